Background: an optimization exercise with open tools, aiming at small area. Do not read the settings as production practice. Function was checked by simulation only, so behaviour that the tests miss may differ from the original. The runs stand in the order in which they began. Some may have run side by side, so a run need not build on the results above it, and the first need not be the original design. The series may have gaps, and a smaller design here may also do less where the tests do not look. The clock cells of runs 10 to 26 come from the design's own scripts or RTL, not from TritonCTS. The flow treats the clock pin as an ideal source. Dropping or thinning the clock tree relies on that and would not hold on a real chip. Power is estimated from default activity; no workload was simulated.

File: config.mk
export PLATFORM = sky130hd
export DESIGN_NAME = TLP_Detector
export DESIGN_NICKNAME = TLP_Detector
export VERILOG_FILES = /design/flow/design.v
export SDC_FILE = /design/flow/constraint.sdc
export NUM_CORES = 4
export LEC_CHECK = 0
export CAP_MARGIN = 20
export CORE_MARGIN = 2
export CORE_UTILIZATION = 40
export SLEW_MARGIN = 20
File: constraint.sdc
create_clock -name core_clock -period 5.0 [get_ports {clk}]
set_input_delay 1.0000 -clock core_clock [delete_from_list [all_inputs] [get_ports {clk}]]
set_output_delay 1.0000 -clock core_clock [all_outputs]
set_load 0.01 [all_outputs]
File: design.v
module counter (input clk, input reset, input datak, input stp, output fin);
localparam [4:0] SEED = 5'b00001;
localparam [4:0] LAST = 5'b00011;  
reg [4:0] st;
wire [4:0] step = {st[3:0], st[4] ^ st[2]};
assign fin = (st == LAST);
always @(posedge clk)
	if (!reset) st <= 5'b00000;
	else if (stp) st <= SEED;
	else if (datak || fin) st <= 5'b00000;
	else st <= step;
endmodule
module decoder (input [7:0] data_in , output reg[9:0] data_out);
always @(*)
begin
case(data_in)
8'h00:data_out = 10'd1;
8'h01:data_out = 10'd2;
8'h02:data_out = 10'd4;
8'h42:data_out = 10'd8;
8'h04:data_out = 10'd16;
8'h44:data_out = 10'd32;
8'h05:data_out = 10'd64;
8'h45:data_out = 10'd128;
8'h0a:data_out = 10'd256;
8'h4a:data_out = 10'd512;
default: data_out = 10'd0;
endcase
end
endmodule
module TLP_Detector #(parameter width = 8)
       (input clk,
	input reset,
	input [7:0] data_in,
	input datak,
	output reg [3:0] tlp_count,
	output [159:0] TLP,
	output MRd, output MWr, output IORd, output IOWr,
	output CfgRd0, output CfgWr0, output CfgRd1, output CfgWr1, output Cpl, output CplD
	);
reg [151:0] sh_n;
always @(posedge clk)
	sh_n <= {sh_n[143:0], ~data_in};
wire stp = datak && data_in == 8'hFB;
wire fin;    
counter framing (.clk(clk), .reset(reset), .datak(datak), .stp(stp), .fin(fin));
wire hit = reset && datak && data_in == 8'hFD && fin;
reg det_n;
always @(posedge clk)
	det_n <= ~hit;
always @(posedge clk or negedge reset)
	if (!reset) tlp_count <= 4'b0000;
	else if (hit) tlp_count <= tlp_count + 1'b1;
wire det = ~det_n;
assign TLP[7:0] = {8{det}} & 8'hFB;
genvar i;
generate
	for (i = 1; i <= 18; i = i + 1) begin : g_byte
		assign TLP[8*i+7:8*i] = ~({8{det_n}} | sh_n[8*(19-i)+7:8*(19-i)]);
	end
endgenerate
assign TLP[159:152] = {8{det}} & 8'hFD;
wire [9:0] dec;
decoder fsmdecoder(~sh_n[8*16+7:8*16], dec);
assign {CplD, Cpl, CfgWr1, CfgRd1, CfgWr0, CfgRd0, IOWr, IORd, MWr, MRd} = {10{det}} & dec;
endmodule
File: run.sh
#!/bin/bash
# synth_recipe.tcl (not shown) runs the flow's synth.tcl, then flattens the netlist and writes it again
# the make line also repeats each setting of config.mk as NAME=value (left out here)
make -C /OpenROAD-flow-scripts/flow DESIGN_CONFIG=/design/flow/config.mk WORK_HOME=/design/flow/orfs CLKGATE_MAP_FILE= SYNTH_SCRIPT=/design/flow/synth_recipe.tcl finish
==> flow_metrics.tcl, run 1 <==
set metrics [dict create \
    dieArea_um2 11600 \
    ctsResizeCount 0 \
    layout-drive-gt1-share 0.0629 \
    hpwl_um 6750 \
    design.core.area_um2 10400 \
    die_w_um 108 \
    grt_max_degree 79 \
    ys_seq_area_frac 0.758 \
    synth_top_family_by_area "simple AND/OR/NAND/NOR gates" \
    peakVddDrop_mv 0.195 \
    critical-path-slowest-cell "dfxtp_4" \
    start_kind "register" \
    ctsHoldBuffers 0 \
    cpLargestDelayFamily "buffers and inverters" \
    reg2regPathDepth 3 \
    first_global_vias 2921 \
    yosys.area_share.xor_xnor 0.00814 \
    cts_buffers 17 \
    leakage_nw 2.68 \
    first_pass_iters 4 \
    grt.total_usage 0.160 \
    root_buffer "clkbuf_8" \
    post_cts_buffers 0 \
    antenna_found_initial 0 \
    clock_sinks 162 \
    synth_fa_ha_area_frac 0.00291 \
    synth.avg_cell_area_um2 11.0 \
    fin_worst_skew_ps 7.46 \
    wl_met2_um 4110 \
    worstSetupPathType "register to output port" \
    gp_congestion 0.772 \
    min_path_type "register to register" \
    slew_viol_final 0 \
    dieHeight_um 108 \
    max_slew.worst_pin.slew_ps 753 \
    final_cell_mix "182 x clkdlybuf4s50_1, 157 x dfxtp_1, 148 x nor2_1" \
    synth_cells 390 \
    outcome "finished clean" \
    final_nets 572 \
    dp_slack_ps 1790 \
    drc 0 \
    hold_viol_final 0 \
    io_buffers 182 \
    synthDistinctLibCells 27 \
    m1WireLength_um 4020 \
    row_count 37 \
    cp_data_required_time_ps 4000 \
    drv_cap 0 \
    grt_first_pass_wirelength_um 14000 \
    synthMuxAreaShare 0.00262 \
    area_delta_synth_final_pct 56.1 \
    overflow 0 \
    slowest_delay_ps 830 \
    r2r_start "framing.st[2]" \
    ys_ff_latch 162 \
    h-tree-depth 4 \
    cts_tree "built" \
    min_period_ps 3670 \
    viasPerCell 4.27 \
    crit_chain "buf_4, nor2_1, clkdlybuf4s50_1" \
    routed_wl_um 9340 \
    path_depth 3 \
    arrival_ps 2670 \
    top_layer_used "met4" \
    worstSkewPairLatency_ps 510 \
    end_kind "output port" \
    path_clk_slew_ps 60 \
    period_share 0.735 \
    crit_start "det_n" \
    fmax_mhz 272 \
    n_fill_cell 837 \
    grt_setup_unrepaired "no" \
    io_pins 185 \
    setup_slack_ps 1330 \
    initial_core_util 0.415 \
    crit_path_max_fanout 78 \
    num_antenna_cells 0 \
    yosys.area_share.simple 0.170 \
    cts.path.max_buffers 2 \
    setup_violations 0 \
    path_buf_inv 2 \
    finalSetupTns_ps 0 \
    whs_path_depth 0 \
    powerDensity_nw_per_um2 397 \
    whs_ps 327 \
    layout_commonest_cell "clkdlybuf4s50_1" \
    yosys_warnings 3 \
    ff_latch_area_um2 3270 \
    initialDrtViolationCount 117 \
    wl_met3_um 1150 \
    netlist_area_um2 4310 \
    vias 3024 \
    min_from "sh_n[5]" \
    multi_input_area_um2 817 \
    synth_compound_area_frac 0.00436 \
    slew_headroom 0.498 \
    wl_per_cell_um 13.2 \
    ant_nets 0 \
]
-- through the flow --
step	instance area, um2	util	power, mW	instances
after floorplan	4310	-	1.42	391
after global placement	6130	0.591	1.44	677
after detailed placement	6130	0.591	1.44	677
after CTS	6720	0.648	2.70	708
after global routing	6720	0.648	2.77	708
final	6720	0.648	2.67	708
-- layer usage --
metal | up-vias | track usage
li1 | 1523 | -
met1 | 1353 | 0.180
met2 | 141 | 0.248
met3 | 7 | 0.104
met4 | 0 | 0.0495
met5 | - | 0
-- worst paths after layout --
check                          endpoint  slack (ps)
max                             TLP[49]        1330
max reg2reg                tlp_count[1]        3330
min reg2reg                    sh_n[13]         330
min                            sh_n[13]         330
max in group asynchronous  tlp_count[2]        4080
min in group asynchronous  tlp_count[0]         720
-- cell usage after synthesis, drive strengths merged --
master | n | area, um2
and2 | 4 | 26.3
buf | 17 | 124
clkbuf | 16 | 60.1
conb | 1 | 3.75
dfrtp | 4 | 100
dfxtp | 158 | 3160
ha | 1 | 12.5
inv | 12 | 45.0
mux2 | 1 | 11.3
nand2 | 3 | 11.3
nand3 | 3 | 15.0
nand3b | 2 | 15.0
nand4 | 3 | 18.8
nand4b | 1 | 8.76
nor2 | 148 | 556
nor2b | 1 | 6.26
nor3 | 4 | 20.0
nor3b | 1 | 7.51
nor4 | 3 | 33.8
o31a | 1 | 10.0
o41ai | 1 | 8.76
or4b | 1 | 13.8
xnor2 | 2 | 17.5
xor2 | 2 | 17.5
-- where the power goes --
group          total, mW  internal [mW]  switching, mW
Combinational     0.0175         0.0107        0.00676
Clock               1.26          0.795          0.466
Sequential          1.39           1.36         0.0331
-- worst register-to-register path: cells and delay by family (launching register included) --
family        cells  cell delay, ps
simple gates      2             840
mux               1             380
flops             1             340
-- cells by family (layout without fill, tap and decap cells) --
logic type,count (synthesis),in the layout
multiplexers,1,1
adder cells (fa/ha/maj),1,1
flip-flops,162,162
AO/OA/AOI/OAI,2,2
other,1,2
AND/OR/NAND/NOR,174,174
XOR/XNOR,4,4
buffers and inverters,45,226
-- state kept, by name, indices dropped and copies added, names as in the netlist --
| name | flops |
|---|---|
| det_n | 1 |
| framing.st | 5 |
| sh_n | 152 |
| tlp_count | 4 |
-- final cells by class --
class,count,area share
flip-flops and latches,162,0.486
repair buffers,183,0.272
multi-input cells,184,0.122
clock buffers,22,0.0689
well taps,136,0.0253
clock inverters,9,0.0194
inverters,12,0.00670
==> run 2, diff against run 1 <==
==> flow/run.sh (new file) <==
#!/bin/bash
set -euo pipefail
bash standard.sh \
  "BUFFER_PORTS_ARGS=-buffer_cell sky130_fd_sc_hd__buf_1" \
  "CTS_ARGS=-sink_clustering_enable -repair_clock_nets -dont_use_dummy_load -sink_clustering_size 20 -sink_clustering_max_diameter 60 -root_buf sky130_fd_sc_hd__clkbuf_8 -buf_list {sky130_fd_sc_hd__clkbuf_4 sky130_fd_sc_hd__clkbuf_8}" \
  finish > standard_flow.log 2>&1
==> standard.sh (new file) <==
#!/bin/bash
# synth_recipe.tcl (not shown) runs the flow's synth.tcl, then flattens the netlist and writes it again
# the make line also repeats each setting of config.mk as NAME=value (left out here)
make -C /OpenROAD-flow-scripts/flow DESIGN_CONFIG=/design/flow/config.mk WORK_HOME=/design/flow/orfs CLKGATE_MAP_FILE= SYNTH_SCRIPT=/design/flow/synth_recipe.tcl "${@:-finish}"
--- a/config.mk
+++ b/config.mk
@@ -7,5 +7,5 @@
 export LEC_CHECK = 0
 export CAP_MARGIN = 20
 export CORE_MARGIN = 2
-export CORE_UTILIZATION = 40
+export CORE_UTILIZATION = 70
 export SLEW_MARGIN = 20
removed: run.sh
==> run 2 against run 1 <==
Net effect: largest power group unchanged; critical path type unchanged; cell area shrank 23%; clock power shrank 48%; flip-flop and latch count is the same; non-clock buffer count is the same; still clean on timing, DRC and antenna.
==> flow_metrics.tcl, run 2 <==
set metrics [dict create \
    start_kind "register" \
    cts_tree "built" \
    vias 2992 \
    dieHeight_um 82.4 \
    synthDistinctLibCells 27 \
    fin_worst_skew_ps 23.1 \
    hold-path-endpoint "sh_n[83]" \
    m1WireLength_um 3420 \
    worstSetupPathType "register to output port" \
    min_path_type "register to register" \
    layout-drive-gt1-share 0.0430 \
    drv_cap 0 \
    grt.total_usage 0.244 \
    synth_top_family_by_area "simple AND/OR/NAND/NOR gates" \
    synth-edff-count 0 \
    whs_path_depth 0 \
    clkPwrFrac 0.318 \
    synth_fa_ha_area_frac 0.00291 \
    slew_headroom 0.377 \
    grt_first_pass_wirelength_um 11800 \
    yosys_warnings 3 \
    netlist_area_um2 4310 \
    drc 0 \
    power_frac_seq 0.676 \
    reg2regPathDepth 3 \
    r2r_setup_slack_ps 3340 \
    period_share 0.638 \
    max_slew.worst_pin.slew_ps 935 \
    n_fill_cell 318 \
    hold_viol_final 0 \
    wl_met2_um 4210 \
    initial_core_util 0.727 \
    final_cell_mix "182 x buf_1, 157 x dfxtp_1, 148 x nor2_1" \
    async_flop_share 0.0247 \
    leakage_nw 2.11 \
    peakVddDrop_mv 0.302 \
    top_register "sh_n" \
    final_nets 572 \
    row_count 28 \
    slew_viol_final 0 \
    min_period_ps 3190 \
    ys.flop_type "dfxtp_1" \
    layout_commonest_cell "buf_1" \
    num_antenna_cells 0 \
    grt_max_degree 102 \
    io_buffers 182 \
    pwr-share-comb 0.006 \
    viasPerCell 4.73 \
    crit_path_max_fanout 101 \
    ant_nets 0 \
    cp_data_required_time_ps 4000 \
    min_from "sh_n[75]" \
    fmax_mhz 314 \
    die_w_um 82.4 \
    gp_congestion 0.768 \
    synth_top_area_frac 0.735 \
    p_sw_mw 0.398 \
    wl_per_cell_um 13.3 \
    yosys.area_share.simple 0.170 \
    routed_wl_um 8400 \
    p_sw_frac 0.193 \
    root_buffer "clkbuf_8" \
    r2r_start "framing.st[2]" \
    cts_buffers 17 \
    h-tree-depth 4 \
    powerDensity_nw_per_um2 400 \
    area_delta_synth_final_pct 19.6 \
    top_layer_used "met4" \
    grt_setup_unrepaired "no" \
    ctsResizeCount 0 \
    synth_cells 390 \
    yosysMostFrequentCell "dfxtp_1" \
    dieArea_um2 6790 \
    post_cts_buffers 0 \
    finalSetupTns_ps 0 \
    synth_top_cells_by_count "158 x dfxtp_1, 148 x nor2_1, 16 x buf_4, 16 x clkbuf_1, 12 x inv_1" \
    ys_ff_latch 162 \
    largest_reg_flops 152 \
    synthMuxAreaShare 0.00262 \
    first_pass_iters 4 \
    r2r-end "tlp_count[1]" \
    outcome "finished clean" \
    cts.path.max_buffers 2 \
    synth.largest_area_cell "dfxtp_1" \
    path_clk_slew_ps 80 \
    first_global_vias 2612 \
    ys_seq_area_frac 0.758 \
    design.core.area_um2 5920 \
    overflow 0 \
    arrival_ps 2190 \
    synth.area.top_cells "dfxtp_1 73%, nor2_1 13%, buf_4 2.8%" \
    clock_sinks 162 \
    wl_met3_um 690 \
    antenna_found_initial 0 \
    yosys.area_share.xor_xnor 0.00814 \
    setup_slack_ps 1810 \
    worstSkewPairLatency_ps 420 \
    synth_compound_area_frac 0.00436 \
    intPower_mw 1.66 \
    ctsHoldBuffers 0 \
    synth.avg_cell_area_um2 11.0 \
    io_pins 185 \
    reg.largest.list "sh_n (152), framing.st (5), tlp_count (4)" \
    end_kind "output port" \
    hpwl_um 5960 \
    setup_violations 0 \
    initialDrtViolationCount 95 \
    dp_slack_ps 2250 \
]
## run 2: changes by cell type in the layout (fill, tap and decap cells not counted)
cell / change
clkinv_2: -2
buf_1: +182
clkbuf_8: +13
clkbuf_1: -2
bufinv_16: -3
clkbuf_16: -16
clkdlybuf4s50_1: -182
clkinvlp_4: -4
## run 2: cell families after synthesis
group / after synthesis
multiplexers: 1
flip-flops: 162
other: 1
buffers and inverters: 45
adder cells (fa/ha/maj): 1
AND/OR/NAND/NOR: 174
XOR/XNOR: 4
AO/OA/AOI/OAI: 2
## run 2: area by class of cell
type	instances	area, um2	share of cell area
clock buffer	17	234	0.0455
inverter	12	45.0	0.00875
multi-input combinational	184	817	0.159
sequential	162	3270	0.635
tap	75	93.8	0.0182
timing repair buffer	183	691	0.134
## run 2: power by group through the flow
| stage | logic, mW | registers [mW] | clock network, mW |
|---|---|---|---|
| after detailed placement | 0.0124 | 1.42 | 0 |
| after floorplan | 0.00884 | 1.41 | 0 |
| final | 0.0124 | 1.39 | 0.656 |
| after CTS | 0.0124 | 1.39 | 0.670 |
| after global routing | 0.0140 | 1.40 | 0.722 |
| after global placement | 0.0119 | 1.42 | 0 |
## run 2: routing by layer
layer,up-vias,track usage
li1,1510,-
met1,1350,0.265
met2,122,0.425
met3,10,0.103
met4,0,0.0867
met5,-,0
## run 2: how the worst max path moves through the flow
stage,start,to
2_1_floorplan,det_n,TLP[0]
3_3_place_gp,det_n,TLP[91]
3_5_place_dp,det_n,TLP[118]
4_1_cts,det_n,TLP[90]
5_1_grt,det_n,TLP[90]
6_report,det_n,TLP[90]
## run 2: through the flow
step / area [um2] / power, mW / hold slack, ps / util / std cells
global route: 5150 / 2.13 / 328 / 0.869 / 633
global placement: 4910 / 1.43 / 310 / 0.830 / 616
finish: 5150 / 2.06 / 320 / 0.869 / 633
floorplan: 4310 / 1.42 / 310 / - / 391
detailed placement: 4910 / 1.43 / 314 / 0.830 / 616
CTS: 5150 / 2.07 / 321 / 0.869 / 633
## run 2: critical path, stage by stage, from the launching register on
cell and delay [ps]:
dfxtp_4 950, buf_4 510, nor2_1 110, buf_1 160
==> run 3, diff against run 2 <==
==> flow/run.sh (replaced) <==
#!/bin/bash
set -euo pipefail
bash standard.sh \
  "BUFFER_PORTS_ARGS=-buffer_cell sky130_fd_sc_hd__buf_1" \
  "CTS_ARGS=-sink_clustering_enable -repair_clock_nets -dont_use_dummy_load -sink_clustering_size 40 -sink_clustering_max_diameter 100 -root_buf sky130_fd_sc_hd__clkbuf_8 -buf_list sky130_fd_sc_hd__clkbuf_8" \
  finish > standard_flow.log 2>&1
==> run 3 against run 2 <==
Net effect: synthesized cell count unchanged; sequential share of layout area unchanged; register-to-register slack about the same; die area unchanged; clock skew unchanged; maximum frequency unchanged; global-route usage unchanged; utilization unchanged; synthesized area unchanged; largest cell class unchanged; largest power group unchanged; highest routed layer unchanged.
==> flow_metrics.tcl, run 3 <==
set metrics [dict create \
    outcome "finished clean" \
    row_count 28 \
    start_kind "register" \
    r2r_setup_slack_ps 3340 \
    fin_worst_skew_ps 23.1 \
    grt.total_usage 0.244 \
    dp_cells 616 \
    io_buffers 182 \
    worstSetupPathType "register to output port" \
    worstSkewPairLatency_ps 420 \
    dieHeight_um 82.4 \
    first_global_vias 2612 \
    final_cell_mix "182 x buf_1, 157 x dfxtp_1, 148 x nor2_1" \
    p_sw_frac 0.193 \
    intPower_mw 1.66 \
    ys_ff_latch 162 \
    grt_setup_unrepaired "no" \
    ctsHoldBuffers 0 \
    netlist_area_um2 4310 \
    synth-edff-count 0 \
    layout-drive-gt1-share 0.0430 \
    h-tree-depth 4 \
    post_cts_buffers 0 \
    synth_top_cells_by_count "158 x dfxtp_1, 148 x nor2_1, 16 x buf_4, 16 x clkbuf_1, 12 x inv_1" \
    area_delta_synth_final_pct 19.6 \
    ctsResizeCount 0 \
    num_antenna_cells 0 \
    antenna_found_initial 0 \
    max_slew.worst_pin.slew_ps 935 \
    layout_commonest_cell "buf_1" \
    io_pins 185 \
    p_sw_mw 0.398 \
    ys.flop_type "dfxtp_1" \
    grt_max_degree 102 \
    end_kind "output port" \
    design.core.area_um2 5920 \
    initial_core_util 0.727 \
    grt_first_pass_wirelength_um 11800 \
    top_register "sh_n" \
    wl_per_cell_um 13.3 \
    vias 2992 \
    power_frac_seq 0.676 \
    synth_top_area_frac 0.735 \
    first_pass_iters 4 \
    min_period_ps 3190 \
    top_layer_used "met4" \
    synthDistinctLibCells 27 \
    reg.largest.list "sh_n (152), framing.st (5), tlp_count (4)" \
    finalSetupTns_ps 0 \
    m1WireLength_um 3420 \
    fin_cells 633 \
    cts_buffers 17 \
    leakage_nw 2.11 \
    slew_viol_final 0 \
    synth.largest_area_cell "dfxtp_1" \
    dieArea_um2 6790 \
    synth.avg_cell_area_um2 11.0 \
    peakVddDrop_mv 0.302 \
    gp_congestion 0.768 \
    cts_tree "built" \
    routed_wl_um 8400 \
    wl_met3_um 690 \
    finalPower_mw 2.06 \
    min_path_type "register to register" \
    largest_reg_flops 152 \
    clkPwrFrac 0.318 \
    final_nets 572 \
    ant_nets 0 \
    arrival_ps 2190 \
    yosys_warnings 3 \
    drc 0 \
    hold_viol_final 0 \
    initialDrtViolationCount 95 \
    drv_cap 0 \
    clock_sinks 162 \
    cp_data_required_time_ps 4000 \
    overflow 0 \
    period_share 0.638 \
    path_clk_slew_ps 80 \
    root_buffer "clkbuf_8" \
    async_flop_share 0.0247 \
    viasPerCell 4.73 \
    fmax_mhz 314 \
    synth_cells 390 \
    cts.path.max_buffers 2 \
    crit_path_max_fanout 101 \
    yosysMostFrequentCell "dfxtp_1" \
    die_w_um 82.4 \
    synth.area.top_cells "dfxtp_1 73%, nor2_1 13%, buf_4 2.8%" \
    hpwl_um 5960 \
    setup_violations 0 \
    ys_seq_area_frac 0.758 \
    pwr-share-comb 0.006 \
    powerDensity_nw_per_um2 400 \
    slew_headroom 0.377 \
    wl_met2_um 4210 \
]
## run 3: cell counts after synthesis
No cell type changed its count.
## run 3: layer usage
| layer | global-route usage | vias to the layer above |
|---|---|---|
| li1 | - | 1510 |
| met1 | 0.265 | 1350 |
| met2 | 0.425 | 122 |
| met3 | 0.103 | 10 |
| met4 | 0.0867 | 0 |
| met5 | 0 | - |
## run 3: power groups by stage
| stage | Combinational [mW] | Sequential, mW | Clock, mW |
|---|---|---|---|
| 3_5_place_dp | 0.0124 | 1.42 | 0 |
| 6_report | 0.0124 | 1.39 | 0.656 |
| 5_1_grt | 0.0140 | 1.40 | 0.722 |
| 4_1_cts | 0.0124 | 1.39 | 0.670 |
| 2_1_floorplan | 0.00884 | 1.41 | 0 |
| 3_3_place_gp | 0.0119 | 1.42 | 0 |
## run 3: worst paths after layout
path	from	endpoint	depth (start not counted)
min reg2reg	sh_n[75]	sh_n[83]	0
min	sh_n[75]	sh_n[83]	0
max in group asynchronous	reset	tlp_count[2]	1
max reg2reg	framing.st[2]	tlp_count[1]	3
max	det_n	TLP[90]	3
min in group asynchronous	reset	tlp_count[1]	1
## run 3: per-stage QoR
step | cell area (um2) | hold slack [ps] | setup slack (ps) | util
global placement | 4910 | 310 | 2280 | 0.830
finish | 5150 | 320 | 1810 | 0.869
global route | 5150 | 328 | 1600 | 0.869
floorplan | 4310 | 310 | 2460 | -
detailed placement | 4910 | 314 | 2250 | 0.830
CTS | 5150 | 321 | 1800 | 0.869
## run 3: critical path: stages (launching register included)
cell and delay [ps]:
dfxtp_4 950, buf_4 510, nor2_1 110, buf_1 160
## run 3: area by class of cell
cell class / count / area, um2
inverters: 12 / 45.0
well taps: 75 / 93.8
fillers: 318 / 773
repair buffers: 183 / 691
clock buffers: 17 / 234
flip-flops and latches: 162 / 3270
multi-input cells: 184 / 817
## run 3: logic make-up (layout without fill, tap and decap cells)
group                      Yosys count  after routing  share of synthesized area
DFF                                162            162                      0.758
AOI/OAI and AO/OA                    2              2                    0.00436
other                                1              2                   0.000871
adders and majority gates            1              1                    0.00291
and+or+nand+nor                    174            174                      0.170
muxes                                1              1                    0.00262
xor gates and xnor gates             4              4                    0.00814
buffers and inverters               45            212                     0.0532
==> run 4, diff against run 3 <==
==> flow/run.sh (replaced) <==
#!/bin/bash
set -euo pipefail
bash standard.sh \
  "BUFFER_PORTS_ARGS=-buffer_cell sky130_fd_sc_hd__buf_1" \
  "CTS_ARGS=-sink_clustering_enable -repair_clock_nets -dont_use_dummy_load -sink_clustering_size 30 -root_buf sky130_fd_sc_hd__clkbuf_8 -buf_list sky130_fd_sc_hd__clkbuf_4" \
  finish > standard_flow.log 2>&1
--- a/config.mk
+++ b/config.mk
@@ -5,7 +5,8 @@
 export SDC_FILE = /design/flow/constraint.sdc
 export NUM_CORES = 4
 export LEC_CHECK = 0
+export ABC_AREA = 1
 export CAP_MARGIN = 20
 export CORE_MARGIN = 2
-export CORE_UTILIZATION = 70
+export CORE_UTILIZATION = 85
 export SLEW_MARGIN = 20
==> run 4 against run 3 <==
Net effect: the flow now stops in 3_3_place_gp; synthesized area grew 4.6%; synthesized cell count increased by 13%.
==> flow_metrics.tcl, run 4 <==
set metrics [dict create \
    dieHeight_um 76.8 \
    firstError "[ERROR GPL-0301] Utilization 100.253 % exceeds 100%." \
    lastStage "3_3_place_gp" \
    ys.flop_type "dfxtp_1" \
    synth.area.top_cells "dfxtp_1 70%, nor2_1 13%, buf_4 3.7%" \
    ys_seq_area_frac 0.724 \
    synth.avg_cell_area_um2 10.3 \
    synth_top_area_frac 0.702 \
    io_buffers 182 \
    yosys_warnings 3 \
    ys_ff_latch 162 \
    row_count 26 \
    die_w_um 76.8 \
    synth.largest_area_cell "dfxtp_1" \
    yosysMostFrequentCell "nor2_1" \
    synth_top_cells_by_count "161 x nor2_1, 158 x dfxtp_1, 26 x nand2_1" \
    netlist_area_um2 4510 \
    outcome "did not finish" \
    initial_core_util 0.882 \
    io_pins 185 \
    async_flop_share 0.0247 \
    synth_cells 439 \
    synthDistinctLibCells 23 \
    synth-edff-count 0 \
]
## run 4: cell types whose count changed after synthesis, moves of 3 or more
cell	change
nand2_2	+3
and2_1	-3
clkbuf_1	-16
buf_4	+6
nor2_2	+4
nor3_1	-3
inv_1	+13
buf_2	+10
nor2_1	+13
nand2_1	+23
## run 4: cell families after synthesis
family	count (synthesis)	synth area share
adder cells (fa/ha/maj)	1	0.00278
AND/OR/NAND/NOR	212	0.195
AO/OA/AOI/OAI	2	0.00333
XOR/XNOR	2	0.00389
flip-flops	162	0.724
buffers and inverters	59	0.0703
other	1	0.000832
==> run 5, diff against run 4 <==
--- a/config.mk
+++ b/config.mk
@@ -9,4 +9,5 @@
 export CAP_MARGIN = 20
 export CORE_MARGIN = 2
 export CORE_UTILIZATION = 85
+export PLACE_DENSITY = 0.85
 export SLEW_MARGIN = 20
==> run 5 against run 4 <==
Net effect: the run again fails in 3_3_place_gp; synthesized area unchanged; synthesized cell count stayed put.
==> flow_metrics.tcl, run 5 <==
set metrics [dict create \
    synth_compound_area_frac 0.00333 \
    row_count 26 \
    synth.largest_area_cell "dfxtp_1" \
    firstError "[ERROR GPL-0301] Utilization 100.253 % exceeds 100%." \
    lastStage "3_3_place_gp" \
    synth_top_cells_by_count "161 x nor2_1, 158 x dfxtp_1, 26 x nand2_1" \
    netlist_area_um2 4510 \
    synth_top_family_by_area "simple AND/OR/NAND/NOR gates" \
    yosys_warnings 3 \
    dieHeight_um 76.8 \
    ys_ff_latch 162 \
    synthDistinctLibCells 23 \
    yosys.area_share.simple 0.195 \
    io_pins 185 \
    synth.avg_cell_area_um2 10.3 \
    synthMuxAreaShare 0 \
    yosysMostFrequentCell "nor2_1" \
    ys_seq_area_frac 0.724 \
    ys.flop_type "dfxtp_1" \
    synth_top_area_frac 0.702 \
    synth_cells 439 \
    synth_fa_ha_area_frac 0.00278 \
    async_flop_share 0.0247 \
    yosys.area_share.xor_xnor 0.00389 \
    initial_core_util 0.882 \
    die_w_um 76.8 \
    synth.area.top_cells "dfxtp_1 70%, nor2_1 13%, buf_4 3.7%" \
    io_buffers 182 \
    outcome "did not finish" \
    synth-edff-count 0 \
]
## run 5: cell counts after synthesis
No cell type changed its count.
## run 5: cells by family after synthesis
logic type / count (synthesis)
simple gates: 212
flops: 162
buf+inv: 59
compound gates: 2
xor+xnor: 2
fa+ha+maj: 1
other cells: 1
==> run 6, diff against run 5 <==
==> flow/run.sh (replaced) <==
#!/bin/bash
set -euo pipefail
export CLK_FIX_SLEW_NS=0.100
bash standard.sh \
  "BUFFER_PORTS_ARGS=-buffer_cell sky130_fd_sc_hd__buf_1" \
  "CTS_ARGS=-sink_clustering_enable -repair_clock_nets -dont_use_dummy_load -root_buf sky130_fd_sc_hd__clkbuf_8 -buf_list sky130_fd_sc_hd__clkbuf_4" \
  "POST_CTS_TCL=$PWD/flow/fix_clk.tcl" \
  finish > standard_flow.log 2>&1
==> flow/fix_clk.tcl (new file) <==
estimate_parasitics -placement
set slow_drivers {}
foreach pin [all_registers -clock_pins -edge_triggered] {
  set worst 0
  foreach edge {rise fall} {
    set s [get_property $pin slew_max_$edge]
    if {$s > $worst} { set worst $s }
  }
  if {$worst > $::env(CLK_FIX_SLEW_NS)} {
    set net [get_nets -of_objects $pin]
    foreach dp [get_pins -of_objects $net -filter "direction == output"] {
      set inst [get_property $dp full_name]
      set inst [string range $inst 0 [expr {[string last "/" $inst] - 1}]]
      if {[lsearch $slow_drivers $inst] < 0} { lappend slow_drivers $inst }
    }
  }
}
foreach inst $slow_drivers {
  set cell [get_property [get_cells $inst] ref_name]
  puts "fix_clk: $inst ($cell) -> sky130_fd_sc_hd__clkbuf_8"
  replace_cell [get_cells $inst] sky130_fd_sc_hd__clkbuf_8
}
if {[llength $slow_drivers] > 0} {
  detailed_placement
  estimate_parasitics -placement
}
--- a/config.mk
+++ b/config.mk
@@ -8,6 +8,5 @@
 export ABC_AREA = 1
 export CAP_MARGIN = 20
 export CORE_MARGIN = 2
-export CORE_UTILIZATION = 85
-export PLACE_DENSITY = 0.85
+export CORE_UTILIZATION = 70
 export SLEW_MARGIN = 20
==> run 6 against run 5 <==
Net effect: now clean on timing, DRC and antenna; synthesized area unchanged; synthesized cell count unchanged.
==> flow_metrics.tcl, run 6 <==
set metrics [dict create \
    synth.area.top_cells "dfxtp_1 70%, nor2_1 13%, buf_4 3.7%" \
    clkPwrFrac 0.284 \
    top_register "sh_n" \
    dieArea_um2 7090 \
    period_share 0.644 \
    cts_tree "built" \
    first_global_vias 3044 \
    finalPower_mw 1.97 \
    min_path_type "register to register" \
    largest_reg_flops 152 \
    antenna_found_initial 0 \
    layout-drive-gt1-share 0.0543 \
    clock_sinks 162 \
    peakVddDrop_mv 0.286 \
    cp_data_required_time_ps 4000 \
    grt_first_pass_wirelength_um 13800 \
    synth_cells 439 \
    slew_headroom 0.511 \
    grt_max_degree 78 \
    outcome "finished clean" \
    finalSetupTns_ps 0 \
    end_kind "output port" \
    yosysMostFrequentCell "nor2_1" \
    final_cell_mix "182 x buf_1, 161 x nor2_1, 157 x dfxtp_1" \
    row_count 29 \
    critical-path-slowest-cell "dfxtp_4" \
    synth.avg_cell_area_um2 10.3 \
    r2r-end "tlp_count[2]" \
    path_clk_slew_ps 90 \
    whs_path_depth 0 \
    vias 3275 \
    r2r_setup_slack_ps 3880 \
    hpwl_um 6260 \
    hold-path-endpoint "sh_n[32]" \
    routed_wl_um 8720 \
    ys.flop_type "dfxtp_1" \
    final_nets 622 \
    powerDensity_nw_per_um2 375 \
    leakage_nw 2.18 \
    p_sw_mw 0.396 \
    synth-edff-count 0 \
    min_period_ps 3220 \
    path_depth 3 \
    synth_top_area_frac 0.702 \
    yosys_warnings 3 \
    reg2regPathDepth 6 \
    worstSetupPathType "register to output port" \
    cpLargestDelayFamily "flip-flops" \
    crit_chain "buf_4, nor2_1, buf_1" \
    path_buf_inv 2 \
    dieHeight_um 84.2 \
    area_delta_synth_final_pct 16.5 \
    max_slew.worst_pin.slew_ps 734 \
    first_pass_iters 4 \
    start_kind "register" \
    drv_cap 0 \
    io_buffers 182 \
    layout_commonest_cell "buf_1" \
    arrival_ps 2220 \
    r2r_start "framing.st[2]" \
    initialDrtViolationCount 107 \
    netlist_area_um2 4510 \
    hold_viol_final 0 \
    multi_input_area_um2 930 \
    grt.total_usage 0.251 \
    power_frac_seq 0.706 \
    synth.largest_area_cell "dfxtp_1" \
    fin_worst_skew_ps 28.6 \
    io_pins 185 \
    worstSkewPairLatency_ps 410 \
    intPower_mw 1.57 \
    drc 0 \
    slew_viol_final 0 \
    num_antenna_cells 0 \
    pwr-share-comb 0.009 \
    ff_latch_area_um2 3270 \
    reg.largest.list "sh_n (152), framing.st (5), tlp_count (4)" \
    fmax_mhz 310 \
    fin_cells 685 \
    synth_top_cells_by_count "161 x nor2_1, 158 x dfxtp_1, 26 x nand2_1" \
    p_sw_frac 0.201 \
    async_flop_share 0.0247 \
    n_fill_cell 398 \
    min_from "sh_n[24]" \
    viasPerCell 4.78 \
    ys_seq_area_frac 0.724 \
    overflow 0 \
    initial_core_util 0.718 \
    die_w_um 84.2 \
    ys_ff_latch 162 \
    crit_path_max_fanout 77 \
    gp_congestion 0.892 \
    grt_setup_unrepaired "no" \
    slowest_delay_ps 840 \
    setup_violations 0 \
    wl_per_cell_um 12.7 \
    dp_cells 668 \
    synthDistinctLibCells 23 \
    ant_nets 0 \
    design.core.area_um2 6280 \
]
-- run 6: worst max-delay path by stage --
stage	startpoint	to	slack (ps)
final	det_n	TLP[75]	1780
after global routing	det_n	TLP[75]	1560
after detailed placement	det_n	TLP[93]	2200
after global placement	det_n	TLP[93]	2240
after floorplan	det_n	TLP[0]	2830
-- run 6: power by group through the flow --
stage	registers [mW]	logic, mW	clock network (mW)
global route	1.40	0.0210	0.625
detailed placement	1.42	0.0182	0
finish	1.39	0.0186	0.559
floorplan	1.41	0.0127	0
global placement	1.41	0.0172	0
-- run 6: cell type report --
class,count,area share
well taps,77,0.0184
flip-flops and latches,162,0.622
multi-input cells,219,0.177
repair buffers,183,0.132
clock buffers,17,0.0315
inverters,27,0.0193
-- run 6: cells by family (layout without fill, tap and decap cells) --
group           Yosys count  after routing  synth area share
compound gates            2              2           0.00333
xor+xnor                  2              2           0.00389
fa+ha+maj                 1              1           0.00278
buf+inv                  59            227            0.0703
flops                   162            162             0.724
other cells               1              2          0.000832
simple gates            212            212             0.195
-- run 6: worst reg2reg max path, cell delays in order (launching register included) --
cell and delay [ps]:
dfxtp_1 340, nor2_1 120, inv_1 70, nor2_2 150
inv_2 90, o21bai_1 160, nand2_1 60
-- run 6: routing by layer --
layer,GRT usage,share of wire,wire [um],up-vias
met5,0,0,0,-
met4,0.106,0.014,125,0
met3,0.104,0.079,685,15
met2,0.426,0.50,4380,121
met1,0.279,0.40,3530,1501
li1,-,-,-,1638
-- run 6: per-stage QoR --
| stage | worst slack, ps | cell area [um2] | utilization | hold slack (ps) |
|---|---|---|---|---|
| after global placement | 2240 | 5080 | 0.810 | 311 |
| after global routing | 1560 | 5250 | 0.836 | 320 |
| after detailed placement | 2200 | 5080 | 0.810 | 314 |
| final | 1780 | 5250 | 0.836 | 322 |
| after floorplan | 2830 | 4510 | - | 310 |
==> run 7, diff against run 6 <==
--- a/config.mk
+++ b/config.mk
@@ -5,7 +5,7 @@
 export SDC_FILE = /design/flow/constraint.sdc
 export NUM_CORES = 4
 export LEC_CHECK = 0
-export ABC_AREA = 1
+export ABC_CLOCK_PERIOD_IN_PS = 20000
 export CAP_MARGIN = 20
 export CORE_MARGIN = 2
 export CORE_UTILIZATION = 70
==> run 7 against run 6 <==
Net effect: still clean; sequential share of layout area grew 2.1 points; synthesized area shrank 4.4%; die area shrank 4.2%; sequential power is essentially flat; synthesized cell count shrank 11%; setup slack gained 28 ps; utilization grew 2.1 points; global-route usage shrank 1.7 points; critical path depth is the same; via count shrank 9.0%; cell area shrank 3.3%; critical endpoint is now TLP[118]; highest routed layer unchanged.
==> flow_metrics.tcl, run 7 <==
set metrics [dict create \
    outcome "finished clean" \
    end_kind "output port" \
    drc 0 \
    initialDrtViolationCount 102 \
    worstSkewPairLatency_ps 400 \
    final_cell_mix "182 x buf_1, 157 x dfxtp_1, 148 x nor2_1" \
    grt.total_usage 0.235 \
    crit_path_max_fanout 101 \
    initial_core_util 0.727 \
    overflow 0 \
    yosys_warnings 3 \
    num_antenna_cells 0 \
    worstSetupPathType "register to output port" \
    leakage_nw 2.08 \
    synth.largest_area_cell "dfxtp_1" \
    setup_violations 0 \
    grt_first_pass_wirelength_um 11400 \
    routed_wl_um 8150 \
    peakVddDrop_mv 0.290 \
    synth_top_cells_by_count "158 x dfxtp_1, 148 x nor2_1, 16 x buf_4, 16 x clkbuf_1, 12 x inv_1" \
    arrival_ps 2190 \
    layout-drive-gt1-share 0.0430 \
    power_frac_seq 0.712 \
    wl_met3_um 702 \
    netlist_area_um2 4310 \
    slew_viol_final 0 \
    intPower_mw 1.57 \
    io_buffers 182 \
    hpwl_um 5960 \
    ant_nets 0 \
    min_path_type "register to register" \
    critical-path-slowest-cell "dfxtp_4" \
    wl_met2_um 3980 \
    cts_tree "built" \
    drv_cap 0 \
    top_layer_used "met4" \
    wl_per_cell_um 12.9 \
    finalSetupTns_ps 0 \
    reg.largest.list "sh_n (152), framing.st (5), tlp_count (4)" \
    antenna_found_initial 0 \
    fin_worst_skew_ps 23.3 \
    synth_cells 390 \
    m1WireLength_um 3410 \
    synth.area.top_cells "dfxtp_1 73%, nor2_1 13%, buf_4 2.8%" \
    final_nets 572 \
    grt_setup_unrepaired "no" \
    yosysMostFrequentCell "dfxtp_1" \
    max_slew.worst_pin.slew_ps 936 \
    grt_max_degree 102 \
    path_clk_slew_ps 80 \
    dieHeight_um 82.4 \
    synth.avg_cell_area_um2 11.0 \
    ys_seq_area_frac 0.758 \
    ys.flop_type "dfxtp_1" \
    top_register "sh_n" \
    fmax_mhz 313 \
    vias 2980 \
    pwr-share-comb 0.006 \
    hold_viol_final 0 \
    first_pass_iters 5 \
    dieArea_um2 6790 \
    clock_sinks 162 \
    async_flop_share 0.0247 \
    row_count 28 \
    slowest_delay_ps 960 \
    slew_headroom 0.376 \
    viasPerCell 4.71 \
    whs_ps 322 \
    cp_data_required_time_ps 4000 \
    clkPwrFrac 0.281 \
    first_global_vias 2575 \
    area_delta_synth_final_pct 18.0 \
    synthDistinctLibCells 27 \
    start_kind "register" \
    io_pins 185 \
    synth_top_area_frac 0.735 \
    min_period_ps 3190 \
    p_sw_mw 0.381 \
    p_sw_frac 0.195 \
    crit_chain "buf_4, nor2_1, buf_1" \
    gp_congestion 0.768 \
    die_w_um 82.4 \
    synth-edff-count 0 \
    design.core.area_um2 5920 \
    powerDensity_nw_per_um2 384 \
    ys_ff_latch 162 \
    layout_commonest_cell "buf_1" \
    largest_reg_flops 152 \
    period_share 0.639 \
]
## run 7: cell types whose count changed in the layout (fill, tap and decap cells not counted), sizes merged, moves of 2 or more
cell	delta
nand3b	+2
and2	+4
inv	-15
nand3	-4
nand2	-26
o21bai	-2
nand4	-2
nor2	-18
nor4	+3
xnor2	+2
## run 7: final cells by class
type	count	area, um2
sequential	162	3270
fill	325	842
multi-input combinational	184	817
timing repair buffer	183	691
clock buffer	17	165
tap	75	93.8
inverter	12	45.0
## run 7: logic make-up (layout without fill, tap and decap cells)
family / count (synthesis) / in the layout / share of synthesized area
and+or+nand+nor: 174 / 174 / 0.170
DFF: 162 / 162 / 0.758
buffers and inverters: 45 / 212 / 0.0532
xor gates and xnor gates: 4 / 4 / 0.00814
AOI/OAI and AO/OA: 2 / 2 / 0.00436
adders and majority gates: 1 / 1 / 0.00291
other: 1 / 2 / 0.000871
muxes: 1 / 1 / 0.00262
## run 7: layer usage
metal  global-route usage  vias to the layer above
met5                    0                        -
met4               0.0717                        0
met3                0.107                        6
met2                0.399                      131
met1                0.263                     1336
li1                     -                     1507
## run 7: critical path, delay by kind of cell, from the launching register on
family,cells,cell delay (ps)
flops,1,960
buf+inv,2,670
simple gates,1,120
## run 7: power by group through the flow
stage,logic (mW),registers [mW],clock network [mW]
2_1_floorplan,0.00884,1.41,0
3_3_place_gp,0.0119,1.42,0
3_5_place_dp,0.0124,1.42,0
5_1_grt,0.0140,1.40,0.617
6_report,0.0123,1.39,0.549
## run 7: final timing paths
kind,start,endpoint,slack (ps),cells after the start
worst min register to register,sh_n[6],sh_n[14],320,0
worst max register to register,framing.st[2],tlp_count[1],3320,3
worst max-delay path,det_n,TLP[118],1810,3
worst min-delay path,sh_n[6],sh_n[14],320,0
min in group asynchronous,reset,tlp_count[1],450,1
max in group asynchronous,reset,tlp_count[2],4340,1
## run 7: metrics by stage
step	instances	instance area, um2	power (mW)	setup WS [ps]	util
floorplan	391	4310	1.42	2460	-
global placement	616	4910	1.43	2280	0.830
detailed placement	616	4910	1.43	2250	0.830
global route	633	5080	2.03	1610	0.858
finish	633	5080	1.95	1810	0.858
==> run 8, diff against run 7 <==
--- a/config.mk
+++ b/config.mk
@@ -5,7 +5,6 @@
 export SDC_FILE = /design/flow/constraint.sdc
 export NUM_CORES = 4
 export LEC_CHECK = 0
-export ABC_CLOCK_PERIOD_IN_PS = 20000
 export CAP_MARGIN = 20
 export CORE_MARGIN = 2
 export CORE_UTILIZATION = 70
==> run 8 against run 7 <==
Net effect: register-to-register slack barely moved; cell area unchanged; worst hold slack stayed put; sequential power about the same; global-route usage unchanged; clock power about the same; first-iteration DRC count unchanged; setup slack did not move; critical endpoint unchanged; largest power group unchanged; highest routed layer unchanged.
==> flow_metrics.tcl, run 8 <==
set metrics [dict create \
    area_delta_synth_final_pct 18.0 \
    synthDistinctLibCells 27 \
    path_clk_slew_ps 80 \
    clock_sinks 162 \
    top_register "sh_n" \
    async_flop_share 0.0247 \
    crit_path_max_fanout 101 \
    ant_nets 0 \
    final_nets 572 \
    fmax_mhz 313 \
    max_slew.worst_pin.slew_ps 936 \
    dieHeight_um 82.4 \
    worstSetupPathType "register to output port" \
    synth-edff-count 0 \
    synth_compound_area_frac 0.00436 \
    gp_congestion 0.768 \
    first_pass_iters 5 \
    ys_seq_area_frac 0.758 \
    slew_viol_final 0 \
    hpwl_um 5960 \
    synth_fa_ha_area_frac 0.00291 \
    antenna_found_initial 0 \
    dieArea_um2 6790 \
    synth.area.top_cells "dfxtp_1 73%, nor2_1 13%, buf_4 2.8%" \
    worstSkewPairLatency_ps 400 \
    grt_max_degree 102 \
    period_share 0.639 \
    slew_headroom 0.376 \
    largest_reg_flops 152 \
    ys.flop_type "dfxtp_1" \
    first_global_vias 2575 \
    start_kind "register" \
    n_fill_cell 325 \
    grt.total_usage 0.235 \
    initial_core_util 0.727 \
    overflow 0 \
    yosysMostFrequentCell "dfxtp_1" \
    layout-drive-gt1-share 0.0430 \
    die_w_um 82.4 \
    end_kind "output port" \
    ys_ff_latch 162 \
    synth_top_cells_by_count "158 x dfxtp_1, 148 x nor2_1, 16 x buf_4, 16 x clkbuf_1, 12 x inv_1" \
    synth.avg_cell_area_um2 11.0 \
    synth.largest_area_cell "dfxtp_1" \
    powerDensity_nw_per_um2 384 \
    io_buffers 182 \
    leakage_nw 2.08 \
    final_cell_mix "182 x buf_1, 157 x dfxtp_1, 148 x nor2_1" \
    drc 0 \
    cp_data_required_time_ps 4000 \
    initialDrtViolationCount 102 \
    synthMuxAreaShare 0.00262 \
    yosys.area_share.simple 0.170 \
    wl_per_cell_um 12.9 \
    finalSetupTns_ps 0 \
    outcome "finished clean" \
    grt_first_pass_wirelength_um 11400 \
    whs_ps 322 \
    num_antenna_cells 0 \
    min_path_type "register to register" \
    hold_viol_final 0 \
    min_period_ps 3190 \
    design.core.area_um2 5920 \
    arrival_ps 2190 \
    vias 2980 \
    reg.largest.list "sh_n (152), framing.st (5), tlp_count (4)" \
    row_count 28 \
    io_pins 185 \
    layout_commonest_cell "buf_1" \
    peakVddDrop_mv 0.290 \
    netlist_area_um2 4310 \
    synth_cells 390 \
    fin_worst_skew_ps 23.3 \
    cts_tree "built" \
    yosys.area_share.xor_xnor 0.00814 \
    routed_wl_um 8150 \
    yosys_warnings 3 \
    drv_cap 0 \
    setup_violations 0 \
    synth_top_family_by_area "simple AND/OR/NAND/NOR gates" \
    viasPerCell 4.71 \
    grt_setup_unrepaired "no" \
    synth_top_area_frac 0.735 \
]
run 8: cell counts after synthesis:
No cell type changed its count.
run 8: routing by layer:
metal | GRT usage | vias to the layer above | routed length (um)
li1 | - | 1507 | -
met1 | 0.263 | 1336 | 3410
met4 | 0.0717 | 0 | 50
met2 | 0.399 | 131 | 3980
met3 | 0.107 | 6 | 702
met5 | 0 | - | 0
run 8: critical path, stage by stage (launching register included):
cell and delay, ps:
dfxtp_4 960, buf_4 520, nor2_1 120, buf_1 150
run 8: final timing paths:
kind	start	endpoint	slack [ps]	depth (start not counted)
worst min-delay path	sh_n[6]	sh_n[14]	320	0
worst max-delay path	det_n	TLP[118]	1810	3
worst max register to register	framing.st[2]	tlp_count[1]	3320	3
min in group asynchronous	reset	tlp_count[1]	450	1
worst min register to register	sh_n[6]	sh_n[14]	320	0
max in group asynchronous	reset	tlp_count[2]	4340	1
run 8: cell type report:
class | count | area [um2] | share of cell area
Inverter | 12 | 45.0 | 0.00887
Multi-Input combinational cell | 184 | 817 | 0.161
Sequential cell | 162 | 3270 | 0.643
Clock buffer | 17 | 165 | 0.0325
Timing Repair Buffer | 183 | 691 | 0.136
Tap cell | 75 | 93.8 | 0.0185
run 8: through the flow:
step | worst slack [ps] | area [um2] | power, mW | cells | utilization
2_1_floorplan | 2460 | 4310 | 1.42 | 391 | -
3_3_place_gp | 2280 | 4910 | 1.43 | 616 | 0.830
3_5_place_dp | 2250 | 4910 | 1.43 | 616 | 0.830
5_1_grt | 1610 | 5080 | 2.03 | 633 | 0.858
6_report | 1810 | 5080 | 1.95 | 633 | 0.858
run 8: cells by family (layout without fill, tap and decap cells):
family	count (synthesis)	after routing
and+or+nand+nor	174	174
DFF	162	162
buffers and inverters	45	212
xor gates and xnor gates	4	4
AOI/OAI and AO/OA	2	2
adders and majority gates	1	1
other	1	2
muxes	1	1
run 8: report_power, final:
group          switching, mW  total (mW)  internal (mW)  leakage [nW]
Combinational        0.00678      0.0123        0.00556         0.602
Clock                  0.340       0.549          0.209        0.0937
Sequential            0.0347        1.39           1.36          1.39
==> run 9, diff against run 8 <==
==> flow/run.sh (replaced) <==
#!/bin/bash
set -euo pipefail
export CLK_FIX_SLEW_NS=0.100
bash standard.sh \
  "BUFFER_PORTS_ARGS=-buffer_cell sky130_fd_sc_hd__buf_1" \
  "CTS_ARGS=-sink_clustering_enable -repair_clock_nets -dont_use_dummy_load -sink_buffer_max_cap_derate 1.0 -root_buf sky130_fd_sc_hd__clkbuf_8 -buf_list sky130_fd_sc_hd__clkbuf_8" \
  "POST_CTS_TCL=$PWD/flow/fix_clk.tcl" \
  finish > standard_flow.log 2>&1
==> run 9 against run 8 <==
Net effect: non-clock buffer count did not move; critical path depth did not move; largest cell class unchanged; sequential share of layout area fell by 0.86 points; maximum frequency rose by 0.13%; via count rose by 0.40%; critical path type unchanged; cell count did not move; utilization rose by 1.2 points; synthesized cell count did not move; still clean on timing, DRC and antenna; clock power rose by 19%; global-route usage rose by 0.96 points; synthesized area did not move.
==> flow_metrics.tcl, run 9 <==
set metrics [dict create \
    ys_seq_area_frac 0.758 \
    start_kind "register" \
    initial_core_util 0.727 \
    synth_fa_ha_area_frac 0.00291 \
    path_clk_slew_ps 80 \
    drv_cap 0 \
    yosys.area_share.simple 0.170 \
    netlist_area_um2 4310 \
    whs_ps 320 \
    arrival_ps 2190 \
    synth.largest_area_cell "dfxtp_1" \
    slew_viol_final 0 \
    io_buffers 182 \
    crit_path_max_fanout 101 \
    layout-drive-gt1-share 0.0430 \
    gp_congestion 0.768 \
    slew_headroom 0.377 \
    ant_nets 0 \
    dp_slack_ps 2250 \
    yosys.area_share.xor_xnor 0.00814 \
    top_register "sh_n" \
    ys_ff_latch 162 \
    synth_compound_area_frac 0.00436 \
    end_kind "output port" \
    finalSetupTns_ps 0 \
    worstSkewPairLatency_ps 420 \
    first_global_vias 2612 \
    outcome "finished clean" \
    cts_tree "built" \
    worstSetupPathType "register to output port" \
    hold_viol_final 0 \
    area_delta_synth_final_pct 19.6 \
    fin_cells 633 \
    ys.flop_type "dfxtp_1" \
    initialDrtViolationCount 95 \
    drc 0 \
    dp_cells 616 \
    viasPerCell 4.73 \
    vias 2992 \
    largest_reg_flops 152 \
    synth-edff-count 0 \
    die_w_um 82.4 \
    async_flop_share 0.0247 \
    period_share 0.638 \
    fmax_mhz 314 \
    max_slew.worst_pin.slew_ps 935 \
    overflow 0 \
    synth_top_cells_by_count "158 x dfxtp_1, 148 x nor2_1, 16 x buf_4, 16 x clkbuf_1, 12 x inv_1" \
    reg.largest.list "sh_n (152), framing.st (5), tlp_count (4)" \
    grt_first_pass_wirelength_um 11800 \
    multi_input_area_um2 817 \
    n_fill_cell 318 \
    fin_worst_skew_ps 23.1 \
    synthMuxAreaShare 0.00262 \
    dieArea_um2 6790 \
    dieHeight_um 82.4 \
    peakVddDrop_mv 0.302 \
    leakage_nw 2.11 \
    antenna_found_initial 0 \
    io_pins 185 \
    setup_violations 0 \
    yosys_warnings 3 \
    whs_path_depth 0 \
    clock_sinks 162 \
    powerDensity_nw_per_um2 400 \
    reg2regPathDepth 3 \
    cp_data_required_time_ps 4000 \
    routed_wl_um 8400 \
    synth_top_family_by_area "simple AND/OR/NAND/NOR gates" \
    design.core.area_um2 5920 \
    final_nets 572 \
    dpl_cell_area_um2 4910 \
    ff_latch_area_um2 3270 \
    hpwl_um 5960 \
    synth.area.top_cells "dfxtp_1 73%, nor2_1 13%, buf_4 2.8%" \
    synth_top_area_frac 0.735 \
    final_cell_mix "182 x buf_1, 157 x dfxtp_1, 148 x nor2_1" \
    wl_per_cell_um 13.3 \
    grt_max_degree 102 \
    grt_setup_unrepaired "no" \
    synth.avg_cell_area_um2 11.0 \
    grt.total_usage 0.244 \
    yosysMostFrequentCell "dfxtp_1" \
    row_count 28 \
    synth_cells 390 \
    setup_slack_ps 1810 \
    layout_commonest_cell "buf_1" \
    fin_area_um2 5150 \
    num_antenna_cells 0 \
    min_path_type "register to register" \
    synthDistinctLibCells 27 \
    first_pass_iters 4 \
    min_period_ps 3190 \
]
## run 9: cell count changes in the layout (fill, tap and decap cells not counted)
cell      change
clkbuf_4     -11
clkbuf_8     +11
## run 9: routing by layer
layer  GRT usage  routed length, um  up-vias
met5           0                  0        -
met4      0.0867                 88        0
met3       0.103                690       10
met2       0.425               4210      122
met1       0.265               3420     1350
li1            -                  -     1510
## run 9: cell type report
cell class              count  area share
flip-flops and latches    162       0.635
multi-input cells         184       0.159
repair buffers            183       0.134
inverters                  12     0.00875
clock buffers              17      0.0455
well taps                  75      0.0182
## run 9: metrics by stage
stage / util / power (mW)
global placement: 0.830 / 1.43
detailed placement: 0.830 / 1.43
floorplan: - / 1.42
global route: 0.869 / 2.13
finish: 0.869 / 2.06
## run 9: kinds of logic (layout without fill, tap and decap cells)
family | count (synthesis) | count (layout)
AOI/OAI and AO/OA | 2 | 2
xor gates and xnor gates | 4 | 4
adders and majority gates | 1 | 1
buffers and inverters | 45 | 212
DFF | 162 | 162
muxes | 1 | 1
other | 1 | 2
and+or+nand+nor | 174 | 174
## run 9: path summary, 6_finish.rpt
check | from | end | slack (ps)
max | det_n | TLP[90] | 1810
max in group asynchronous | reset | tlp_count[2] | 4340
min reg2reg | sh_n[75] | sh_n[83] | 320
min in group asynchronous | reset | tlp_count[1] | 450
max reg2reg | framing.st[2] | tlp_count[1] | 3340
min | sh_n[75] | sh_n[83] | 320
## run 9: critical path: stages (launching register included)
cell     delay (ps)
dfxtp_4         950
buf_4           510
nor2_1          110
buf_1           160
## run 9: power by group
part / internal (mW) / switching (mW)
logic: 0.00556 / 0.00687
registers: 1.36 / 0.0355
clock network: 0.300 / 0.356
total: 1.66 / 0.398
==> run 10, diff against run 9 <==
==> flow/run.sh (replaced) <==
#!/bin/bash
set -euo pipefail
export CLK_PORT_NET=clk
export CLK_GROUPS=${CLK_GROUPS:-8}
export CLK_LEAF_CELL=${CLK_LEAF_CELL:-sky130_fd_sc_hd__clkbuf_8}
export CLK_ROOT_CELL=${CLK_ROOT_CELL:-sky130_fd_sc_hd__clkbuf_8}
bash standard.sh \
  "BUFFER_PORTS_ARGS=-buffer_cell sky130_fd_sc_hd__buf_1" \
  "PRE_CTS_TCL=$PWD/flow/clock_tree.tcl" \
  finish > standard_flow.log 2>&1
==> flow/clock_tree.tcl (new file) <==
# A small balanced clock tree in place of TritonCTS: the flip-flops are split
# by placement into CLK_GROUPS groups of near-equal size (halving alternately
# by x and by y), and each group is driven by one CLK_LEAF_CELL placed at the
# group's centre. The clock port drives those buffers, or one CLK_ROOT_CELL
# that drives them.
proc split_groups {pts n by_x} {
  if {$n <= 1} { return [list $pts] }
  set idx [expr {$by_x ? 1 : 2}]
  set s [lsort -real -index $idx $pts]
  set h [expr {[llength $s] / 2}]
  set n1 [expr {$n / 2}]
  return [concat [split_groups [lrange $s 0 [expr {$h - 1}]] $n1 [expr {!$by_x}]] \
                 [split_groups [lrange $s $h end] [expr {$n - $n1}] [expr {!$by_x}]]]
}

proc clock_tree_synthesis {args} {
  set block [ord::get_db_block]
  set clk_net [$block findNet $::env(CLK_PORT_NET)]
  set master [[ord::get_db] findMaster $::env(CLK_LEAF_CELL)]
  set pts {}
  foreach it [$clk_net getITerms] {
    set inst [$it getInst]
    set bb [$inst getBBox]
    lappend pts [list $it [expr {([$bb xMin] + [$bb xMax]) / 2}] [expr {([$bb yMin] + [$bb yMax]) / 2}]]
  }
  set groups [split_groups $pts $::env(CLK_GROUPS) 1]
  # optional root buffer between the clock port and the leaf buffers
  set src_net $clk_net
  if {[info exists ::env(CLK_ROOT_CELL)] && $::env(CLK_ROOT_CELL) ne ""} {
    set src_net [odb::dbNet_create $block "clknet_root"]
    $src_net setSigType CLOCK
    set root [odb::dbInst_create $block [[ord::get_db] findMaster $::env(CLK_ROOT_CELL)] "clkbuf_root"]
    set sx 0; set sy 0
    foreach p $pts { set sx [expr {$sx + [lindex $p 1]}]; set sy [expr {$sy + [lindex $p 2]}] }
    $root setLocation [expr {$sx / [llength $pts]}] [expr {$sy / [llength $pts]}]
    $root setPlacementStatus PLACED
    [$root findITerm A] connect $clk_net
    [$root findITerm X] connect $src_net
  }
  set g 0
  foreach grp $groups {
    set net [odb::dbNet_create $block "clknet_leaf_$g"]
    $net setSigType CLOCK
    set buf [odb::dbInst_create $block $master "clkbuf_leaf_$g"]
    set sx 0; set sy 0
    foreach p $grp {
      set it [lindex $p 0]
      $it disconnect
      $it connect $net
      set sx [expr {$sx + [lindex $p 1]}]
      set sy [expr {$sy + [lindex $p 2]}]
    }
    set n [llength $grp]
    $buf setLocation [expr {$sx / $n}] [expr {$sy / $n}]
    $buf setPlacementStatus PLACED
    [$buf findITerm A] connect $src_net
    [$buf findITerm X] connect $net
    puts "clock_tree: clkbuf_leaf_$g drives $n flip-flops"
    incr g
  }
  $clk_net setSigType CLOCK
  set_propagated_clock [all_clocks]
}
removed: flow/fix_clk.tcl
==> run 10 against run 9 <==
Net effect: still clean on timing, DRC and antenna; first-iteration DRC count fell by 20%; maximum frequency up 0.27%; setup slack gained 8.4 ps; cell area decreased by 2.1%; global-route usage fell by 3.1 points; synthesized area stayed put; critical path type unchanged; critical endpoint is now TLP[118].
==> flow_metrics.tcl, run 10 <==
set metrics [dict create \
    synth.avg_cell_area_um2 11.0 \
    path_clk_slew_ps 110 \
    crit_path_max_fanout 101 \
    dp_slack_ps 2250 \
    min_path_type "register to register" \
    finalSetupTns_ps 0 \
    fin_worst_skew_ps 5.76 \
    initial_core_util 0.727 \
    wl_per_cell_um 12.9 \
    gp_congestion 0.768 \
    dpl_cell_area_um2 4910 \
    synth.largest_area_cell "dfxtp_1" \
    io_pins 185 \
    largest_reg_flops 152 \
    arrival_ps 2180 \
    reg.largest.list "sh_n (152), framing.st (5), tlp_count (4)" \
    antenna_found_initial 0 \
    slew_headroom 0.373 \
    viasPerCell 4.65 \
    setup_violations 0 \
    vias 2908 \
    cp_data_required_time_ps 4000 \
    ys_seq_area_frac 0.758 \
    fin_area_um2 5040 \
    drc 0 \
    area_delta_synth_final_pct 17.0 \
    synth.area.top_cells "dfxtp_1 73%, nor2_1 13%, buf_4 2.8%" \
    path_depth 3 \
    synth_cells 390 \
    crit_chain "buf_4, nor2_1, buf_1" \
    row_count 28 \
    final_nets 564 \
    first_pass_iters 4 \
    critical-path-slowest-cell "dfxtp_4" \
    end_kind "output port" \
    synth_top_area_frac 0.735 \
    cpLargestDelayFamily "flip-flops" \
    first_global_vias 2501 \
    powerDensity_nw_per_um2 377 \
    min_period_ps 3180 \
    fmax_mhz 314 \
    outcome "finished clean" \
    synthDistinctLibCells 27 \
    design.core.area_um2 5920 \
    die_w_um 82.4 \
    ctsHoldBuffers 0 \
    slowest_delay_ps 960 \
    final_cell_mix "182 x buf_1, 157 x dfxtp_1, 148 x nor2_1" \
    num_antenna_cells 0 \
    ys_ff_latch 162 \
    ctsResizeCount 0 \
    setup_slack_ps 1820 \
    grt_setup_unrepaired "no" \
    ant_nets 0 \
    grt_first_pass_wirelength_um 11300 \
    yosys_warnings 3 \
    io_buffers 182 \
    initialDrtViolationCount 76 \
    post_cts_buffers 0 \
    dieHeight_um 82.4 \
    layout_commonest_cell "buf_1" \
    yosysMostFrequentCell "dfxtp_1" \
    overflow 0 \
    grt_max_degree 102 \
    ys.flop_type "dfxtp_1" \
    period_share 0.636 \
    synth_top_cells_by_count "158 x dfxtp_1, 148 x nor2_1, 16 x buf_4, 16 x clkbuf_1, 12 x inv_1" \
    drv_cap 0 \
    peakVddDrop_mv 0.313 \
    slew_viol_final 0 \
    path_buf_inv 2 \
    dieArea_um2 6790 \
    leakage_nw 2.05 \
    max_slew.worst_pin.slew_ps 941 \
    start_kind "register" \
    routed_wl_um 8060 \
    n_fill_cell 342 \
    grt.total_usage 0.213 \
    async_flop_share 0.0247 \
    worstSkewPairLatency_ps 370 \
    hpwl_um 5960 \
    worstSetupPathType "register to output port" \
    synth-edff-count 0 \
    netlist_area_um2 4310 \
    top_register "sh_n" \
    whs_path_depth 0 \
    finalPower_mw 1.90 \
    reg2regPathDepth 3 \
    layout-drive-gt1-share 0.0291 \
    hold_viol_final 0 \
]
-- run 10: cell counts after synthesis --
Identical to the previous run, type by type.
-- run 10: routing by layer --
layer,share of wire,global-route usage
met5,0,0
met4,0.0066,0.0267
met3,0.089,0.0467
met2,0.49,0.395
met1,0.41,0.261
-- run 10: area by class of cell --
type	count	area, um2	area share
plain buffers	9	124	0.0246
flip-flops and latches	162	3270	0.649
repair buffers	183	691	0.137
well taps	75	93.8	0.0186
inverters	12	45.0	0.00894
multi-input cells	184	817	0.162
-- run 10: cell families (layout without fill, tap and decap cells) --
kind of cell | after synthesis | count (layout) | share of synthesized area
XOR/XNOR | 4 | 4 | 0.00814
buffers and inverters | 45 | 204 | 0.0532
adder cells (fa/ha/maj) | 1 | 1 | 0.00291
multiplexers | 1 | 1 | 0.00262
other | 1 | 2 | 0.000871
AO/OA/AOI/OAI | 2 | 2 | 0.00436
AND/OR/NAND/NOR | 174 | 174 | 0.170
flip-flops | 162 | 162 | 0.758
-- run 10: worst paths after layout --
kind,start,end,slack [ps]
setup reg to reg,framing.st[2],tlp_count[1],3340
hold reg to reg,sh_n[6],sh_n[14],340
setup / recovery,det_n,TLP[118],1820
hold / removal,sh_n[6],sh_n[14],340
min in group asynchronous,reset,tlp_count[1],460
max in group asynchronous,reset,tlp_count[2],4330
-- run 10: report_power, final --
| part | internal (mW) | leakage (nW) | switching (mW) |
|---|---|---|---|
| Combinational | 0.00556 | 0.602 | 0.00684 |
| Clock | 0.165 | 0.0647 | 0.329 |
| Sequential | 1.36 | 1.39 | 0.0347 |
-- run 10: per-stage QoR --
stage	instances	util	hold slack, ps
2_1_floorplan	391	-	310
3_3_place_gp	616	0.830	310
3_5_place_dp	616	0.830	314
4_1_cts	625	0.851	341
5_1_grt	625	0.851	347
6_report	625	0.851	337
==> run 11, diff against run 10 <==
--- a/flow/run.sh
+++ b/flow/run.sh
@@ -7,4 +7,5 @@
 bash standard.sh \
   "BUFFER_PORTS_ARGS=-buffer_cell sky130_fd_sc_hd__buf_1" \
   "PRE_CTS_TCL=$PWD/flow/clock_tree.tcl" \
+  "POST_CTS_TCL=$PWD/flow/downsize.tcl" \
   finish > standard_flow.log 2>&1
==> flow/downsize.tcl (new file) <==
# Downsize logic cells to drive strength 1 where timing, slew and
# capacitance limits still hold. Clock-tree cells are left alone.
proc downsize_logic {min_slack} {
  set changed 0
  set area_saved 0.0
  foreach inst [get_cells *] {
    set ref [get_property $inst ref_name]
    if {![regexp {^(sky130_fd_sc_hd__[a-z0-9]+)_([0-9]+)$} $ref -> base drv]} { continue }
    if {$drv <= 1} { continue }
    if {[string match "*clkbuf*" $base] || [string match "*clkinv*" $base]} { continue }
    set target ""
    foreach d {1 2} {
      if {$d >= $drv} { break }
      if {[llength [get_lib_cells -quiet */${base}_$d]] > 0} { set target ${base}_$d; break }
    }
    if {$target eq ""} { continue }
    replace_cell $inst $target
    if {[sta::worst_slack -max] < $min_slack || [sta::max_slew_violation_count] > 0 \
        || [sta::max_capacitance_violation_count] > 0} {
      replace_cell $inst $ref
    } else {
      incr changed
      puts "downsize: [get_property $inst full_name] $ref -> $target"
    }
  }
  puts "downsize: $changed cells"
}
downsize_logic 0.5
==> run 11 against run 10 <==
Net effect: critical endpoint unchanged; flip-flop and latch count did not move; worst hold slack barely moved; clock skew barely moved; synthesized area did not move; utilization fell by 0.36 points; clock power barely moved; largest power group unchanged; sequential power barely moved.
==> flow_metrics.tcl, run 11 <==
set metrics [dict create \
    outcome "finished clean" \
    final_cell_mix "182 x buf_1, 157 x dfxtp_1, 148 x nor2_1" \
    fin_worst_skew_ps 5.59 \
    initial_core_util 0.727 \
    initialDrtViolationCount 79 \
    vias 2937 \
    final_nets 564 \
    synth_top_area_frac 0.735 \
    netlist_area_um2 4310 \
    synth.area.top_cells "dfxtp_1 73%, nor2_1 13%, buf_4 2.8%" \
    hpwl_um 5960 \
    slew_viol_final 0 \
    grt_max_degree 102 \
    min_path_type "register to register" \
    die_w_um 82.4 \
    synth_top_cells_by_count "158 x dfxtp_1, 148 x nor2_1, 16 x buf_4, 16 x clkbuf_1, 12 x inv_1" \
    fmax_mhz 314 \
    yosys_warnings 3 \
    async_flop_share 0.0247 \
    hold_viol_final 0 \
    leakage_nw 2.04 \
    multi_input_area_um2 796 \
    synth.avg_cell_area_um2 11.0 \
    start_kind "register" \
    area_delta_synth_final_pct 16.5 \
    synth-edff-count 0 \
    largest_reg_flops 152 \
    worstSkewPairLatency_ps 370 \
    synth_cells 390 \
    ys.flop_type "dfxtp_1" \
    grt_setup_unrepaired "no" \
    cp_data_required_time_ps 4000 \
    slew_headroom 0.375 \
    layout_commonest_cell "buf_1" \
    peakVddDrop_mv 0.313 \
    reg.largest.list "sh_n (152), framing.st (5), tlp_count (4)" \
    ant_nets 0 \
    routed_wl_um 8050 \
    top_register "sh_n" \
    worstSetupPathType "register to output port" \
    n_fill_cell 348 \
    num_antenna_cells 0 \
    first_global_vias 2495 \
    crit_path_max_fanout 101 \
    finalSetupTns_ps 0 \
    overflow 0 \
    path_clk_slew_ps 110 \
    powerDensity_nw_per_um2 377 \
    ys_seq_area_frac 0.758 \
    end_kind "output port" \
    dpl_cell_area_um2 4910 \
    viasPerCell 4.70 \
    whs_ps 338 \
    layout-drive-gt1-share 0.0200 \
    period_share 0.636 \
    ys_ff_latch 162 \
    ff_latch_area_um2 3270 \
    dieHeight_um 82.4 \
    wl_per_cell_um 12.9 \
    drc 0 \
    design.core.area_um2 5920 \
    synth.largest_area_cell "dfxtp_1" \
    io_buffers 182 \
    yosysMostFrequentCell "dfxtp_1" \
    first_pass_iters 4 \
    grt.total_usage 0.213 \
    drv_cap 0 \
    synthDistinctLibCells 27 \
    antenna_found_initial 0 \
    max_slew.worst_pin.slew_ps 937 \
    grt_first_pass_wirelength_um 11300 \
    io_pins 185 \
    min_period_ps 3180 \
    row_count 28 \
    arrival_ps 2180 \
    dieArea_um2 6790 \
    fin_area_um2 5020 \
    gp_congestion 0.768 \
    setup_violations 0 \
]
run 11: cell counts after synthesis:
No cell type changed its count.
run 11: worst paths after layout:
| kind | start | endpoint | slack, ps | depth (start not counted) |
|---|---|---|---|---|
| setup reg to reg | framing.st[2] | tlp_count[1] | 3000 | 3 |
| hold / removal | sh_n[6] | sh_n[14] | 340 | 0 |
| setup / recovery | det_n | TLP[118] | 1820 | 3 |
| hold reg to reg | sh_n[6] | sh_n[14] | 340 | 0 |
| min in group asynchronous | reset | tlp_count[1] | 460 | 1 |
| max in group asynchronous | reset | tlp_count[2] | 4330 | 1 |
run 11: per-layer routing:
metal	track usage	wire length, um	vias to the layer above
met5	0	0	-
met4	0.0267	53	0
met3	0.0467	722	6
met2	0.394	4040	124
met1	0.261	3230	1323
li1	-	-	1484
run 11: cell families after synthesis:
group,share of synthesized area
multiplexers,0.00262
adder cells (fa/ha/maj),0.00291
AO/OA/AOI/OAI,0.00436
other,0.000871
AND/OR/NAND/NOR,0.170
flip-flops,0.758
XOR/XNOR,0.00814
buffers and inverters,0.0532
run 11: per-stage QoR:
step                instances   util  power [mW]  setup WS (ps)
global route              625  0.847        1.97           1630
floorplan                 391      -        1.42           2460
detailed placement        616  0.830        1.43           2250
finish                    625  0.847        1.89           1820
global placement          616  0.830        1.43           2280
run 11: final cells by class:
type / instances / share of cell area
multi-input combinational: 184 / 0.159
inverter: 12 / 0.00898
buffer: 9 / 0.0247
timing repair buffer: 183 / 0.138
sequential: 162 / 0.651
tap: 75 / 0.0187
run 11: critical path: stages, from the launching register on:
cell     delay [ps]
dfxtp_4         960
buf_4           520
nor2_1          120
buf_1           150
run 11: power breakdown:
| group | internal, mW | leakage (nW) | switching [mW] |
|---|---|---|---|
| sequential | 1.36 | 1.39 | 0.0346 |
| combinational | 0.00507 | 0.590 | 0.00637 |
| clock | 0.165 | 0.0647 | 0.327 |
| total | 1.53 | 2.04 | 0.368 |
==> run 12, diff against run 11 <==
==> flow/run.sh (replaced) <==
#!/bin/bash
set -euo pipefail
export CLK_PORT_NET=clk
export CLK_GROUPS=${CLK_GROUPS:-8}
export CLK_LEAF_CELL=${CLK_LEAF_CELL:-sky130_fd_sc_hd__clkbuf_8}
export CLK_ROOT_CELL=${CLK_ROOT_CELL:-sky130_fd_sc_hd__clkbuf_4}
export CLK_KMEANS_ITERS=${CLK_KMEANS_ITERS:-10}
bash standard.sh \
  "BUFFER_PORTS_ARGS=-buffer_cell sky130_fd_sc_hd__buf_1" \
  "PRE_CTS_TCL=$PWD/flow/clock_tree.tcl" \
  "POST_CTS_TCL=$PWD/flow/downsize.tcl" \
  finish > standard_flow.log 2>&1
--- a/flow/clock_tree.tcl
+++ b/flow/clock_tree.tcl
@@ -13,6 +13,34 @@
                  [split_groups [lrange $s $h end] [expr {$n - $n1}] [expr {!$by_x}]]]
 }
 
+# Lloyd's k-means on the groups' points, started from the halving split,
+# to make each group more compact.
+proc refine_groups {groups iters} {
+  set pts [concat {*}$groups]
+  for {set i 0} {$i < $iters} {incr i} {
+    set cs {}
+    foreach grp $groups {
+      if {[llength $grp] == 0} { continue }
+      set sx 0; set sy 0
+      foreach p $grp { set sx [expr {$sx + [lindex $p 1]}]; set sy [expr {$sy + [lindex $p 2]}] }
+      lappend cs [list [expr {double($sx) / [llength $grp]}] [expr {double($sy) / [llength $grp]}]]
+    }
+    set new {}
+    foreach c $cs { lappend new {} }
+    foreach p $pts {
+      set best 0; set bd 1e30; set k 0
+      foreach c $cs {
+        set d [expr {([lindex $p 1] - [lindex $c 0]) ** 2 + ([lindex $p 2] - [lindex $c 1]) ** 2}]
+        if {$d < $bd} { set bd $d; set best $k }
+        incr k
+      }
+      lset new $best [concat [lindex $new $best] [list $p]]
+    }
+    set groups $new
+  }
+  return $groups
+}
+
 proc clock_tree_synthesis {args} {
   set block [ord::get_db_block]
   set clk_net [$block findNet $::env(CLK_PORT_NET)]
@@ -24,6 +52,9 @@
     lappend pts [list $it [expr {([$bb xMin] + [$bb xMax]) / 2}] [expr {([$bb yMin] + [$bb yMax]) / 2}]]
   }
   set groups [split_groups $pts $::env(CLK_GROUPS) 1]
+  if {[info exists ::env(CLK_KMEANS_ITERS)]} {
+    set groups [refine_groups $groups $::env(CLK_KMEANS_ITERS)]
+  }
   # optional root buffer between the clock port and the leaf buffers
   set src_net $clk_net
   if {[info exists ::env(CLK_ROOT_CELL)] && $::env(CLK_ROOT_CELL) ne ""} {
@@ -39,6 +70,7 @@
   }
   set g 0
   foreach grp $groups {
+    if {[llength $grp] == 0} { continue }
     set net [odb::dbNet_create $block "clknet_leaf_$g"]
     $net setSigType CLOCK
     set buf [odb::dbInst_create $block $master "clkbuf_leaf_$g"]
==> run 12 against run 11 <==
Net effect: via count fell by 0.17%; largest power group unchanged; maximum frequency fell by 1.4%; global-route usage rose by 0.25 points; cell count did not move; die area did not move; flip-flop and latch count did not move; sequential share of layout area rose by 0.081 points; utilization fell by 0.11 points; wire length rose by 1.6%; worst hold slack got worse by 13 ps; critical path depth did not move.
==> flow_metrics.tcl, run 12 <==
set metrics [dict create \
    outcome "finished clean" \
    min_path_type "register to register" \
    final_nets 564 \
    ys_seq_area_frac 0.758 \
    dieHeight_um 82.4 \
    m1WireLength_um 3380 \
    synth.avg_cell_area_um2 11.0 \
    wl_per_cell_um 13.1 \
    crit_path_max_fanout 101 \
    first_pass_iters 4 \
    worstSkewPairLatency_ps 440 \
    ys_ff_latch 162 \
    drv_cap 0 \
    row_count 28 \
    dp_cells 616 \
    leakage_nw 2.04 \
    synth_top_area_frac 0.735 \
    io_buffers 182 \
    cp_data_required_time_ps 4000 \
    synth-edff-count 0 \
    n_fill_cell 347 \
    antenna_found_initial 0 \
    grt_first_pass_wirelength_um 11400 \
    powerDensity_nw_per_um2 376 \
    fin_worst_skew_ps 20.6 \
    r2r_setup_slack_ps 2980 \
    peakVddDrop_mv 0.340 \
    slew_headroom 0.377 \
    final_util 0.846 \
    dieArea_um2 6790 \
    fin_cells 625 \
    period_share 0.646 \
    top_register "sh_n" \
    layout_commonest_cell "buf_1" \
    ant_nets 0 \
    final_cell_mix "182 x buf_1, 157 x dfxtp_1, 148 x nor2_1" \
    gp_congestion 0.768 \
    io_pins 185 \
    grt.total_usage 0.216 \
    start_kind "register" \
    finalSetupTns_ps 0 \
    layout-drive-gt1-share 0.0200 \
    slew_viol_final 0 \
    synthDistinctLibCells 27 \
    yosys_warnings 3 \
    synth.area.top_cells "dfxtp_1 73%, nor2_1 13%, buf_4 2.8%" \
    die_w_um 82.4 \
    yosysMostFrequentCell "dfxtp_1" \
    viasPerCell 4.69 \
    synth.largest_area_cell "dfxtp_1" \
    hold_viol_final 0 \
    top_layer_used "met4" \
    wl_met2_um 4040 \
    wl_met3_um 715 \
    netlist_area_um2 4310 \
    initial_core_util 0.727 \
    synth_cells 390 \
    max_slew.worst_pin.slew_ps 935 \
    fmax_mhz 310 \
    async_flop_share 0.0247 \
    arrival_ps 2230 \
    path_clk_slew_ps 120 \
    end_kind "output port" \
    design.core.area_um2 5920 \
    setup_violations 0 \
    ys.flop_type "dfxtp_1" \
    synth_top_cells_by_count "158 x dfxtp_1, 148 x nor2_1, 16 x buf_4, 16 x clkbuf_1, 12 x inv_1" \
    first_global_vias 2477 \
    grt_setup_unrepaired "no" \
    reg.largest.list "sh_n (152), framing.st (5), tlp_count (4)" \
    hpwl_um 5960 \
    area_delta_synth_final_pct 16.4 \
    vias 2932 \
    min_period_ps 3230 \
    num_antenna_cells 0 \
    drc 0 \
    routed_wl_um 8170 \
    initialDrtViolationCount 78 \
    overflow 0 \
    grt_max_degree 102 \
    largest_reg_flops 152 \
    worstSetupPathType "register to output port" \
    finalPower_mw 1.88 \
]
-- run 12: power by group --
part / leakage [nW] / internal [mW] / switching (mW)
clock network: 0.0621 / 0.154 / 0.328
logic: 0.590 / 0.00508 / 0.00655
registers: 1.39 / 1.36 / 0.0350
-- run 12: path summary, 6_finish.rpt --
| check | endpoint | from | depth (start not counted) |
|---|---|---|---|
| max in group asynchronous | tlp_count[2] | reset | 1 |
| setup / recovery | TLP[118] | det_n | 3 |
| hold reg to reg | sh_n[14] | sh_n[6] | 0 |
| hold / removal | sh_n[14] | sh_n[6] | 0 |
| setup reg to reg | tlp_count[1] | framing.st[2] | 3 |
| min in group asynchronous | tlp_count[0] | reset | 1 |
-- run 12: per-layer routing --
layer | vias to the layer above | track usage
met4 | 0 | 0.0217
met5 | - | 0
met3 | 4 | 0.0467
li1 | 1493 | -
met2 | 124 | 0.404
met1 | 1311 | 0.262
-- run 12: cell families after synthesis --
kind of cell	after synthesis	share of synthesized area
buffers and inverters	45	0.0532
adder cells (fa/ha/maj)	1	0.00291
AO/OA/AOI/OAI	2	0.00436
multiplexers	1	0.00262
XOR/XNOR	4	0.00814
other	1	0.000871
AND/OR/NAND/NOR	174	0.170
flip-flops	162	0.758
-- run 12: critical path: stages, from the launching register on --
cell and delay [ps]:
dfxtp_4 970, buf_4 510, nor2_1 120, buf_1 140
-- run 12: area by class of cell --
class / instances / area (um2) / area share
flip-flops and latches: 162 / 3270 / 0.652
multi-input cells: 184 / 796 / 0.159
repair buffers: 183 / 691 / 0.138
plain buffers: 9 / 118 / 0.0235
well taps: 75 / 93.8 / 0.0187
inverters: 12 / 45.0 / 0.00899
-- run 12: stage by stage --
step                      hold slack, ps  worst slack [ps]  cell area (um2)
after floorplan                      310              2460             4310
after global placement               310              2280             4910
after detailed placement             314              2250             4910
after global routing                 339              1580             5010
final                                324              1770             5010
==> run 13, diff against run 12 <==
--- a/flow/run.sh
+++ b/flow/run.sh
@@ -4,7 +4,6 @@
 export CLK_GROUPS=${CLK_GROUPS:-8}
 export CLK_LEAF_CELL=${CLK_LEAF_CELL:-sky130_fd_sc_hd__clkbuf_8}
 export CLK_ROOT_CELL=${CLK_ROOT_CELL:-sky130_fd_sc_hd__clkbuf_4}
-export CLK_KMEANS_ITERS=${CLK_KMEANS_ITERS:-10}
 bash standard.sh \
   "BUFFER_PORTS_ARGS=-buffer_cell sky130_fd_sc_hd__buf_1" \
   "PRE_CTS_TCL=$PWD/flow/clock_tree.tcl" \
--- a/flow/clock_tree.tcl
+++ b/flow/clock_tree.tcl
@@ -13,34 +13,6 @@
                  [split_groups [lrange $s $h end] [expr {$n - $n1}] [expr {!$by_x}]]]
 }
 
-# Lloyd's k-means on the groups' points, started from the halving split,
-# to make each group more compact.
-proc refine_groups {groups iters} {
-  set pts [concat {*}$groups]
-  for {set i 0} {$i < $iters} {incr i} {
-    set cs {}
-    foreach grp $groups {
-      if {[llength $grp] == 0} { continue }
-      set sx 0; set sy 0
-      foreach p $grp { set sx [expr {$sx + [lindex $p 1]}]; set sy [expr {$sy + [lindex $p 2]}] }
-      lappend cs [list [expr {double($sx) / [llength $grp]}] [expr {double($sy) / [llength $grp]}]]
-    }
-    set new {}
-    foreach c $cs { lappend new {} }
-    foreach p $pts {
-      set best 0; set bd 1e30; set k 0
-      foreach c $cs {
-        set d [expr {([lindex $p 1] - [lindex $c 0]) ** 2 + ([lindex $p 2] - [lindex $c 1]) ** 2}]
-        if {$d < $bd} { set bd $d; set best $k }
-        incr k
-      }
-      lset new $best [concat [lindex $new $best] [list $p]]
-    }
-    set groups $new
-  }
-  return $groups
-}
-
 proc clock_tree_synthesis {args} {
   set block [ord::get_db_block]
   set clk_net [$block findNet $::env(CLK_PORT_NET)]
@@ -52,9 +24,6 @@
     lappend pts [list $it [expr {([$bb xMin] + [$bb xMax]) / 2}] [expr {([$bb yMin] + [$bb yMax]) / 2}]]
   }
   set groups [split_groups $pts $::env(CLK_GROUPS) 1]
-  if {[info exists ::env(CLK_KMEANS_ITERS)]} {
-    set groups [refine_groups $groups $::env(CLK_KMEANS_ITERS)]
-  }
   # optional root buffer between the clock port and the leaf buffers
   set src_net $clk_net
   if {[info exists ::env(CLK_ROOT_CELL)] && $::env(CLK_ROOT_CELL) ne ""} {
@@ -70,7 +39,6 @@
   }
   set g 0
   foreach grp $groups {
-    if {[llength $grp] == 0} { continue }
     set net [odb::dbNet_create $block "clknet_leaf_$g"]
     $net setSigType CLOCK
     set buf [odb::dbInst_create $block $master "clkbuf_leaf_$g"]
==> run 13 against run 12 <==
Net effect: still clean; setup slack lost 30 ps; clock power is essentially flat; clock skew shrank 15 ps; synthesized area is the same; register-to-register slack gained 20 ps; sequential power is essentially flat; cell area is the same; utilization is the same; cell count is the same; largest power group unchanged.
==> flow_metrics.tcl, run 13 <==
set metrics [dict create \
    outcome "finished clean" \
    final_cell_mix "182 x buf_1, 157 x dfxtp_1, 148 x nor2_1" \
    end_kind "output port" \
    path_clk_slew_ps 110 \
    n_fill_cell 350 \
    num_antenna_cells 0 \
    arrival_ps 2260 \
    hold-path-endpoint "sh_n[14]" \
    min_from "sh_n[6]" \
    synth_top_cells_by_count "158 x dfxtp_1, 148 x nor2_1, 16 x buf_4, 16 x clkbuf_1, 12 x inv_1" \
    ys_seq_area_frac 0.758 \
    crit_path_max_fanout 101 \
    dieArea_um2 6790 \
    p_sw_mw 0.367 \
    largest_reg_flops 152 \
    top_register "sh_n" \
    gp_congestion 0.768 \
    grt_first_pass_wirelength_um 11300 \
    area_delta_synth_final_pct 16.4 \
    vias 2941 \
    synth.avg_cell_area_um2 11.0 \
    layout-drive-gt1-share 0.0200 \
    setup_violations 0 \
    drv_cap 0 \
    netlist_area_um2 4310 \
    yosysMostFrequentCell "dfxtp_1" \
    ys.flop_type "dfxtp_1" \
    synth.largest_area_cell "dfxtp_1" \
    dieHeight_um 82.4 \
    slew_viol_final 0 \
    initial_core_util 0.727 \
    power_frac_seq 0.739 \
    reg2regPathDepth 3 \
    grt.total_usage 0.213 \
    pwr-share-comb 0.006 \
    cpLargestDelayFamily "flip-flops" \
    max_slew.worst_pin.slew_ps 937 \
    async_flop_share 0.0247 \
    cp_data_required_time_ps 4000 \
    clkPwrFrac 0.255 \
    ys_ff_latch 162 \
    antenna_found_initial 0 \
    dp_cells 616 \
    grt_setup_unrepaired "no" \
    wl_per_cell_um 12.9 \
    min_period_ps 3260 \
    start_kind "register" \
    r2r_start "framing.st[2]" \
    intPower_mw 1.51 \
    design.core.area_um2 5920 \
    powerDensity_nw_per_um2 376 \
    r2r_setup_slack_ps 3000 \
    final_nets 564 \
    viasPerCell 4.71 \
    die_w_um 82.4 \
    critical-path-slowest-cell "dfxtp_4" \
    crit_chain "buf_4, nor2_1, buf_1" \
    fin_cells 625 \
    fin_worst_skew_ps 5.60 \
    p_sw_frac 0.195 \
    first_pass_iters 4 \
    leakage_nw 2.04 \
    slew_headroom 0.375 \
    worstSkewPairLatency_ps 440 \
    whs_ps 338 \
    setup_slack_ps 1740 \
    hold_viol_final 0 \
    worstSetupPathType "register to output port" \
    whs_path_depth 0 \
    synth.area.top_cells "dfxtp_1 73%, nor2_1 13%, buf_4 2.8%" \
    overflow 0 \
    period_share 0.652 \
    fmax_mhz 307 \
    dp_slack_ps 2250 \
    slowest_delay_ps 960 \
    synth_cells 390 \
    finalSetupTns_ps 0 \
    row_count 28 \
    reg.largest.list "sh_n (152), framing.st (5), tlp_count (4)" \
    grt_max_degree 102 \
    routed_wl_um 8050 \
    path_buf_inv 2 \
    initialDrtViolationCount 79 \
    ant_nets 0 \
    peakVddDrop_mv 0.312 \
    io_buffers 182 \
    layout_commonest_cell "buf_1" \
    min_path_type "register to register" \
    r2r-end "tlp_count[1]" \
    drc 0 \
    first_global_vias 2495 \
    yosys_warnings 3 \
    synth-edff-count 0 \
    synth_top_area_frac 0.735 \
    io_pins 185 \
    hpwl_um 5960 \
    synthDistinctLibCells 27 \
]
[run 13: layer usage]
metal	GRT usage	vias to the layer above	routed length (um)	part of all wire
met5	0	-	0	0
met4	0.0267	0	53	0.0066
met3	0.0467	6	725	0.090
met2	0.394	124	4040	0.50
met1	0.261	1326	3230	0.40
li1	-	1485	-	-
[run 13: worst max-delay path by stage]
stage	from	slack, ps	cells after the start	endpoint
finish	det_n	1740	3	TLP[118]
global route	det_n	1540	3	TLP[117]
detailed placement	det_n	2250	3	TLP[118]
global placement	det_n	2280	3	TLP[91]
floorplan	det_n	2460	5	TLP[0]
[run 13: final cells by class]
cell class | count | area [um2] | share of cell area
Buffer | 9 | 118 | 0.0235
Inverter | 12 | 45.0 | 0.00899
Multi-Input combinational cell | 184 | 796 | 0.159
Sequential cell | 162 | 3270 | 0.652
Tap cell | 75 | 93.8 | 0.0187
Timing Repair Buffer | 183 | 691 | 0.138
[run 13: power groups by stage]
stage          Combinational [mW]  Clock (mW)  Sequential (mW)
2_1_floorplan             0.00884           0             1.41
3_3_place_gp               0.0119           0             1.42
3_5_place_dp               0.0124           0             1.42
5_1_grt                    0.0130       0.543             1.40
6_report                   0.0114       0.480             1.39
[run 13: cell families (layout without fill, tap and decap cells)]
group                    count (synthesis)  count (layout)  share of synthesized area
AO/OA/AOI/OAI                            2               2                    0.00436
XOR/XNOR                                 4               4                    0.00814
adder cells (fa/ha/maj)                  1               1                    0.00291
buffers and inverters                   45             204                     0.0532
flip-flops                             162             162                      0.758
multiplexers                             1               1                    0.00262
other                                    1               2                   0.000871
AND/OR/NAND/NOR                        174             174                      0.170
[run 13: worst reg2reg max path, stage by stage, from the launching register on]
cell,delay (ps)
dfxtp_1,360
or4b_1,510
nor4_1,640
mux2_1,380
[run 13: per-stage QoR]
stage | power, mW | cell area [um2] | utilization
after floorplan | 1.42 | 4310 | -
after global placement | 1.43 | 4910 | 0.830
after detailed placement | 1.43 | 4910 | 0.830
after global routing | 1.95 | 5010 | 0.846
final | 1.88 | 5010 | 0.846
==> run 14, diff against run 13 <==
--- a/config.mk
+++ b/config.mk
@@ -7,5 +7,5 @@
 export LEC_CHECK = 0
 export CAP_MARGIN = 20
 export CORE_MARGIN = 2
-export CORE_UTILIZATION = 70
+export CORE_UTILIZATION = 72
 export SLEW_MARGIN = 20
==> run 14 against run 13 <==
Net effect: critical path depth stayed put; largest cell class unchanged; highest routed layer unchanged; die area down 2.6%; sequential power is essentially flat; critical endpoint is now TLP[49].
==> flow_metrics.tcl, run 14 <==
set metrics [dict create \
    outcome "finished clean" \
    largest_reg_flops 152 \
    start_kind "register" \
    min_path_type "register to register" \
    powerDensity_nw_per_um2 376 \
    dp_slack_ps 2220 \
    initial_core_util 0.736 \
    p_sw_frac 0.197 \
    power_frac_seq 0.737 \
    cp_data_required_time_ps 4000 \
    gp_congestion 0.731 \
    worstSkewPairLatency_ps 450 \
    final_nets 564 \
    netlist_area_um2 4310 \
    io_pins 185 \
    final_cell_mix "182 x buf_1, 157 x dfxtp_1, 148 x nor2_1" \
    ys.flop_type "dfxtp_1" \
    layout_commonest_cell "buf_1" \
    ant_nets 0 \
    synth.largest_area_cell "dfxtp_1" \
    first_global_vias 2439 \
    synth-edff-count 0 \
    p_sw_mw 0.371 \
    worstSetupPathType "register to output port" \
    grt_max_degree 104 \
    first_pass_iters 4 \
    ys_seq_area_frac 0.758 \
    slew_viol_final 0 \
    max_slew.worst_pin.slew_ps 973 \
    num_antenna_cells 0 \
    dieHeight_um 81.3 \
    n_fill_cell 352 \
    setup_slack_ps 1740 \
    synthDistinctLibCells 27 \
    grt.total_usage 0.223 \
    end_kind "output port" \
    hpwl_um 6070 \
    ys_ff_latch 162 \
    yosys.area_share.xor_xnor 0.00814 \
    area_delta_synth_final_pct 16.4 \
    overflow 0 \
    row_count 28 \
    crit_chain "buf_4, nor2_1, buf_1" \
    drv_cap 0 \
    wl_per_cell_um 13.1 \
    synth_fa_ha_area_frac 0.00291 \
    design.core.area_um2 5850 \
    critical-path-slowest-cell "dfxtp_4" \
    min_period_ps 3260 \
    synth.area.top_cells "dfxtp_1 73%, nor2_1 13%, buf_4 2.8%" \
    vias 2978 \
    reg.largest.list "sh_n (152), framing.st (5), tlp_count (4)" \
    pwr-share-comb 0.006 \
    leakage_nw 2.04 \
    cpLargestDelayFamily "flip-flops" \
    path_buf_inv 2 \
    slew_headroom 0.351 \
    period_share 0.652 \
    slowest_delay_ps 990 \
    top_register "sh_n" \
    peakVddDrop_mv 0.298 \
    routed_wl_um 8210 \
    synth_top_cells_by_count "158 x dfxtp_1, 148 x nor2_1, 16 x buf_4, 16 x clkbuf_1, 12 x inv_1" \
    finalSetupTns_ps 0 \
    setup_violations 0 \
    intPower_mw 1.51 \
    crit_path_max_fanout 103 \
    initialDrtViolationCount 123 \
    yosysMostFrequentCell "dfxtp_1" \
    grt_first_pass_wirelength_um 11500 \
    grt_setup_unrepaired "no" \
    arrival_ps 2260 \
    fin_worst_skew_ps 8.12 \
    synth_top_family_by_area "simple AND/OR/NAND/NOR gates" \
    yosys.area_share.simple 0.170 \
    synth.avg_cell_area_um2 11.0 \
    layout-drive-gt1-share 0.0200 \
    synth_compound_area_frac 0.00436 \
    synth_top_area_frac 0.735 \
    io_buffers 182 \
    viasPerCell 4.76 \
    path_clk_slew_ps 110 \
    dieArea_um2 6610 \
    yosys_warnings 3 \
    die_w_um 81.3 \
    async_flop_share 0.0247 \
    fmax_mhz 307 \
    synth_cells 390 \
    drc 0 \
    hold_viol_final 0 \
    antenna_found_initial 0 \
    clkPwrFrac 0.257 \
    synthMuxAreaShare 0.00262 \
]
-- run 14: cell counts in the layout (fill, tap and decap cells not counted) --
No cell type changed its count.
-- run 14: power groups by stage --
stage	clock, mW	combinational, mW	sequential, mW
6_report	0.484	0.0122	1.39
5_1_grt	0.542	0.0133	1.40
3_5_place_dp	0	0.0128	1.42
3_3_place_gp	0	0.0120	1.42
2_1_floorplan	0	0.00884	1.41
-- run 14: layout make-up --
cell class / instances / area, um2 / area share
inverters: 12 / 45.0 / 0.00899
well taps: 75 / 93.8 / 0.0187
repair buffers: 183 / 691 / 0.138
plain buffers: 9 / 118 / 0.0235
flip-flops and latches: 162 / 3270 / 0.652
multi-input cells: 184 / 796 / 0.159
-- run 14: path summary, 6_finish.rpt --
check	slack, ps	cells after the start	from	to
worst max-delay path	1740	3	det_n	TLP[49]
worst min-delay path	340	0	sh_n[7]	sh_n[15]
worst max register to register	3030	3	framing.st[2]	tlp_count[1]
worst min register to register	340	0	sh_n[7]	sh_n[15]
max in group asynchronous	4390	1	reset	tlp_count[3]
min in group asynchronous	390	1	reset	tlp_count[1]
-- run 14: kinds of logic (layout without fill, tap and decap cells) --
logic type               count (synthesis)  in the layout
other                                    1              2
buffers and inverters                   45            204
multiplexers                             1              1
flip-flops                             162            162
XOR/XNOR                                 4              4
AO/OA/AOI/OAI                            2              2
adder cells (fa/ha/maj)                  1              1
AND/OR/NAND/NOR                        174            174
-- run 14: per-layer routing --
| layer | vias to the layer above | GRT usage | part of all wire |
|---|---|---|---|
| met5 | - | 0 | 0 |
| met4 | 0 | 0.0356 | 0.0090 |
| met3 | 9 | 0.0533 | 0.088 |
| met2 | 125 | 0.403 | 0.50 |
| met1 | 1350 | 0.274 | 0.40 |
| li1 | 1494 | - | - |
-- run 14: per-stage QoR --
| step | utilization | area [um2] | std cells | power, mW | hold slack (ps) |
|---|---|---|---|---|---|
| after global placement | 0.840 | 4910 | 616 | 1.43 | 311 |
| after floorplan | - | 4310 | 391 | 1.42 | 310 |
| after global routing | 0.856 | 5010 | 625 | 1.95 | 345 |
| after detailed placement | 0.840 | 4910 | 616 | 1.43 | 314 |
| final | 0.856 | 5010 | 625 | 1.89 | 340 |
==> run 15, diff against run 14 <==
==> flow/downsize.tcl (replaced) <==
# Downsize logic cells to drive strength 1 (else 2) where timing, slew and
# capacitance limits still hold. Clock-tree cells are left alone.
proc downsize_logic {min_slack} {
  set changed 0
  foreach inst [get_cells *] {
    set ref [get_property $inst ref_name]
    if {![regexp {^(sky130_fd_sc_hd__[a-z0-9]+)_([0-9]+)$} $ref -> base drv]} { continue }
    if {$drv <= 1} { continue }
    if {[string match "*clkbuf*" $base] || [string match "*clkinv*" $base]} { continue }
    foreach d {1 2} {
      if {$d >= $drv} { break }
      set target ${base}_$d
      if {[llength [get_lib_cells -quiet */$target]] == 0} { continue }
      replace_cell $inst $target
      if {[sta::worst_slack -max] < $min_slack || [sta::max_slew_violation_count] > 0 \
          || [sta::max_capacitance_violation_count] > 0} {
        replace_cell $inst $ref
      } else {
        incr changed
        puts "downsize: [get_property $inst full_name] $ref -> $target"
        break
      }
    }
  }
  puts "downsize: $changed cells"
}
downsize_logic 0.5
--- a/config.mk
+++ b/config.mk
@@ -7,5 +7,5 @@
 export LEC_CHECK = 0
 export CAP_MARGIN = 20
 export CORE_MARGIN = 2
-export CORE_UTILIZATION = 72
+export CORE_UTILIZATION = 70
 export SLEW_MARGIN = 20
==> run 15 against run 14 <==
Net effect: still clean on timing, DRC and antenna; cell area about the same; global-route usage shrank 0.95 points; clock power shrank 0.8%; first-iteration DRC count decreased by 36%; register-to-register slack worse by 30 ps; synthesized cell count is the same; wire length fell by 1.9%; total power decreased by 0.18%; setup slack worse by 250 ps; sequential power about the same; clock skew shrank 2.5 ps; synthesized area unchanged; largest power group unchanged.
==> flow_metrics.tcl, run 15 <==
set metrics [dict create \
    outcome "finished clean" \
    io_buffers 182 \
    first_global_vias 2495 \
    synthDistinctLibCells 27 \
    antenna_found_initial 0 \
    final_cell_mix "182 x buf_1, 157 x dfxtp_1, 148 x nor2_1" \
    synth.area.top_cells "dfxtp_1 73%, nor2_1 13%, buf_4 2.8%" \
    drv_cap 0 \
    crit_path_max_fanout 101 \
    synth_top_cells_by_count "158 x dfxtp_1, 148 x nor2_1, 16 x buf_4, 16 x clkbuf_1, 12 x inv_1" \
    setup_violations 0 \
    overflow 0 \
    grt.total_usage 0.213 \
    synth_cells 390 \
    gp_congestion 0.768 \
    grtUsageMet2 0.394 \
    yosysMostFrequentCell "dfxtp_1" \
    first_pass_iters 4 \
    use_met1 0.261 \
    fmax_mhz 285 \
    drc 0 \
    worstSkewPairLatency_ps 440 \
    largest_reg_flops 152 \
    leakage_nw 2.04 \
    layout-drive-gt1-share 0.0200 \
    finalSetupTns_ps 0 \
    netlist_area_um2 4310 \
    grt_first_pass_wirelength_um 11300 \
    peakVddDrop_mv 0.312 \
    grt_max_degree 102 \
    grt_setup_unrepaired "no" \
    synth-edff-count 0 \
    hpwl_um 5960 \
    path_clk_slew_ps 110 \
    period_share 0.701 \
    routed_wl_um 8050 \
    die_w_um 82.4 \
    busiest_layer "met2" \
    ys_seq_area_frac 0.758 \
    synth.largest_area_cell "dfxtp_1" \
    slew_viol_final 0 \
    hold_viol_final 0 \
    final_nets 564 \
    arrival_ps 2510 \
    synth_top_area_frac 0.735 \
    async_flop_share 0.0247 \
    powerDensity_nw_per_um2 376 \
    row_count 28 \
    design.core.area_um2 5920 \
    synth.avg_cell_area_um2 11.0 \
    area_delta_synth_final_pct 16.3 \
    ant_nets 0 \
    end_kind "output port" \
    num_antenna_cells 0 \
    layout_commonest_cell "buf_1" \
    ys.flop_type "dfxtp_1" \
    yosys_warnings 3 \
    viasPerCell 4.71 \
    initial_core_util 0.727 \
    max_slew.worst_pin.slew_ps 935 \
    initialDrtViolationCount 79 \
    slew_headroom 0.377 \
    fin_area_um2 5010 \
    fin_worst_skew_ps 5.60 \
    wl_per_cell_um 12.9 \
    io_pins 185 \
    ys_ff_latch 162 \
    dpl_cell_area_um2 4910 \
    min_path_type "register to register" \
    top_register "sh_n" \
    grtUsageMet3 0.0467 \
    vias 2942 \
    start_kind "register" \
    dieHeight_um 82.4 \
    min_period_ps 3510 \
    worstSetupPathType "register to output port" \
    dieArea_um2 6790 \
    cp_data_required_time_ps 4000 \
    reg.largest.list "sh_n (152), framing.st (5), tlp_count (4)" \
]
run 15: cell counts after synthesis:
No cell type changed its count.
run 15: area by class of cell:
cell class | count | area (um2)
sequential | 162 | 3270
timing repair buffer | 183 | 688
inverter | 12 | 45.0
buffer | 9 | 118
tap | 75 | 93.8
fill | 351 | 913
multi-input combinational | 184 | 796
run 15: worst paths after layout:
| path | start | end | slack [ps] | depth (start not counted) |
|---|---|---|---|---|
| max | det_n | TLP[118] | 1490 | 3 |
| min | sh_n[6] | sh_n[14] | 340 | 0 |
| max reg2reg | framing.st[2] | tlp_count[1] | 3000 | 3 |
| min reg2reg | sh_n[6] | sh_n[14] | 340 | 0 |
| max in group asynchronous | reset | tlp_count[2] | 4410 | 1 |
| min in group asynchronous | reset | tlp_count[1] | 380 | 1 |
run 15: kinds of logic after synthesis:
kind of cell,after synthesis,share of synthesized area
xor gates and xnor gates,4,0.00814
AOI/OAI and AO/OA,2,0.00436
DFF,162,0.758
buffers and inverters,45,0.0532
other,1,0.000871
muxes,1,0.00262
adders and majority gates,1,0.00291
and+or+nand+nor,174,0.170
run 15: per-stage QoR:
step	setup slack, ps	std cells	util	power [mW]	hold slack (ps)
final	1490	625	0.846	1.88	338
after global routing	1270	625	0.846	1.95	347
after detailed placement	2250	616	0.830	1.43	314
after global placement	2280	616	0.830	1.43	310
after floorplan	2460	391	-	1.42	310
run 15: per-layer routing:
layer / wire [um] / vias up
met5: 0 / -
met4: 53 / 0
met3: 725 / 6
met2: 4050 / 124
met1: 3230 / 1326
li1: - / 1486
run 15: power by group:
group	switching, mW	internal (mW)	leakage (nW)
clock network	0.327	0.154	0.0621
logic	0.00637	0.00507	0.588
registers	0.0346	1.36	1.39
total	0.367	1.51	2.04
run 15: critical path, stage by stage, from the launching register on:
cell,delay (ps)
dfxtp_4,960
buf_2,720
nor2_1,150
buf_1,160
==> run 16, diff against run 15 <==
==> flow/run.sh (replaced) <==
#!/bin/bash
set -euo pipefail
export CLK_PORT_NET=clk
export CLK_GROUPS=${CLK_GROUPS:-8}
export CLK_LEAF_CELL=${CLK_LEAF_CELL:-sky130_fd_sc_hd__inv_8}
export CLK_ROOT_CELL=${CLK_ROOT_CELL:-sky130_fd_sc_hd__inv_4}
bash standard.sh \
  "BUFFER_PORTS_ARGS=-buffer_cell sky130_fd_sc_hd__buf_1" \
  "PRE_CTS_TCL=$PWD/flow/clock_tree.tcl" \
  "POST_CTS_TCL=$PWD/flow/downsize.tcl" \
  finish > standard_flow.log 2>&1
--- a/flow/clock_tree.tcl
+++ b/flow/clock_tree.tcl
@@ -11,6 +11,14 @@
   set n1 [expr {$n / 2}]
   return [concat [split_groups [lrange $s 0 [expr {$h - 1}]] $n1 [expr {!$by_x}]] \
                  [split_groups [lrange $s $h end] [expr {$n - $n1}] [expr {!$by_x}]]]
+}
+
+# the output pin of a one-input buffer or inverter
+proc out_iterm {inst} {
+  foreach it [$inst getITerms] {
+    if {[$it isOutputSignal]} { return $it }
+  }
+  error "no output pin on [$inst getName]"
 }
 
 proc clock_tree_synthesis {args} {
@@ -35,7 +43,7 @@
     $root setLocation [expr {$sx / [llength $pts]}] [expr {$sy / [llength $pts]}]
     $root setPlacementStatus PLACED
     [$root findITerm A] connect $clk_net
-    [$root findITerm X] connect $src_net
+    [out_iterm $root] connect $src_net
   }
   set g 0
   foreach grp $groups {
@@ -54,7 +62,7 @@
     $buf setLocation [expr {$sx / $n}] [expr {$sy / $n}]
     $buf setPlacementStatus PLACED
     [$buf findITerm A] connect $src_net
-    [$buf findITerm X] connect $net
+    [out_iterm $buf] connect $net
     puts "clock_tree: clkbuf_leaf_$g drives $n flip-flops"
     incr g
   }
--- a/flow/downsize.tcl
+++ b/flow/downsize.tcl
@@ -7,6 +7,8 @@
     if {![regexp {^(sky130_fd_sc_hd__[a-z0-9]+)_([0-9]+)$} $ref -> base drv]} { continue }
     if {$drv <= 1} { continue }
     if {[string match "*clkbuf*" $base] || [string match "*clkinv*" $base]} { continue }
+    # the clock tree's own cells (flow/clock_tree.tcl) keep their size
+    if {[string match "clkbuf_*" [get_property $inst full_name]]} { continue }
     foreach d {1 2} {
       if {$d >= $drv} { break }
       set target ${base}_$d
==> run 16 against run 15 <==
Net effect: still clean on timing, DRC and antenna; worst hold slack better by 0.54 ps; clock power decreased by 4%; first-iteration DRC count rose by 28%; synthesized cell count unchanged; sequential power about the same; die area stayed put; clock skew is 1.3 ps higher; sequential share of layout area up 0.28 points.
==> flow_metrics.tcl, run 16 <==
set metrics [dict create \
    drv_cap 0 \
    grt_first_pass_wirelength_um 11200 \
    io_pins 185 \
    synth_top_family_by_area "simple AND/OR/NAND/NOR gates" \
    io_buffers 182 \
    synth-edff-count 0 \
    yosys.area_share.xor_xnor 0.00814 \
    wl_met3_um 727 \
    outcome "finished clean" \
    antenna_found_initial 0 \
    first_pass_iters 4 \
    worstSetupPathType "register to output port" \
    wl_per_cell_um 12.7 \
    grt.total_usage 0.212 \
    synth_top_area_frac 0.735 \
    final_cell_mix "182 x buf_1, 157 x dfxtp_1, 148 x nor2_1" \
    max_slew.worst_pin.slew_ps 930 \
    setup_violations 0 \
    fmax_mhz 297 \
    design.core.area_um2 5920 \
    critical-path-slowest-cell "dfxtp_4" \
    overflow 0 \
    gp_congestion 0.768 \
    synth_cells 390 \
    viasPerCell 4.70 \
    synth_fa_ha_area_frac 0.00291 \
    initialDrtViolationCount 101 \
    row_count 28 \
    arrival_ps 2360 \
    netlist_area_um2 4310 \
    synth_top_cells_by_count "158 x dfxtp_1, 148 x nor2_1, 16 x buf_4, 16 x clkbuf_1, 12 x inv_1" \
    final_nets 564 \
    top_register "sh_n" \
    finalSetupTns_ps 0 \
    dp_slack_ps 2250 \
    wl_met2_um 3830 \
    min_path_type "register to register" \
    slowest_delay_ps 950 \
    synth.area.top_cells "dfxtp_1 73%, nor2_1 13%, buf_4 2.8%" \
    ys.flop_type "dfxtp_1" \
    min_period_ps 3360 \
    start_kind "register" \
    ant_nets 0 \
    hpwl_um 5960 \
    dieHeight_um 82.4 \
    ys_seq_area_frac 0.758 \
    worstSkewPairLatency_ps 310 \
    m1WireLength_um 3310 \
    drc 0 \
    cp_data_required_time_ps 4000 \
    routed_wl_um 7950 \
    synth_compound_area_frac 0.00436 \
    top_layer_used "met4" \
    period_share 0.673 \
    layout_commonest_cell "buf_1" \
    powerDensity_nw_per_um2 374 \
    synthDistinctLibCells 27 \
    setup_slack_ps 1640 \
    leakage_nw 2.03 \
    synth.largest_area_cell "dfxtp_1" \
    layout-drive-gt1-share 0.0200 \
    synth.avg_cell_area_um2 11.0 \
    grt_setup_unrepaired "no" \
    ys_ff_latch 162 \
    crit_chain "buf_2, nor2_1, buf_1" \
    grt_max_degree 102 \
    die_w_um 82.4 \
    area_delta_synth_final_pct 15.8 \
    slew_viol_final 0 \
    crit_path_max_fanout 101 \
    hold_viol_final 0 \
    slew_headroom 0.380 \
    synthMuxAreaShare 0.00262 \
    dieArea_um2 6790 \
    largest_reg_flops 152 \
    initial_core_util 0.727 \
    path_clk_slew_ps 110 \
    yosysMostFrequentCell "dfxtp_1" \
    fin_worst_skew_ps 6.90 \
    end_kind "output port" \
    first_global_vias 2479 \
    reg.largest.list "sh_n (152), framing.st (5), tlp_count (4)" \
    yosys.area_share.simple 0.170 \
    num_antenna_cells 0 \
    async_flop_share 0.0247 \
    peakVddDrop_mv 0.282 \
    yosys_warnings 3 \
    vias 2936 \
]
[run 16: cell types whose count changed in the layout (fill, tap and decap cells not counted)]
cell      change
clkbuf_4      -1
inv_8         +8
inv_4         +1
clkbuf_8      -8
[run 16: final cells by class]
| type | count | area [um2] |
|---|---|---|
| flip-flops and latches | 162 | 3270 |
| well taps | 75 | 93.8 |
| repair buffers | 183 | 688 |
| multi-input cells | 184 | 796 |
| inverters | 21 | 141 |
| fillers | 363 | 935 |
[run 16: worst paths after layout]
kind / start / end / slack, ps / cells past startpoint
max reg2reg: framing.st[2] / tlp_count[1] / 3000 / 3
min: sh_n[2] / sh_n[10] / 340 / 0
max: det_n / TLP[118] / 1640 / 3
min in group asynchronous: reset / tlp_count[0] / 520 / 1
max in group asynchronous: reset / tlp_count[2] / 4270 / 1
min reg2reg: sh_n[2] / sh_n[10] / 340 / 0
[run 16: through the flow]
stage               total power [mW]  std cells  area (um2)  hold WS [ps]   util
detailed placement              1.43        616        4910           314  0.830
floorplan                       1.42        391        4310           310      -
global placement                1.43        616        4910           310  0.830
global route                    1.94        625        4990           344  0.842
finish                          1.86        625        4990           338  0.842
[run 16: metal layers]
metal	vias to the layer above	GRT usage
met4	0	0.0283
li1	1493	-
met1	1311	0.260
met3	11	0.0489
met5	-	0
met2	121	0.389
[run 16: cell families (layout without fill, tap and decap cells)]
family                     Yosys count  in the layout
and+or+nand+nor                    174            174
AOI/OAI and AO/OA                    2              2
buffers and inverters               45            204
other                                1              2
DFF                                162            162
adders and majority gates            1              1
muxes                                1              1
xor gates and xnor gates             4              4
[run 16: critical path: cells and delay by family, from the launching register on]
family / cells / cell delay, ps
buffers and inverters: 2 / 880
flip-flops: 1 / 950
AND/OR/NAND/NOR: 1 / 150
[run 16: where the power goes]
part           internal (mW)  switching, mW
clock                 0.0600          0.402
sequential              1.36         0.0344
combinational        0.00507        0.00635
==> run 17, diff against run 16 <==
==> flow/run.sh (replaced) <==
#!/bin/bash
set -euo pipefail
export CLK_PORT_NET=clk
export CLK_GROUPS=${CLK_GROUPS:-8}
export CLK_LEAF_CELL=${CLK_LEAF_CELL:-sky130_fd_sc_hd__inv_8}
export CLK_ROOT_CELL=${CLK_ROOT_CELL:-sky130_fd_sc_hd__inv_8}
bash standard.sh \
  "BUFFER_PORTS_ARGS=-buffer_cell sky130_fd_sc_hd__buf_1" \
  "PRE_CTS_TCL=$PWD/flow/clock_tree.tcl" \
  "POST_CTS_TCL=$PWD/flow/downsize.tcl" \
  finish > standard_flow.log 2>&1
==> run 17 against run 16 <==
Net effect: still clean; clock power up 0.9%; via count down 0.10%; synthesized area unchanged; largest power group unchanged; highest routed layer unchanged.
==> flow_metrics.tcl, run 17 <==
set metrics [dict create \
    outcome "finished clean" \
    worstSetupPathType "register to output port" \
    reg.largest.list "sh_n (152), framing.st (5), tlp_count (4)" \
    final_cell_mix "182 x buf_1, 157 x dfxtp_1, 148 x nor2_1" \
    leakage_nw 2.03 \
    grt_first_pass_wirelength_um 11200 \
    peakVddDrop_mv 0.283 \
    top_register "sh_n" \
    fin_worst_skew_ps 7.37 \
    drc 0 \
    overflow 0 \
    hpwl_um 5960 \
    grt_max_degree 102 \
    synth-edff-count 0 \
    yosysMostFrequentCell "dfxtp_1" \
    first_pass_iters 4 \
    synthDistinctLibCells 27 \
    io_buffers 182 \
    max_slew.worst_pin.slew_ps 931 \
    worstSkewPairLatency_ps 200 \
    layout-drive-gt1-share 0.0200 \
    first_global_vias 2479 \
    routed_wl_um 7960 \
    slew_viol_final 0 \
    ant_nets 0 \
    ff_latch_area_um2 3270 \
    final_nets 564 \
    num_antenna_cells 0 \
    synth.area.top_cells "dfxtp_1 73%, nor2_1 13%, buf_4 2.8%" \
    synth_top_area_frac 0.735 \
    area_delta_synth_final_pct 15.9 \
    grt_setup_unrepaired "no" \
    arrival_ps 2250 \
    crit_path_max_fanout 101 \
    dp_cells 616 \
    design.core.area_um2 5920 \
    die_w_um 82.4 \
    r2r_start "framing.st[2]" \
    multi_input_area_um2 796 \
    wl_met3_um 715 \
    async_flop_share 0.0247 \
    m1WireLength_um 3320 \
    drv_cap 0 \
    grt.total_usage 0.212 \
    initialDrtViolationCount 100 \
    yosys_warnings 3 \
    min_from "sh_n[2]" \
    viasPerCell 4.69 \
    path_clk_slew_ps 90 \
    min_period_ps 3250 \
    wl_met2_um 3850 \
    hold_viol_final 0 \
    synth_top_cells_by_count "158 x dfxtp_1, 148 x nor2_1, 16 x buf_4, 16 x clkbuf_1, 12 x inv_1" \
    ys.flop_type "dfxtp_1" \
    wl_per_cell_um 12.7 \
    initial_core_util 0.727 \
    end_kind "output port" \
    top_layer_used "met4" \
    ys_ff_latch 162 \
    slew_headroom 0.379 \
    antenna_found_initial 0 \
    largest_reg_flops 152 \
    vias 2933 \
    setup_violations 0 \
    synth_cells 390 \
    synth.largest_area_cell "dfxtp_1" \
    fmax_mhz 307 \
    fin_cells 625 \
    netlist_area_um2 4310 \
    ys_seq_area_frac 0.758 \
    n_fill_cell 362 \
    period_share 0.650 \
    cp_data_required_time_ps 4000 \
    gp_congestion 0.768 \
    min_path_type "register to register" \
    powerDensity_nw_per_um2 374 \
    crit_start "det_n" \
    io_pins 185 \
    dieArea_um2 6790 \
    reg2regPathDepth 3 \
    start_kind "register" \
    dieHeight_um 82.4 \
    finalSetupTns_ps 0 \
    layout_commonest_cell "buf_1" \
    whs_path_depth 0 \
    synth.avg_cell_area_um2 11.0 \
    row_count 28 \
]
-- run 17: final timing paths --
check                                to  slack (ps)
setup / recovery               TLP[118]        1750
hold / removal                 sh_n[10]         340
setup reg to reg           tlp_count[1]        3000
hold reg to reg                sh_n[10]         340
max in group asynchronous  tlp_count[2]        4160
min in group asynchronous  tlp_count[0]         630
-- run 17: per-stage QoR --
step,cell area [um2],total power [mW],worst slack (ps),hold slack (ps),utilization
floorplan,4310,1.42,2460,310,-
detailed placement,4910,1.43,2250,314,0.830
global placement,4910,1.43,2280,310,0.830
finish,4990,1.87,1750,335,0.843
global route,4990,1.94,1530,340,0.843
-- run 17: area by class of cell --
cell class | count | area share
timing repair buffer | 183 | 0.138
multi-input combinational | 184 | 0.159
sequential | 162 | 0.655
tap | 75 | 0.0188
inverter | 21 | 0.0293
-- run 17: cells by family (layout without fill, tap and decap cells) --
kind of cell,count (synthesis),count (layout),synth area share
AO/OA/AOI/OAI,2,2,0.00436
XOR/XNOR,4,4,0.00814
adder cells (fa/ha/maj),1,1,0.00291
buffers and inverters,45,204,0.0532
flip-flops,162,162,0.758
multiplexers,1,1,0.00262
other,1,2,0.000871
AND/OR/NAND/NOR,174,174,0.170
-- run 17: worst max-delay path, cell delays in order (launching register included) --
cell and delay (ps):
dfxtp_4 950, buf_2 720, nor2_1 150, buf_1 160
-- run 17: per-layer routing --
layer / vias up / GRT usage
met4: 0 / 0.0283
met1: 1311 / 0.260
met3: 8 / 0.0489
li1: 1495 / -
met5: - / 0
met2: 119 / 0.389
-- run 17: power by group --
part | switching, mW | internal, mW
logic | 0.00635 | 0.00507
registers | 0.0344 | 1.36
clock network | 0.401 | 0.0645
==> run 18, diff against run 17 <==
--- a/flow/run.sh
+++ b/flow/run.sh
@@ -1,7 +1,7 @@
 #!/bin/bash
 set -euo pipefail
 export CLK_PORT_NET=clk
-export CLK_GROUPS=${CLK_GROUPS:-8}
+export CLK_GROUPS=${CLK_GROUPS:-6}
 export CLK_LEAF_CELL=${CLK_LEAF_CELL:-sky130_fd_sc_hd__inv_8}
 export CLK_ROOT_CELL=${CLK_ROOT_CELL:-sky130_fd_sc_hd__inv_8}
 bash standard.sh \
--- a/flow/clock_tree.tcl
+++ b/flow/clock_tree.tcl
@@ -7,8 +7,9 @@
   if {$n <= 1} { return [list $pts] }
   set idx [expr {$by_x ? 1 : 2}]
   set s [lsort -real -index $idx $pts]
-  set h [expr {[llength $s] / 2}]
   set n1 [expr {$n / 2}]
+  # points in proportion to the groups on each side
+  set h [expr {([llength $s] * $n1 + $n / 2) / $n}]
   return [concat [split_groups [lrange $s 0 [expr {$h - 1}]] $n1 [expr {!$by_x}]] \
                  [split_groups [lrange $s $h end] [expr {$n - $n1}] [expr {!$by_x}]]]
 }
==> run 18 against run 17 <==
Net effect: still clean; flip-flop and latch count is the same; sequential power is essentially flat; synthesized area is the same; utilization shrank 0.38 points; sequential share of layout area grew 0.30 points; register-to-register slack is essentially flat; cell area shrank 0.45%; cell count shrank 0.32%; first-iteration DRC count shrank 11%; maximum frequency shrank 0.40%; clock skew is essentially flat; die area is the same.
==> flow_metrics.tcl, run 18 <==
set metrics [dict create \
    first_global_vias 2464 \
    powerDensity_nw_per_um2 369 \
    first_pass_iters 4 \
    period_share 0.653 \
    initial_core_util 0.727 \
    min_period_ps 3270 \
    crit_path_max_fanout 101 \
    antenna_found_initial 0 \
    dpl_cell_area_um2 4910 \
    setup_violations 0 \
    ys.flop_type "dfxtp_1" \
    clkPwrFrac 0.235 \
    dieArea_um2 6790 \
    yosys.area_share.simple 0.170 \
    dieHeight_um 82.4 \
    finalSetupTns_ps 0 \
    path_clk_slew_ps 120 \
    top_register "sh_n" \
    netlist_area_um2 4310 \
    synth.avg_cell_area_um2 11.0 \
    layout_commonest_cell "buf_1" \
    p_sw_mw 0.418 \
    leakage_nw 2.02 \
    hpwl_um 5960 \
    synth_top_area_frac 0.735 \
    synth_top_family_by_area "simple AND/OR/NAND/NOR gates" \
    fin_area_um2 4970 \
    grtUsageMet3 0.0457 \
    busiest_layer "met2" \
    cp_data_required_time_ps 4000 \
    yosysMostFrequentCell "dfxtp_1" \
    final_nets 562 \
    worstSetupPathType "register to output port" \
    wl_per_cell_um 12.8 \
    ant_nets 0 \
    vias 2920 \
    die_w_um 82.4 \
    yosys.area_share.xor_xnor 0.00814 \
    finalPower_mw 1.83 \
    min_path_type "register to register" \
    start_kind "register" \
    routed_wl_um 7990 \
    num_antenna_cells 0 \
    drc 0 \
    synth_cells 390 \
    ys_seq_area_frac 0.758 \
    grt_first_pass_wirelength_um 11100 \
    synthDistinctLibCells 27 \
    worstSkewPairLatency_ps 200 \
    grt.total_usage 0.210 \
    use_met1 0.258 \
    synth-edff-count 0 \
    overflow 0 \
    viasPerCell 4.69 \
    reg.largest.list "sh_n (152), framing.st (5), tlp_count (4)" \
    pwr-share-comb 0.006 \
    initialDrtViolationCount 89 \
    p_sw_frac 0.228 \
    n_fill_cell 366 \
    design.core.area_um2 5920 \
    yosys_warnings 3 \
    grt_max_degree 102 \
    synth.area.top_cells "dfxtp_1 73%, nor2_1 13%, buf_4 2.8%" \
    row_count 28 \
    grt_setup_unrepaired "no" \
    io_buffers 182 \
    outcome "finished clean" \
    hold_viol_final 0 \
    drv_cap 0 \
    grtUsageMet2 0.387 \
    synth.largest_area_cell "dfxtp_1" \
    largest_reg_flops 152 \
    peakVddDrop_mv 0.320 \
    arrival_ps 2270 \
    whs_ps 342 \
    layout-drive-gt1-share 0.0164 \
    end_kind "output port" \
    async_flop_share 0.0247 \
    synth_fa_ha_area_frac 0.00291 \
    io_pins 185 \
    slew_viol_final 0 \
    synth_top_cells_by_count "158 x dfxtp_1, 148 x nor2_1, 16 x buf_4, 16 x clkbuf_1, 12 x inv_1" \
    max_slew.worst_pin.slew_ps 945 \
    synthMuxAreaShare 0.00262 \
    synth_compound_area_frac 0.00436 \
    slew_headroom 0.370 \
    fmax_mhz 306 \
    power_frac_seq 0.759 \
    fin_worst_skew_ps 7.16 \
    gp_congestion 0.768 \
    ys_ff_latch 162 \
    area_delta_synth_final_pct 15.4 \
    final_cell_mix "182 x buf_1, 157 x dfxtp_1, 148 x nor2_1" \
    intPower_mw 1.41 \
]
==> run 18: through the flow <==
stage	util	cells	setup WS, ps
after floorplan	-	391	2460
after global placement	0.830	616	2280
after detailed placement	0.830	616	2250
after global routing	0.839	623	1530
final	0.839	623	1730
==> run 18: path summary, 6_finish.rpt <==
kind	startpoint	to	slack, ps	cells past startpoint
worst min-delay path	sh_n[2]	sh_n[10]	340	0
min in group asynchronous	reset	tlp_count[1]	630	1
max in group asynchronous	reset	tlp_count[2]	4160	1
worst max-delay path	det_n	TLP[118]	1730	3
worst max register to register	framing.st[2]	tlp_count[1]	2990	3
worst min register to register	sh_n[2]	sh_n[10]	340	0
==> run 18: power groups by stage <==
stage	combinational [mW]	sequential [mW]	clock, mW
after detailed placement	0.0124	1.42	0
after floorplan	0.00884	1.41	0
after global placement	0.0119	1.42	0
after global routing	0.0130	1.40	0.485
final	0.0114	1.39	0.431
==> run 18: final cells by class <==
type                            count  area [um2]  share of cell area
Timing Repair Buffer              183         688               0.139
Multi-Input combinational cell    184         796               0.160
Inverter                           19         124              0.0249
Tap cell                           75        93.8              0.0189
Sequential cell                   162        3270               0.658
==> run 18: logic make-up (layout without fill, tap and decap cells) <==
group                    Yosys count  in the layout
AO/OA/AOI/OAI                      2              2
other                              1              2
AND/OR/NAND/NOR                  174            174
adder cells (fa/ha/maj)            1              1
buffers and inverters             45            202
flip-flops                       162            162
multiplexers                       1              1
XOR/XNOR                           4              4
==> run 18: per-layer routing <==
layer | wire (um) | share of wire | vias to the layer above
li1 | - | - | 1486
met3 | 691 | 0.087 | 11
met1 | 3360 | 0.42 | 1307
met5 | 0 | 0 | -
met2 | 3840 | 0.48 | 116
met4 | 99 | 0.012 | 0
==> run 18: critical path, stage by stage (launching register included) <==
cell,delay (ps)
dfxtp_4,980
buf_2,720
nor2_1,150
buf_1,160
==> run 19, diff against run 18 <==
--- a/flow/run.sh
+++ b/flow/run.sh
@@ -1,7 +1,7 @@
 #!/bin/bash
 set -euo pipefail
 export CLK_PORT_NET=clk
-export CLK_GROUPS=${CLK_GROUPS:-6}
+export CLK_GROUPS=${CLK_GROUPS:-7}
 export CLK_LEAF_CELL=${CLK_LEAF_CELL:-sky130_fd_sc_hd__inv_8}
 export CLK_ROOT_CELL=${CLK_ROOT_CELL:-sky130_fd_sc_hd__inv_8}
 bash standard.sh \
==> run 19 against run 18 <==
Net effect: sequential power barely moved; cell area rose by 0.23%; first-iteration DRC count fell by 9.0%; synthesized cell count did not move; cell count rose by 0.16%; clock skew fell by 0.76 ps; via count fell by 0.41%; wire length fell by 0.63%; sequential share of layout area fell by 0.15 points; utilization rose by 0.19 points; critical endpoint unchanged; highest routed layer unchanged.
==> flow_metrics.tcl, run 19 <==
set metrics [dict create \
    fin_worst_skew_ps 6.40 \
    hold_viol_final 0 \
    leakage_nw 2.02 \
    grt_first_pass_wirelength_um 11200 \
    top_register "sh_n" \
    p_sw_frac 0.232 \
    dieArea_um2 6790 \
    ys.flop_type "dfxtp_1" \
    fmax_mhz 308 \
    dp_slack_ps 2250 \
    crit_start "det_n" \
    cp_data_required_time_ps 4000 \
    antenna_found_initial 0 \
    slowest_delay_ps 970 \
    row_count 28 \
    crit_chain "buf_2, nor2_1, buf_1" \
    ys_ff_latch 162 \
    vias 2908 \
    slew_viol_final 0 \
    setup_slack_ps 1760 \
    synth.area.top_cells "dfxtp_1 73%, nor2_1 13%, buf_4 2.8%" \
    yosys_warnings 3 \
    layout_commonest_cell "buf_1" \
    hpwl_um 5960 \
    grtUsageMet3 0.0457 \
    min_path_type "register to register" \
    start_kind "register" \
    cpLargestDelayFamily "flip-flops" \
    initialDrtViolationCount 81 \
    ys_seq_area_frac 0.758 \
    busiest_layer "met2" \
    num_antenna_cells 0 \
    grt.total_usage 0.210 \
    intPower_mw 1.42 \
    die_w_um 82.4 \
    design.core.area_um2 5920 \
    path_buf_inv 2 \
    layout-drive-gt1-share 0.0182 \
    peakVddDrop_mv 0.301 \
    p_sw_mw 0.429 \
    outcome "finished clean" \
    yosysMostFrequentCell "dfxtp_1" \
    io_buffers 182 \
    drc 0 \
    use_met1 0.256 \
    power_frac_seq 0.752 \
    routed_wl_um 7940 \
    path_clk_slew_ps 100 \
    reg.largest.list "sh_n (152), framing.st (5), tlp_count (4)" \
    wl_per_cell_um 12.7 \
    grt_max_degree 102 \
    area_delta_synth_final_pct 15.7 \
    initial_core_util 0.727 \
    io_pins 185 \
    min_period_ps 3240 \
    first_global_vias 2469 \
    dieHeight_um 82.4 \
    largest_reg_flops 152 \
    finalPower_mw 1.85 \
    overflow 0 \
    final_nets 563 \
    viasPerCell 4.66 \
    powerDensity_nw_per_um2 371 \
    synth_cells 390 \
    synth.avg_cell_area_um2 11.0 \
    r2r_start "framing.st[2]" \
    grtUsageMet2 0.389 \
    max_slew.worst_pin.slew_ps 931 \
    worstSkewPairLatency_ps 200 \
    clkPwrFrac 0.242 \
    worstSetupPathType "register to output port" \
    slew_headroom 0.379 \
    ant_nets 0 \
    pwr-share-comb 0.006 \
    crit_path_max_fanout 101 \
    grt_setup_unrepaired "no" \
    gp_congestion 0.768 \
    min_from "sh_n[2]" \
    drv_cap 0 \
    end_kind "output port" \
    async_flop_share 0.0247 \
    arrival_ps 2240 \
    first_pass_iters 4 \
    netlist_area_um2 4310 \
    synth.largest_area_cell "dfxtp_1" \
    final_cell_mix "182 x buf_1, 157 x dfxtp_1, 148 x nor2_1" \
    synth-edff-count 0 \
    n_fill_cell 365 \
    finalSetupTns_ps 0 \
    period_share 0.648 \
    synth_top_area_frac 0.735 \
    critical-path-slowest-cell "dfxtp_4" \
    synth_top_cells_by_count "158 x dfxtp_1, 148 x nor2_1, 16 x buf_4, 16 x clkbuf_1, 12 x inv_1" \
    synthDistinctLibCells 27 \
    setup_violations 0 \
]
[run 19: cell count changes in the layout (fill, tap and decap cells not counted)]
cell,previous run,this run
inv_8,7,8
[run 19: final timing paths]
kind | slack (ps) | cells after the start | to
max in group asynchronous | 4160 | 1 | tlp_count[2]
min in group asynchronous | 630 | 1 | tlp_count[1]
min | 340 | 0 | sh_n[10]
max reg2reg | 3000 | 3 | tlp_count[1]
min reg2reg | 340 | 0 | sh_n[10]
max | 1760 | 3 | TLP[118]
[run 19: cells by family after synthesis]
| logic type | count (synthesis) | share of synthesized area |
|---|---|---|
| AND/OR/NAND/NOR | 174 | 0.170 |
| multiplexers | 1 | 0.00262 |
| XOR/XNOR | 4 | 0.00814 |
| flip-flops | 162 | 0.758 |
| other | 1 | 0.000871 |
| AO/OA/AOI/OAI | 2 | 0.00436 |
| adder cells (fa/ha/maj) | 1 | 0.00291 |
| buffers and inverters | 45 | 0.0532 |
[run 19: final cells by class]
cell class                 count  area, um2  share of cell area
inverter                      20        135              0.0271
multi-input combinational    184        796               0.160
sequential                   162       3270               0.656
tap                           75       93.8              0.0188
timing repair buffer         183        688               0.138
[run 19: routing by layer]
metal  vias up  part of all wire
met5         -                 0
met4         0             0.013
met3        12             0.089
met2       120              0.48
met1      1289              0.42
li1       1487                 -
[run 19: power groups by stage]
stage	Clock (mW)	Sequential (mW)	Combinational [mW]
2_1_floorplan	0	1.41	0.00884
3_3_place_gp	0	1.42	0.0119
3_5_place_dp	0	1.42	0.0124
5_1_grt	0.507	1.40	0.0130
6_report	0.447	1.39	0.0114
[run 19: metrics by stage]
stage          area (um2)  utilization  hold WS [ps]  cells
3_3_place_gp         4910        0.830           310    616
6_report             4980        0.841           338    624
2_1_floorplan        4310            -           310    391
5_1_grt              4980        0.841           343    624
3_5_place_dp         4910        0.830           314    616
==> run 20, diff against run 19 <==
--- a/flow/clock_tree.tcl
+++ b/flow/clock_tree.tcl
@@ -1,8 +1,9 @@
 # A small balanced clock tree in place of TritonCTS: the flip-flops are split
-# by placement into CLK_GROUPS groups of near-equal size (halving alternately
+# by placement into CLK_GROUPS groups of near-equal size (cutting alternately
 # by x and by y), and each group is driven by one CLK_LEAF_CELL placed at the
-# group's centre. The clock port drives those buffers, or one CLK_ROOT_CELL
-# that drives them.
+# group's centre. The clock port drives those cells, or one CLK_ROOT_CELL
+# that drives them. The cells may be buffers, or inverters for both the root
+# and the leaves, so that the flip-flops see the clock's own polarity.
 proc split_groups {pts n by_x} {
   if {$n <= 1} { return [list $pts] }
   set idx [expr {$by_x ? 1 : 2}]
==> run 20 against run 19 <==
Net effect: worst hold slack is the same; critical path depth did not move; clock power is essentially flat; largest cell class unchanged; sequential share of layout area unchanged; wire length stayed put; clock skew stayed put.
==> flow_metrics.tcl, run 20 <==
set metrics [dict create \
    finalSetupTns_ps 0 \
    outcome "finished clean" \
    fin_worst_skew_ps 6.40 \
    reg.largest.list "sh_n (152), framing.st (5), tlp_count (4)" \
    netlist_area_um2 4310 \
    path_clk_slew_ps 100 \
    crit_chain "buf_2, nor2_1, buf_1" \
    initialDrtViolationCount 81 \
    peakVddDrop_mv 0.301 \
    grt.total_usage 0.210 \
    io_buffers 182 \
    grt_first_pass_wirelength_um 11200 \
    drc 0 \
    dpl_cell_area_um2 4910 \
    die_w_um 82.4 \
    setup_slack_ps 1760 \
    row_count 28 \
    leakage_nw 2.02 \
    gp_congestion 0.768 \
    clkPwrFrac 0.242 \
    layout_commonest_cell "buf_1" \
    first_pass_iters 4 \
    slew_viol_final 0 \
    routed_wl_um 7940 \
    yosysMostFrequentCell "dfxtp_1" \
    slew_headroom 0.379 \
    arrival_ps 2240 \
    ys_seq_area_frac 0.758 \
    setup_violations 0 \
    design.core.area_um2 5920 \
    synth_top_area_frac 0.735 \
    fin_area_um2 4980 \
    end_kind "output port" \
    pwr-share-comb 0.006 \
    ant_nets 0 \
    finalPower_mw 1.85 \
    grt_setup_unrepaired "no" \
    min_period_ps 3240 \
    grt_max_degree 102 \
    worstSetupPathType "register to output port" \
    synth-edff-count 0 \
    period_share 0.648 \
    hold_viol_final 0 \
    p_sw_mw 0.429 \
    io_pins 185 \
    start_kind "register" \
    overflow 0 \
    layout-drive-gt1-share 0.0182 \
    final_nets 563 \
    viasPerCell 4.66 \
    initial_core_util 0.727 \
    synth.largest_area_cell "dfxtp_1" \
    area_delta_synth_final_pct 15.7 \
    ys.flop_type "dfxtp_1" \
    drv_cap 0 \
    num_antenna_cells 0 \
    antenna_found_initial 0 \
    min_path_type "register to register" \
    intPower_mw 1.42 \
    largest_reg_flops 152 \
    critical-path-slowest-cell "dfxtp_4" \
    max_slew.worst_pin.slew_ps 931 \
    whs_ps 338 \
    synth.area.top_cells "dfxtp_1 73%, nor2_1 13%, buf_4 2.8%" \
    fmax_mhz 308 \
    slowest_delay_ps 970 \
    synth_cells 390 \
    hpwl_um 5960 \
    synth_top_cells_by_count "158 x dfxtp_1, 148 x nor2_1, 16 x buf_4, 16 x clkbuf_1, 12 x inv_1" \
    first_global_vias 2469 \
    yosys_warnings 3 \
    synthDistinctLibCells 27 \
    async_flop_share 0.0247 \
    final_cell_mix "182 x buf_1, 157 x dfxtp_1, 148 x nor2_1" \
    wl_per_cell_um 12.7 \
    vias 2908 \
    powerDensity_nw_per_um2 371 \
    dieHeight_um 82.4 \
    ys_ff_latch 162 \
    power_frac_seq 0.752 \
    synth.avg_cell_area_um2 11.0 \
    dp_slack_ps 2250 \
    top_register "sh_n" \
    crit_path_max_fanout 101 \
    cp_data_required_time_ps 4000 \
    worstSkewPairLatency_ps 200 \
    dieArea_um2 6790 \
    p_sw_frac 0.232 \
]
-- run 20: per-layer routing --
layer	GRT usage	share of wire	up-vias
li1	-	-	1487
met1	0.256	0.42	1289
met2	0.389	0.48	120
met3	0.0457	0.089	12
met4	0.0283	0.013	0
met5	0	0	-
-- run 20: critical path, delay by kind of cell (launching register included) --
kind	cells	cell delay [ps]
simple gates	1	150
flops	1	970
buf+inv	2	880
-- run 20: cells by family after synthesis --
logic type | after synthesis | synth area share
xor gates and xnor gates | 4 | 0.00814
muxes | 1 | 0.00262
DFF | 162 | 0.758
buffers and inverters | 45 | 0.0532
AOI/OAI and AO/OA | 2 | 0.00436
and+or+nand+nor | 174 | 0.170
other | 1 | 0.000871
adders and majority gates | 1 | 0.00291
-- run 20: worst paths after layout --
kind	startpoint	to	slack [ps]	cells past startpoint
worst max-delay path	det_n	TLP[118]	1760	3
worst min-delay path	sh_n[2]	sh_n[10]	340	0
worst max register to register	framing.st[2]	tlp_count[1]	3000	3
worst min register to register	sh_n[2]	sh_n[10]	340	0
max in group asynchronous	reset	tlp_count[2]	4160	1
min in group asynchronous	reset	tlp_count[1]	630	1
-- run 20: final cells by class --
cell class | instances | area [um2]
timing repair buffer | 183 | 688
sequential | 162 | 3270
tap | 75 | 93.8
multi-input combinational | 184 | 796
fill | 365 | 941
inverter | 20 | 135
-- run 20: per-stage QoR --
step           instances   util
2_1_floorplan        391      -
3_3_place_gp         616  0.830
3_5_place_dp         616  0.830
5_1_grt              624  0.841
6_report             624  0.841
-- run 20: power by group through the flow --
stage,Combinational (mW),Sequential [mW],Clock [mW]
2_1_floorplan,0.00884,1.41,0
3_3_place_gp,0.0119,1.42,0
3_5_place_dp,0.0124,1.42,0
5_1_grt,0.0130,1.40,0.507
6_report,0.0114,1.39,0.447
==> run 21, diff against run 20 <==
--- a/design.v
+++ b/design.v
@@ -1,14 +1,21 @@
-module counter (input clk, input reset, input datak, input stp, output fin);
-localparam [4:0] SEED = 5'b00001;
-localparam [4:0] LAST = 5'b00011;  
+module counter (input clk, input reset, input datak, input stp, input fd,
+                output fin, output det);
+localparam [4:0] SEED = 5'b01100;
+localparam [4:0] LAST = 5'b10101;  
+localparam [4:0] DET  = 5'b01000;
 reg [4:0] st;
-wire [4:0] step = {st[3:0], st[4] ^ st[2]};
-assign fin = (st == LAST);
-always @(posedge clk)
-	if (!reset) st <= 5'b00000;
-	else if (stp) st <= SEED;
-	else if (datak || fin) st <= 5'b00000;
-	else st <= step;
+assign fin = st[3:1] == LAST[3:1];
+assign det = st[4:2] == DET[4:2];
+wire load = reset & stp;
+wire hit = reset & fd & fin;
+wire go = reset & ~datak & ~fin & ~det;
+always @(posedge clk) begin
+	st[0] <= go & (st[4] ^ st[2]);
+	st[1] <= go & st[0];
+	st[2] <= load | (go & st[1]);
+	st[3] <= load | hit | (go & st[2]);
+	st[4] <= go & st[3];
+end
 endmodule
 module decoder (input [7:0] data_in , output reg[9:0] data_out);
 always @(*)
@@ -41,17 +48,18 @@
 reg [151:0] sh_n;
 always @(posedge clk)
 	sh_n <= {sh_n[143:0], ~data_in};
-wire stp = datak && data_in == 8'hFB;
+wire kfx = datak & (&data_in[7:3]) & data_in[0];
+wire stp = kfx & ~data_in[2] & data_in[1];
 wire fin;    
-counter framing (.clk(clk), .reset(reset), .datak(datak), .stp(stp), .fin(fin));
-wire hit = reset && datak && data_in == 8'hFD && fin;
-reg det_n;
-always @(posedge clk)
-	det_n <= ~hit;
+wire fd = kfx & data_in[2] & ~data_in[1];
+wire det;    
+counter framing (.clk(clk), .reset(reset), .datak(datak), .stp(stp), .fd(fd),
+	.fin(fin), .det(det));
+wire hit = reset & fd & fin;
 always @(posedge clk or negedge reset)
 	if (!reset) tlp_count <= 4'b0000;
 	else if (hit) tlp_count <= tlp_count + 1'b1;
-wire det = ~det_n;
+wire det_n = ~det;
 assign TLP[7:0] = {8{det}} & 8'hFB;
 genvar i;
 generate
==> run 21 against run 20 <==
Net effect: still clean; clock power about the same; sequential power about the same; cell count up 0.80%; total power down 0.34%; worst hold slack worse by 2.1 ps; via count up 3.3%; first-iteration DRC count up 35%; global-route usage up 0.70 points; die area down 0.19%; largest power group unchanged.
==> flow_metrics.tcl, run 21 <==
set metrics [dict create \
    final_nets 568 \
    top_register "sh_n" \
    fmax_mhz 312 \
    async_flop_share 0.0248 \
    synthDistinctLibCells 28 \
    finalSetupTns_ps 0 \
    final_cell_mix "182 x buf_1, 157 x dfxtp_1, 154 x nor2_1" \
    netlist_area_um2 4300 \
    viasPerCell 4.77 \
    routed_wl_um 8080 \
    fin_worst_skew_ps 5.67 \
    largest_reg_flops 152 \
    path_clk_slew_ps 110 \
    initialDrtViolationCount 109 \
    worstSetupPathType "register to output port" \
    synth.largest_area_cell "dfxtp_1" \
    ys_ff_latch 161 \
    io_buffers 182 \
    use_met1 0.270 \
    outcome "finished clean" \
    synth_cells 394 \
    max_slew.worst_pin.slew_ps 715 \
    grt_max_degree 80 \
    gp_congestion 0.776 \
    dieArea_um2 6780 \
    period_share 0.641 \
    row_count 28 \
    slew_headroom 0.519 \
    leakage_nw 2.13 \
    powerDensity_nw_per_um2 369 \
    num_antenna_cells 0 \
    drv_cap 0 \
    reg.largest.list "sh_n (152), framing.st (5), tlp_count (4)" \
    fin_cells 629 \
    hpwl_um 5980 \
    grt.total_usage 0.217 \
    crit_path_max_fanout 58 \
    area_delta_synth_final_pct 16.3 \
    synth_top_cells_by_count "157 x dfxtp_1, 154 x nor2_1, 16 x buf_4, 16 x clkbuf_1, 11 x inv_1" \
    dp_cells 620 \
    initial_core_util 0.726 \
    start_kind "register" \
    grtUsageMet3 0.0348 \
    synth-edff-count 0 \
    ys_seq_area_frac 0.755 \
    hold_viol_final 0 \
    vias 3003 \
    layout_commonest_cell "buf_1" \
    cp_data_required_time_ps 4000 \
    dieHeight_um 82.3 \
    synth.area.top_cells "dfxtp_1 73%, nor2_1 13%, buf_4 2.8%" \
    min_period_ps 3210 \
    wl_per_cell_um 12.8 \
    grt_first_pass_wirelength_um 11500 \
    min_path_type "register to register" \
    yosysMostFrequentCell "dfxtp_1" \
    synth.avg_cell_area_um2 10.9 \
    design.core.area_um2 5920 \
    die_w_um 82.3 \
    arrival_ps 2210 \
    ys.flop_type "dfxtp_1" \
    slew_viol_final 0 \
    end_kind "output port" \
    first_pass_iters 4 \
    first_global_vias 2561 \
    overflow 0 \
    grtUsageMet2 0.397 \
    yosys_warnings 3 \
    synth_top_area_frac 0.732 \
    ant_nets 0 \
    layout-drive-gt1-share 0.0199 \
    worstSkewPairLatency_ps 200 \
    busiest_layer "met2" \
    io_pins 185 \
    whs_ps 336 \
    setup_violations 0 \
    peakVddDrop_mv 0.324 \
    antenna_found_initial 0 \
    drc 0 \
    grt_setup_unrepaired "no" \
]
-- run 21: cell count changes in the layout (fill, tap and decap cells not counted), sizes merged, moves of 2 or more --
cell | before | now
and2 | 4 | 0
nor2 | 148 | 154
nor4 | 3 | 1
or3b | 0 | 2
nand2b | 0 | 2
-- run 21: cell families (layout without fill, tap and decap cells) --
logic type	count (synthesis)	count (layout)	share of synthesized area
compound gates	3	3	0.00524
xor+xnor	4	4	0.00816
fa+ha+maj	1	1	0.00291
buf+inv	44	203	0.0524
flops	161	161	0.755
mux	1	1	0.00262
other cells	1	2	0.000873
simple gates	179	179	0.173
-- run 21: final timing paths --
path,start,depth (start not counted),to,slack [ps]
worst min-delay path,sh_n[6],0,sh_n[14],340
max in group asynchronous,reset,1,tlp_count[1],4150
min in group asynchronous,reset,1,tlp_count[2],630
worst max register to register,framing.st[2],3,tlp_count[1],3030
worst min register to register,sh_n[6],0,sh_n[14],340
worst max-delay path,framing.st[3],6,Cpl,1790
-- run 21: metrics by stage --
stage	worst slack [ps]	area, um2	total power, mW	utilization
after global placement	1930	4900	1.42	0.828
final	1790	5000	1.84	0.844
after floorplan	2380	4300	1.41	-
after detailed placement	1900	4900	1.42	0.828
after global routing	1640	5000	1.91	0.844
-- run 21: final cells by class --
class,instances,area (um2)
well taps,75,93.8
inverters,19,131
multi-input cells,190,817
fillers,363,925
repair buffers,184,711
flip-flops and latches,161,3240
-- run 21: power breakdown --
group	leakage [nW]	switching (mW)	internal [mW]	total, mW
clock network	0.0484	0.389	0.0589	0.447
registers	1.38	0.0338	1.35	1.38
logic	0.706	0.00803	0.00467	0.0127
-- run 21: worst max-delay path: stages, from the launching register on --
cell and delay (ps):
dfxtp_1 380, or3b_4 520, buf_12 240, nor2_1 220, nand4b_1 240, nor3b_1 240, buf_1 170
-- run 21: routing by layer --
layer  vias up  wire (um)
met5         -          0
li1       1509          -
met1      1343       3300
met2       138       3970
met4         0        151
met3        13        652
==> run 22, diff against run 21 <==
--- a/flow/downsize.tcl
+++ b/flow/downsize.tcl
@@ -1,4 +1,4 @@
-# Downsize logic cells to drive strength 1 (else 2) where timing, slew and
+# Downsize logic cells to the smallest drive strength at which timing, slew and
 # capacitance limits still hold. Clock-tree cells are left alone.
 proc downsize_logic {min_slack} {
   set changed 0
@@ -9,7 +9,7 @@
     if {[string match "*clkbuf*" $base] || [string match "*clkinv*" $base]} { continue }
     # the clock tree's own cells (flow/clock_tree.tcl) keep their size
     if {[string match "clkbuf_*" [get_property $inst full_name]]} { continue }
-    foreach d {1 2} {
+    foreach d {1 2 3 4 6 8 12} {
       if {$d >= $drv} { break }
       set target ${base}_$d
       if {[llength [get_lib_cells -quiet */$target]] == 0} { continue }
==> run 22 against run 21 <==
Net effect: cell area stayed put; maximum frequency unchanged; die area unchanged; highest routed layer unchanged; still clean.
==> flow_metrics.tcl, run 22 <==
set metrics [dict create \
    outcome "finished clean" \
    io_buffers 182 \
    ys_seq_area_frac 0.755 \
    grt.total_usage 0.217 \
    grt_max_degree 80 \
    wl_per_cell_um 12.8 \
    p_sw_mw 0.430 \
    min_path_type "register to register" \
    synth_top_cells_by_count "157 x dfxtp_1, 154 x nor2_1, 16 x buf_4, 16 x clkbuf_1, 11 x inv_1" \
    fin_worst_skew_ps 5.67 \
    path_clk_slew_ps 110 \
    synth.largest_area_cell "dfxtp_1" \
    top_register "sh_n" \
    design.core.area_um2 5920 \
    gp_congestion 0.776 \
    hold-path-endpoint "sh_n[14]" \
    worstSkewPairLatency_ps 200 \
    first_pass_iters 4 \
    finalSetupTns_ps 0 \
    final_cell_mix "182 x buf_1, 157 x dfxtp_1, 154 x nor2_1" \
    ant_nets 0 \
    layout_commonest_cell "buf_1" \
    initial_core_util 0.726 \
    die_w_um 82.3 \
    antenna_found_initial 0 \
    drv_cap 0 \
    hold_viol_final 0 \
    slew_viol_final 0 \
    min_period_ps 3210 \
    r2r_start "framing.st[2]" \
    max_slew.worst_pin.slew_ps 715 \
    power_frac_seq 0.750 \
    start_kind "register" \
    peakVddDrop_mv 0.324 \
    clkPwrFrac 0.243 \
    crit_path_max_fanout 58 \
    r2r-end "tlp_count[1]" \
    grt_setup_unrepaired "no" \
    whs_ps 336 \
    dp_cells 620 \
    vias 3003 \
    pwr-share-comb 0.007 \
    ys_ff_latch 161 \
    finalPower_mw 1.84 \
    end_kind "output port" \
    largest_reg_flops 152 \
    synth_cells 394 \
    row_count 28 \
    setup_slack_ps 1790 \
    intPower_mw 1.41 \
    synthDistinctLibCells 28 \
    synth_top_area_frac 0.732 \
    hpwl_um 5980 \
    routed_wl_um 8080 \
    whs_path_depth 0 \
    min_from "sh_n[6]" \
    drc 0 \
    io_pins 185 \
    reg.largest.list "sh_n (152), framing.st (5), tlp_count (4)" \
    dieHeight_um 82.3 \
    leakage_nw 2.13 \
    yosys_warnings 3 \
    worstSetupPathType "register to output port" \
    yosysMostFrequentCell "dfxtp_1" \
    netlist_area_um2 4300 \
    fmax_mhz 312 \
    num_antenna_cells 0 \
    synth-edff-count 0 \
    fin_cells 629 \
    setup_violations 0 \
    synth.avg_cell_area_um2 10.9 \
    dp_slack_ps 1900 \
    cp_data_required_time_ps 4000 \
    layout-drive-gt1-share 0.0199 \
    area_delta_synth_final_pct 16.3 \
    dieArea_um2 6780 \
    async_flop_share 0.0248 \
    p_sw_frac 0.234 \
    overflow 0 \
    ys.flop_type "dfxtp_1" \
    final_nets 568 \
    powerDensity_nw_per_um2 369 \
    initialDrtViolationCount 109 \
    period_share 0.641 \
    r2r_setup_slack_ps 3030 \
    arrival_ps 2210 \
    synth.area.top_cells "dfxtp_1 73%, nor2_1 13%, buf_4 2.8%" \
    viasPerCell 4.77 \
    first_global_vias 2561 \
    grt_first_pass_wirelength_um 11500 \
    slew_headroom 0.519 \
    reg2regPathDepth 3 \
]
[run 22: cell counts after synthesis]
Identical to the previous run, type by type.
[run 22: critical path, stage by stage, from the launching register on]
cell      delay [ps]
dfxtp_1          380
or3b_4           520
buf_12           240
nor2_1           220
nand4b_1         240
nor3b_1          240
buf_1            170
[run 22: cells by family (layout without fill, tap and decap cells)]
logic type      Yosys count  in the layout  share of synthesized area
fa+ha+maj                 1              1                    0.00291
other cells               1              2                   0.000873
buf+inv                  44            203                     0.0524
xor+xnor                  4              4                    0.00816
simple gates            179            179                      0.173
mux                       1              1                    0.00262
compound gates            3              3                    0.00524
flops                   161            161                      0.755
[run 22: metal layers]
| metal | GRT usage | routed length, um | up-vias |
|---|---|---|---|
| met5 | 0 | 0 | - |
| met4 | 0.0467 | 151 | 0 |
| met3 | 0.0348 | 652 | 13 |
| met2 | 0.397 | 3970 | 138 |
| met1 | 0.270 | 3300 | 1343 |
| li1 | - | - | 1509 |
[run 22: worst max path at each step]
stage          endpoint     startpoint  slack (ps)
2_1_floorplan    TLP[0]  framing.st[3]        2380
3_3_place_gp   TLP[105]  framing.st[3]        1930
5_1_grt             Cpl  framing.st[3]        1640
3_5_place_dp   TLP[104]  framing.st[3]        1900
6_report            Cpl  framing.st[3]        1790
[run 22: metrics by stage]
stage          instance area [um2]  utilization
5_1_grt                       5000        0.844
3_3_place_gp                  4900        0.828
6_report                      5000        0.844
2_1_floorplan                 4300            -
3_5_place_dp                  4900        0.828
[run 22: cell type report]
| cell class | count | area, um2 |
|---|---|---|
| multi-input combinational | 190 | 817 |
| timing repair buffer | 184 | 711 |
| tap | 75 | 93.8 |
| fill | 363 | 925 |
| inverter | 19 | 131 |
| sequential | 161 | 3240 |
[run 22: power by group through the flow]
stage / clock, mW / combinational, mW / sequential (mW)
final: 0.447 / 0.0127 / 1.38
after global routing: 0.505 / 0.0144 / 1.39
after detailed placement: 0 / 0.0132 / 1.41
after global placement: 0 / 0.0124 / 1.41
after floorplan: 0 / 0.00828 / 1.40
==> run 23, diff against run 22 <==
==> design.v (replaced) <==
module counter (input clk, input reset, input datak, input stp, output fin);
localparam [4:0] SEED = 5'b00001;
localparam [4:0] LAST = 5'b00011;  
reg [4:0] st;
wire [4:0] step = {st[3:0], st[4] ^ st[2]};
assign fin = (st == LAST);
always @(posedge clk)
	if (!reset) st <= 5'b00000;
	else if (stp) st <= SEED;
	else if (datak || fin) st <= 5'b00000;
	else st <= step;
endmodule
module decoder (input [7:0] data_in , output reg[9:0] data_out);
always @(*)
begin
case(data_in)
8'h00:data_out = 10'd1;
8'h01:data_out = 10'd2;
8'h02:data_out = 10'd4;
8'h42:data_out = 10'd8;
8'h04:data_out = 10'd16;
8'h44:data_out = 10'd32;
8'h05:data_out = 10'd64;
8'h45:data_out = 10'd128;
8'h0a:data_out = 10'd256;
8'h4a:data_out = 10'd512;
default: data_out = 10'd0;
endcase
end
endmodule
module TLP_Detector #(parameter width = 8)
       (input clk,
	input reset,
	input [7:0] data_in,
	input datak,
	output reg [3:0] tlp_count,
	output [159:0] TLP,
	output MRd, output MWr, output IORd, output IOWr,
	output CfgRd0, output CfgWr0, output CfgRd1, output CfgWr1, output Cpl, output CplD
	);
reg [151:0] sh_n;
always @(posedge clk)
	sh_n <= {sh_n[143:0], ~data_in};
wire stp = datak && data_in == 8'hFB;
wire fin;    
counter framing (.clk(clk), .reset(reset), .datak(datak), .stp(stp), .fin(fin));
wire hit = reset && datak && data_in == 8'hFD && fin;
reg det_n;
always @(posedge clk)
	det_n <= ~hit;
always @(posedge clk or negedge reset)
	if (!reset) tlp_count <= 4'b0000;
	else if (hit) tlp_count <= tlp_count + 1'b1;
wire det = ~det_n;
assign TLP[7:0] = {8{det}} & 8'hFB;
genvar i;
generate
	for (i = 1; i <= 18; i = i + 1) begin : g_byte
		assign TLP[8*i+7:8*i] = ~({8{det_n}} | sh_n[8*(19-i)+7:8*(19-i)]);
	end
endgenerate
assign TLP[159:152] = {8{det}} & 8'hFD;
wire [9:0] dec;
decoder fsmdecoder(~sh_n[8*16+7:8*16], dec);
assign {CplD, Cpl, CfgWr1, CfgRd1, CfgWr0, CfgRd0, IOWr, IORd, MWr, MRd} = {10{det}} & dec;
endmodule
--- a/flow/run.sh
+++ b/flow/run.sh
@@ -8,4 +8,5 @@
   "BUFFER_PORTS_ARGS=-buffer_cell sky130_fd_sc_hd__buf_1" \
   "PRE_CTS_TCL=$PWD/flow/clock_tree.tcl" \
   "POST_CTS_TCL=$PWD/flow/downsize.tcl" \
+  "POST_GLOBAL_ROUTE_TCL=$PWD/flow/downsize.tcl" \
   finish > standard_flow.log 2>&1
==> run 23 against run 22 <==
Net effect: critical path type unchanged; highest routed layer unchanged; register-to-register slack lost 30 ps; clock skew rose by 0.73 ps; die area is 0.19% higher; synthesized cell count is 1.0% lower; sequential power is essentially flat; global-route usage down 0.70 points; via count down 3.2%.
==> flow_metrics.tcl, run 23 <==
set metrics [dict create \
    outcome "finished clean" \
    synth.largest_area_cell "dfxtp_1" \
    start_kind "register" \
    p_sw_frac 0.232 \
    largest_reg_flops 152 \
    worstSetupPathType "register to output port" \
    clkPwrFrac 0.242 \
    final_nets 563 \
    layout_commonest_cell "buf_1" \
    r2r_setup_slack_ps 3000 \
    io_pins 185 \
    synth.area.top_cells "dfxtp_1 73%, nor2_1 13%, buf_4 2.8%" \
    synth_top_area_frac 0.735 \
    netlist_area_um2 4310 \
    viasPerCell 4.66 \
    fin_worst_skew_ps 6.40 \
    powerDensity_nw_per_um2 371 \
    dieArea_um2 6790 \
    final_cell_mix "182 x buf_1, 157 x dfxtp_1, 148 x nor2_1" \
    arrival_ps 2240 \
    cpLargestDelayFamily "flip-flops" \
    yosys_warnings 3 \
    routed_wl_um 7940 \
    ff_latch_area_um2 3270 \
    multi_input_area_um2 796 \
    slew_headroom 0.379 \
    slew_viol_final 0 \
    wl_per_cell_um 12.7 \
    drc 0 \
    yosysMostFrequentCell "dfxtp_1" \
    max_slew.worst_pin.slew_ps 931 \
    io_buffers 182 \
    num_antenna_cells 0 \
    p_sw_mw 0.429 \
    dp_cells 616 \
    die_w_um 82.4 \
    drv_cap 0 \
    path_buf_inv 2 \
    top_register "sh_n" \
    reg.largest.list "sh_n (152), framing.st (5), tlp_count (4)" \
    crit_chain "buf_2, nor2_1, buf_1" \
    design.core.area_um2 5920 \
    hpwl_um 5960 \
    slowest_delay_ps 970 \
    ant_nets 0 \
    cp_data_required_time_ps 4000 \
    setup_violations 0 \
    synth_cells 390 \
    fin_area_um2 4980 \
    first_pass_iters 4 \
    fin_cells 624 \
    vias 2908 \
    power_frac_seq 0.752 \
    antenna_found_initial 0 \
    min_path_type "register to register" \
    synth-edff-count 0 \
    min_period_ps 3240 \
    synthDistinctLibCells 27 \
    dieHeight_um 82.4 \
    grt_first_pass_wirelength_um 11200 \
    peakVddDrop_mv 0.301 \
    overflow 0 \
    intPower_mw 1.42 \
    worstSkewPairLatency_ps 200 \
    grt_max_degree 102 \
    synth.avg_cell_area_um2 11.0 \
    layout-drive-gt1-share 0.0182 \
    ys.flop_type "dfxtp_1" \
    pwr-share-comb 0.006 \
    row_count 28 \
    ys_ff_latch 162 \
    path_clk_slew_ps 100 \
    initialDrtViolationCount 81 \
    first_global_vias 2469 \
    synth_top_cells_by_count "158 x dfxtp_1, 148 x nor2_1, 16 x buf_4, 16 x clkbuf_1, 12 x inv_1" \
    final_util 0.841 \
    crit_path_max_fanout 101 \
    area_delta_synth_final_pct 15.7 \
    end_kind "output port" \
    hold_viol_final 0 \
    period_share 0.648 \
    fmax_mhz 308 \
    ys_seq_area_frac 0.758 \
    critical-path-slowest-cell "dfxtp_4" \
    gp_congestion 0.768 \
    finalSetupTns_ps 0 \
    async_flop_share 0.0247 \
    grt.total_usage 0.210 \
    initial_core_util 0.727 \
    leakage_nw 2.02 \
    dpl_cell_area_um2 4910 \
    n_fill_cell 365 \
]
run 23: area by class of cell:
cell class	instances	area share
multi-input cells	184	0.160
inverters	20	0.0271
repair buffers	183	0.138
well taps	75	0.0188
flip-flops and latches	162	0.656
run 23: through the flow:
stage | hold WS, ps | total power, mW | setup WS (ps)
detailed placement | 314 | 1.43 | 2250
global placement | 310 | 1.43 | 2280
finish | 338 | 1.85 | 1760
floorplan | 310 | 1.42 | 2460
run 23: path summary, 6_finish.rpt:
check / from / endpoint / cells after the start
worst max-delay path: det_n / TLP[118] / 3
max in group asynchronous: reset / tlp_count[2] / 1
worst min register to register: sh_n[2] / sh_n[10] / 0
worst max register to register: framing.st[2] / tlp_count[1] / 3
min in group asynchronous: reset / tlp_count[1] / 1
worst min-delay path: sh_n[2] / sh_n[10] / 0
run 23: power by group through the flow:
stage | logic, mW | clock network (mW) | registers (mW)
after floorplan | 0.00884 | 0 | 1.41
after global placement | 0.0119 | 0 | 1.42
after detailed placement | 0.0124 | 0 | 1.42
final | 0.0114 | 0.447 | 1.39
run 23: cell families after synthesis:
group	Yosys count	share of synthesized area
mux	1	0.00262
flops	162	0.758
xor+xnor	4	0.00814
fa+ha+maj	1	0.00291
compound gates	2	0.00436
simple gates	174	0.170
buf+inv	45	0.0532
other cells	1	0.000871
run 23: layer usage:
layer / GRT usage / up-vias / part of all wire
li1: - / 1487 / -
met1: 0.256 / 1289 / 0.42
met2: 0.389 / 120 / 0.48
met3: 0.0457 / 12 / 0.089
met4: 0.0283 / 0 / 0.013
met5: 0 / - / 0
==> run 24, diff against run 23 <==
--- a/design.v
+++ b/design.v
@@ -1,14 +1,21 @@
-module counter (input clk, input reset, input datak, input stp, output fin);
-localparam [4:0] SEED = 5'b00001;
-localparam [4:0] LAST = 5'b00011;  
+module counter (input clk, input reset, input datak, input stp, input fd,
+                output fin, output det);
+localparam [4:0] SEED = 5'b01100;
+localparam [4:0] LAST = 5'b10101;  
+localparam [4:0] DET  = 5'b01000;
 reg [4:0] st;
-wire [4:0] step = {st[3:0], st[4] ^ st[2]};
-assign fin = (st == LAST);
-always @(posedge clk)
-	if (!reset) st <= 5'b00000;
-	else if (stp) st <= SEED;
-	else if (datak || fin) st <= 5'b00000;
-	else st <= step;
+assign fin = st[3:1] == LAST[3:1];
+assign det = st[4:2] == DET[4:2];
+wire load = reset & stp;
+wire hit = reset & fd & fin;
+wire go = reset & ~datak & ~fin & ~det;
+always @(posedge clk) begin
+	st[0] <= go & (st[4] ^ st[2]);
+	st[1] <= go & st[0];
+	st[2] <= load | (go & st[1]);
+	st[3] <= load | hit | (go & st[2]);
+	st[4] <= go & st[3];
+end
 endmodule
 module decoder (input [7:0] data_in , output reg[9:0] data_out);
 always @(*)
@@ -41,17 +48,18 @@
 reg [151:0] sh_n;
 always @(posedge clk)
 	sh_n <= {sh_n[143:0], ~data_in};
-wire stp = datak && data_in == 8'hFB;
+wire kfx = datak & (&data_in[7:3]) & data_in[0];
+wire stp = kfx & ~data_in[2] & data_in[1];
 wire fin;    
-counter framing (.clk(clk), .reset(reset), .datak(datak), .stp(stp), .fin(fin));
-wire hit = reset && datak && data_in == 8'hFD && fin;
-reg det_n;
-always @(posedge clk)
-	det_n <= ~hit;
+wire fd = kfx & data_in[2] & ~data_in[1];
+wire det;    
+counter framing (.clk(clk), .reset(reset), .datak(datak), .stp(stp), .fd(fd),
+	.fin(fin), .det(det));
+wire hit = reset & fd & fin;
 always @(posedge clk or negedge reset)
 	if (!reset) tlp_count <= 4'b0000;
 	else if (hit) tlp_count <= tlp_count + 1'b1;
-wire det = ~det_n;
+wire det_n = ~det;
 assign TLP[7:0] = {8{det}} & 8'hFB;
 genvar i;
 generate
==> run 24 against run 23 <==
Net effect: global-route usage increased by 0.70 points; still clean; cell count increased by 0.80%; utilization decreased by 0.063 points; sequential share of layout area decreased by 0.43 points; maximum frequency decreased by 13%; cell area about the same; largest cell class unchanged; synthesized cell count increased by 1.0%; total power decreased by 0.35%; worst hold slack got worse by 2.1 ps; clock skew about the same; via count increased by 3.4%; synthesized area decreased by 0.20%.
==> flow_metrics.tcl, run 24 <==
set metrics [dict create \
    initial_core_util 0.726 \
    fin_worst_skew_ps 6.74 \
    max_slew.worst_pin.slew_ps 1120 \
    fin_cells 629 \
    largest_reg_flops 152 \
    initialDrtViolationCount 108 \
    synth_cells 394 \
    dp_cells 620 \
    whs_path_depth 0 \
    outcome "finished clean" \
    min_path_type "register to register" \
    final_nets 568 \
    io_buffers 182 \
    crit_chain "or3b_1, buf_2, nor2_1, nand4b_1, nor3b_1, buf_1" \
    finalSetupTns_ps 0 \
    synth.largest_area_cell "dfxtp_1" \
    slowest_delay_ps 640 \
    start_kind "register" \
    path_clk_slew_ps 100 \
    r2r_setup_slack_ps 2650 \
    reg.largest.list "sh_n (152), framing.st (5), tlp_count (4)" \
    gp_congestion 0.776 \
    grt.total_usage 0.217 \
    first_pass_iters 4 \
    async_flop_share 0.0248 \
    layout-drive-gt1-share 0.0181 \
    r2r_start "framing.st[2]" \
    row_count 28 \
    wl_per_cell_um 12.8 \
    ant_nets 0 \
    fmax_mhz 268 \
    die_w_um 82.3 \
    synth.area.top_cells "dfxtp_1 73%, nor2_1 13%, buf_4 2.8%" \
    ys_seq_area_frac 0.755 \
    arrival_ps 2740 \
    synth.avg_cell_area_um2 10.9 \
    antenna_found_initial 0 \
    first_global_vias 2561 \
    synth-edff-count 0 \
    netlist_area_um2 4300 \
    setup_violations 0 \
    period_share 0.747 \
    critical-path-slowest-cell "or3b_1" \
    min_period_ps 3740 \
    worstSetupPathType "register to output port" \
    slew_viol_final 0 \
    routed_wl_um 8060 \
    hpwl_um 5980 \
    whs_ps 336 \
    worstSkewPairLatency_ps 200 \
    grt_first_pass_wirelength_um 11500 \
    yosys_warnings 3 \
    drv_cap 0 \
    dieHeight_um 82.3 \
    hold_viol_final 0 \
    slew_headroom 0.250 \
    design.core.area_um2 5920 \
    num_antenna_cells 0 \
    reg2regPathDepth 4 \
    cp_data_required_time_ps 4000 \
    min_from "sh_n[6]" \
    synth_top_area_frac 0.732 \
    dieArea_um2 6780 \
    r2r-end "framing.st[0]" \
    final_util 0.840 \
    ys_ff_latch 161 \
    end_kind "output port" \
    layout_commonest_cell "buf_1" \
    overflow 0 \
    setup_slack_ps 1260 \
    powerDensity_nw_per_um2 370 \
    synth_top_cells_by_count "157 x dfxtp_1, 154 x nor2_1, 16 x buf_4, 16 x clkbuf_1, 11 x inv_1" \
    hold-path-endpoint "sh_n[14]" \
    viasPerCell 4.78 \
    leakage_nw 2.12 \
    grt_max_degree 80 \
    peakVddDrop_mv 0.324 \
    vias 3008 \
    drc 0 \
    final_cell_mix "182 x buf_1, 157 x dfxtp_1, 154 x nor2_1" \
    io_pins 185 \
    n_fill_cell 367 \
    area_delta_synth_final_pct 15.8 \
    top_register "sh_n" \
    dp_slack_ps 1900 \
    ys.flop_type "dfxtp_1" \
    synthDistinctLibCells 28 \
    crit_path_max_fanout 58 \
    yosysMostFrequentCell "dfxtp_1" \
]
==> run 24: cell types whose count changed after synthesis, moves of 2 or more <==
cell,previous run,this run
nor4_1,2,0
nand2b_1,0,2
and2_1,3,0
nor2_1,148,154
==> run 24: worst max-delay path by stage <==
| stage | from | endpoint | cells past startpoint |
|---|---|---|---|
| finish | framing.st[3] | Cpl | 6 |
| floorplan | framing.st[3] | TLP[0] | 6 |
| detailed placement | framing.st[3] | TLP[104] | 4 |
| global placement | framing.st[3] | TLP[105] | 4 |
==> run 24: cell families after synthesis <==
logic type	Yosys count	share of synthesized area
buffers and inverters	44	0.0524
flip-flops	161	0.755
AO/OA/AOI/OAI	3	0.00524
XOR/XNOR	4	0.00816
other	1	0.000873
AND/OR/NAND/NOR	179	0.173
adder cells (fa/ha/maj)	1	0.00291
multiplexers	1	0.00262
==> run 24: cell type report <==
cell class / instances / area, um2 / share of cell area
sequential: 161 / 3240 / 0.652
multi-input combinational: 190 / 815 / 0.164
timing repair buffer: 184 / 693 / 0.139
inverter: 19 / 131 / 0.0264
tap: 75 / 93.8 / 0.0189
==> run 24: power by group <==
part           switching (mW)  internal (mW)
combinational         0.00803        0.00465
sequential             0.0337           1.35
clock                   0.388         0.0589
==> run 24: worst max-delay path: cells and delay by family (launching register included) <==
kind,cells,cell delay [ps]
AND/OR/NAND/NOR,4,1440
flip-flops,1,380
buffers and inverters,2,700
==> run 24: stage by stage <==
stage	power [mW]	area, um2
2_1_floorplan	1.41	4300
6_report	1.84	4980
3_3_place_gp	1.42	4900
3_5_place_dp	1.42	4900
==> run 24: layer usage <==
layer / wire length [um] / share of wire / vias up / global-route usage
met4: 151 / 0.019 / 0 / 0.0467
li1: - / - / 1509 / -
met3: 647 / 0.080 / 13 / 0.0348
met1: 3290 / 0.41 / 1349 / 0.270
met5: 0 / 0 / - / 0
met2: 3970 / 0.49 / 137 / 0.397
==> run 25, diff against run 24 <==
--- a/config.mk
+++ b/config.mk
@@ -5,7 +5,7 @@
 export SDC_FILE = /design/flow/constraint.sdc
 export NUM_CORES = 4
 export LEC_CHECK = 0
-export CAP_MARGIN = 20
+export CAP_MARGIN = 0
 export CORE_MARGIN = 2
 export CORE_UTILIZATION = 70
-export SLEW_MARGIN = 20
+export SLEW_MARGIN = 0
==> run 25 against run 24 <==
Net effect: still clean on timing, DRC and antenna; total power is the same; first-iteration DRC count grew 0.93%; flip-flop and latch count is the same; worst hold slack about the same; maximum frequency is 1.5% higher; synthesized area unchanged; critical path depth is 2 lower; clock power about the same; via count down 0.70%; wire length decreased by 1.1%; critical path type unchanged; largest power group unchanged.
==> flow_metrics.tcl, run 25 <==
set metrics [dict create \
    reg2regPathDepth 4 \
    worstSetupPathType "register to output port" \
    power_frac_seq 0.750 \
    setup_slack_ps 1320 \
    first_global_vias 2561 \
    peakVddDrop_mv 0.324 \
    ys_seq_area_frac 0.755 \
    drc 0 \
    first_pass_iters 4 \
    io_pins 185 \
    worstSkewPairLatency_ps 200 \
    synth_cells 394 \
    period_share 0.736 \
    design.core.area_um2 5920 \
    crit_path_max_fanout 79 \
    cpLargestDelayFamily "buffers and inverters" \
    slew_viol_final 0 \
    slowest_delay_ps 1000 \
    layout-drive-gt1-share 0.0181 \
    wl_per_cell_um 12.7 \
    fmax_mhz 272 \
    viasPerCell 4.76 \
    finalSetupTns_ps 0 \
    reg.largest.list "sh_n (152), framing.st (5), tlp_count (4)" \
    dieHeight_um 82.3 \
    dpl_cell_area_um2 4900 \
    area_delta_synth_final_pct 15.8 \
    powerDensity_nw_per_um2 370 \
    synth.avg_cell_area_um2 10.9 \
    final_cell_mix "182 x buf_1, 157 x dfxtp_1, 154 x nor2_1" \
    path_clk_slew_ps 110 \
    row_count 28 \
    io_buffers 182 \
    netlist_area_um2 4300 \
    outcome "finished clean" \
    r2r-end "framing.st[1]" \
    final_nets 567 \
    routed_wl_um 7970 \
    ant_nets 0 \
    drv_cap 0 \
    dieArea_um2 6780 \
    grt_first_pass_wirelength_um 11500 \
    whs_path_depth 0 \
    pwr-share-comb 0.007 \
    p_sw_frac 0.233 \
    fin_worst_skew_ps 4.21 \
    die_w_um 82.3 \
    end_kind "output port" \
    slew_headroom 0.250 \
    critical-path-slowest-cell "buf_2" \
    synth.largest_area_cell "dfxtp_1" \
    layout_commonest_cell "buf_1" \
    synth_top_area_frac 0.732 \
    setup_violations 0 \
    min_period_ps 3680 \
    yosysMostFrequentCell "dfxtp_1" \
    synthDistinctLibCells 28 \
    overflow 0 \
    initial_core_util 0.726 \
    async_flop_share 0.0248 \
    hold-path-endpoint "sh_n[14]" \
    largest_reg_flops 152 \
    start_kind "register" \
    arrival_ps 2680 \
    grt.total_usage 0.217 \
    ys_ff_latch 161 \
    max_slew.worst_pin.slew_ps 1130 \
    yosys_warnings 3 \
    antenna_found_initial 0 \
    top_register "sh_n" \
    gp_congestion 0.776 \
    p_sw_mw 0.430 \
    r2r_start "framing.st[3]" \
    synth-edff-count 0 \
    num_antenna_cells 0 \
    synth_top_cells_by_count "157 x dfxtp_1, 154 x nor2_1, 16 x buf_4, 16 x clkbuf_1, 11 x inv_1" \
    leakage_nw 2.12 \
    r2r_setup_slack_ps 2450 \
    cp_data_required_time_ps 4000 \
    hpwl_um 5980 \
    vias 2987 \
    min_path_type "register to register" \
    hold_viol_final 0 \
    synth.area.top_cells "dfxtp_1 73%, nor2_1 13%, buf_4 2.8%" \
    intPower_mw 1.41 \
    path_buf_inv 2 \
    grt_max_degree 80 \
    initialDrtViolationCount 109 \
    dp_slack_ps 1900 \
    clkPwrFrac 0.243 \
    ys.flop_type "dfxtp_1" \
    min_from "sh_n[6]" \
    whs_ps 335 \
    crit_chain "or3b_4, buf_2, nor2_1, buf_1" \
    fin_area_um2 4970 \
]
run 25: cell types whose count changed in the layout (fill, tap and decap cells not counted):
cell,before,now
or3b_1,2,1
or3b_4,0,1
buf_2,2,1
run 25: logic make-up after synthesis:
group                    share of synthesized area
AND/OR/NAND/NOR                              0.173
XOR/XNOR                                   0.00816
buffers and inverters                       0.0524
AO/OA/AOI/OAI                              0.00524
other                                     0.000873
multiplexers                               0.00262
adder cells (fa/ha/maj)                    0.00291
flip-flops                                   0.755
run 25: final cells by class:
class,count,area (um2)
Tap cell,75,93.8
Sequential cell,161,3240
Inverter,19,131
Timing Repair Buffer,183,688
Fill cell,367,947
Multi-Input combinational cell,190,817
run 25: layer usage:
metal	up-vias	part of all wire	global-route usage
met1	1335	0.42	0.270
li1	1509	-	-
met4	0	0.021	0.0467
met2	128	0.49	0.397
met5	-	0	0
met3	15	0.076	0.0348
run 25: worst max-delay path by stage:
stage | startpoint | end | slack (ps) | cells after the start
floorplan | framing.st[3] | TLP[0] | 2380 | 6
global placement | framing.st[3] | TLP[105] | 1930 | 4
detailed placement | framing.st[3] | TLP[104] | 1900 | 4
finish | framing.st[3] | TLP[96] | 1320 | 4
run 25: per-stage QoR:
step	instances	total power, mW	util
final	628	1.84	0.840
after detailed placement	620	1.42	0.828
after global placement	620	1.42	0.828
after floorplan	395	1.41	-
run 25: power groups by stage:
| stage | Clock, mW | Sequential, mW | Combinational (mW) |
|---|---|---|---|
| final | 0.447 | 1.38 | 0.0128 |
| after detailed placement | 0 | 1.41 | 0.0132 |
| after floorplan | 0 | 1.40 | 0.00828 |
| after global placement | 0 | 1.41 | 0.0124 |
==> run 26, diff against run 25 <==
==> flow/run.sh (replaced) <==
#!/bin/bash
set -euo pipefail
export CLK_PORT_NET=clk
export CLK_GROUPS=${CLK_GROUPS:-6}
export CLK_LEAF_CELL=${CLK_LEAF_CELL:-sky130_fd_sc_hd__inv_8}
export CLK_ROOT_CELL=${CLK_ROOT_CELL:-sky130_fd_sc_hd__inv_12}
bash standard.sh \
  "BUFFER_PORTS_ARGS=-buffer_cell sky130_fd_sc_hd__buf_1" \
  "PRE_CTS_TCL=$PWD/flow/clock_tree.tcl" \
  "POST_CTS_TCL=$PWD/flow/downsize.tcl" \
  "POST_GLOBAL_ROUTE_TCL=$PWD/flow/downsize.tcl" \
  finish > standard_flow.log 2>&1
--- a/config.mk
+++ b/config.mk
@@ -5,7 +5,7 @@
 export SDC_FILE = /design/flow/constraint.sdc
 export NUM_CORES = 4
 export LEC_CHECK = 0
-export CAP_MARGIN = 0
+export CAP_MARGIN = 20
 export CORE_MARGIN = 2
 export CORE_UTILIZATION = 70
-export SLEW_MARGIN = 0
+export SLEW_MARGIN = 20
==> run 26 against run 25 <==
Net effect: utilization fell by 0.063 points; wire length rose by 1.1%; total power fell by 0.67%; via count rose by 0.64%; cell count did not move; still clean on timing, DRC and antenna.
==> flow_metrics.tcl, run 26 <==
set metrics [dict create \
    arrival_ps 2710 \
    io_pins 185 \
    ys.flop_type "dfxtp_1" \
    slew_viol_final 0 \
    area_delta_synth_final_pct 15.7 \
    ff_latch_area_um2 3240 \
    hpwl_um 5980 \
    dp_cells 620 \
    worstSkewPairLatency_ps 170 \
    period_share 0.742 \
    fin_worst_skew_ps 5.57 \
    layout_commonest_cell "buf_1" \
    fmax_mhz 270 \
    grt_first_pass_wirelength_um 11700 \
    initialDrtViolationCount 119 \
    p_sw_frac 0.228 \
    path_clk_slew_ps 120 \
    synth_top_area_frac 0.732 \
    clkPwrFrac 0.238 \
    hold_viol_final 0 \
    die_w_um 82.3 \
    power_frac_seq 0.755 \
    dieHeight_um 82.3 \
    n_fill_cell 369 \
    row_count 28 \
    viasPerCell 4.79 \
    finalSetupTns_ps 0 \
    ant_nets 0 \
    overflow 0 \
    antenna_found_initial 0 \
    io_buffers 182 \
    outcome "finished clean" \
    fin_cells 628 \
    worstSetupPathType "register to output port" \
    routed_wl_um 8060 \
    min_from "sh_n[6]" \
    intPower_mw 1.41 \
    r2r_setup_slack_ps 2660 \
    synth-edff-count 0 \
    yosysMostFrequentCell "dfxtp_1" \
    wl_per_cell_um 12.8 \
    synth.largest_area_cell "dfxtp_1" \
    multi_input_area_um2 815 \
    netlist_area_um2 4300 \
    ys_ff_latch 161 \
    first_global_vias 2542 \
    final_nets 567 \
    dieArea_um2 6780 \
    peakVddDrop_mv 0.355 \
    layout-drive-gt1-share 0.0163 \
    start_kind "register" \
    final_util 0.839 \
    r2r_start "framing.st[2]" \
    design.core.area_um2 5920 \
    min_period_ps 3710 \
    min_path_type "register to register" \
    gp_congestion 0.776 \
    drc 0 \
    drv_cap 0 \
    synth_top_cells_by_count "157 x dfxtp_1, 154 x nor2_1, 16 x buf_4, 16 x clkbuf_1, 11 x inv_1" \
    grt_max_degree 80 \
    pwr-share-comb 0.007 \
    cp_data_required_time_ps 4000 \
    first_pass_iters 4 \
    ys_seq_area_frac 0.755 \
    largest_reg_flops 152 \
    grt.total_usage 0.219 \
    initial_core_util 0.726 \
    synth.avg_cell_area_um2 10.9 \
    synth_cells 394 \
    crit_path_max_fanout 58 \
    async_flop_share 0.0248 \
    reg.largest.list "sh_n (152), framing.st (5), tlp_count (4)" \
    synthDistinctLibCells 28 \
    whs_path_depth 0 \
    synth.area.top_cells "dfxtp_1 73%, nor2_1 13%, buf_4 2.8%" \
    num_antenna_cells 0 \
    reg2regPathDepth 4 \
    yosys_warnings 3 \
    leakage_nw 2.11 \
    top_register "sh_n" \
    max_slew.worst_pin.slew_ps 1110 \
    end_kind "output port" \
    setup_violations 0 \
    p_sw_mw 0.417 \
    r2r-end "framing.st[0]" \
    vias 3006 \
    powerDensity_nw_per_um2 368 \
    slew_headroom 0.259 \
    final_cell_mix "182 x buf_1, 157 x dfxtp_1, 154 x nor2_1" \
    hold-path-endpoint "sh_n[14]" \
]
run 26: logic make-up (layout without fill, tap and decap cells):
family | count (synthesis) | after routing | share of synthesized area
simple gates | 179 | 179 | 0.173
xor+xnor | 4 | 4 | 0.00816
other cells | 1 | 2 | 0.000873
mux | 1 | 1 | 0.00262
flops | 161 | 161 | 0.755
buf+inv | 44 | 202 | 0.0524
fa+ha+maj | 1 | 1 | 0.00291
compound gates | 3 | 3 | 0.00524
run 26: cell type report:
class / instances / share of cell area
inverters: 18 / 0.0252
well taps: 75 / 0.0189
multi-input cells: 190 / 0.164
flip-flops and latches: 161 / 0.653
repair buffers: 184 / 0.139
run 26: how the worst max path moves through the flow:
stage / slack [ps] / cells past startpoint / endpoint / start
final: 1290 / 6 / Cpl / framing.st[3]
after detailed placement: 1900 / 4 / TLP[104] / framing.st[3]
after global placement: 1930 / 4 / TLP[105] / framing.st[3]
after floorplan: 2380 / 6 / TLP[0] / framing.st[3]
run 26: power by group through the flow:
| stage | Combinational [mW] | Sequential [mW] | Clock, mW |
|---|---|---|---|
| after detailed placement | 0.0132 | 1.41 | 0 |
| after floorplan | 0.00828 | 1.40 | 0 |
| final | 0.0128 | 1.38 | 0.435 |
| after global placement | 0.0124 | 1.41 | 0 |
run 26: routing by layer:
metal / global-route usage / part of all wire
met1: 0.276 / 0.41
met2: 0.410 / 0.50
met3: 0.0315 / 0.079
met4: 0.0250 / 0.0086
met5: 0 / 0
run 26: critical path, stage by stage (launching register included):
cell and delay [ps]:
dfxtp_1 380, or3b_1 640, buf_2 530, nor2_1 320
nand4b_1 240, nor3b_1 240, buf_1 170
run 26: metrics by stage:
stage | power [mW] | setup slack [ps] | hold WS [ps] | area (um2)
2_1_floorplan | 1.41 | 2380 | 310 | 4300
6_report | 1.83 | 1290 | 339 | 4970
3_5_place_dp | 1.42 | 1900 | 312 | 4900
3_3_place_gp | 1.42 | 1930 | 311 | 4900

[separate check: timing with driven ports]
How much do the figures lean on ideal ports? The routed layouts below were timed once more, with nothing changed but the port constraints. Step 1 assumes that a clkbuf_16 drives the clock port and a buf_2 every other input. Step 2, shift: input delay + t, output delay - t, t = (earliest + latest rising clock arrival at the registers) / 2. This alone moves slack from input paths to output paths. Three values: ideal ports, drivers, drivers and shift; two values: the first two.
run	shift t [ns]	setup WS [ns]	clock arrival spread, ns	worst register clock-pin slew, ns	pins driven straight from the clock port
run 1	0.534	1.327 / 1.298 / 1.831	0.009 / 0.009	0.06 / 0.06	1
run 2	0.434	1.811 / 1.782 / 2.216	0.027 / 0.027	0.08 / 0.08	1
run 3	0.434	1.811 / 1.782 / 2.216	0.027 / 0.027	0.08 / 0.08	1
run 6	0.420	1.778 / 1.750 / 2.170	0.030 / 0.029	0.10 / 0.10	1
run 7	0.414	1.806 / 1.779 / 2.193	0.025 / 0.024	0.09 / 0.09	1
run 8	0.414	1.806 / 1.779 / 2.193	0.025 / 0.024	0.09 / 0.09	1
run 9	0.434	1.811 / 1.782 / 2.216	0.027 / 0.027	0.08 / 0.08	1
run 10	0.393	1.819 / 1.790 / 2.183	0.006 / 0.007	0.11 / 0.11	1
run 11	0.393	1.818 / 1.789 / 2.181	0.006 / 0.007	0.11 / 0.11	1
run 12	0.460	1.772 / 1.745 / 2.205	0.021 / 0.021	0.12 / 0.12	1
run 13	0.466	1.742 / 1.715 / 2.181	0.007 / 0.007	0.11 / 0.11	1
run 14	0.471	1.740 / 1.715 / 2.186	0.009 / 0.010	0.11 / 0.11	1
run 15	0.466	1.494 / 1.467 / 1.932	0.007 / 0.007	0.11 / 0.11	1
run 16	0.339	1.636 / 1.604 / 1.942	0.007 / 0.007	0.11 / 0.11	1
run 17	0.246	1.748 / 1.700 / 1.946	0.007 / 0.008	0.09 / 0.10	1
run 18	0.241	1.734 / 1.687 / 1.928	0.009 / 0.009	0.12 / 0.12	1
run 19	0.241	1.758 / 1.711 / 1.952	0.008 / 0.007	0.11 / 0.11	1
run 20	0.241	1.758 / 1.711 / 1.952	0.008 / 0.007	0.11 / 0.11	1
run 21	0.243	1.794 / 1.746 / 1.989	0.007 / 0.008	0.11 / 0.11	1
run 22	0.243	1.794 / 1.746 / 1.989	0.007 / 0.008	0.11 / 0.11	1
run 23	0.241	1.758 / 1.711 / 1.952	0.008 / 0.007	0.11 / 0.11	1
run 24	0.243	1.265 / 1.216 / 1.459	0.008 / 0.008	0.11 / 0.11	1
run 25	0.241	1.321 / 1.273 / 1.514	0.006 / 0.006	0.11 / 0.11	1
run 26	0.224	1.292 / 1.238 / 1.462	0.009 / 0.009	0.12 / 0.12	1
After both steps setup and hold are still met in every run listed.
